Background: an optimization exercise with open tools, aiming at small area. Do not read the settings as production practice.
RTL that was checked went through simulation tests only; none was proved equivalent to the original.
Order is by start time. A run may have started before the one above it ended, and the first run may already hold edits.
Not every run is shown, and edits may drop behaviour that the tests do not exercise.
Function not checked in runs 1, 4, 5 and 9: the RTL went through the layout flow alone.
Power and IR drop assume default switching activity.

File: flow/run.sh
#!/bin/bash
# synth_recipe.tcl (not shown) runs the flow's synth.tcl, then flattens the netlist and writes it again
# the make line also repeats each setting of config.mk as NAME=value (left out here)
make -C /OpenROAD-flow-scripts/flow DESIGN_CONFIG=/design/flow/config.mk WORK_HOME=/design/flow/orfs CLKGATE_MAP_FILE= SYNTH_SCRIPT=/design/flow/synth_recipe.tcl finish
File: flow/config.mk
export PLATFORM = sky130hd
export DESIGN_NAME = opl2
export DESIGN_NICKNAME = opl2
export VERILOG_FILES = /design/flow/design.v
export SDC_FILE = /design/flow/constraint.sdc
export NUM_CORES = 4
export LEC_CHECK = 0
export CAP_MARGIN = 20
export CORE_MARGIN = 2
export CORE_UTILIZATION = 30
export PLACE_DENSITY = 0.5
export SLEW_MARGIN = 20
File: flow/constraint.sdc
create_clock -name core_clock -period 20.8 [get_ports {clk}]
set_input_delay 4.1600 -clock core_clock [delete_from_list [all_inputs] [get_ports {clk}]]
set_output_delay 4.1600 -clock core_clock [all_outputs]
set_load 0.01 [all_outputs]
File: flow/design.v
`timescale 1ns / 1ps
module opl_edge_detector #(
  parameter EDGE_LEVEL = 1,          
  parameter CLK_DLY = 0,             
  parameter INITIAL_INPUT_LEVEL = 0
) (
  input wire rst,
  input wire clk,
  input wire clk_en,
  input wire in,
  output reg edge_detected
);
  reg in_r0;
  reg in_r1;
  always @(posedge clk)
   if (rst) begin
      in_r0 <= INITIAL_INPUT_LEVEL;
      in_r1 <= INITIAL_INPUT_LEVEL;
   end else if (!CLK_DLY)
      in_r0 <= in;
    else if (clk_en) begin
      in_r0 <= in;
      in_r1 <= in_r0;
    end
  always @ *
    if (EDGE_LEVEL)
      if (!CLK_DLY)
        edge_detected = in && !in_r0;
      else
        edge_detected = in_r0 && !in_r1;
    else
      if (!CLK_DLY)
        edge_detected = !in && in_r0;
      else
        edge_detected = !in_r0 && in_r1;
endmodule
`timescale 1ns / 1ps
module opl_exp_lut (
  input wire rst,
  input wire clk,
  input wire [7:0] in,
  output reg [9:0] out
);
  always @(posedge clk)
    if (rst)
      out <= 0;
    else case(in)
      8'h0:  out <= 0;
      8'h1:  out <= 3;
      8'h2:  out <= 6;
      8'h3:  out <= 8;
      8'h4:  out <= 11;
      8'h5:  out <= 14;
      8'h6:  out <= 17;
      8'h7:  out <= 20;
      8'h8:  out <= 22;
      8'h9:  out <= 25;
      8'ha:  out <= 28;
      8'hb:  out <= 31;
      8'hc:  out <= 34;
      8'hd:  out <= 37;
      8'he:  out <= 40;
      8'hf:  out <= 42;
      8'h10: out <= 45;
      8'h11: out <= 48;
      8'h12: out <= 51;
      8'h13: out <= 54;
      8'h14: out <= 57;
      8'h15: out <= 60;
      8'h16: out <= 63;
      8'h17: out <= 66;
      8'h18: out <= 69;
      8'h19: out <= 72;
      8'h1a: out <= 75;
      8'h1b: out <= 78;
      8'h1c: out <= 81;
      8'h1d: out <= 84;
      8'h1e: out <= 87;
      8'h1f: out <= 90;
      8'h20: out <= 93;
      8'h21: out <= 96;
      8'h22: out <= 99;
      8'h23: out <= 102;
      8'h24: out <= 105;
      8'h25: out <= 108;
      8'h26: out <= 111;
      8'h27: out <= 114;
      8'h28: out <= 117;
      8'h29: out <= 120;
      8'h2a: out <= 123;
      8'h2b: out <= 126;
      8'h2c: out <= 130;
      8'h2d: out <= 133;
      8'h2e: out <= 136;
      8'h2f: out <= 139;
      8'h30: out <= 142;
      8'h31: out <= 145;
      8'h32: out <= 148;
      8'h33: out <= 152;
      8'h34: out <= 155;
      8'h35: out <= 158;
      8'h36: out <= 161;
      8'h37: out <= 164;
      8'h38: out <= 168;
      8'h39: out <= 171;
      8'h3a: out <= 174;
      8'h3b: out <= 177;
      8'h3c: out <= 181;
      8'h3d: out <= 184;
      8'h3e: out <= 187;
      8'h3f: out <= 190;
      8'h40: out <= 194;
      8'h41: out <= 197;
      8'h42: out <= 200;
      8'h43: out <= 204;
      8'h44: out <= 207;
      8'h45: out <= 210;
      8'h46: out <= 214;
      8'h47: out <= 217;
      8'h48: out <= 220;
      8'h49: out <= 224;
      8'h4a: out <= 227;
      8'h4b: out <= 231;
      8'h4c: out <= 234;
      8'h4d: out <= 237;
      8'h4e: out <= 241;
      8'h4f: out <= 244;
      8'h50: out <= 248;
      8'h51: out <= 251;
      8'h52: out <= 255;
      8'h53: out <= 258;
      8'h54: out <= 262;
      8'h55: out <= 265;
      8'h56: out <= 268;
      8'h57: out <= 272;
      8'h58: out <= 276;
      8'h59: out <= 279;
      8'h5a: out <= 283;
      8'h5b: out <= 286;
      8'h5c: out <= 290;
      8'h5d: out <= 293;
      8'h5e: out <= 297;
      8'h5f: out <= 300;
      8'h60: out <= 304;
      8'h61: out <= 308;
      8'h62: out <= 311;
      8'h63: out <= 315;
      8'h64: out <= 318;
      8'h65: out <= 322;
      8'h66: out <= 326;
      8'h67: out <= 329;
      8'h68: out <= 333;
      8'h69: out <= 337;
      8'h6a: out <= 340;
      8'h6b: out <= 344;
      8'h6c: out <= 348;
      8'h6d: out <= 352;
      8'h6e: out <= 355;
      8'h6f: out <= 359;
      8'h70: out <= 363;
      8'h71: out <= 367;
      8'h72: out <= 370;
      8'h73: out <= 374;
      8'h74: out <= 378;
      8'h75: out <= 382;
      8'h76: out <= 385;
      8'h77: out <= 389;
      8'h78: out <= 393;
      8'h79: out <= 397;
      8'h7a: out <= 401;
      8'h7b: out <= 405;
      8'h7c: out <= 409;
      8'h7d: out <= 412;
      8'h7e: out <= 416;
      8'h7f: out <= 420;
      8'h80: out <= 424;
      8'h81: out <= 428;
      8'h82: out <= 432;
      8'h83: out <= 436;
      8'h84: out <= 440;
      8'h85: out <= 444;
      8'h86: out <= 448;
      8'h87: out <= 452;
      8'h88: out <= 456;
      8'h89: out <= 460;
      8'h8a: out <= 464;
      8'h8b: out <= 468;
      8'h8c: out <= 472;
      8'h8d: out <= 476;
      8'h8e: out <= 480;
      8'h8f: out <= 484;
      8'h90: out <= 488;
      8'h91: out <= 492;
      8'h92: out <= 496;
      8'h93: out <= 501;
      8'h94: out <= 505;
      8'h95: out <= 509;
      8'h96: out <= 513;
      8'h97: out <= 517;
      8'h98: out <= 521;
      8'h99: out <= 526;
      8'h9a: out <= 530;
      8'h9b: out <= 534;
      8'h9c: out <= 538;
      8'h9d: out <= 542;
      8'h9e: out <= 547;
      8'h9f: out <= 551;
      8'ha0: out <= 555;
      8'ha1: out <= 560;
      8'ha2: out <= 564;
      8'ha3: out <= 568;
      8'ha4: out <= 572;
      8'ha5: out <= 577;
      8'ha6: out <= 581;
      8'ha7: out <= 585;
      8'ha8: out <= 590;
      8'ha9: out <= 594;
      8'haa: out <= 599;
      8'hab: out <= 603;
      8'hac: out <= 607;
      8'had: out <= 612;
      8'hae: out <= 616;
      8'haf: out <= 621;
      8'hb0: out <= 625;
      8'hb1: out <= 630;
      8'hb2: out <= 634;
      8'hb3: out <= 639;
      8'hb4: out <= 643;
      8'hb5: out <= 648;
      8'hb6: out <= 652;
      8'hb7: out <= 657;
      8'hb8: out <= 661;
      8'hb9: out <= 666;
      8'hba: out <= 670;
      8'hbb: out <= 675;
      8'hbc: out <= 680;
      8'hbd: out <= 684;
      8'hbe: out <= 689;
      8'hbf: out <= 693;
      8'hc0: out <= 698;
      8'hc1: out <= 703;
      8'hc2: out <= 708;
      8'hc3: out <= 712;
      8'hc4: out <= 717;
      8'hc5: out <= 722;
      8'hc6: out <= 726;
      8'hc7: out <= 731;
      8'hc8: out <= 736;
      8'hc9: out <= 741;
      8'hca: out <= 745;
      8'hcb: out <= 750;
      8'hcc: out <= 755;
      8'hcd: out <= 760;
      8'hce: out <= 765;
      8'hcf: out <= 770;
      8'hd0: out <= 774;
      8'hd1: out <= 779;
      8'hd2: out <= 784;
      8'hd3: out <= 789;
      8'hd4: out <= 794;
      8'hd5: out <= 799;
      8'hd6: out <= 804;
      8'hd7: out <= 809;
      8'hd8: out <= 814;
      8'hd9: out <= 819;
      8'hda: out <= 824;
      8'hdb: out <= 829;
      8'hdc: out <= 834;
      8'hdd: out <= 839;
      8'hde: out <= 844;
      8'hdf: out <= 849;
      8'he0: out <= 854;
      8'he1: out <= 859;
      8'he2: out <= 864;
      8'he3: out <= 869;
      8'he4: out <= 874;
      8'he5: out <= 880;
      8'he6: out <= 885;
      8'he7: out <= 890;
      8'he8: out <= 895;
      8'he9: out <= 900;
      8'hea: out <= 906;
      8'heb: out <= 911;
      8'hec: out <= 916;
      8'hed: out <= 921;
      8'hee: out <= 927;
      8'hef: out <= 932;
      8'hf0: out <= 937;
      8'hf1: out <= 942;
      8'hf2: out <= 948;
      8'hf3: out <= 953;
      8'hf4: out <= 959;
      8'hf5: out <= 964;
      8'hf6: out <= 969;
      8'hf7: out <= 975;
      8'hf8: out <= 980;
      8'hf9: out <= 986;
      8'hfa: out <= 991;
      8'hfb: out <= 996;
      8'hfc: out <= 1002;
      8'hfd: out <= 1007;
      8'hfe: out <= 1013;
      8'hff: out <= 1018;
    endcase
endmodule
`timescale 1ns / 1ps
module opl_log_sine_lut (
  input wire rst,
  input wire clk,
  input wire [7:0] theta,
  output reg [11:0] out
);
  always @(posedge clk)
    if (rst)
      out <= 0;
    else case(theta)
      8'h0:  out <= 2137;
      8'h1:  out <= 1731;
      8'h2:  out <= 1543;
      8'h3:  out <= 1419;
      8'h4:  out <= 1326;
      8'h5:  out <= 1252;
      8'h6:  out <= 1190;
      8'h7:  out <= 1137;
      8'h8:  out <= 1091;
      8'h9:  out <= 1050;
      8'ha:  out <= 1013;
      8'hb:  out <= 979;
      8'hc:  out <= 949;
      8'hd:  out <= 920;
      8'he:  out <= 894;
      8'hf:  out <= 869;
      8'h10: out <= 846;
      8'h11: out <= 825;
      8'h12: out <= 804;
      8'h13: out <= 785;
      8'h14: out <= 767;
      8'h15: out <= 749;
      8'h16: out <= 732;
      8'h17: out <= 717;
      8'h18: out <= 701;
      8'h19: out <= 687;
      8'h1a: out <= 672;
      8'h1b: out <= 659;
      8'h1c: out <= 646;
      8'h1d: out <= 633;
      8'h1e: out <= 621;
      8'h1f: out <= 609;
      8'h20: out <= 598;
      8'h21: out <= 587;
      8'h22: out <= 576;
      8'h23: out <= 566;
      8'h24: out <= 556;
      8'h25: out <= 546;
      8'h26: out <= 536;
      8'h27: out <= 527;
      8'h28: out <= 518;
      8'h29: out <= 509;
      8'h2a: out <= 501;
      8'h2b: out <= 492;
      8'h2c: out <= 484;
      8'h2d: out <= 476;
      8'h2e: out <= 468;
      8'h2f: out <= 461;
      8'h30: out <= 453;
      8'h31: out <= 446;
      8'h32: out <= 439;
      8'h33: out <= 432;
      8'h34: out <= 425;
      8'h35: out <= 418;
      8'h36: out <= 411;
      8'h37: out <= 405;
      8'h38: out <= 399;
      8'h39: out <= 392;
      8'h3a: out <= 386;
      8'h3b: out <= 380;
      8'h3c: out <= 375;
      8'h3d: out <= 369;
      8'h3e: out <= 363;
      8'h3f: out <= 358;
      8'h40: out <= 352;
      8'h41: out <= 347;
      8'h42: out <= 341;
      8'h43: out <= 336;
      8'h44: out <= 331;
      8'h45: out <= 326;
      8'h46: out <= 321;
      8'h47: out <= 316;
      8'h48: out <= 311;
      8'h49: out <= 307;
      8'h4a: out <= 302;
      8'h4b: out <= 297;
      8'h4c: out <= 293;
      8'h4d: out <= 289;
      8'h4e: out <= 284;
      8'h4f: out <= 280;
      8'h50: out <= 276;
      8'h51: out <= 271;
      8'h52: out <= 267;
      8'h53: out <= 263;
      8'h54: out <= 259;
      8'h55: out <= 255;
      8'h56: out <= 251;
      8'h57: out <= 248;
      8'h58: out <= 244;
      8'h59: out <= 240;
      8'h5a: out <= 236;
      8'h5b: out <= 233;
      8'h5c: out <= 229;
      8'h5d: out <= 226;
      8'h5e: out <= 222;
      8'h5f: out <= 219;
      8'h60: out <= 215;
      8'h61: out <= 212;
      8'h62: out <= 209;
      8'h63: out <= 205;
      8'h64: out <= 202;
      8'h65: out <= 199;
      8'h66: out <= 196;
      8'h67: out <= 193;
      8'h68: out <= 190;
      8'h69: out <= 187;
      8'h6a: out <= 184;
      8'h6b: out <= 181;
      8'h6c: out <= 178;
      8'h6d: out <= 175;
      8'h6e: out <= 172;
      8'h6f: out <= 169;
      8'h70: out <= 167;
      8'h71: out <= 164;
      8'h72: out <= 161;
      8'h73: out <= 159;
      8'h74: out <= 156;
      8'h75: out <= 153;
      8'h76: out <= 151;
      8'h77: out <= 148;
      8'h78: out <= 146;
      8'h79: out <= 143;
      8'h7a: out <= 141;
      8'h7b: out <= 138;
      8'h7c: out <= 136;
      8'h7d: out <= 134;
      8'h7e: out <= 131;
      8'h7f: out <= 129;
      8'h80: out <= 127;
      8'h81: out <= 125;
      8'h82: out <= 122;
      8'h83: out <= 120;
      8'h84: out <= 118;
      8'h85: out <= 116;
      8'h86: out <= 114;
      8'h87: out <= 112;
      8'h88: out <= 110;
      8'h89: out <= 108;
      8'h8a: out <= 106;
      8'h8b: out <= 104;
      8'h8c: out <= 102;
      8'h8d: out <= 100;
      8'h8e: out <= 98;
      8'h8f: out <= 96;
      8'h90: out <= 94;
      8'h91: out <= 92;
      8'h92: out <= 91;
      8'h93: out <= 89;
      8'h94: out <= 87;
      8'h95: out <= 85;
      8'h96: out <= 83;
      8'h97: out <= 82;
      8'h98: out <= 80;
      8'h99: out <= 78;
      8'h9a: out <= 77;
      8'h9b: out <= 75;
      8'h9c: out <= 74;
      8'h9d: out <= 72;
      8'h9e: out <= 70;
      8'h9f: out <= 69;
      8'ha0: out <= 67;
      8'ha1: out <= 66;
      8'ha2: out <= 64;
      8'ha3: out <= 63;
      8'ha4: out <= 62;
      8'ha5: out <= 60;
      8'ha6: out <= 59;
      8'ha7: out <= 57;
      8'ha8: out <= 56;
      8'ha9: out <= 55;
      8'haa: out <= 53;
      8'hab: out <= 52;
      8'hac: out <= 51;
      8'had: out <= 49;
      8'hae: out <= 48;
      8'haf: out <= 47;
      8'hb0: out <= 46;
      8'hb1: out <= 45;
      8'hb2: out <= 43;
      8'hb3: out <= 42;
      8'hb4: out <= 41;
      8'hb5: out <= 40;
      8'hb6: out <= 39;
      8'hb7: out <= 38;
      8'hb8: out <= 37;
      8'hb9: out <= 36;
      8'hba: out <= 35;
      8'hbb: out <= 34;
      8'hbc: out <= 33;
      8'hbd: out <= 32;
      8'hbe: out <= 31;
      8'hbf: out <= 30;
      8'hc0: out <= 29;
      8'hc1: out <= 28;
      8'hc2: out <= 27;
      8'hc3: out <= 26;
      8'hc4: out <= 25;
      8'hc5: out <= 24;
      8'hc6: out <= 23;
      8'hc7: out <= 23;
      8'hc8: out <= 22;
      8'hc9: out <= 21;
      8'hca: out <= 20;
      8'hcb: out <= 20;
      8'hcc: out <= 19;
      8'hcd: out <= 18;
      8'hce: out <= 17;
      8'hcf: out <= 17;
      8'hd0: out <= 16;
      8'hd1: out <= 15;
      8'hd2: out <= 15;
      8'hd3: out <= 14;
      8'hd4: out <= 13;
      8'hd5: out <= 13;
      8'hd6: out <= 12;
      8'hd7: out <= 12;
      8'hd8: out <= 11;
      8'hd9: out <= 10;
      8'hda: out <= 10;
      8'hdb: out <= 9;
      8'hdc: out <= 9;
      8'hdd: out <= 8;
      8'hde: out <= 8;
      8'hdf: out <= 7;
      8'he0: out <= 7;
      8'he1: out <= 7;
      8'he2: out <= 6;
      8'he3: out <= 6;
      8'he4: out <= 5;
      8'he5: out <= 5;
      8'he6: out <= 5;
      8'he7: out <= 4;
      8'he8: out <= 4;
      8'he9: out <= 4;
      8'hea: out <= 3;
      8'heb: out <= 3;
      8'hec: out <= 3;
      8'hed: out <= 2;
      8'hee: out <= 2;
      8'hef: out <= 2;
      8'hf0: out <= 2;
      8'hf1: out <= 1;
      8'hf2: out <= 1;
      8'hf3: out <= 1;
      8'hf4: out <= 1;
      8'hf5: out <= 1;
      8'hf6: out <= 1;
      8'hf7: out <= 1;
      8'hf8: out <= 0;
      8'hf9: out <= 0;
      8'hfa: out <= 0;
      8'hfb: out <= 0;
      8'hfc: out <= 0;
      8'hfd: out <= 0;
      8'hfe: out <= 0;
      8'hff: out <= 0;
    endcase
endmodule
`timescale 1ns / 1ps
module ksl_add_rom # (
  parameter integer KSL_ADD_WIDTH = 8  
) (
  input wire rst,
  input wire clk,
  input wire [10-1:0] fnum,
  input wire [3-1:0] block,
  input wire [2-1:0] ksl,
  output reg [KSL_ADD_WIDTH-1:0] ksl_add
);
  reg [6:0] rom_out;
  wire signed [KSL_ADD_WIDTH-1:0] tmp0;
  wire signed [KSL_ADD_WIDTH-1:0] tmp1;
  wire [10-6-1:0] fnum_shifted;
  assign fnum_shifted = fnum >> 6;
  always @(posedge clk)
    if (rst)
      rom_out <= 0;
    else case (fnum_shifted)
      0:  rom_out <= 0;
      1:  rom_out <= 32;
      2:  rom_out <= 40;
      3:  rom_out <= 45;
      4:  rom_out <= 48;
      5:  rom_out <= 51;
      6:  rom_out <= 53;
      7:  rom_out <= 55;
      8:  rom_out <= 56;
      9:  rom_out <= 58;
      10: rom_out <= 59;
      11: rom_out <= 60;
      12: rom_out <= 61;
      13: rom_out <= 62;
      14: rom_out <= 63;
      15: rom_out <= 64;
    endcase
  assign tmp0 = block - 8;
  assign tmp1 = rom_out + (tmp0 << 3);
  always @(posedge clk)
    if (rst)
      ksl_add <= 0;
    else
      case (ksl)
      0: ksl_add <= 0;
      1: ksl_add <= tmp1 <= 0 ? 0 : tmp1 << 1;
      2: ksl_add <= tmp1 <= 0 ? 0 : tmp1;
      3: ksl_add <= tmp1 <= 0 ? 0 : tmp1 << 2;
      endcase
endmodule
`timescale 1ns / 1ps
module tremolo (
  input wire rst,
  input wire clk,
  input wire sample_clk_en,
  input wire [5-1:0] op_num,
  input wire dam,  
  output reg [5-1:0] am_val
);
  localparam TREMOLO_MAX_COUNT = 13*1024;
  localparam TREMOLO_INDEX_WIDTH = 14;
  reg [TREMOLO_INDEX_WIDTH-1:0] tremolo_index;
  wire [TREMOLO_INDEX_WIDTH-8-1:0] am_val_tmp0;
  wire [TREMOLO_INDEX_WIDTH-8-1:0] am_val_tmp1;
  always @(posedge clk)
    if (rst)
      tremolo_index <= 0;
    else if (sample_clk_en && op_num == 0)
      if (tremolo_index == TREMOLO_MAX_COUNT - 1)
        tremolo_index <= 0;
      else
        tremolo_index <= tremolo_index + 1;
  assign am_val_tmp0 = tremolo_index >> 8;
  assign am_val_tmp1 = (am_val_tmp0 > 26) ? (2*26 + ~am_val_tmp0) : am_val_tmp0;
  always @(posedge clk)
    if (rst)
      am_val <= 0;
    else if (dam)
      am_val <= am_val_tmp1;
    else
      am_val <= am_val_tmp1 >> 2;
endmodule
`timescale 1ns / 1ps
module vibrato (
  input wire rst,
  input wire clk,
  input wire sample_clk_en,
  input wire [10-1:0] fnum,
  input wire dvb,
  output reg [10-1:0] vib_val
);
  localparam VIBRATO_INDEX_WIDTH = 13;
  reg [VIBRATO_INDEX_WIDTH-1:0] vibrato_index;
  wire [10-1:0] delta0;
  wire [10-1:0] delta1;
  wire [10-1:0] delta2;
  always @(posedge clk)
    if (rst)
      vibrato_index <= 0;
    else if (sample_clk_en)
      vibrato_index <= vibrato_index + 1;
  assign delta0 = fnum >> 7;
  assign delta1 = ((vibrato_index >> 10) & 3) == 3 ? delta0 >> 1 : delta0;
  assign delta2 = !dvb ? delta1 >> 1 : delta1;
  always @(posedge clk)
    if (rst)
      vib_val <= 0;
    else
      vib_val <= ((vibrato_index >> 10) & 4) != 0 ? ~delta2 : delta2;
endmodule
`timescale 1ns / 1ps
module env_rate_counter (
  input wire rst,
  input wire clk,
  input wire sample_clk_en,
  input wire [5-1:0] op_num,
  input wire ksr,  
  input wire nts,  
  input wire [10-1:0] fnum,
  input wire [3-1:0] block,
  input wire [4-1:0] requested_rate,
  output wire [8-1:0] rate_counter_overflow
);
  localparam COUNTER_WIDTH = 15;
  localparam OVERFLOW_TMP_MAX_VALUE = 7<<15;
  wire [8-1:0] rate_tmp0;
  wire [8-1:0] rate_tmp1;
  wire [8-1:0] rate_tmp2;
  wire [8-1:0] effective_rate;
  wire [8-1:0] rate_value;
  wire [8-1:0] requested_rate_shifted;
  wire [1:0] rof;
  reg [COUNTER_WIDTH-1:0] counter [0:18-1];
  wire [
  (OVERFLOW_TMP_MAX_VALUE <= 2) ? 1 : (
  (OVERFLOW_TMP_MAX_VALUE <= 4) ? 2 : (
  (OVERFLOW_TMP_MAX_VALUE <= 8) ? 3 : (
  (OVERFLOW_TMP_MAX_VALUE <= 16) ? 4 : (
  (OVERFLOW_TMP_MAX_VALUE <= 32) ? 5 : (
  (OVERFLOW_TMP_MAX_VALUE <= 64) ? 6 : (
  (OVERFLOW_TMP_MAX_VALUE <= 128) ? 7 : (
  (OVERFLOW_TMP_MAX_VALUE <= 256) ? 8 : (
  (OVERFLOW_TMP_MAX_VALUE <= 512) ? 9 : (
  (OVERFLOW_TMP_MAX_VALUE <= 1024) ? 10 : (
  (OVERFLOW_TMP_MAX_VALUE <= 2048) ? 11 : (
  (OVERFLOW_TMP_MAX_VALUE <= 4196) ? 12 : (
  (OVERFLOW_TMP_MAX_VALUE <= 8192) ? 13 : (
  (OVERFLOW_TMP_MAX_VALUE <= 16384) ? 14 : (
  (OVERFLOW_TMP_MAX_VALUE <= 32768) ? 15 : (
  (OVERFLOW_TMP_MAX_VALUE <= 32768) ? 16 : (
  (OVERFLOW_TMP_MAX_VALUE <= 131072) ? 17 : (
  (OVERFLOW_TMP_MAX_VALUE <= 262144) ? 18 : (
  (OVERFLOW_TMP_MAX_VALUE <= 524288) ? 19 : (
  (OVERFLOW_TMP_MAX_VALUE <= 1048576) ? 20 : (
  (OVERFLOW_TMP_MAX_VALUE <= 2097152) ? 21 : (
  (OVERFLOW_TMP_MAX_VALUE <= 4194304) ? 22 : (
  (OVERFLOW_TMP_MAX_VALUE <= 8388608) ? 23 : (
  (OVERFLOW_TMP_MAX_VALUE <= 4194304) ? 24 : (
  (OVERFLOW_TMP_MAX_VALUE <= 16777216) ? 25 : (
  (OVERFLOW_TMP_MAX_VALUE <= 33554432) ? 26 : (
  -1))))))))))))))))))))))))))-1:0] overflow_tmp;
  reg sample_clk_en_d0;
  assign rate_tmp0 = nts ? fnum[8] : fnum[9];
  assign rate_tmp1 = rate_tmp0 | (block << 1);
  assign rate_tmp2 = ksr ? rate_tmp1 : rate_tmp1 >> 2;
  assign requested_rate_shifted = requested_rate << 2;
  assign effective_rate = (rate_tmp2 + requested_rate_shifted > 60) ?  60 : rate_tmp2 + requested_rate_shifted;
  assign rate_value = effective_rate >> 2;
  assign rof = effective_rate[1:0];
  always @(posedge clk)
    if (rst)
      sample_clk_en_d0 <= 0;
    else
      sample_clk_en_d0 <= sample_clk_en;
  genvar i;
  generate
    for (i = 0; i < 18; i = i + 1) begin: named
      always @(posedge clk)
        if (rst)
          counter[i] <= 0;
        else if (sample_clk_en_d0 && requested_rate != 0 && (op_num == i))
          counter[i] <= counter[i] + ((4 | rof) << rate_value);
    end
  endgenerate
  assign overflow_tmp = counter[op_num] + ((4 | rof) << rate_value);
  assign rate_counter_overflow = overflow_tmp >> 15;
endmodule
`timescale 1ns / 1ps
module envelope_generator #(
  parameter SILENCE = 511
)(
  input wire rst,
  input wire clk,
  input wire sample_clk_en,
  input wire [5-1:0] op_num,
  input wire [4-1:0] ar,   
  input wire [4-1:0] dr,   
  input wire [4-1:0] sl,   
  input wire [4-1:0] rr,   
  input wire [6-1:0] tl,    
  input wire ksr,                       
  input wire [2-1:0] ksl,  
  input wire egt,                       
  input wire am,                        
  input wire dam,                       
  input wire nts,                       
  input wire [10-1:0] fnum,
  input wire [3-1:0] block,
  input wire key_on_pulse,
  input wire key_off_pulse,
  output reg [9-1:0] env
);
  localparam KSL_ADD_WIDTH = 8;
  localparam PIPELINE_DELAY = 2;
  localparam [1:0]
    RELEASE  = 2'b00,
    ATTACK  = 2'b01,
    DECAY   = 2'b10,
    SUSTAIN  = 2'b11;
  reg [1:0] state [18-1:0];
  reg [1:0] next_state;
  wire [KSL_ADD_WIDTH-1:0] ksl_add;
  reg [9-1:0] env_int [0:18-1];
  wire [5-1:0] am_val;
  reg [4-1:0] requested_rate;
  wire [8-1:0] rate_counter_overflow;
  reg signed [9+1:0] env_tmp;  
  reg [PIPELINE_DELAY-1:0] sample_clk_en_delayed;
  ksl_add_rom ksl_add_rom (
    .rst(rst),
    .clk(clk),
    .fnum(fnum),
    .block(block),
    .ksl(ksl),
    .ksl_add(ksl_add)
  );
  genvar i;
  generate
    for (i = 0; i < 18; i = i + 1) begin: named
      always @(posedge clk) begin
        if (rst)
          state[i] <= RELEASE;
        else if (key_on_pulse && (op_num == i))
          state[i] <= ATTACK;
        else if (key_off_pulse && (op_num == i))
          state[i] <= RELEASE;
        else if (sample_clk_en && (op_num == i))
          state[i] <= next_state;
      end
    end
  endgenerate
  always @ *
    case (state[op_num])
    ATTACK: next_state = env_int[op_num] == 0 ? DECAY : ATTACK;
    DECAY: next_state = (env_int[op_num] >> 4) >= sl ? SUSTAIN : DECAY;
    SUSTAIN: next_state = !egt ? RELEASE : SUSTAIN;
    RELEASE: next_state = RELEASE;
    default: next_state = RELEASE;
    endcase
  always @ *
    case (state[op_num])
    ATTACK: requested_rate = ar;
    DECAY: requested_rate = dr;
    SUSTAIN: requested_rate = 0;
    RELEASE: requested_rate = rr;
    default: requested_rate = rr;
    endcase
  env_rate_counter env_rate_counter (
    .rst(rst),
    .clk(clk),
    .sample_clk_en(sample_clk_en),
    .op_num(op_num),
    .ksr(ksr),
    .nts(nts),
    .fnum(fnum),
    .block(block),
    .requested_rate(requested_rate),
    .rate_counter_overflow(rate_counter_overflow)
  );
  always @(posedge clk) begin
    if (rst)
      sample_clk_en_delayed <= 0;
    else begin
      sample_clk_en_delayed <= sample_clk_en_delayed << 1;
      sample_clk_en_delayed[0] <= sample_clk_en;
    end
  end
  generate
  for (i = 0; i < 18; i = i + 1) begin: named1
    always @(posedge clk) begin
      if (rst)
        env_int[i] <= SILENCE;
      else if (sample_clk_en_delayed[PIPELINE_DELAY-1] && (op_num == i))
        if (state[i] == ATTACK && rate_counter_overflow != 0 && env_int[i] != 0)
          env_int[i] <= env_int[i] - (((env_int[i]*rate_counter_overflow) >> 3) + 1);
        else if (state[i] == DECAY || state[i] == RELEASE)
          if (env_int[i] + rate_counter_overflow > SILENCE)
            env_int[i] <= SILENCE;
          else
            env_int[i] <= env_int[i] + rate_counter_overflow;
    end
  end
  endgenerate
  tremolo tremolo (
    .rst(rst),
    .clk(clk),
    .sample_clk_en(sample_clk_en),
    .op_num(op_num),
    .dam(dam),
    .am_val(am_val)
  );
  always @ *
    if (am)
      env_tmp = env_int[op_num] + (tl << 2) + ksl_add + am_val;
    else
      env_tmp = env_int[op_num] + (tl << 2) + ksl_add;
  always @(posedge clk)
    if (rst)
      env <= 0;
    else if (env_tmp < 0)
      env <= 0;
    else if (env_tmp > SILENCE)
      env <= SILENCE;
    else
      env <= env_tmp;
endmodule
`timescale 1ns / 1ps
module calc_rhythm_phase (
  input wire rst,
  input wire clk,
  input wire sample_clk_en,
  input wire [5-1:0] op_num,
  input wire [20-1:0] phase_acc,
  input wire [20-1:0] phase_acc_17,
  input wire [20-1:0] phase_acc_13,
  input wire [2:0] op_type,
  output reg [20-1:0] rhythm_phase
);
  localparam RAND_POLYNOMIAL = 'h800302;  
  localparam RAND_NUM_WIDTH = 24;
  reg [20-10-1:0] friend_phase;
  wire [20-10-1:0] phase_bit;
  wire [20-10-1:0] upper_current_phase;
  reg [20-10-1:0] noise_bit;
  reg [RAND_NUM_WIDTH-1:0] rand_num;
  assign upper_current_phase = phase_acc >> 10;
  always @ *
    case (op_type)
    2:   friend_phase = phase_acc_17 >> 10;
    5: friend_phase = phase_acc_13 >> 10;
    default:    friend_phase = 0;
    endcase
  assign
    phase_bit = (((upper_current_phase & 'h88) ^ ((upper_current_phase << 5) & 'h80)) |
     ((friend_phase ^ (friend_phase << 2)) & 'h20)) ? 'h02 : 'h00;
  always @ *
    case (op_type)
    2:   noise_bit = rand_num[0] << 1;
    4: noise_bit = rand_num[0] << 8;
    default:    noise_bit = 0;
    endcase
  always @ *
    case (op_type)
    0:   rhythm_phase = phase_acc;
    1: rhythm_phase = phase_acc;
    2:   rhythm_phase = ((phase_bit << 8) | ('h34 << (phase_bit ^ noise_bit))) << 10;
    3:  rhythm_phase = phase_acc;
    4: rhythm_phase = (('h100 + (upper_current_phase & 'h100)) ^ noise_bit) << 10;
    5: rhythm_phase = ((1 + phase_bit) << 8) << 10;
    default:    rhythm_phase = phase_acc;
    endcase
  always @(posedge clk)
    if (rst)
      rand_num <= 1;
    else if (sample_clk_en && op_num == 0)
      if (rand_num & 1)
        rand_num <= (rand_num ^ RAND_POLYNOMIAL) >> 1;
      else
        rand_num <= rand_num >> 1;
endmodule
`timescale 1ns / 1ps
module calc_phase_inc (
  input wire rst,
  input wire clk,
  input wire sample_clk_en,
  input wire [10-1:0] fnum,
  input wire [4-1:0] mult,
  input wire [3-1:0] block,
  input wire vib,
  input wire dvb,
  output reg signed [20-1:0] phase_inc
);
  wire signed [20-1:0] pre_mult;
  reg signed [20-1:0] post_mult;
  wire signed [10-1:0] vib_val;
  assign pre_mult = fnum << block;
  reg signed [4:0] pre_mult_adj;
  always @(*) begin
    case (mult)
    'h0: pre_mult_adj <= 1;
    'h1: pre_mult_adj <= 1;
    'h2: pre_mult_adj <= 2;
    'h3: pre_mult_adj <= 3;
    'h4: pre_mult_adj <= 4;
    'h5: pre_mult_adj <= 5;
    'h6: pre_mult_adj <= 6;
    'h7: pre_mult_adj <= 7;
    'h8: pre_mult_adj <= 8;
    'h9: pre_mult_adj <= 9;
    'hA: pre_mult_adj <= 10;
    'hB: pre_mult_adj <= 10;
    'hC: pre_mult_adj <= 12;
    'hD: pre_mult_adj <= 12;
    'hE: pre_mult_adj <= 15;
    'hF: pre_mult_adj <= 15;
    default: pre_mult_adj <= 1;
    endcase
  end
  always @(posedge clk)
    if (rst)
      post_mult <= 0;
    else
      case (mult)
      'h0: post_mult <= pre_mult >> 1;
      default: post_mult <= pre_mult * pre_mult_adj;
      endcase
  always @ *
    if (vib)
      phase_inc = post_mult + vib_val;
    else
      phase_inc = post_mult;
  vibrato vibrato (
    .clk(clk),
    .rst(rst),
    .sample_clk_en(sample_clk_en),
    .fnum(fnum),
    .dvb(dvb),
    .vib_val(vib_val)
  );
endmodule
`timescale 1ns / 1ps
module phase_generator (
  input wire rst,
  input wire clk,
  input wire sample_clk_en,
  input wire [5-1:0] op_num,
  input wire [20-1:0] phase_inc,
  input wire [2-1:0] ws,
  input wire [9-1:0] env,
  input wire key_on_pulse,
  input wire [13-1:0] modulation,
  input wire [2:0] op_type,
  output reg signed [13-1:0] out
);
  localparam LOG_SIN_OUT_WIDTH = 12;
  localparam EXP_OUT_WIDTH = 10;
  localparam LOG_SIN_PLUS_GAIN_WIDTH = 13;
  localparam PIPELINE_DELAY = 2;
  reg [PIPELINE_DELAY-1:0] sample_clk_en_delayed;
  reg [20-1:0] phase_acc [0:18-1];
  reg [20-1:0] final_phase [0:18-1];
  wire [20-1:0] rhythm_phase;
  wire [LOG_SIN_OUT_WIDTH-1:0] log_sin_out;
  wire [LOG_SIN_PLUS_GAIN_WIDTH-1:0] log_sin_plus_gain;
  wire [EXP_OUT_WIDTH-1:0] exp_out;
  wire [13-1:0] tmp_out0;
  reg signed [13-1:0] tmp_out1;
  reg signed [13-1:0] tmp_out2;
  wire signed [13-1:0] tmp_ws2;
  always @(posedge clk) begin
    if (rst)
      sample_clk_en_delayed <= 0;
    else begin
      sample_clk_en_delayed <= sample_clk_en_delayed << 1;
      sample_clk_en_delayed[0] <= sample_clk_en;
    end
  end
  calc_rhythm_phase calc_rhythm_phase (
    .rst(rst),
    .clk(clk),
    .sample_clk_en(sample_clk_en),
    .op_num(op_num),
    .phase_acc(phase_acc[op_num]),
    .phase_acc_17(phase_acc[17]),
    .phase_acc_13(phase_acc[13]),
    .op_type(op_type),
    .rhythm_phase(rhythm_phase)
  );
  integer k;
  always @(posedge clk)
    if (rst) begin
      for (k = 0; k < 18; k = k + 1) begin
        phase_acc[k] <= 0;
        final_phase[k] <= 0;
      end
    end else if (sample_clk_en_delayed[PIPELINE_DELAY-1])
      if (key_on_pulse) begin
        phase_acc[op_num] <= 0;
        final_phase[op_num] <= 0;
      end else begin
        phase_acc[op_num] <= phase_acc[op_num] + phase_inc;
        final_phase[op_num] <= rhythm_phase + phase_inc + (modulation << 10);
      end
  assign tmp_ws2 = tmp_out1 < 0 ? ~tmp_out1 : tmp_out1;
  opl_log_sine_lut log_sine_lut_inst (
    .rst(rst),
    .clk(clk),
    .theta(final_phase[op_num][18] ? ~final_phase[op_num][17:10]
     : final_phase[op_num][17:10]),
    .out(log_sin_out)
  );
  assign log_sin_plus_gain = (log_sin_out) + (env << 3);
  opl_exp_lut exp_lut_inst (
    .rst(rst),
    .clk(clk),
    .in(~log_sin_plus_gain[7:0]),
    .out(exp_out)
  );
  assign tmp_out0 = (2**10 + exp_out) << 1;
  always @ *
    if (final_phase[op_num][19])
      tmp_out1 = ~(tmp_out0 >> log_sin_plus_gain[LOG_SIN_PLUS_GAIN_WIDTH-1:8]);
    else
      tmp_out1 = tmp_out0 >> log_sin_plus_gain[LOG_SIN_PLUS_GAIN_WIDTH-1:8];
  always @ *
    case (ws)
    0: tmp_out2 = tmp_out1;
    1: tmp_out2 = tmp_out1 < 0 ? 0 : tmp_out1;
    2: tmp_out2 = tmp_ws2;
    3: tmp_out2 = final_phase[op_num][20-2] ? 0 : tmp_ws2;
    endcase
  always @(posedge clk)
    if (rst)
      out <= 0;
    else
      case (op_type)
      0:    out <= tmp_out2;
      1: out <= tmp_out2;
      default:       out <= tmp_out2 << 1;
      endcase
endmodule
`timescale 1ns / 1ps
module operator (
  input wire rst,
  input wire clk,
  input wire sample_clk_en,
  input wire [5-1:0] op_num,
  input wire [10-1:0] fnum,
  input wire [4-1:0] mult,
  input wire [3-1:0] block,
  input wire [2-1:0] ws,
  input wire vib,
  input wire dvb,
  input wire [18-1:0] kon,
  input wire [4-1:0] ar,   
  input wire [4-1:0] dr,   
  input wire [4-1:0] sl,   
  input wire [4-1:0] rr,   
  input wire [6-1:0] tl,    
  input wire ksr,                       
  input wire [2-1:0] ksl,  
  input wire egt,                       
  input wire am,                        
  input wire dam,                       
  input wire nts,                       
  input wire bd,
  input wire sd,
  input wire tom,
  input wire tc,
  input wire hh,
  input wire use_feedback,
  input wire [3-1:0] fb,
  input wire [13-1:0] modulation,
  input wire latch_feedback_pulse,
  input wire [2:0] op_type,
  output wire signed [13-1:0] out
);
  wire [18-1:0] key_on_pulse_array;
  wire [18-1:0] key_off_pulse_array;
  wire bd_on_pulse;
  wire sd_on_pulse;
  wire tom_on_pulse;
  wire tc_on_pulse;
  wire hh_on_pulse;
  wire key_on_pulse;
  wire key_off_pulse;
  wire [20-1:0] phase_inc;
  wire [9-1:0] env;
  reg signed [13-1:0] feedback1 [0:18-1];
  reg signed [13-1:0] feedback2 [0:18-1];
  wire signed [13-1:0] feedback_result;
  reg signed [13+1+2**3-1:0] feedback_result_p0;
  wire rhythm_kon_pulse;
  genvar j;
  generate
    for (j = 0; j < 18; j = j + 1) begin: detect
      opl_edge_detector #(
        .EDGE_LEVEL(1),
        .CLK_DLY(1)
      ) key_on_edge_detect (
        .clk_en(j == op_num && sample_clk_en),
        .in(kon[j]),
        .edge_detected(key_on_pulse_array[j]),
        .rst(rst),
        .clk(clk)
      );
      opl_edge_detector #(
        .EDGE_LEVEL(0),
        .CLK_DLY(1)
      ) key_off_edge_detect (
        .clk_en(j == op_num && sample_clk_en && op_type == 0),
        .in(kon[j]),
        .edge_detected(key_off_pulse_array[j]),
        .rst(rst),
        .clk(clk)
      );
    end
  endgenerate
  opl_edge_detector #(
    .EDGE_LEVEL(1),
    .CLK_DLY(1)
  ) bd_edge_detect (
    .clk_en(op_type == 1 && sample_clk_en),
    .in(bd),
    .edge_detected(bd_on_pulse),
    .rst(rst),
    .clk(clk)
  );
  opl_edge_detector #(
    .EDGE_LEVEL(1),
    .CLK_DLY(1)
  ) sd_edge_detect (
    .clk_en(op_type == 4 && sample_clk_en),
    .in(sd),
    .edge_detected(sd_on_pulse),
    .rst(rst),
    .clk(clk)
  );
  opl_edge_detector #(
    .EDGE_LEVEL(1),
    .CLK_DLY(1)
  ) tom_edge_detect (
    .clk_en(op_type == 3 && sample_clk_en),
    .in(tom),
    .edge_detected(tom_on_pulse),
    .rst(rst),
    .clk(clk)
  );
  opl_edge_detector #(
    .EDGE_LEVEL(1),
    .CLK_DLY(1)
  ) tc_edge_detect (
    .clk_en(op_type == 5 && sample_clk_en),
    .in(tc),
    .edge_detected(tc_on_pulse),
    .rst(rst),
    .clk(clk)
  );
  opl_edge_detector #(
    .EDGE_LEVEL(1),
    .CLK_DLY(1)
  ) hh_edge_detect (
    .clk_en(op_type == 2 && sample_clk_en),
    .in(hh),
    .edge_detected(hh_on_pulse),
    .rst(rst),
    .clk(clk)
  );
  assign rhythm_kon_pulse =
   (op_type == 1 && bd_on_pulse) ||
   (op_type == 4 && sd_on_pulse) ||
   (op_type == 3 && tom_on_pulse) ||
   (op_type == 5 && tc_on_pulse) ||
   (op_type == 2 && hh_on_pulse);
  assign key_on_pulse = key_on_pulse_array[op_num] || rhythm_kon_pulse;
  assign key_off_pulse = key_off_pulse_array[op_num];
  generate
    for (j = 0; j < 18; j = j + 1) begin: named
      always @(posedge clk) begin
        if (rst) begin
          feedback1[j] <= 0;
          feedback2[j] <= 0;
        end else if (latch_feedback_pulse && (op_num == j)) begin
          feedback1[j] <= out;
          feedback2[j] <= feedback1[j];
        end
      end
    end
  endgenerate
  always @ *
    if (fb == 0)
      feedback_result_p0 = 0;
    else
      feedback_result_p0 = ((feedback1[op_num] +
       feedback2[op_num]) <<< fb);
  assign feedback_result = feedback_result_p0 >>> 9;
  calc_phase_inc calc_phase_inc (
    .rst(rst),
    .clk(clk),
    .sample_clk_en(sample_clk_en),
    .fnum(fnum),
    .mult(mult),
    .block(block),
    .vib(vib),
    .dvb(dvb),
    .phase_inc(phase_inc)
  );
  envelope_generator envelope_generator (
    .rst(rst),
    .clk(clk),
    .sample_clk_en(sample_clk_en),
    .op_num(op_num),
    .ar(ar),
    .dr(dr),
    .sl(sl),
    .rr(rr),
    .tl(tl),
    .ksr(ksr),
    .ksl(ksl),
    .egt(egt),
    .am(am),
    .dam(dam),
    .nts(nts),
    .fnum(fnum),
    .block(block),
    .key_on_pulse(key_on_pulse),
    .key_off_pulse(key_off_pulse),
    .env(env)
  );
  phase_generator phase_generator (
    .rst(rst),
    .clk(clk),
    .sample_clk_en(sample_clk_en),
    .op_num(op_num),
    .phase_inc(phase_inc),
    .ws(ws),
    .env(env),
    .key_on_pulse(key_on_pulse),
    .modulation(use_feedback ? feedback_result : modulation),
    .op_type(op_type),
    .out(out)
  );
endmodule
`timescale 1ns / 1ps
module timer #(
  parameter MAX_VALUE  
) (
  input wire rst,
  input wire clk,
  input wire [8-1:0] init,
  input wire start,
  output reg overflow
);
  reg [8-1:0] counter;
  reg [
  (MAX_VALUE <= 2) ? 1 : (
  (MAX_VALUE <= 4) ? 2 : (
  (MAX_VALUE <= 8) ? 3 : (
  (MAX_VALUE <= 16) ? 4 : (
  (MAX_VALUE <= 32) ? 5 : (
  (MAX_VALUE <= 64) ? 6 : (
  (MAX_VALUE <= 128) ? 7 : (
  (MAX_VALUE <= 256) ? 8 : (
  (MAX_VALUE <= 512) ? 9 : (
  (MAX_VALUE <= 1024) ? 10 : (
  (MAX_VALUE <= 2048) ? 11 : (
  (MAX_VALUE <= 4196) ? 12 : (
  (MAX_VALUE <= 8192) ? 13 : (
  (MAX_VALUE <= 16384) ? 14 : (
  (MAX_VALUE <= 32768) ? 15 : (
  (MAX_VALUE <= 32768) ? 16 : (
  (MAX_VALUE <= 131072) ? 17 : (
  (MAX_VALUE <= 262144) ? 18 : (
  (MAX_VALUE <= 524288) ? 19 : (
  (MAX_VALUE <= 1048576) ? 20 : (
  (MAX_VALUE <= 2097152) ? 21 : (
  (MAX_VALUE <= 4194304) ? 22 : (
  (MAX_VALUE <= 8388608) ? 23 : (
  (MAX_VALUE <= 4194304) ? 24 : (
  (MAX_VALUE <= 16777216) ? 25 : (
  (MAX_VALUE <= 33554432) ? 26 : (
  -1))))))))))))))))))))))))))-1:0] sub_counter;
  wire start_pulse;
  opl_edge_detector #(
    .EDGE_LEVEL(1),
    .CLK_DLY(1)
  ) start_timer_edge_detect (
    .rst(rst),
    .clk(clk),
    .clk_en(1'b1),
    .in(start),
    .edge_detected(start_pulse)
  );
  always @(posedge clk) begin
    overflow <= 0;
    if (rst) begin
      counter <= 0;
      sub_counter <= 0;
    end else if (start_pulse) begin
      counter <= init;
      sub_counter <= MAX_VALUE - 1;
    end else if (start) begin
      sub_counter <= sub_counter - 1;
      if (!sub_counter) begin
        sub_counter <= MAX_VALUE - 1;
        counter <= counter + 1;
        if (&counter) begin
          overflow <= 1;
          counter <= init;
        end
      end
    end
  end
endmodule
`timescale 1ns / 1ps
module opl2 (
  input rst,  
  input clk,  
  input  [7:0] din,
  output [7:0] dout,
  input cs_n,
  input wr_n,
  input a0,
  output reg irq_n,
  output reg signed [15:0] sample
);
localparam integer CNTR_MAX = 873;
localparam integer TIMER1_MAX = 3456;
localparam integer TIMER2_MAX = 15360;
localparam OPERATOR_PIPELINE_DELAY = 7;
localparam NUM_OPERATOR_UPDATE_STATES = 18 + 1;
localparam IDLE = 0, CALC_OUTPUTS = 1;
reg [7:0] opl2_reg[255:0];
reg [11:0] cntr;
reg sample_clk_en;
reg nts;
reg [17:0] am;
reg [17:0] vib;
reg [17:0] egt;
reg [17:0] ksr;
reg [3:0] mult[17:0];
reg [1:0] ksl[17:0];
reg [5:0] tl[17:0];
reg [3:0] ar[17:0];
reg [3:0] dr[17:0];
reg [3:0] sl[17:0];
reg [3:0] rr[17:0];
reg [9:0] fnum[8:0];
reg [8:0] kon;
reg [2:0] block[8:0];
reg dam;
reg dvb;
reg ryt;
reg bd;
reg sd;
reg tom;
reg tc;
reg hh;
reg [8:0] chb;
reg [8:0] cha;
reg [2:0] fb[8:0];
reg [8:0] cnt;
reg [1:0] ws[17:0];
reg [9:0] fnum_tmp[17:0];
reg [2:0] block_tmp[17:0];
reg [2:0] fb_tmp[17:0];
reg [2:0] op_type_tmp[17:0];
reg [17:0] kon_tmp;
reg [17:0] use_feedback;
reg signed [12:0] modulation[17:0];
reg [
  (OPERATOR_PIPELINE_DELAY <= 2) ? 1 : (
  (OPERATOR_PIPELINE_DELAY <= 4) ? 2 : (
  (OPERATOR_PIPELINE_DELAY <= 8) ? 3 : (
  (OPERATOR_PIPELINE_DELAY <= 16) ? 4 : (
  (OPERATOR_PIPELINE_DELAY <= 32) ? 5 : (
  (OPERATOR_PIPELINE_DELAY <= 64) ? 6 : (
  (OPERATOR_PIPELINE_DELAY <= 128) ? 7 : (
  (OPERATOR_PIPELINE_DELAY <= 256) ? 8 : (
  (OPERATOR_PIPELINE_DELAY <= 512) ? 9 : (
  (OPERATOR_PIPELINE_DELAY <= 1024) ? 10 : (
  (OPERATOR_PIPELINE_DELAY <= 2048) ? 11 : (
  (OPERATOR_PIPELINE_DELAY <= 4196) ? 12 : (
  (OPERATOR_PIPELINE_DELAY <= 8192) ? 13 : (
  (OPERATOR_PIPELINE_DELAY <= 16384) ? 14 : (
  (OPERATOR_PIPELINE_DELAY <= 32768) ? 15 : (
  (OPERATOR_PIPELINE_DELAY <= 32768) ? 16 : (
  (OPERATOR_PIPELINE_DELAY <= 131072) ? 17 : (
  (OPERATOR_PIPELINE_DELAY <= 262144) ? 18 : (
  (OPERATOR_PIPELINE_DELAY <= 524288) ? 19 : (
  (OPERATOR_PIPELINE_DELAY <= 1048576) ? 20 : (
  (OPERATOR_PIPELINE_DELAY <= 2097152) ? 21 : (
  (OPERATOR_PIPELINE_DELAY <= 4194304) ? 22 : (
  (OPERATOR_PIPELINE_DELAY <= 8388608) ? 23 : (
  (OPERATOR_PIPELINE_DELAY <= 4194304) ? 24 : (
  (OPERATOR_PIPELINE_DELAY <= 16777216) ? 25 : (
  (OPERATOR_PIPELINE_DELAY <= 33554432) ? 26 : (
  -1))))))))))))))))))))))))))-1:0] delay_counter;
reg [
  (NUM_OPERATOR_UPDATE_STATES <= 2) ? 1 : (
  (NUM_OPERATOR_UPDATE_STATES <= 4) ? 2 : (
  (NUM_OPERATOR_UPDATE_STATES <= 8) ? 3 : (
  (NUM_OPERATOR_UPDATE_STATES <= 16) ? 4 : (
  (NUM_OPERATOR_UPDATE_STATES <= 32) ? 5 : (
  (NUM_OPERATOR_UPDATE_STATES <= 64) ? 6 : (
  (NUM_OPERATOR_UPDATE_STATES <= 128) ? 7 : (
  (NUM_OPERATOR_UPDATE_STATES <= 256) ? 8 : (
  (NUM_OPERATOR_UPDATE_STATES <= 512) ? 9 : (
  (NUM_OPERATOR_UPDATE_STATES <= 1024) ? 10 : (
  (NUM_OPERATOR_UPDATE_STATES <= 2048) ? 11 : (
  (NUM_OPERATOR_UPDATE_STATES <= 4196) ? 12 : (
  (NUM_OPERATOR_UPDATE_STATES <= 8192) ? 13 : (
  (NUM_OPERATOR_UPDATE_STATES <= 16384) ? 14 : (
  (NUM_OPERATOR_UPDATE_STATES <= 32768) ? 15 : (
  (NUM_OPERATOR_UPDATE_STATES <= 32768) ? 16 : (
  (NUM_OPERATOR_UPDATE_STATES <= 131072) ? 17 : (
  (NUM_OPERATOR_UPDATE_STATES <= 262144) ? 18 : (
  (NUM_OPERATOR_UPDATE_STATES <= 524288) ? 19 : (
  (NUM_OPERATOR_UPDATE_STATES <= 1048576) ? 20 : (
  (NUM_OPERATOR_UPDATE_STATES <= 2097152) ? 21 : (
  (NUM_OPERATOR_UPDATE_STATES <= 4194304) ? 22 : (
  (NUM_OPERATOR_UPDATE_STATES <= 8388608) ? 23 : (
  (NUM_OPERATOR_UPDATE_STATES <= 4194304) ? 24 : (
  (NUM_OPERATOR_UPDATE_STATES <= 16777216) ? 25 : (
  (NUM_OPERATOR_UPDATE_STATES <= 33554432) ? 26 : (
  -1))))))))))))))))))))))))))-1:0] delay_state;
reg [
  (NUM_OPERATOR_UPDATE_STATES <= 2) ? 1 : (
  (NUM_OPERATOR_UPDATE_STATES <= 4) ? 2 : (
  (NUM_OPERATOR_UPDATE_STATES <= 8) ? 3 : (
  (NUM_OPERATOR_UPDATE_STATES <= 16) ? 4 : (
  (NUM_OPERATOR_UPDATE_STATES <= 32) ? 5 : (
  (NUM_OPERATOR_UPDATE_STATES <= 64) ? 6 : (
  (NUM_OPERATOR_UPDATE_STATES <= 128) ? 7 : (
  (NUM_OPERATOR_UPDATE_STATES <= 256) ? 8 : (
  (NUM_OPERATOR_UPDATE_STATES <= 512) ? 9 : (
  (NUM_OPERATOR_UPDATE_STATES <= 1024) ? 10 : (
  (NUM_OPERATOR_UPDATE_STATES <= 2048) ? 11 : (
  (NUM_OPERATOR_UPDATE_STATES <= 4196) ? 12 : (
  (NUM_OPERATOR_UPDATE_STATES <= 8192) ? 13 : (
  (NUM_OPERATOR_UPDATE_STATES <= 16384) ? 14 : (
  (NUM_OPERATOR_UPDATE_STATES <= 32768) ? 15 : (
  (NUM_OPERATOR_UPDATE_STATES <= 32768) ? 16 : (
  (NUM_OPERATOR_UPDATE_STATES <= 131072) ? 17 : (
  (NUM_OPERATOR_UPDATE_STATES <= 262144) ? 18 : (
  (NUM_OPERATOR_UPDATE_STATES <= 524288) ? 19 : (
  (NUM_OPERATOR_UPDATE_STATES <= 1048576) ? 20 : (
  (NUM_OPERATOR_UPDATE_STATES <= 2097152) ? 21 : (
  (NUM_OPERATOR_UPDATE_STATES <= 4194304) ? 22 : (
  (NUM_OPERATOR_UPDATE_STATES <= 8388608) ? 23 : (
  (NUM_OPERATOR_UPDATE_STATES <= 4194304) ? 24 : (
  (NUM_OPERATOR_UPDATE_STATES <= 16777216) ? 25 : (
  (NUM_OPERATOR_UPDATE_STATES <= 33554432) ? 26 : (
  -1))))))))))))))))))))))))))-1:0] next_delay_state;
reg [
  (18 <= 2) ? 1 : (
  (18 <= 4) ? 2 : (
  (18 <= 8) ? 3 : (
  (18 <= 16) ? 4 : (
  (18 <= 32) ? 5 : (
  (18 <= 64) ? 6 : (
  (18 <= 128) ? 7 : (
  (18 <= 256) ? 8 : (
  (18 <= 512) ? 9 : (
  (18 <= 1024) ? 10 : (
  (18 <= 2048) ? 11 : (
  (18 <= 4196) ? 12 : (
  (18 <= 8192) ? 13 : (
  (18 <= 16384) ? 14 : (
  (18 <= 32768) ? 15 : (
  (18 <= 32768) ? 16 : (
  (18 <= 131072) ? 17 : (
  (18 <= 262144) ? 18 : (
  (18 <= 524288) ? 19 : (
  (18 <= 1048576) ? 20 : (
  (18 <= 2097152) ? 21 : (
  (18 <= 4194304) ? 22 : (
  (18 <= 8388608) ? 23 : (
  (18 <= 4194304) ? 24 : (
  (18 <= 16777216) ? 25 : (
  (18 <= 33554432) ? 26 : (
  -1))))))))))))))))))))))))))-1:0] op_num;
wire signed [12:0] operator_out_tmp;
reg signed [12:0] operator_out[17:0];
wire latch_feedback_pulse;
reg calc_state;
reg next_calc_state;
reg [3:0] channel;
reg signed [16-1:0] channel_2_op[8:0];
reg signed [19-1:0] channel_acc_pre_clamp;
reg signed [19-1:0] channel_acc_pre_clamp_p[8:0];
wire read  = !cs_n && !a0;
wire write = !cs_n && !wr_n;
wire addr_write = (!a0 && write);
wire reg_write = (a0 && write);
assign dout = read ? {timer1_overflow | timer2_overflow, timer1_overflow, timer2_overflow, 5'd0} : 8'h00;
reg [7:0] index;
always @(posedge clk, posedge rst) begin
  if (rst) index <= 0;
  else if (addr_write) index <= {din};
end
genvar i;
generate
  for (i = 0; i < 256; i = i + 1) begin: named
    always @ (posedge clk, posedge rst)
      if (rst)
        opl2_reg[i] <= 8'd0;
      else if (reg_write && index == i)
        opl2_reg[i] <= din;
  end
endgenerate
always @(posedge clk, posedge rst)
  if (rst) begin
    cntr <= 12'd0;
    sample_clk_en <= 1'b0;
  end else begin
    cntr <= cntr == CNTR_MAX-1 ? 12'd0 : cntr + 1'b1;
    sample_clk_en <= cntr == 12'd0;
  end
always @(posedge clk, posedge rst)
  if (rst) begin
    nts <= 1'b0;
    dam <= 1'b0;
    dvb <= 1'b0;
    ryt <= 1'b0;
    bd  <= 1'b0;
    sd  <= 1'b0;
    tom <= 1'b0;
    tc  <= 1'b0;
    hh  <= 1'b0;
  end else if (sample_clk_en) begin
    nts <= opl2_reg[8][6];
    dam <= opl2_reg['hBD][7];
    dvb <= opl2_reg['hBD][6];
    ryt <= opl2_reg['hBD][5];
    bd  <= opl2_reg['hBD][4];
    sd  <= opl2_reg['hBD][3];
    tom <= opl2_reg['hBD][2];
    tc  <= opl2_reg['hBD][1];
    hh  <= opl2_reg['hBD][0];
  end
generate
  for (i = 0; i < 6; i = i + 1) begin: name1
    always @(posedge clk, posedge rst) begin
      if (rst) begin
        am[i]   <= 1'b0;
        vib[i]  <= 1'b0;
        egt[i]  <= 1'b0;
        ksr[i]  <= 1'b0;
        mult[i] <= 4'd0;
        ksl[i] <= 2'd0;
        tl[i]  <= 6'd0;
        ar[i] <= 4'd0;
        dr[i] <= 4'd0;
        sl[i] <= 4'd0;
        rr[i] <= 4'd0;
        ws[i] <= 2'd0;
      end else if (sample_clk_en) begin
        am[i]   <= opl2_reg['h20+i][7];
        vib[i]  <= opl2_reg['h20+i][6];
        egt[i]  <= opl2_reg['h20+i][5];
        ksr[i]  <= opl2_reg['h20+i][4];
        mult[i] <= opl2_reg['h20+i][3:0];
        ksl[i] <= opl2_reg['h40+i][7:6];
        tl[i]  <= opl2_reg['h40+i][5:0];
        ar[i] <= opl2_reg['h60+i][7:4];
        dr[i] <= opl2_reg['h60+i][3:0];
        sl[i] <= opl2_reg['h80+i][7:4];
        rr[i] <= opl2_reg['h80+i][3:0];
        ws[i] <= opl2_reg['hE0+i][1:0];
      end
    end
  end
endgenerate
generate
  for (i = 6; i < 12; i = i + 1) begin: name2
    always @(posedge clk, posedge rst) begin
      if (rst) begin
        am[i]   <= 1'b0;
        vib[i]  <= 1'b0;
        egt[i]  <= 1'b0;
        ksr[i]  <= 1'b0;
        mult[i] <= 4'd0;
        ksl[i] <= 2'd0;
        tl[i]  <= 6'd0;
        ar[i] <= 4'd0;
        dr[i] <= 4'd0;
        sl[i] <= 4'd0;
        rr[i] <= 4'd0;
        ws[i] <= 2'd0;
      end else if (sample_clk_en) begin
        am[i]   <= opl2_reg['h22+i][7];
        vib[i]  <= opl2_reg['h22+i][6];
        egt[i]  <= opl2_reg['h22+i][5];
        ksr[i]  <= opl2_reg['h22+i][4];
        mult[i] <= opl2_reg['h22+i][3:0];
        ksl[i] <= opl2_reg['h42+i][7:6];
        tl[i]  <= opl2_reg['h42+i][5:0];
        ar[i] <= opl2_reg['h62+i][7:4];
        dr[i] <= opl2_reg['h62+i][3:0];
        sl[i] <= opl2_reg['h82+i][7:4];
        rr[i] <= opl2_reg['h82+i][3:0];
        ws[i] <= opl2_reg['hE2+i][1:0];
      end
    end
  end
endgenerate
generate
  for (i = 12; i < 18; i = i + 1) begin: name3
    always @(posedge clk, posedge rst) begin
      if (rst) begin
        am[i]   <= 1'b0;
        vib[i]  <= 1'b0;
        egt[i]  <= 1'b0;
        ksr[i]  <= 1'b0;
        mult[i] <= 4'd0;
        ksl[i] <= 2'd0;
        tl[i]  <= 6'd0;
        ar[i] <= 4'd0;
        dr[i] <= 4'd0;
        sl[i] <= 4'd0;
        rr[i] <= 4'd0;
        ws[i] <= 2'd0;
      end else if (sample_clk_en) begin
        am[i]   <= opl2_reg['h24+i][7];
        vib[i]  <= opl2_reg['h24+i][6];
        egt[i]  <= opl2_reg['h24+i][5];
        ksr[i]  <= opl2_reg['h24+i][4];
        mult[i] <= opl2_reg['h24+i][3:0];
        ksl[i] <= opl2_reg['h44+i][7:6];
        tl[i]  <= opl2_reg['h44+i][5:0];
        ar[i] <= opl2_reg['h64+i][7:4];
        dr[i] <= opl2_reg['h64+i][3:0];
        sl[i] <= opl2_reg['h84+i][7:4];
        rr[i] <= opl2_reg['h84+i][3:0];
        ws[i] <= opl2_reg['hE4+i][1:0];
      end
    end
  end
endgenerate
generate
  for (i = 0; i < 9; i = i + 1) begin: name4
    always @(posedge clk, posedge rst) begin
      if (rst) begin
        fnum[i] <= 10'd0;
        kon[i] <= 1'b0;
        block[i] <= 3'd0;
        chb[i] <= 1'b0;
        cha[i] <= 1'b0;
        fb[i]  <= 3'd0;
        cnt[i] <= 1'b0;
      end else if (sample_clk_en) begin
        fnum[i][7:0] <= opl2_reg['hA0+i];
        fnum[i][9:8] <= opl2_reg['hB0+i][1:0];
        kon[i] <= opl2_reg['hB0+i][5];
        block[i] <= opl2_reg['hB0+i][4:2];
        chb[i] <= opl2_reg['hC0+i][5];
        cha[i] <= opl2_reg['hC0+i][4];
        fb[i]  <= opl2_reg['hC0+i][3:1];
        cnt[i] <= opl2_reg['hC0+i][0];
      end
    end
  end
endgenerate
always @ (*) begin
  fnum_tmp[0] = fnum[0];
  block_tmp[0] = block[0];
  kon_tmp[0] = kon[0];
  fb_tmp[0] = fb[0];
  op_type_tmp[0] = 0;
  use_feedback[0] = 1;
  modulation[0] = 0;
  fnum_tmp[3] = fnum[0];
  block_tmp[3] = block[0];
  kon_tmp[3] = kon[0];
  fb_tmp[3] = 0;
  op_type_tmp[3] = 0;
  use_feedback[3] = 0;
  modulation[3] = cnt[0] ? 0 : operator_out[0];
  fnum_tmp[1] = fnum[1];
  block_tmp[1] = block[1];
  kon_tmp[1] = kon[1];
  fb_tmp[1] = fb[1];
  op_type_tmp[1] = 0;
  use_feedback[1] = 1;
  modulation[1] = 0;
  fnum_tmp[4] = fnum[1];
  block_tmp[4] = block[1];
  kon_tmp[4] = kon[1];
  fb_tmp[4] = 0;
  op_type_tmp[4] = 0;
  use_feedback[4] = 0;
  modulation[4] = cnt[1] ? 0 : operator_out[1];
  fnum_tmp[2] = fnum[2];
  block_tmp[2] = block[2];
  kon_tmp[2] = kon[2];
  fb_tmp[2] = fb[2];
  op_type_tmp[2] = 0;
  use_feedback[2] = 1;
  modulation[2] = 0;
  fnum_tmp[5] = fnum[2];
  block_tmp[5] = block[2];
  kon_tmp[5] = kon[2];
  fb_tmp[5] = 0;
  op_type_tmp[5] = 0;
  use_feedback[5] = 0;
  modulation[5] = cnt[2] ? 0 : operator_out[2];
  fnum_tmp[6] = fnum[3];
  block_tmp[6] = block[3];
  kon_tmp[6] = kon[3];
  fb_tmp[6] = fb[3];
  op_type_tmp[6] = 0;
  use_feedback[6] = 1;
  modulation[6] = 0;
  fnum_tmp[9] = fnum[3];
  block_tmp[9] = block[3];
  kon_tmp[9] = kon[3];
  fb_tmp[9] = 0;
  op_type_tmp[9] = 0;
  use_feedback[9] = 0;
  modulation[9] = cnt[3] ? 0 : operator_out[6];
  fnum_tmp[7] = fnum[4];
  block_tmp[7] = block[4];
  kon_tmp[7] = kon[4];
  fb_tmp[7] = fb[4];
  op_type_tmp[7] = 0;
  use_feedback[7] = 1;
  modulation[7] = 0;
  fnum_tmp[10] = fnum[4];
  block_tmp[10] = block[4];
  kon_tmp[10] = kon[4];
  fb_tmp[10] = 0;
  op_type_tmp[10] = 0;
  use_feedback[10] = 0;
  modulation[10] = cnt[4] ? 0 : operator_out[7];
  fnum_tmp[8] = fnum[5];
  block_tmp[8] = block[5];
  kon_tmp[8] = kon[5];
  fb_tmp[8] = fb[5];
  op_type_tmp[8] = 0;
  use_feedback[8] = 1;
  modulation[8] = 0;
  fnum_tmp[11] = fnum[5];
  block_tmp[11] = block[5];
  kon_tmp[11] = kon[5];
  fb_tmp[11] = 0;
  op_type_tmp[11] = 0;
  use_feedback[11] = 0;
  modulation[11] = cnt[5] ? 0 : operator_out[8];
  fnum_tmp[12] = fnum[6];
  block_tmp[12] = block[6];
  kon_tmp[12] = kon[6];
  fb_tmp[12] = fb[6];
  op_type_tmp[12] = ryt ? 1 : 0;
  use_feedback[12] = 1;
  modulation[12] = 0;
  fnum_tmp[15] = fnum[6];
  block_tmp[15] = block[6];
  kon_tmp[15] = kon[6];
  fb_tmp[15] = 0;
  op_type_tmp[15] = ryt ? 1 : 0;
  use_feedback[15] = 0;
  modulation[15] = cnt[6] ? 0 : operator_out[12];
  fnum_tmp[13] = fnum[7];
  block_tmp[13] = block[7];
  kon_tmp[13] = kon[7];
  fb_tmp[13] = ryt ? 0 : fb[7];
  op_type_tmp[13] = ryt ? 2 : 0;
  use_feedback[13] = ryt ? 0 : 1;
  modulation[13] = 0;
  fnum_tmp[16] = fnum[7];
  block_tmp[16] = block[7];
  kon_tmp[16] = kon[7];
  fb_tmp[16] = 0;
  op_type_tmp[16] = ryt ? 4 : 0;
  use_feedback[16] = 0;
  modulation[16] = cnt[7] || ryt ? 0 : operator_out[13];
  fnum_tmp[14] = fnum[8];
  block_tmp[14] = block[8];
  kon_tmp[14] = kon[8];
  fb_tmp[14] = ryt ? 0 : fb[8];
  op_type_tmp[14] = ryt ? 3 : 0;
  use_feedback[14] = ryt ? 0 : 1;
  modulation[14] = 0;
  fnum_tmp[17] = fnum[8];
  block_tmp[17] = block[8];
  kon_tmp[17] = kon[8];
  fb_tmp[17] = 0;
  op_type_tmp[17] = ryt ? 5 : 0;
  use_feedback[17] = 0;
  modulation[17] = cnt[8] || ryt ? 0 : operator_out[14];
end
always @(posedge clk, posedge rst)
  if (rst)
    delay_state <= 5'd0;
  else
    delay_state <= next_delay_state;
always @ (*)
  if (delay_state == 0)
    next_delay_state = sample_clk_en ? 1 : 0;
  else if (delay_counter == OPERATOR_PIPELINE_DELAY - 1)
    if (delay_state == NUM_OPERATOR_UPDATE_STATES - 1)
      next_delay_state = 0;
    else
      next_delay_state = delay_state + 1;
  else
    next_delay_state = delay_state;
always @(posedge clk, posedge rst)
  if (rst)
    delay_counter <= 0;
  else begin
    if (next_delay_state != delay_state)
      delay_counter <= 0;
    else if (delay_counter == OPERATOR_PIPELINE_DELAY - 1)
      delay_counter <= 0;
    else
      delay_counter <= delay_counter + 1;
  end
always @ (*)
  if (delay_state == 0)
    op_num = 0;
  else
    op_num = delay_state - 1;
operator operator_inst(
  .rst(rst),
  .clk(clk),
  .sample_clk_en(delay_state != 0 && delay_counter == 0),
  .op_num(op_num),
  .fnum(fnum_tmp[op_num]),
  .mult(mult[op_num]),
  .block(block_tmp[op_num]),
  .ws(ws[op_num]),
  .vib(vib[op_num]),
  .kon(kon_tmp),
  .ar(ar[op_num]),
  .dr(dr[op_num]),
  .sl(sl[op_num]),
  .rr(rr[op_num]),
  .tl(tl[op_num]),
  .ksr(ksr[op_num]),
  .ksl(ksl[op_num]),
  .egt(egt[op_num]),
  .am(am[op_num]),
  .dam(dam),
  .dvb(dvb),
  .nts(nts),
  .bd(bd),
  .sd(sd),
  .tom(tom),
  .tc(tc),
  .hh(hh),
  .use_feedback(use_feedback[op_num]),
  .fb(fb_tmp[op_num]),
  .modulation(modulation[op_num]),
  .op_type(op_type_tmp[op_num]),
  .latch_feedback_pulse(latch_feedback_pulse),
  .out(operator_out_tmp)
);
integer k;
always @(posedge clk, posedge rst)
  if (rst) begin
    for (k = 0; k < 18; k = k + 1)
      operator_out[k] <= 0;
  end else if (delay_state != 0 && delay_counter == OPERATOR_PIPELINE_DELAY - 1)
    operator_out[op_num] <= operator_out_tmp;
assign latch_feedback_pulse = delay_state != 0 && delay_counter == OPERATOR_PIPELINE_DELAY - 1;
always @(posedge clk, posedge rst)
  if (rst)
    calc_state <= IDLE;
  else
    calc_state <= next_calc_state;
always @ (*)
  case (calc_state)
  IDLE: next_calc_state = sample_clk_en ? CALC_OUTPUTS : IDLE;
  CALC_OUTPUTS: next_calc_state = channel == 8 ? IDLE : CALC_OUTPUTS;
  endcase
always @(posedge clk, posedge rst)
  if (rst)
    channel <= 0;
  else if (calc_state == IDLE || channel == 8)
    channel <= 0;
  else
    channel <= channel + 1;
always @ (*) begin
  channel_2_op[0] = cnt[0] ? operator_out[0] + operator_out[ 3] : operator_out[ 3];
  channel_2_op[1] = cnt[1] ? operator_out[1] + operator_out[ 4] : operator_out[ 4];
  channel_2_op[2] = cnt[2] ? operator_out[2] + operator_out[ 5] : operator_out[ 5];
  channel_2_op[3] = cnt[3] ? operator_out[6] + operator_out[ 9] : operator_out[ 9];
  channel_2_op[4] = cnt[4] ? operator_out[7] + operator_out[10] : operator_out[10];
  channel_2_op[5] = cnt[5] ? operator_out[8] + operator_out[11] : operator_out[11];
  if (ryt)
    channel_2_op[6] = cnt[6] ? operator_out[15] : operator_out[12];
  else
    channel_2_op[6] = cnt[6] ? operator_out[12] + operator_out[15] : operator_out[15];
  channel_2_op[7] = cnt[7] || (ryt) ? operator_out[13] + operator_out[16] : operator_out[16];
  channel_2_op[8] = cnt[8] || (ryt)  ? operator_out[14] + operator_out[17] : operator_out[17];
end
always @(posedge clk, posedge rst)
  if (rst) begin
    for (k = 0; k < 9; k = k + 1)
      channel_acc_pre_clamp_p[k] <= 0;
  end else begin
  channel_acc_pre_clamp_p[0] <= channel_2_op[0];
  channel_acc_pre_clamp_p[1] <= channel_2_op[1];
  channel_acc_pre_clamp_p[2] <= channel_2_op[2];
  channel_acc_pre_clamp_p[3] <= channel_2_op[3];
  channel_acc_pre_clamp_p[4] <= channel_2_op[4];
  channel_acc_pre_clamp_p[5] <= channel_2_op[5];
  channel_acc_pre_clamp_p[6] <= channel_2_op[6];
  channel_acc_pre_clamp_p[7] <= channel_2_op[7];
  channel_acc_pre_clamp_p[8] <= channel_2_op[8];
end
always @(posedge clk, posedge rst)
  if (rst)
    channel_acc_pre_clamp <= 0;
  else if (sample_clk_en)
    channel_acc_pre_clamp <= 0;
  else if (calc_state == CALC_OUTPUTS)
    channel_acc_pre_clamp <= channel_acc_pre_clamp +
     channel_acc_pre_clamp_p[channel];
always @(posedge clk, posedge rst)
  if (rst)
    sample <= 0;
  else if (sample_clk_en)
    if (channel_acc_pre_clamp > 2**15 - 1)
      sample <= 2**15 - 1;
    else if (channel_acc_pre_clamp < -2**15)
      sample <= -2**15;
    else
      sample <= channel_acc_pre_clamp;
reg [7:0] timer1_preset;
always @(posedge clk, posedge rst) begin
  if (rst)                  timer1_preset <= 0;
  else if (reg_write && index == 2) timer1_preset <= din;
end
reg timer1_mask;
reg timer1_active;
always @(posedge clk, posedge rst) begin
  if (rst) {timer1_mask, timer1_active} <= 0;
  else if (reg_write && index == 4 && ~din[7]) {timer1_mask, timer1_active} <= {din[6], din[0]};
end
wire timer1_pulse;
timer #(
  .MAX_VALUE(TIMER1_MAX)
) timer1(
  .rst(rst),
  .clk(clk),
  .init(timer1_preset),
  .start(timer1_active),
  .overflow(timer1_pulse)
);
reg timer1_overflow;
always @(posedge clk, posedge rst) begin
  if (rst) timer1_overflow <= 0;
  else begin
    if (reg_write && index == 4 && din[7]) timer1_overflow <= 0;
    if (timer1_pulse)                 		 timer1_overflow <= 1;
  end
end
reg [7:0] timer2_preset;
always @(posedge clk, posedge rst) begin
  if (rst) timer2_preset <= 0;
  else if (reg_write && index == 3) timer2_preset <= din;
end
reg timer2_mask;
reg timer2_active;
always @(posedge clk, posedge rst) begin
  if (rst) {timer2_mask, timer2_active} <= 0;
  else if (reg_write && index == 4 && ~din[7]) {timer2_mask, timer2_active} <= {din[5], din[1]};
end
wire timer2_pulse;
timer #(.MAX_VALUE(TIMER2_MAX)) timer2 (
  .rst(rst),
  .clk(clk),
  .init(timer2_preset),
  .start(timer2_active),
  .overflow(timer2_pulse)
);
reg timer2_overflow;
always @(posedge clk, posedge rst) begin
  if (rst) timer2_overflow <= 0;
  else begin
    if (reg_write && index == 4 && din[7]) timer2_overflow <= 0;
    if (timer2_pulse)                      timer2_overflow <= 1;
  end
end
always @(posedge clk, posedge rst) begin
  if (rst) irq_n <= 1;
  else begin
    if (reg_write && index == 4 && din[7]) irq_n <= 1;
    if (~timer1_mask && timer1_pulse)      irq_n <= 0;
    if (~timer2_mask && timer2_pulse)      irq_n <= 0;
  end
end
endmodule
==> impl_results.md, run 1 <==
- Outcome: finished clean
- Clk_skew: approximately 0.17 ns
- Post-DP HPWL: ~540000 um
- Site Rows: roughly 320
- Largest net degree at the start of global routing: between 150 and 200
- TNS Setup: 0 ns
- First-pass GRT wire length: between 1000000 and 1500000 um
- EDFF count, synth: 960
- Clock-pin transition on the worst setup and hold timing paths: 0.06 ns
- Clock sink count: between 4k and 5k
- Peak supply drop: 0.0000784 V
- Post-synth ARST share: between 40% and 50%
- Crit end category: flop
- Vias/cell: 5.40
- Vias in the first global route: between 150k and 200k
- Top cell type's share of synthesized area: 22.8%
- Die Span Y: 864 um
- # resized after CTS: 0
- WL final: 814000 um
- Avg Inst Size Synth: ~9.9 um2
- Final WS setup: between 3 and 4 ns
- GPL Wtd Cong: 0.878
- Mapped Cells: 22.4k
- Delay-heaviest family, CP: simple AND/OR/NAND/NOR gates
- Synth warn: 61
- Final number of hold-violating endpoints: 0
- Fin nets: 23.2k
- Initial antenna violation count: 40
- Leak pwr: approximately 100 nW
- Mapped cell area: about 220000 um2
- Multi-input logic area: 110000 um2
- Routed via count: approximately 170k
- Max reg flops: 783
- CP peak stage delay: 0.95 ns
- CP Class: flop to flop
- Area after DPL: 234000 um2
- Post-CTS Setup Bufs: 0
- Area Growth Syn to Fin: 12.6%
- Max cap viols: 0
- Post-synthesis register bit count: between 4k and 5k
- Worst hold margin: ~0.43 ns
- Fill count: 74.8k
- Pre-CTS setup slack: 3.97 ns
- CP required: 21.75 ns
- Clk buf depth: 4
- Metal-1 WL: 361000 um
- Final Cell Area: 250000 um2
- Core area: around 740000 um2
- Pwr Density: 73.1 nW/um2
- First-iteration detailed-routing DRC count: 17.2k
- Hold crit path type: flop to flop
- Cell taking the most area after synthesis: dfrtp_1
- GRT Residual Overflow: 0
- Slew @ Worst Pin: 1.30 ns
- Worst skew pair latency: 1.16 ns
- Utilization after layout: about a third
- Critical Path Source Type: flop
- Register area: ~100000 um2
- WL/cell: between 20 and 30 um
- CP max stage cell: o32ai_2
- Main flop type after synthesis: dfrtp_1
- CTS H-Tree Depth: 5
- Worst rel slew slack: 13.2%
- Horiz. Die Dim: 864 um
- Most frequent cells in the layout: 3317 x nand2_1, 2012 x dfrtp_1, 1703 x mux2_2
- Synth cell types: 110
- Crit path time final: 17.29 ns
- Period utilization: between 80% and 90%
- Cts hold-fix bufs: 0
- Top cell by count, worst path: fa_1
- Starting Density: 30.1%
- Max Clk Rate: 0.0578 GHz
- Clk Tree Root Cell: clkbuf_16
- Routed length on met3: 58300 um
- RSZ-0062 raised after global routing: false
- Share of layout cells above drive strength 1: 14.5%
- Setup Viol. Count Final: 0
- Critical Path Fanout Max: 64
- Final Max Tran Viols: 0
- Boundary Pins: 38
- PortBufs: 32
- CTS Buf Count: roughly 470
- # DRC: 0
- Most common cell after layout, fill and taps aside: nand2_1
- DRT antenna net count: 0
- Pre-Repair DR Iteration Count: 9
- Crit path buf inv count: 4
- CTS tree: built
- Largest cells by area after synthesis: dfrtp_1 23%, edfxtp_1 13%, dfxtp_1 11%
- Die Area: roughly 750000 um2
- Crit path DAT: 18.24 ns
- Highest metal used: met5
- Met2 WL post-DR: approximately 370000 um
- Seq/Total Area, Yosys: about 47%
- Aggregate global-route resource usage: 21.0%
==> worst reg2reg max path, delay by kind of cell, from the launching register on <==
kind	cells	cell delay, ns
xor+xnor	1	0.24
buf+inv	4	1.53
simple gates	18	5.79
compound gates	17	5.22
flops	1	0.94
mux	1	0.58
fa+ha+maj	7	2.85
==> layout make-up <==
class,instances,area share [%]
clock inverter,188,0.881
clock buffer,683,5.42
antenna,36,0.0361
inverter,917,1.38
timing repair buffer,520,1.70
multi-input combinational,15800,44.2
tap,9827,4.92
sequential,4184,41.4
==> worst paths after layout <==
| path | startpoint | cells after the start | endpoint | slack, ns |
|---|---|---|---|---|
| setup reg to reg | delay_state[4] | 48 | operator_inst.envelope_generator.env_int[8][8] | 3.51 |
| max in group asynchronous | rst | 7 | opl2_reg[168][1] | 12.70 |
| min in group asynchronous | rst | 2 | operator_out[8][0] | 3.44 |
| hold / removal | opl2_reg[144][1] | 1 | rr[12][1] | 0.43 |
| setup / recovery | delay_state[4] | 48 | operator_inst.envelope_generator.env_int[8][8] | 3.51 |
| hold reg to reg | opl2_reg[144][1] | 1 | rr[12][1] | 0.43 |
==> power breakdown <==
| part | internal, W | leakage [nW] | switching [W] |
|---|---|---|---|
| Clock | 0.00495 | 7.70 | 0.00365 |
| Combinational | 0.000329 | 50.4 | 0.000649 |
| Sequential | 0.00853 | 46.5 | 0.000140 |
| Total | 0.0138 | 105 | 0.00444 |
==> cells by family (layout without fill, tap and decap cells) <==
family | Yosys count | after routing | synth area share, %
multiplexers | 2091 | 2091 | 10.5
adder cells (fa/ha/maj) | 1243 | 1243 | 7.92
buffers and inverters | 2376 | 2308 | 4.10
flip-flops | 4184 | 4184 | 46.7
AO/OA/AOI/OAI | 4757 | 4757 | 14.1
XOR/XNOR | 840 | 840 | 3.33
other | 1 | 41 | 0.00169
AND/OR/NAND/NOR | 6887 | 6887 | 13.4
==> Yosys cell counts (292+ instances only) <==
library cell     n
mux2i_1        377
a21oi_1       1633
dfxtp_1       1206
nand2_1       3356
mux2_2        1703
inv_1          912
ha_1           975
o21bai_1       320
edfxtp_1       960
xor2_1         292
dfrtp_1       2017
xnor2_1        546
nand3_1        537
clkbuf_1      1170
o21ai_0        580
nor2_1        1694
a22oi_1        392
nor3_1         293
==> routing by layer <==
layer / GRT usage, % / up-vias
met1: 29.1 / 88100
met2: 33.6 / 5968
met5: 0 / -
li1: - / 78400
met3: 3.48 / 1209
met4: 6.35 / 16
==> per-stage QoR <==
stage,total power (W),std cells
after floorplan,0.00947,22400
after global placement,0.00979,31300
after detailed placement,0.00980,31300
after CTS,0.0184,32100
after global routing,0.0188,32200
final,0.0182,32200
==> run 2: changes to the inputs <==
--- a/flow/design.v
+++ b/flow/design.v
@@ -38,3 +38,2 @@
 module opl_exp_lut (
-  input wire rst,
   input wire clk,
@@ -44,5 +43,3 @@
   always @(posedge clk)
-    if (rst)
-      out <= 0;
-    else case(in)
+    case(in)
       8'h0:  out <= 0;
@@ -307,3 +304,2 @@
 module opl_log_sine_lut (
-  input wire rst,
   input wire clk,
@@ -313,5 +309,3 @@
   always @(posedge clk)
-    if (rst)
-      out <= 0;
-    else case(theta)
+    case(theta)
       8'h0:  out <= 2137;
@@ -578,3 +572,2 @@
 ) (
-  input wire rst,
   input wire clk,
@@ -591,5 +584,3 @@
   always @(posedge clk)
-    if (rst)
-      rom_out <= 0;
-    else case (fnum_shifted)
+    case (fnum_shifted)
       0:  rom_out <= 0;
@@ -614,5 +605,2 @@
   always @(posedge clk)
-    if (rst)
-      ksl_add <= 0;
-    else
       case (ksl)
@@ -649,5 +637,3 @@
   always @(posedge clk)
-    if (rst)
-      am_val <= 0;
-    else if (dam)
+    if (dam)
       am_val <= am_val_tmp1;
@@ -679,6 +665,3 @@
   always @(posedge clk)
-    if (rst)
-      vib_val <= 0;
-    else
-      vib_val <= ((vibrato_index >> 10) & 4) != 0 ? ~delta2 : delta2;
+    vib_val <= ((vibrato_index >> 10) & 4) != 0 ? ~delta2 : delta2;
 endmodule
@@ -689,3 +672,3 @@
   input wire sample_clk_en,
-  input wire [5-1:0] op_num,
+  input wire slot_end,
   input wire ksr,  
@@ -707,2 +690,3 @@
   reg [COUNTER_WIDTH-1:0] counter [0:18-1];
+  wire [COUNTER_WIDTH-1:0] counter_next;
   wire [
@@ -744,17 +728,17 @@
   always @(posedge clk)
-    if (rst)
-      sample_clk_en_d0 <= 0;
-    else
-      sample_clk_en_d0 <= sample_clk_en;
-  genvar i;
-  generate
-    for (i = 0; i < 18; i = i + 1) begin: named
-      always @(posedge clk)
-        if (rst)
-          counter[i] <= 0;
-        else if (sample_clk_en_d0 && requested_rate != 0 && (op_num == i))
-          counter[i] <= counter[i] + ((4 | rof) << rate_value);
-    end
-  endgenerate
-  assign overflow_tmp = counter[op_num] + ((4 | rof) << rate_value);
+    sample_clk_en_d0 <= sample_clk_en;
+  assign counter_next = (sample_clk_en_d0 && requested_rate != 0) ?
+   counter[0] + ((4 | rof) << rate_value) : counter[0];
+  integer k;
+  always @(posedge clk)
+    if (rst) begin
+      for (k = 0; k < 18; k = k + 1)
+        counter[k] <= 0;
+    end else if (slot_end) begin
+      for (k = 0; k < 18-1; k = k + 1)
+        counter[k] <= counter[k+1];
+      counter[18-1] <= counter_next;
+    end else
+      counter[0] <= counter_next;
+  assign overflow_tmp = counter[0] + ((4 | rof) << rate_value);
   assign rate_counter_overflow = overflow_tmp >> 15;
@@ -768,2 +752,3 @@
   input wire sample_clk_en,
+  input wire slot_end,
   input wire [5-1:0] op_num,
@@ -795,4 +780,6 @@
   reg [1:0] next_state;
+  reg [1:0] state_next;
   wire [KSL_ADD_WIDTH-1:0] ksl_add;
   reg [9-1:0] env_int [0:18-1];
+  reg [9-1:0] env_int_next;
   wire [5-1:0] am_val;
@@ -803,3 +790,2 @@
   ksl_add_rom ksl_add_rom (
-    .rst(rst),
     .clk(clk),
@@ -810,21 +796,6 @@
   );
-  genvar i;
-  generate
-    for (i = 0; i < 18; i = i + 1) begin: named
-      always @(posedge clk) begin
-        if (rst)
-          state[i] <= RELEASE;
-        else if (key_on_pulse && (op_num == i))
-          state[i] <= ATTACK;
-        else if (key_off_pulse && (op_num == i))
-          state[i] <= RELEASE;
-        else if (sample_clk_en && (op_num == i))
-          state[i] <= next_state;
-      end
-    end
-  endgenerate
   always @ *
-    case (state[op_num])
-    ATTACK: next_state = env_int[op_num] == 0 ? DECAY : ATTACK;
-    DECAY: next_state = (env_int[op_num] >> 4) >= sl ? SUSTAIN : DECAY;
+    case (state[0])
+    ATTACK: next_state = env_int[0] == 0 ? DECAY : ATTACK;
+    DECAY: next_state = (env_int[0] >> 4) >= sl ? SUSTAIN : DECAY;
     SUSTAIN: next_state = !egt ? RELEASE : SUSTAIN;
@@ -834,3 +805,12 @@
   always @ *
-    case (state[op_num])
+    if (key_on_pulse)
+      state_next = ATTACK;
+    else if (key_off_pulse)
+      state_next = RELEASE;
+    else if (sample_clk_en)
+      state_next = next_state;
+    else
+      state_next = state[0];
+  always @ *
+    case (state[0])
     ATTACK: requested_rate = ar;
@@ -845,3 +825,3 @@
     .sample_clk_en(sample_clk_en),
-    .op_num(op_num),
+    .slot_end(slot_end),
     .ksr(ksr),
@@ -854,25 +834,34 @@
   always @(posedge clk) begin
-    if (rst)
-      sample_clk_en_delayed <= 0;
-    else begin
-      sample_clk_en_delayed <= sample_clk_en_delayed << 1;
-      sample_clk_en_delayed[0] <= sample_clk_en;
-    end
+    sample_clk_en_delayed <= sample_clk_en_delayed << 1;
+    sample_clk_en_delayed[0] <= sample_clk_en;
   end
-  generate
-  for (i = 0; i < 18; i = i + 1) begin: named1
-    always @(posedge clk) begin
-      if (rst)
-        env_int[i] <= SILENCE;
-      else if (sample_clk_en_delayed[PIPELINE_DELAY-1] && (op_num == i))
-        if (state[i] == ATTACK && rate_counter_overflow != 0 && env_int[i] != 0)
-          env_int[i] <= env_int[i] - (((env_int[i]*rate_counter_overflow) >> 3) + 1);
-        else if (state[i] == DECAY || state[i] == RELEASE)
-          if (env_int[i] + rate_counter_overflow > SILENCE)
-            env_int[i] <= SILENCE;
-          else
-            env_int[i] <= env_int[i] + rate_counter_overflow;
-    end
+  always @ * begin
+    env_int_next = env_int[0];
+    if (sample_clk_en_delayed[PIPELINE_DELAY-1])
+      if (state[0] == ATTACK && rate_counter_overflow != 0 && env_int[0] != 0)
+        env_int_next = env_int[0] - (((env_int[0]*rate_counter_overflow) >> 3) + 1);
+      else if (state[0] == DECAY || state[0] == RELEASE)
+        if (env_int[0] + rate_counter_overflow > SILENCE)
+          env_int_next = SILENCE;
+        else
+          env_int_next = env_int[0] + rate_counter_overflow;
   end
-  endgenerate
+  integer k;
+  always @(posedge clk)
+    if (rst) begin
+      for (k = 0; k < 18; k = k + 1) begin
+        state[k] <= RELEASE;
+        env_int[k] <= SILENCE;
+      end
+    end else if (slot_end) begin
+      for (k = 0; k < 18-1; k = k + 1) begin
+        state[k] <= state[k+1];
+        env_int[k] <= env_int[k+1];
+      end
+      state[18-1] <= state_next;
+      env_int[18-1] <= env_int_next;
+    end else begin
+      state[0] <= state_next;
+      env_int[0] <= env_int_next;
+    end
   tremolo tremolo (
@@ -887,9 +876,7 @@
     if (am)
-      env_tmp = env_int[op_num] + (tl << 2) + ksl_add + am_val;
+      env_tmp = env_int[0] + (tl << 2) + ksl_add + am_val;
     else
-      env_tmp = env_int[op_num] + (tl << 2) + ksl_add;
+      env_tmp = env_int[0] + (tl << 2) + ksl_add;
   always @(posedge clk)
-    if (rst)
-      env <= 0;
-    else if (env_tmp < 0)
+    if (env_tmp < 0)
       env <= 0;
@@ -993,5 +980,2 @@
   always @(posedge clk)
-    if (rst)
-      post_mult <= 0;
-    else
       case (mult)
@@ -1019,2 +1003,3 @@
   input wire sample_clk_en,
+  input wire slot_end,
   input wire [5-1:0] op_num,
@@ -1034,3 +1019,4 @@
   reg [20-1:0] phase_acc [0:18-1];
-  reg [20-1:0] final_phase [0:18-1];
+  reg [20-1:0] phase_acc_next;
+  reg [20-1:0] final_phase;
   wire [20-1:0] rhythm_phase;
@@ -1044,8 +1030,4 @@
   always @(posedge clk) begin
-    if (rst)
-      sample_clk_en_delayed <= 0;
-    else begin
-      sample_clk_en_delayed <= sample_clk_en_delayed << 1;
-      sample_clk_en_delayed[0] <= sample_clk_en;
-    end
+    sample_clk_en_delayed <= sample_clk_en_delayed << 1;
+    sample_clk_en_delayed[0] <= sample_clk_en;
   end
@@ -1056,5 +1038,5 @@
     .op_num(op_num),
-    .phase_acc(phase_acc[op_num]),
-    .phase_acc_17(phase_acc[17]),
-    .phase_acc_13(phase_acc[13]),
+    .phase_acc(phase_acc[0]),
+    .phase_acc_17(phase_acc[4]),
+    .phase_acc_13(phase_acc[14]),
     .op_type(op_type),
@@ -1062,2 +1044,7 @@
   );
+  always @ *
+    if (sample_clk_en_delayed[PIPELINE_DELAY-1])
+      phase_acc_next = key_on_pulse ? 0 : phase_acc[0] + phase_inc;
+    else
+      phase_acc_next = phase_acc[0];
   integer k;
@@ -1065,20 +1052,21 @@
     if (rst) begin
-      for (k = 0; k < 18; k = k + 1) begin
+      for (k = 0; k < 18; k = k + 1)
         phase_acc[k] <= 0;
-        final_phase[k] <= 0;
-      end
-    end else if (sample_clk_en_delayed[PIPELINE_DELAY-1])
-      if (key_on_pulse) begin
-        phase_acc[op_num] <= 0;
-        final_phase[op_num] <= 0;
-      end else begin
-        phase_acc[op_num] <= phase_acc[op_num] + phase_inc;
-        final_phase[op_num] <= rhythm_phase + phase_inc + (modulation << 10);
-      end
+    end else if (slot_end) begin
+      for (k = 0; k < 18-1; k = k + 1)
+        phase_acc[k] <= phase_acc[k+1];
+      phase_acc[18-1] <= phase_acc_next;
+    end else
+      phase_acc[0] <= phase_acc_next;
+  always @(posedge clk)
+    if (sample_clk_en_delayed[PIPELINE_DELAY-1])
+      if (key_on_pulse)
+        final_phase <= 0;
+      else
+        final_phase <= rhythm_phase + phase_inc + (modulation << 10);
   assign tmp_ws2 = tmp_out1 < 0 ? ~tmp_out1 : tmp_out1;
   opl_log_sine_lut log_sine_lut_inst (
-    .rst(rst),
     .clk(clk),
-    .theta(final_phase[op_num][18] ? ~final_phase[op_num][17:10]
-     : final_phase[op_num][17:10]),
+    .theta(final_phase[18] ? ~final_phase[17:10]
+     : final_phase[17:10]),
     .out(log_sin_out)
@@ -1087,3 +1075,2 @@
   opl_exp_lut exp_lut_inst (
-    .rst(rst),
     .clk(clk),
@@ -1094,3 +1081,3 @@
   always @ *
-    if (final_phase[op_num][19])
+    if (final_phase[19])
       tmp_out1 = ~(tmp_out0 >> log_sin_plus_gain[LOG_SIN_PLUS_GAIN_WIDTH-1:8]);
@@ -1103,13 +1090,10 @@
     2: tmp_out2 = tmp_ws2;
-    3: tmp_out2 = final_phase[op_num][20-2] ? 0 : tmp_ws2;
+    3: tmp_out2 = final_phase[20-2] ? 0 : tmp_ws2;
     endcase
   always @(posedge clk)
-    if (rst)
-      out <= 0;
-    else
-      case (op_type)
-      0:    out <= tmp_out2;
-      1: out <= tmp_out2;
-      default:       out <= tmp_out2 << 1;
-      endcase
+    case (op_type)
+    0:    out <= tmp_out2;
+    1: out <= tmp_out2;
+    default:       out <= tmp_out2 << 1;
+    endcase
 endmodule
@@ -1120,2 +1104,4 @@
   input wire sample_clk_en,
+  input wire slot_end,
+  input wire fb_rot,
   input wire [5-1:0] op_num,
@@ -1127,3 +1113,3 @@
   input wire dvb,
-  input wire [18-1:0] kon,
+  input wire kon,                       
   input wire [4-1:0] ar,   
@@ -1147,3 +1133,2 @@
   input wire [13-1:0] modulation,
-  input wire latch_feedback_pulse,
   input wire [2:0] op_type,
@@ -1151,4 +1136,4 @@
 );
-  wire [18-1:0] key_on_pulse_array;
-  wire [18-1:0] key_off_pulse_array;
+  localparam N = 18;
+  localparam NFB = 9;
   wire bd_on_pulse;
@@ -1162,4 +1147,4 @@
   wire [9-1:0] env;
-  reg signed [13-1:0] feedback1 [0:18-1];
-  reg signed [13-1:0] feedback2 [0:18-1];
+  reg signed [13-1:0] feedback1 [0:NFB-1];
+  reg signed [13-1:0] feedback2 [0:NFB-1];
   wire signed [13-1:0] feedback_result;
@@ -1167,27 +1152,26 @@
   wire rhythm_kon_pulse;
-  genvar j;
-  generate
-    for (j = 0; j < 18; j = j + 1) begin: detect
-      opl_edge_detector #(
-        .EDGE_LEVEL(1),
-        .CLK_DLY(1)
-      ) key_on_edge_detect (
-        .clk_en(j == op_num && sample_clk_en),
-        .in(kon[j]),
-        .edge_detected(key_on_pulse_array[j]),
-        .rst(rst),
-        .clk(clk)
-      );
-      opl_edge_detector #(
-        .EDGE_LEVEL(0),
-        .CLK_DLY(1)
-      ) key_off_edge_detect (
-        .clk_en(j == op_num && sample_clk_en && op_type == 0),
-        .in(kon[j]),
-        .edge_detected(key_off_pulse_array[j]),
-        .rst(rst),
-        .clk(clk)
-      );
+  reg [N-1:0] kon_r0, kon_r1, koff_r0, koff_r1;
+  wire kon_clk_en = sample_clk_en;
+  wire koff_clk_en = sample_clk_en && op_type == 0;
+  wire kon_r0_next = kon_clk_en ? kon : kon_r0[0];
+  wire kon_r1_next = kon_clk_en ? kon_r0[0] : kon_r1[0];
+  wire koff_r0_next = koff_clk_en ? kon : koff_r0[0];
+  wire koff_r1_next = koff_clk_en ? koff_r0[0] : koff_r1[0];
+  always @(posedge clk)
+    if (rst) begin
+      kon_r0 <= 0;
+      kon_r1 <= 0;
+      koff_r0 <= 0;
+      koff_r1 <= 0;
+    end else if (slot_end) begin
+      kon_r0 <= {kon_r0_next, kon_r0[N-1:1]};
+      kon_r1 <= {kon_r1_next, kon_r1[N-1:1]};
+      koff_r0 <= {koff_r0_next, koff_r0[N-1:1]};
+      koff_r1 <= {koff_r1_next, koff_r1[N-1:1]};
+    end else begin
+      kon_r0[0] <= kon_r0_next;
+      kon_r1[0] <= kon_r1_next;
+      koff_r0[0] <= koff_r0_next;
+      koff_r1[0] <= koff_r1_next;
     end
-  endgenerate
   opl_edge_detector #(
@@ -1248,17 +1232,19 @@
    (op_type == 2 && hh_on_pulse);
-  assign key_on_pulse = key_on_pulse_array[op_num] || rhythm_kon_pulse;
-  assign key_off_pulse = key_off_pulse_array[op_num];
-  generate
-    for (j = 0; j < 18; j = j + 1) begin: named
-      always @(posedge clk) begin
-        if (rst) begin
-          feedback1[j] <= 0;
-          feedback2[j] <= 0;
-        end else if (latch_feedback_pulse && (op_num == j)) begin
-          feedback1[j] <= out;
-          feedback2[j] <= feedback1[j];
-        end
+  assign key_on_pulse = (kon_r0[0] && !kon_r1[0]) || rhythm_kon_pulse;
+  assign key_off_pulse = !koff_r0[0] && koff_r1[0];
+  integer k;
+  always @(posedge clk)
+    if (rst) begin
+      for (k = 0; k < NFB; k = k + 1) begin
+        feedback1[k] <= 0;
+        feedback2[k] <= 0;
       end
+    end else if (fb_rot) begin
+      for (k = 0; k < NFB-1; k = k + 1) begin
+        feedback1[k] <= feedback1[k+1];
+        feedback2[k] <= feedback2[k+1];
+      end
+      feedback1[NFB-1] <= out;
+      feedback2[NFB-1] <= feedback1[0];
     end
-  endgenerate
   always @ *
@@ -1267,4 +1253,4 @@
     else
-      feedback_result_p0 = ((feedback1[op_num] +
-       feedback2[op_num]) <<< fb);
+      feedback_result_p0 = ((feedback1[0] +
+       feedback2[0]) <<< fb);
   assign feedback_result = feedback_result_p0 >>> 9;
@@ -1285,2 +1271,3 @@
     .sample_clk_en(sample_clk_en),
+    .slot_end(slot_end),
     .op_num(op_num),
@@ -1307,2 +1294,3 @@
     .sample_clk_en(sample_clk_en),
+    .slot_end(slot_end),
     .op_num(op_num),
@@ -1406,40 +1394,12 @@
 localparam IDLE = 0, CALC_OUTPUTS = 1;
-reg [7:0] opl2_reg[255:0];
+localparam NOP = 18;
+localparam NCH = 9;
+function [7:0] op_off(input integer k);
+  op_off = (k < 6) ? k : (k < 12) ? k + 2 : k + 4;
+endfunction
+function [3:0] op_ch(input [4:0] k);
+  op_ch = (k < 3) ? k : (k < 9) ? k - 3 : (k < 15) ? k - 6 : k - 9;
+endfunction
 reg [11:0] cntr;
 reg sample_clk_en;
-reg nts;
-reg [17:0] am;
-reg [17:0] vib;
-reg [17:0] egt;
-reg [17:0] ksr;
-reg [3:0] mult[17:0];
-reg [1:0] ksl[17:0];
-reg [5:0] tl[17:0];
-reg [3:0] ar[17:0];
-reg [3:0] dr[17:0];
-reg [3:0] sl[17:0];
-reg [3:0] rr[17:0];
-reg [9:0] fnum[8:0];
-reg [8:0] kon;
-reg [2:0] block[8:0];
-reg dam;
-reg dvb;
-reg ryt;
-reg bd;
-reg sd;
-reg tom;
-reg tc;
-reg hh;
-reg [8:0] chb;
-reg [8:0] cha;
-reg [2:0] fb[8:0];
-reg [8:0] cnt;
-reg [1:0] ws[17:0];
-reg [9:0] fnum_tmp[17:0];
-reg [2:0] block_tmp[17:0];
-reg [2:0] fb_tmp[17:0];
-reg [2:0] op_type_tmp[17:0];
-reg [17:0] kon_tmp;
-reg [17:0] use_feedback;
-reg signed [12:0] modulation[17:0];
 reg [
@@ -1557,4 +1517,2 @@
 wire signed [12:0] operator_out_tmp;
-reg signed [12:0] operator_out[17:0];
-wire latch_feedback_pulse;
 reg calc_state;
@@ -1562,5 +1520,3 @@
 reg [3:0] channel;
-reg signed [16-1:0] channel_2_op[8:0];
 reg signed [19-1:0] channel_acc_pre_clamp;
-reg signed [19-1:0] channel_acc_pre_clamp_p[8:0];
 wire read  = !cs_n && !a0;
@@ -1569,2 +1525,4 @@
 wire reg_write = (a0 && write);
+reg timer1_overflow;
+reg timer2_overflow;
 assign dout = read ? {timer1_overflow | timer2_overflow, timer1_overflow, timer2_overflow, 5'd0} : 8'h00;
@@ -1575,12 +1533,35 @@
 end
+reg [7:0] r20 [0:NOP-1];
+reg [7:0] r40 [0:NOP-1];
+reg [7:0] r60 [0:NOP-1];
+reg [7:0] r80 [0:NOP-1];
+reg [1:0] rE0 [0:NOP-1];
+reg [7:0] rA0 [0:NCH-1];
+reg [5:0] rB0 [0:NCH-1];
+reg [5:0] rC0 [0:NCH-1];
+reg r08;
+reg [7:0] rBD;
 genvar i;
 generate
-  for (i = 0; i < 256; i = i + 1) begin: named
-    always @ (posedge clk, posedge rst)
-      if (rst)
-        opl2_reg[i] <= 8'd0;
-      else if (reg_write && index == i)
-        opl2_reg[i] <= din;
+  for (i = 0; i < NOP; i = i + 1) begin: op_regs
+    always @(posedge clk) begin
+      if (rst) r20[i] <= 0; else if (reg_write && index == 8'h20 + op_off(i)) r20[i] <= din;
+      if (rst) r40[i] <= 0; else if (reg_write && index == 8'h40 + op_off(i)) r40[i] <= din;
+      if (rst) r60[i] <= 0; else if (reg_write && index == 8'h60 + op_off(i)) r60[i] <= din;
+      if (rst) r80[i] <= 0; else if (reg_write && index == 8'h80 + op_off(i)) r80[i] <= din;
+      if (rst) rE0[i] <= 0; else if (reg_write && index == 8'hE0 + op_off(i)) rE0[i] <= din[1:0];
+    end
+  end
+  for (i = 0; i < NCH; i = i + 1) begin: ch_regs
+    always @(posedge clk) begin
+      if (rst) rA0[i] <= 0; else if (reg_write && index == 8'hA0 + i) rA0[i] <= din;
+      if (rst) rB0[i] <= 0; else if (reg_write && index == 8'hB0 + i) rB0[i] <= din[5:0];
+      if (rst) rC0[i] <= 0; else if (reg_write && index == 8'hC0 + i) rC0[i] <= din[5:0];
+    end
   end
 endgenerate
+always @(posedge clk) begin
+  if (rst) r08 <= 0; else if (reg_write && index == 8'h08) r08 <= din[6];
+  if (rst) rBD <= 0; else if (reg_write && index == 8'hBD) rBD <= din;
+end
 always @(posedge clk, posedge rst)
@@ -1593,275 +1574,45 @@
   end
-always @(posedge clk, posedge rst)
-  if (rst) begin
-    nts <= 1'b0;
-    dam <= 1'b0;
-    dvb <= 1'b0;
-    ryt <= 1'b0;
-    bd  <= 1'b0;
-    sd  <= 1'b0;
-    tom <= 1'b0;
-    tc  <= 1'b0;
-    hh  <= 1'b0;
-  end else if (sample_clk_en) begin
-    nts <= opl2_reg[8][6];
-    dam <= opl2_reg['hBD][7];
-    dvb <= opl2_reg['hBD][6];
-    ryt <= opl2_reg['hBD][5];
-    bd  <= opl2_reg['hBD][4];
-    sd  <= opl2_reg['hBD][3];
-    tom <= opl2_reg['hBD][2];
-    tc  <= opl2_reg['hBD][1];
-    hh  <= opl2_reg['hBD][0];
-  end
-generate
-  for (i = 0; i < 6; i = i + 1) begin: name1
-    always @(posedge clk, posedge rst) begin
-      if (rst) begin
-        am[i]   <= 1'b0;
-        vib[i]  <= 1'b0;
-        egt[i]  <= 1'b0;
-        ksr[i]  <= 1'b0;
-        mult[i] <= 4'd0;
-        ksl[i] <= 2'd0;
-        tl[i]  <= 6'd0;
-        ar[i] <= 4'd0;
-        dr[i] <= 4'd0;
-        sl[i] <= 4'd0;
-        rr[i] <= 4'd0;
-        ws[i] <= 2'd0;
-      end else if (sample_clk_en) begin
-        am[i]   <= opl2_reg['h20+i][7];
-        vib[i]  <= opl2_reg['h20+i][6];
-        egt[i]  <= opl2_reg['h20+i][5];
-        ksr[i]  <= opl2_reg['h20+i][4];
-        mult[i] <= opl2_reg['h20+i][3:0];
-        ksl[i] <= opl2_reg['h40+i][7:6];
-        tl[i]  <= opl2_reg['h40+i][5:0];
-        ar[i] <= opl2_reg['h60+i][7:4];
-        dr[i] <= opl2_reg['h60+i][3:0];
-        sl[i] <= opl2_reg['h80+i][7:4];
-        rr[i] <= opl2_reg['h80+i][3:0];
-        ws[i] <= opl2_reg['hE0+i][1:0];
-      end
-    end
-  end
-endgenerate
-generate
-  for (i = 6; i < 12; i = i + 1) begin: name2
-    always @(posedge clk, posedge rst) begin
-      if (rst) begin
-        am[i]   <= 1'b0;
-        vib[i]  <= 1'b0;
-        egt[i]  <= 1'b0;
-        ksr[i]  <= 1'b0;
-        mult[i] <= 4'd0;
-        ksl[i] <= 2'd0;
-        tl[i]  <= 6'd0;
-        ar[i] <= 4'd0;
-        dr[i] <= 4'd0;
-        sl[i] <= 4'd0;
-        rr[i] <= 4'd0;
-        ws[i] <= 2'd0;
-      end else if (sample_clk_en) begin
-        am[i]   <= opl2_reg['h22+i][7];
-        vib[i]  <= opl2_reg['h22+i][6];
-        egt[i]  <= opl2_reg['h22+i][5];
-        ksr[i]  <= opl2_reg['h22+i][4];
-        mult[i] <= opl2_reg['h22+i][3:0];
-        ksl[i] <= opl2_reg['h42+i][7:6];
-        tl[i]  <= opl2_reg['h42+i][5:0];
-        ar[i] <= opl2_reg['h62+i][7:4];
-        dr[i] <= opl2_reg['h62+i][3:0];
-        sl[i] <= opl2_reg['h82+i][7:4];
-        rr[i] <= opl2_reg['h82+i][3:0];
-        ws[i] <= opl2_reg['hE2+i][1:0];
-      end
+reg [7:0] s20 [0:NOP-1];
+reg [7:0] s40 [0:NOP-1];
+reg [7:0] s60 [0:NOP-1];
+reg [7:0] s80 [0:NOP-1];
+reg [1:0] sE0 [0:NOP-1];
+reg [7:0] sA0 [0:NCH-1];
+reg [5:0] sB0 [0:NCH-1];
+reg [5:0] sC0 [0:NCH-1];
+reg s08;
+reg [7:0] sBD;
+integer k;
+always @(posedge clk)
+  if (sample_clk_en) begin
+    for (k = 0; k < NOP; k = k + 1) begin
+      s20[k] <= r20[k];
+      s40[k] <= r40[k];
+      s60[k] <= r60[k];
+      s80[k] <= r80[k];
+      sE0[k] <= rE0[k];
     end
-  end
-endgenerate
-generate
-  for (i = 12; i < 18; i = i + 1) begin: name3
-    always @(posedge clk, posedge rst) begin
-      if (rst) begin
-        am[i]   <= 1'b0;
-        vib[i]  <= 1'b0;
-        egt[i]  <= 1'b0;
-        ksr[i]  <= 1'b0;
-        mult[i] <= 4'd0;
-        ksl[i] <= 2'd0;
-        tl[i]  <= 6'd0;
-        ar[i] <= 4'd0;
-        dr[i] <= 4'd0;
-        sl[i] <= 4'd0;
-        rr[i] <= 4'd0;
-        ws[i] <= 2'd0;
-      end else if (sample_clk_en) begin
-        am[i]   <= opl2_reg['h24+i][7];
-        vib[i]  <= opl2_reg['h24+i][6];
-        egt[i]  <= opl2_reg['h24+i][5];
-        ksr[i]  <= opl2_reg['h24+i][4];
-        mult[i] <= opl2_reg['h24+i][3:0];
-        ksl[i] <= opl2_reg['h44+i][7:6];
-        tl[i]  <= opl2_reg['h44+i][5:0];
-        ar[i] <= opl2_reg['h64+i][7:4];
-        dr[i] <= opl2_reg['h64+i][3:0];
-        sl[i] <= opl2_reg['h84+i][7:4];
-        rr[i] <= opl2_reg['h84+i][3:0];
-        ws[i] <= opl2_reg['hE4+i][1:0];
-      end
+    for (k = 0; k < NCH; k = k + 1) begin
+      sA0[k] <= rA0[k];
+      sB0[k] <= rB0[k];
+      sC0[k] <= rC0[k];
     end
+    s08 <= r08;
+    sBD <= rBD;
   end
-endgenerate
+wire nts = s08;
+wire dam = sBD[7];
+wire dvb = sBD[6];
+wire ryt = sBD[5];
+wire bd  = sBD[4];
+wire sd  = sBD[3];
+wire tom = sBD[2];
+wire tc  = sBD[1];
+wire hh  = sBD[0];
+wire [NCH-1:0] cnt;
 generate
-  for (i = 0; i < 9; i = i + 1) begin: name4
-    always @(posedge clk, posedge rst) begin
-      if (rst) begin
-        fnum[i] <= 10'd0;
-        kon[i] <= 1'b0;
-        block[i] <= 3'd0;
-        chb[i] <= 1'b0;
-        cha[i] <= 1'b0;
-        fb[i]  <= 3'd0;
-        cnt[i] <= 1'b0;
-      end else if (sample_clk_en) begin
-        fnum[i][7:0] <= opl2_reg['hA0+i];
-        fnum[i][9:8] <= opl2_reg['hB0+i][1:0];
-        kon[i] <= opl2_reg['hB0+i][5];
-        block[i] <= opl2_reg['hB0+i][4:2];
-        chb[i] <= opl2_reg['hC0+i][5];
-        cha[i] <= opl2_reg['hC0+i][4];
-        fb[i]  <= opl2_reg['hC0+i][3:1];
-        cnt[i] <= opl2_reg['hC0+i][0];
-      end
-    end
+  for (i = 0; i < NCH; i = i + 1) begin: ch_cnt
+    assign cnt[i] = sC0[i][0];
   end
 endgenerate
-always @ (*) begin
-  fnum_tmp[0] = fnum[0];
-  block_tmp[0] = block[0];
-  kon_tmp[0] = kon[0];
-  fb_tmp[0] = fb[0];
-  op_type_tmp[0] = 0;
-  use_feedback[0] = 1;
-  modulation[0] = 0;
-  fnum_tmp[3] = fnum[0];
-  block_tmp[3] = block[0];
-  kon_tmp[3] = kon[0];
-  fb_tmp[3] = 0;
-  op_type_tmp[3] = 0;
-  use_feedback[3] = 0;
-  modulation[3] = cnt[0] ? 0 : operator_out[0];
-  fnum_tmp[1] = fnum[1];
-  block_tmp[1] = block[1];
-  kon_tmp[1] = kon[1];
-  fb_tmp[1] = fb[1];
-  op_type_tmp[1] = 0;
-  use_feedback[1] = 1;
-  modulation[1] = 0;
-  fnum_tmp[4] = fnum[1];
-  block_tmp[4] = block[1];
-  kon_tmp[4] = kon[1];
-  fb_tmp[4] = 0;
-  op_type_tmp[4] = 0;
-  use_feedback[4] = 0;
-  modulation[4] = cnt[1] ? 0 : operator_out[1];
-  fnum_tmp[2] = fnum[2];
-  block_tmp[2] = block[2];
-  kon_tmp[2] = kon[2];
-  fb_tmp[2] = fb[2];
-  op_type_tmp[2] = 0;
-  use_feedback[2] = 1;
-  modulation[2] = 0;
-  fnum_tmp[5] = fnum[2];
-  block_tmp[5] = block[2];
-  kon_tmp[5] = kon[2];
-  fb_tmp[5] = 0;
-  op_type_tmp[5] = 0;
-  use_feedback[5] = 0;
-  modulation[5] = cnt[2] ? 0 : operator_out[2];
-  fnum_tmp[6] = fnum[3];
-  block_tmp[6] = block[3];
-  kon_tmp[6] = kon[3];
-  fb_tmp[6] = fb[3];
-  op_type_tmp[6] = 0;
-  use_feedback[6] = 1;
-  modulation[6] = 0;
-  fnum_tmp[9] = fnum[3];
-  block_tmp[9] = block[3];
-  kon_tmp[9] = kon[3];
-  fb_tmp[9] = 0;
-  op_type_tmp[9] = 0;
-  use_feedback[9] = 0;
-  modulation[9] = cnt[3] ? 0 : operator_out[6];
-  fnum_tmp[7] = fnum[4];
-  block_tmp[7] = block[4];
-  kon_tmp[7] = kon[4];
-  fb_tmp[7] = fb[4];
-  op_type_tmp[7] = 0;
-  use_feedback[7] = 1;
-  modulation[7] = 0;
-  fnum_tmp[10] = fnum[4];
-  block_tmp[10] = block[4];
-  kon_tmp[10] = kon[4];
-  fb_tmp[10] = 0;
-  op_type_tmp[10] = 0;
-  use_feedback[10] = 0;
-  modulation[10] = cnt[4] ? 0 : operator_out[7];
-  fnum_tmp[8] = fnum[5];
-  block_tmp[8] = block[5];
-  kon_tmp[8] = kon[5];
-  fb_tmp[8] = fb[5];
-  op_type_tmp[8] = 0;
-  use_feedback[8] = 1;
-  modulation[8] = 0;
-  fnum_tmp[11] = fnum[5];
-  block_tmp[11] = block[5];
-  kon_tmp[11] = kon[5];
-  fb_tmp[11] = 0;
-  op_type_tmp[11] = 0;
-  use_feedback[11] = 0;
-  modulation[11] = cnt[5] ? 0 : operator_out[8];
-  fnum_tmp[12] = fnum[6];
-  block_tmp[12] = block[6];
-  kon_tmp[12] = kon[6];
-  fb_tmp[12] = fb[6];
-  op_type_tmp[12] = ryt ? 1 : 0;
-  use_feedback[12] = 1;
-  modulation[12] = 0;
-  fnum_tmp[15] = fnum[6];
-  block_tmp[15] = block[6];
-  kon_tmp[15] = kon[6];
-  fb_tmp[15] = 0;
-  op_type_tmp[15] = ryt ? 1 : 0;
-  use_feedback[15] = 0;
-  modulation[15] = cnt[6] ? 0 : operator_out[12];
-  fnum_tmp[13] = fnum[7];
-  block_tmp[13] = block[7];
-  kon_tmp[13] = kon[7];
-  fb_tmp[13] = ryt ? 0 : fb[7];
-  op_type_tmp[13] = ryt ? 2 : 0;
-  use_feedback[13] = ryt ? 0 : 1;
-  modulation[13] = 0;
-  fnum_tmp[16] = fnum[7];
-  block_tmp[16] = block[7];
-  kon_tmp[16] = kon[7];
-  fb_tmp[16] = 0;
-  op_type_tmp[16] = ryt ? 4 : 0;
-  use_feedback[16] = 0;
-  modulation[16] = cnt[7] || ryt ? 0 : operator_out[13];
-  fnum_tmp[14] = fnum[8];
-  block_tmp[14] = block[8];
-  kon_tmp[14] = kon[8];
-  fb_tmp[14] = ryt ? 0 : fb[8];
-  op_type_tmp[14] = ryt ? 3 : 0;
-  use_feedback[14] = ryt ? 0 : 1;
-  modulation[14] = 0;
-  fnum_tmp[17] = fnum[8];
-  block_tmp[17] = block[8];
-  kon_tmp[17] = kon[8];
-  fb_tmp[17] = 0;
-  op_type_tmp[17] = ryt ? 5 : 0;
-  use_feedback[17] = 0;
-  modulation[17] = cnt[8] || ryt ? 0 : operator_out[14];
-end
 always @(posedge clk, posedge rst)
@@ -1897,2 +1648,43 @@
     op_num = delay_state - 1;
+wire slot_start = delay_state != 0 && delay_counter == 0;
+wire slot_end = delay_state != 0 && delay_counter == OPERATOR_PIPELINE_DELAY - 1;
+reg signed [12:0] operator_out [0:NOP-1];
+always @(posedge clk)
+  if (rst) begin
+    for (k = 0; k < NOP; k = k + 1)
+      operator_out[k] <= 0;
+  end else if (slot_end) begin
+    for (k = 0; k < NOP-1; k = k + 1)
+      operator_out[k] <= operator_out[k+1];
+    operator_out[NOP-1] <= operator_out_tmp;
+  end
+wire [3:0] ch = op_ch(op_num);
+wire is_mod = (op_num < 3) || (op_num >= 6 && op_num < 9) || (op_num >= 12 && op_num < 15);
+wire ryt_hh_tom = ryt && (op_num == 13 || op_num == 14);
+wire ryt_sd_tc = ryt && (op_num == 16 || op_num == 17);
+reg [2:0] op_type;
+always @ (*)
+  if (!ryt)
+    op_type = 0;
+  else
+    case (op_num)
+    12, 15: op_type = 1;
+    13: op_type = 2;
+    16: op_type = 4;
+    14: op_type = 3;
+    17: op_type = 5;
+    default: op_type = 0;
+    endcase
+wire [7:0] c20 = s20[op_num];
+wire [7:0] c40 = s40[op_num];
+wire [7:0] c60 = s60[op_num];
+wire [7:0] c80 = s80[op_num];
+wire [1:0] cE0 = sE0[op_num];
+wire [7:0] cA0 = sA0[ch];
+wire [5:0] cB0 = sB0[ch];
+wire [5:0] cC0 = sC0[ch];
+wire use_feedback = is_mod && !ryt_hh_tom;
+wire [2:0] fb_cur = use_feedback ? cC0[3:1] : 3'd0;
+wire [12:0] modulation = (is_mod || cC0[0] || ryt_sd_tc) ? 13'd0 : operator_out[15];
+wire fb_rot = slot_end && is_mod;
 operator operator_inst(
@@ -1900,19 +1692,21 @@
   .clk(clk),
-  .sample_clk_en(delay_state != 0 && delay_counter == 0),
+  .sample_clk_en(slot_start),
+  .slot_end(slot_end),
+  .fb_rot(fb_rot),
   .op_num(op_num),
-  .fnum(fnum_tmp[op_num]),
-  .mult(mult[op_num]),
-  .block(block_tmp[op_num]),
-  .ws(ws[op_num]),
-  .vib(vib[op_num]),
-  .kon(kon_tmp),
-  .ar(ar[op_num]),
-  .dr(dr[op_num]),
-  .sl(sl[op_num]),
-  .rr(rr[op_num]),
-  .tl(tl[op_num]),
-  .ksr(ksr[op_num]),
-  .ksl(ksl[op_num]),
-  .egt(egt[op_num]),
-  .am(am[op_num]),
+  .fnum({cB0[1:0], cA0}),
+  .mult(c20[3:0]),
+  .block(cB0[4:2]),
+  .ws(cE0),
+  .vib(c20[6]),
+  .kon(cB0[5]),
+  .ar(c60[7:4]),
+  .dr(c60[3:0]),
+  .sl(c80[7:4]),
+  .rr(c80[3:0]),
+  .tl(c40[5:0]),
+  .ksr(c20[4]),
+  .ksl(c40[7:6]),
+  .egt(c20[5]),
+  .am(c20[7]),
   .dam(dam),
@@ -1925,17 +1719,8 @@
   .hh(hh),
-  .use_feedback(use_feedback[op_num]),
-  .fb(fb_tmp[op_num]),
-  .modulation(modulation[op_num]),
-  .op_type(op_type_tmp[op_num]),
-  .latch_feedback_pulse(latch_feedback_pulse),
+  .use_feedback(use_feedback),
+  .fb(fb_cur),
+  .modulation(modulation),
+  .op_type(op_type),
   .out(operator_out_tmp)
 );
-integer k;
-always @(posedge clk, posedge rst)
-  if (rst) begin
-    for (k = 0; k < 18; k = k + 1)
-      operator_out[k] <= 0;
-  end else if (delay_state != 0 && delay_counter == OPERATOR_PIPELINE_DELAY - 1)
-    operator_out[op_num] <= operator_out_tmp;
-assign latch_feedback_pulse = delay_state != 0 && delay_counter == OPERATOR_PIPELINE_DELAY - 1;
 always @(posedge clk, posedge rst)
@@ -1957,31 +1742,27 @@
     channel <= channel + 1;
+wire [3:0] ch_next = calc_state == CALC_OUTPUTS ? channel + 1'b1 : 4'd0;
+reg signed [12:0] ch_a;
+reg signed [12:0] ch_b;
 always @ (*) begin
-  channel_2_op[0] = cnt[0] ? operator_out[0] + operator_out[ 3] : operator_out[ 3];
-  channel_2_op[1] = cnt[1] ? operator_out[1] + operator_out[ 4] : operator_out[ 4];
-  channel_2_op[2] = cnt[2] ? operator_out[2] + operator_out[ 5] : operator_out[ 5];
-  channel_2_op[3] = cnt[3] ? operator_out[6] + operator_out[ 9] : operator_out[ 9];
-  channel_2_op[4] = cnt[4] ? operator_out[7] + operator_out[10] : operator_out[10];
-  channel_2_op[5] = cnt[5] ? operator_out[8] + operator_out[11] : operator_out[11];
-  if (ryt)
-    channel_2_op[6] = cnt[6] ? operator_out[15] : operator_out[12];
-  else
-    channel_2_op[6] = cnt[6] ? operator_out[12] + operator_out[15] : operator_out[15];
-  channel_2_op[7] = cnt[7] || (ryt) ? operator_out[13] + operator_out[16] : operator_out[16];
-  channel_2_op[8] = cnt[8] || (ryt)  ? operator_out[14] + operator_out[17] : operator_out[17];
-end
-always @(posedge clk, posedge rst)
-  if (rst) begin
-    for (k = 0; k < 9; k = k + 1)
-      channel_acc_pre_clamp_p[k] <= 0;
-  end else begin
-  channel_acc_pre_clamp_p[0] <= channel_2_op[0];
-  channel_acc_pre_clamp_p[1] <= channel_2_op[1];
-  channel_acc_pre_clamp_p[2] <= channel_2_op[2];
-  channel_acc_pre_clamp_p[3] <= channel_2_op[3];
-  channel_acc_pre_clamp_p[4] <= channel_2_op[4];
-  channel_acc_pre_clamp_p[5] <= channel_2_op[5];
-  channel_acc_pre_clamp_p[6] <= channel_2_op[6];
-  channel_acc_pre_clamp_p[7] <= channel_2_op[7];
-  channel_acc_pre_clamp_p[8] <= channel_2_op[8];
+  ch_a = 0;
+  case (ch_next)
+  0: begin ch_b = operator_out[3];  if (cnt[0]) ch_a = operator_out[0]; end
+  1: begin ch_b = operator_out[4];  if (cnt[1]) ch_a = operator_out[1]; end
+  2: begin ch_b = operator_out[5];  if (cnt[2]) ch_a = operator_out[2]; end
+  3: begin ch_b = operator_out[9];  if (cnt[3]) ch_a = operator_out[6]; end
+  4: begin ch_b = operator_out[10]; if (cnt[4]) ch_a = operator_out[7]; end
+  5: begin ch_b = operator_out[11]; if (cnt[5]) ch_a = operator_out[8]; end
+  6: if (ryt)
+       ch_b = cnt[6] ? operator_out[15] : operator_out[12];
+     else begin
+       ch_b = operator_out[15];
+       if (cnt[6]) ch_a = operator_out[12];
+     end
+  7: begin ch_b = operator_out[16]; if (cnt[7] || ryt) ch_a = operator_out[13]; end
+  default: begin ch_b = operator_out[16]; if (cnt[8] || ryt) ch_a = operator_out[13]; end
+  endcase
 end
+reg signed [13:0] channel_out;
+always @(posedge clk)
+  channel_out <= ch_a + ch_b;
 always @(posedge clk, posedge rst)
@@ -1992,4 +1773,3 @@
   else if (calc_state == CALC_OUTPUTS)
-    channel_acc_pre_clamp <= channel_acc_pre_clamp +
-     channel_acc_pre_clamp_p[channel];
+    channel_acc_pre_clamp <= channel_acc_pre_clamp + channel_out;
 always @(posedge clk, posedge rst)
@@ -2025,3 +1805,2 @@
 );
-reg timer1_overflow;
 always @(posedge clk, posedge rst) begin
@@ -2052,3 +1831,2 @@
 );
-reg timer2_overflow;
 always @(posedge clk, posedge rst) begin
==> run 2 against run 1 <==
Clock power down 26%. Routed wire length down 51%. Hold slack worse by 0.060 ns. Design area down 39%. Largest cell class is now flip-flops and latches. Synthesized cell count down 32%. Non-clock buffer count down 254. Fmax up 0.39%. Power down 27%. Clock skew down 0.087 ns. Clock-buffer cell count down 181. Register-to-register slack better by 0.07 ns.
==> impl_results.md, run 2 <==
- Cts hold-fix bufs: 0
- CTS tree: built
- Final Max Tran Viols: 0
- Horiz. Die Dim: between 600 and 700 um
- Post-synthesis register bit count: 3248
- CTS H-Tree Depth: 5
- Max Clk Rate: 0.0581 GHz
- Area Growth Syn to Fin: 13.1%
- Crit. Startpoint: delay_state[0]
- Compound-Gate Fraction of Synth Area: between 15 and 20%
- Clk_skew: 0.0847 ns
- Worst rel slew slack: 17.6%
- Vias/cell: 5.06
- Crit path buf inv count: 5
- CTS Buf Count: 354
- EDFF count, synth: 793
- Post-DP HPWL: ~250000 um
- Clock share of power: 48.0%
- # resized after CTS: 0
- Switching share of power: 22.6%
- Setup Viol. Count Final: 0
- Crit path DAT: 18.03 ns
- Mux cell area share after synthesis: 2.22%
- CP peak stage delay: 0.82 ns
- Simple-Gate Fraction of Synth Area: 18.8%
- Net Switching: between 0.003 and 0.004 W
- Part of the power in registers: 48.8%
- Power share of the combinational group: between 3 and 4%
- Routed via count: 106k
- Post-synth top cells: 3880 x nand2_1, 2363 x dfxtp_1, 2290 x a21oi_1
- GRT Residual Overflow: 0
- Share of layout cells above drive strength 1: 6.95%
- # DRC: 0
- Period utilization: 82.8%
- Die Span Y: 676 um
- Worst Setup EP: operator_inst.envelope_generator.env_int[0][8]
- Critical path depth in cells: 56
- TNS Setup: 0 ns
- Largest net degree at the start of global routing: 234
- Slew @ Worst Pin: 1.24 ns
- Synth Area in XOR/XNOR: 1.50%
- Main flop type after synthesis: dfxtp_1
- Avg Inst Size Synth: around 8.9 um2
- Main combinational cell family by area after synthesis: simple AND/OR/NAND/NOR gates
- Delay-heaviest family, CP: compound AO/OA/AOI/OAI gates
- Crit end category: flop
- First-iteration detailed-routing DRC count: 9561
- Critical Path Source Type: flop
- Starting Density: 30.1%
- Clk buf depth: 4
- Die Area: 456000 um2
- Core area: 449000 um2
- Crit path time final: 17.22 ns
- R2r worst-path depth: 56
- Synth Area in Adders: 3.56%
- Leak pwr: between 50 and 60 nW
- RR Endpoint: operator_inst.envelope_generator.env_int[0][8]
- DRT antenna net count: 0
- Boundary Pins: 38
- Critical Path Fanout Max: 20
- PortBufs: 32
- Final WS setup: ~3.6 ns
- Most frequent cell after synthesis: nand2_1
- WL final: 401000 um
- First-pass GRT wire length: 610000 um
- Mapped Cells: 15.1k
- Top cell type's share of synthesized area: between 30% and 40%
- Clock-pin transition on the worst setup and hold timing paths: 0.06 ns
- Clock sink count: around 3.2k
- Most common cell after layout, fill and taps aside: nand2_1
- Pre-CTS setup slack: 3.70 ns
- Aggregate global-route resource usage: 16.9%
- Worst skew pair latency: 0.97 ns
- CP Class: flop to flop
- Cell taking the most area after synthesis: dfxtp_1
- Final number of hold-violating endpoints: 0
- Fin nets: 15.0k
- Hold crit path type: flop to flop
- Outcome: finished clean
- WL/cell: 19.2 um
- Post-CTS Setup Bufs: 0
- Post-synth ARST share: 2.83%
- Initial antenna violation count: 10
- Peak supply drop: 0.0000661 V
- CP max stage cell: or4b_1
- GPL Wtd Cong: about 0.86
- R2R Setup Slk: 3.58 ns
- CP required: 21.61 ns
- Most frequent cells in the layout: 3879 x nand2_1, 2362 x dfxtp_1, 2289 x a21oi_1
- Mapped cell area: 135000 um2
- Synth warn: 39
- Pre-Repair DR Iteration Count: 6
- Critical R2R Launch: delay_state[0]
- Largest cells by area after synthesis: dfxtp_1 35%, edfxtp_1 18%, nand2_1 11%
- Seq/Total Area, Yosys: 54.3%
- Synth cell types: 131
- Utilization after layout: between 30 and 40%
- Clk Tree Root Cell: clkbuf_16
- Max reg flops: 360
- Max cap viols: 0
- Vias in the first global route: 97.7k
- Internal: a little over 0.01 W
- Site Rows: 246
- Pwr Density: 87.2 nW/um2
- RSZ-0062 raised after global routing: false
run 2: changes by cell type after synthesis, moves of 524 or more:
cell     previous run  this run
dfrtp_1          2017        91
mux2_2           1703        67
dfxtp_1          1206      2363
nor2_1           1694       632
ha_1              975       283
a21oi_1          1633      2290
inv_1             912       267
nand2_1          3356      3880
run 2: worst min-delay path by stage:
stage               cells after the start          to  slack, ns  startpoint
detailed placement                      0  s40[15][7]       0.41  r40[15][7]
global placement                        0   sB0[3][2]       0.41   rB0[3][2]
finish                                  0  s80[17][1]       0.37  r80[17][1]
global route                            0   s60[5][3]       0.38   r60[5][3]
CTS                                     0  s80[17][1]       0.37  r80[17][1]
floorplan                               0        flop       0.35        flop
run 2: area by class of cell:
cell class / count / area (um2)
antenna: 7 / 17.5
clock buffer: 502 / 10200
clock inverter: 141 / 1610
fill: 46400 / 296000
inverter: 276 / 1050
multi-input combinational: 10500 / 57100
sequential: 3248 / 73400
tap: 5952 / 7450
timing repair buffer: 266 / 2170
run 2: cells by family (layout without fill, tap and decap cells):
family                   count (synthesis)  in the layout
adder cells (fa/ha/maj)                347            347
multiplexers                           284            284
AND/OR/NAND/NOR                       6043           6043
buffers and inverters                 1398           1185
other                                    1             12
XOR/XNOR                               225            225
flip-flops                            3248           3248
AO/OA/AOI/OAI                         3577           3577
run 2: worst reg2reg max path: cells and delay by family, from the launching register on:
kind            cells  cell delay, ns
fa+ha+maj           6            2.29
simple gates       19            4.47
compound gates     23            7.60
flops               1            0.57
buf+inv             5            1.44
xor+xnor            1            0.14
mux                 2            0.58
run 2: through the flow:
stage | total power, W | hold slack, ns | instance area [um2] | cells
2_1_floorplan | 0.00693 | 0.348 | 135000 | 15100
3_3_place_gp | 0.00708 | 0.409 | 141000 | 20200
3_5_place_dp | 0.00708 | 0.413 | 141000 | 20200
4_1_cts | 0.0135 | 0.366 | 153000 | 20900
5_1_grt | 0.0138 | 0.380 | 153000 | 20900
6_report | 0.0133 | 0.371 | 153000 | 20900
run 2: per-layer routing:
layer	global-route usage, %	vias to the layer above	share of wire, %
met5	0	-	0.0095
met4	5.06	4	3.0
met3	1.89	545	4.6
met2	27.5	2433	46
met1	23.3	51300	46
li1	-	51400	-
run 2: power by group through the flow:
stage	registers [W]	clock network [W]	logic [W]
final	0.00652	0.00640	0.000428
after CTS	0.00652	0.00657	0.000429
after global placement	0.00665	0	0.000427
after floorplan	0.00664	0	0.000290
after global routing	0.00652	0.00681	0.000466
after detailed placement	0.00665	0	0.000428
==> run 3: changes to the inputs <==
==> flow/design.v (replaced) <==
`timescale 1ns / 1ps
module opl_edge_detector #(
  parameter EDGE_LEVEL = 1,          
  parameter CLK_DLY = 0,             
  parameter INITIAL_INPUT_LEVEL = 0
) (
  input wire rst,
  input wire clk,
  input wire clk_en,
  input wire in,
  output reg edge_detected
);
  reg in_r0;
  reg in_r1;
  always @(posedge clk)
   if (rst) begin
      in_r0 <= INITIAL_INPUT_LEVEL;
      in_r1 <= INITIAL_INPUT_LEVEL;
   end else if (!CLK_DLY)
      in_r0 <= in;
    else if (clk_en) begin
      in_r0 <= in;
      in_r1 <= in_r0;
    end
  always @ *
    if (EDGE_LEVEL)
      if (!CLK_DLY)
        edge_detected = in && !in_r0;
      else
        edge_detected = in_r0 && !in_r1;
    else
      if (!CLK_DLY)
        edge_detected = !in && in_r0;
      else
        edge_detected = !in_r0 && in_r1;
endmodule
`timescale 1ns / 1ps
module opl_exp_lut (
  input wire [7:0] in,
  output reg [9:0] out
);
  always @ *
    case(in)
      8'h0:  out = 0;
      8'h1:  out = 3;
      8'h2:  out = 6;
      8'h3:  out = 8;
      8'h4:  out = 11;
      8'h5:  out = 14;
      8'h6:  out = 17;
      8'h7:  out = 20;
      8'h8:  out = 22;
      8'h9:  out = 25;
      8'ha:  out = 28;
      8'hb:  out = 31;
      8'hc:  out = 34;
      8'hd:  out = 37;
      8'he:  out = 40;
      8'hf:  out = 42;
      8'h10: out = 45;
      8'h11: out = 48;
      8'h12: out = 51;
      8'h13: out = 54;
      8'h14: out = 57;
      8'h15: out = 60;
      8'h16: out = 63;
      8'h17: out = 66;
      8'h18: out = 69;
      8'h19: out = 72;
      8'h1a: out = 75;
      8'h1b: out = 78;
      8'h1c: out = 81;
      8'h1d: out = 84;
      8'h1e: out = 87;
      8'h1f: out = 90;
      8'h20: out = 93;
      8'h21: out = 96;
      8'h22: out = 99;
      8'h23: out = 102;
      8'h24: out = 105;
      8'h25: out = 108;
      8'h26: out = 111;
      8'h27: out = 114;
      8'h28: out = 117;
      8'h29: out = 120;
      8'h2a: out = 123;
      8'h2b: out = 126;
      8'h2c: out = 130;
      8'h2d: out = 133;
      8'h2e: out = 136;
      8'h2f: out = 139;
      8'h30: out = 142;
      8'h31: out = 145;
      8'h32: out = 148;
      8'h33: out = 152;
      8'h34: out = 155;
      8'h35: out = 158;
      8'h36: out = 161;
      8'h37: out = 164;
      8'h38: out = 168;
      8'h39: out = 171;
      8'h3a: out = 174;
      8'h3b: out = 177;
      8'h3c: out = 181;
      8'h3d: out = 184;
      8'h3e: out = 187;
      8'h3f: out = 190;
      8'h40: out = 194;
      8'h41: out = 197;
      8'h42: out = 200;
      8'h43: out = 204;
      8'h44: out = 207;
      8'h45: out = 210;
      8'h46: out = 214;
      8'h47: out = 217;
      8'h48: out = 220;
      8'h49: out = 224;
      8'h4a: out = 227;
      8'h4b: out = 231;
      8'h4c: out = 234;
      8'h4d: out = 237;
      8'h4e: out = 241;
      8'h4f: out = 244;
      8'h50: out = 248;
      8'h51: out = 251;
      8'h52: out = 255;
      8'h53: out = 258;
      8'h54: out = 262;
      8'h55: out = 265;
      8'h56: out = 268;
      8'h57: out = 272;
      8'h58: out = 276;
      8'h59: out = 279;
      8'h5a: out = 283;
      8'h5b: out = 286;
      8'h5c: out = 290;
      8'h5d: out = 293;
      8'h5e: out = 297;
      8'h5f: out = 300;
      8'h60: out = 304;
      8'h61: out = 308;
      8'h62: out = 311;
      8'h63: out = 315;
      8'h64: out = 318;
      8'h65: out = 322;
      8'h66: out = 326;
      8'h67: out = 329;
      8'h68: out = 333;
      8'h69: out = 337;
      8'h6a: out = 340;
      8'h6b: out = 344;
      8'h6c: out = 348;
      8'h6d: out = 352;
      8'h6e: out = 355;
      8'h6f: out = 359;
      8'h70: out = 363;
      8'h71: out = 367;
      8'h72: out = 370;
      8'h73: out = 374;
      8'h74: out = 378;
      8'h75: out = 382;
      8'h76: out = 385;
      8'h77: out = 389;
      8'h78: out = 393;
      8'h79: out = 397;
      8'h7a: out = 401;
      8'h7b: out = 405;
      8'h7c: out = 409;
      8'h7d: out = 412;
      8'h7e: out = 416;
      8'h7f: out = 420;
      8'h80: out = 424;
      8'h81: out = 428;
      8'h82: out = 432;
      8'h83: out = 436;
      8'h84: out = 440;
      8'h85: out = 444;
      8'h86: out = 448;
      8'h87: out = 452;
      8'h88: out = 456;
      8'h89: out = 460;
      8'h8a: out = 464;
      8'h8b: out = 468;
      8'h8c: out = 472;
      8'h8d: out = 476;
      8'h8e: out = 480;
      8'h8f: out = 484;
      8'h90: out = 488;
      8'h91: out = 492;
      8'h92: out = 496;
      8'h93: out = 501;
      8'h94: out = 505;
      8'h95: out = 509;
      8'h96: out = 513;
      8'h97: out = 517;
      8'h98: out = 521;
      8'h99: out = 526;
      8'h9a: out = 530;
      8'h9b: out = 534;
      8'h9c: out = 538;
      8'h9d: out = 542;
      8'h9e: out = 547;
      8'h9f: out = 551;
      8'ha0: out = 555;
      8'ha1: out = 560;
      8'ha2: out = 564;
      8'ha3: out = 568;
      8'ha4: out = 572;
      8'ha5: out = 577;
      8'ha6: out = 581;
      8'ha7: out = 585;
      8'ha8: out = 590;
      8'ha9: out = 594;
      8'haa: out = 599;
      8'hab: out = 603;
      8'hac: out = 607;
      8'had: out = 612;
      8'hae: out = 616;
      8'haf: out = 621;
      8'hb0: out = 625;
      8'hb1: out = 630;
      8'hb2: out = 634;
      8'hb3: out = 639;
      8'hb4: out = 643;
      8'hb5: out = 648;
      8'hb6: out = 652;
      8'hb7: out = 657;
      8'hb8: out = 661;
      8'hb9: out = 666;
      8'hba: out = 670;
      8'hbb: out = 675;
      8'hbc: out = 680;
      8'hbd: out = 684;
      8'hbe: out = 689;
      8'hbf: out = 693;
      8'hc0: out = 698;
      8'hc1: out = 703;
      8'hc2: out = 708;
      8'hc3: out = 712;
      8'hc4: out = 717;
      8'hc5: out = 722;
      8'hc6: out = 726;
      8'hc7: out = 731;
      8'hc8: out = 736;
      8'hc9: out = 741;
      8'hca: out = 745;
      8'hcb: out = 750;
      8'hcc: out = 755;
      8'hcd: out = 760;
      8'hce: out = 765;
      8'hcf: out = 770;
      8'hd0: out = 774;
      8'hd1: out = 779;
      8'hd2: out = 784;
      8'hd3: out = 789;
      8'hd4: out = 794;
      8'hd5: out = 799;
      8'hd6: out = 804;
      8'hd7: out = 809;
      8'hd8: out = 814;
      8'hd9: out = 819;
      8'hda: out = 824;
      8'hdb: out = 829;
      8'hdc: out = 834;
      8'hdd: out = 839;
      8'hde: out = 844;
      8'hdf: out = 849;
      8'he0: out = 854;
      8'he1: out = 859;
      8'he2: out = 864;
      8'he3: out = 869;
      8'he4: out = 874;
      8'he5: out = 880;
      8'he6: out = 885;
      8'he7: out = 890;
      8'he8: out = 895;
      8'he9: out = 900;
      8'hea: out = 906;
      8'heb: out = 911;
      8'hec: out = 916;
      8'hed: out = 921;
      8'hee: out = 927;
      8'hef: out = 932;
      8'hf0: out = 937;
      8'hf1: out = 942;
      8'hf2: out = 948;
      8'hf3: out = 953;
      8'hf4: out = 959;
      8'hf5: out = 964;
      8'hf6: out = 969;
      8'hf7: out = 975;
      8'hf8: out = 980;
      8'hf9: out = 986;
      8'hfa: out = 991;
      8'hfb: out = 996;
      8'hfc: out = 1002;
      8'hfd: out = 1007;
      8'hfe: out = 1013;
      8'hff: out = 1018;
    endcase
endmodule
`timescale 1ns / 1ps
module opl_log_sine_lut (
  input wire [7:0] theta,
  output reg [11:0] out
);
  always @ *
    case(theta)
      8'h0:  out = 2137;
      8'h1:  out = 1731;
      8'h2:  out = 1543;
      8'h3:  out = 1419;
      8'h4:  out = 1326;
      8'h5:  out = 1252;
      8'h6:  out = 1190;
      8'h7:  out = 1137;
      8'h8:  out = 1091;
      8'h9:  out = 1050;
      8'ha:  out = 1013;
      8'hb:  out = 979;
      8'hc:  out = 949;
      8'hd:  out = 920;
      8'he:  out = 894;
      8'hf:  out = 869;
      8'h10: out = 846;
      8'h11: out = 825;
      8'h12: out = 804;
      8'h13: out = 785;
      8'h14: out = 767;
      8'h15: out = 749;
      8'h16: out = 732;
      8'h17: out = 717;
      8'h18: out = 701;
      8'h19: out = 687;
      8'h1a: out = 672;
      8'h1b: out = 659;
      8'h1c: out = 646;
      8'h1d: out = 633;
      8'h1e: out = 621;
      8'h1f: out = 609;
      8'h20: out = 598;
      8'h21: out = 587;
      8'h22: out = 576;
      8'h23: out = 566;
      8'h24: out = 556;
      8'h25: out = 546;
      8'h26: out = 536;
      8'h27: out = 527;
      8'h28: out = 518;
      8'h29: out = 509;
      8'h2a: out = 501;
      8'h2b: out = 492;
      8'h2c: out = 484;
      8'h2d: out = 476;
      8'h2e: out = 468;
      8'h2f: out = 461;
      8'h30: out = 453;
      8'h31: out = 446;
      8'h32: out = 439;
      8'h33: out = 432;
      8'h34: out = 425;
      8'h35: out = 418;
      8'h36: out = 411;
      8'h37: out = 405;
      8'h38: out = 399;
      8'h39: out = 392;
      8'h3a: out = 386;
      8'h3b: out = 380;
      8'h3c: out = 375;
      8'h3d: out = 369;
      8'h3e: out = 363;
      8'h3f: out = 358;
      8'h40: out = 352;
      8'h41: out = 347;
      8'h42: out = 341;
      8'h43: out = 336;
      8'h44: out = 331;
      8'h45: out = 326;
      8'h46: out = 321;
      8'h47: out = 316;
      8'h48: out = 311;
      8'h49: out = 307;
      8'h4a: out = 302;
      8'h4b: out = 297;
      8'h4c: out = 293;
      8'h4d: out = 289;
      8'h4e: out = 284;
      8'h4f: out = 280;
      8'h50: out = 276;
      8'h51: out = 271;
      8'h52: out = 267;
      8'h53: out = 263;
      8'h54: out = 259;
      8'h55: out = 255;
      8'h56: out = 251;
      8'h57: out = 248;
      8'h58: out = 244;
      8'h59: out = 240;
      8'h5a: out = 236;
      8'h5b: out = 233;
      8'h5c: out = 229;
      8'h5d: out = 226;
      8'h5e: out = 222;
      8'h5f: out = 219;
      8'h60: out = 215;
      8'h61: out = 212;
      8'h62: out = 209;
      8'h63: out = 205;
      8'h64: out = 202;
      8'h65: out = 199;
      8'h66: out = 196;
      8'h67: out = 193;
      8'h68: out = 190;
      8'h69: out = 187;
      8'h6a: out = 184;
      8'h6b: out = 181;
      8'h6c: out = 178;
      8'h6d: out = 175;
      8'h6e: out = 172;
      8'h6f: out = 169;
      8'h70: out = 167;
      8'h71: out = 164;
      8'h72: out = 161;
      8'h73: out = 159;
      8'h74: out = 156;
      8'h75: out = 153;
      8'h76: out = 151;
      8'h77: out = 148;
      8'h78: out = 146;
      8'h79: out = 143;
      8'h7a: out = 141;
      8'h7b: out = 138;
      8'h7c: out = 136;
      8'h7d: out = 134;
      8'h7e: out = 131;
      8'h7f: out = 129;
      8'h80: out = 127;
      8'h81: out = 125;
      8'h82: out = 122;
      8'h83: out = 120;
      8'h84: out = 118;
      8'h85: out = 116;
      8'h86: out = 114;
      8'h87: out = 112;
      8'h88: out = 110;
      8'h89: out = 108;
      8'h8a: out = 106;
      8'h8b: out = 104;
      8'h8c: out = 102;
      8'h8d: out = 100;
      8'h8e: out = 98;
      8'h8f: out = 96;
      8'h90: out = 94;
      8'h91: out = 92;
      8'h92: out = 91;
      8'h93: out = 89;
      8'h94: out = 87;
      8'h95: out = 85;
      8'h96: out = 83;
      8'h97: out = 82;
      8'h98: out = 80;
      8'h99: out = 78;
      8'h9a: out = 77;
      8'h9b: out = 75;
      8'h9c: out = 74;
      8'h9d: out = 72;
      8'h9e: out = 70;
      8'h9f: out = 69;
      8'ha0: out = 67;
      8'ha1: out = 66;
      8'ha2: out = 64;
      8'ha3: out = 63;
      8'ha4: out = 62;
      8'ha5: out = 60;
      8'ha6: out = 59;
      8'ha7: out = 57;
      8'ha8: out = 56;
      8'ha9: out = 55;
      8'haa: out = 53;
      8'hab: out = 52;
      8'hac: out = 51;
      8'had: out = 49;
      8'hae: out = 48;
      8'haf: out = 47;
      8'hb0: out = 46;
      8'hb1: out = 45;
      8'hb2: out = 43;
      8'hb3: out = 42;
      8'hb4: out = 41;
      8'hb5: out = 40;
      8'hb6: out = 39;
      8'hb7: out = 38;
      8'hb8: out = 37;
      8'hb9: out = 36;
      8'hba: out = 35;
      8'hbb: out = 34;
      8'hbc: out = 33;
      8'hbd: out = 32;
      8'hbe: out = 31;
      8'hbf: out = 30;
      8'hc0: out = 29;
      8'hc1: out = 28;
      8'hc2: out = 27;
      8'hc3: out = 26;
      8'hc4: out = 25;
      8'hc5: out = 24;
      8'hc6: out = 23;
      8'hc7: out = 23;
      8'hc8: out = 22;
      8'hc9: out = 21;
      8'hca: out = 20;
      8'hcb: out = 20;
      8'hcc: out = 19;
      8'hcd: out = 18;
      8'hce: out = 17;
      8'hcf: out = 17;
      8'hd0: out = 16;
      8'hd1: out = 15;
      8'hd2: out = 15;
      8'hd3: out = 14;
      8'hd4: out = 13;
      8'hd5: out = 13;
      8'hd6: out = 12;
      8'hd7: out = 12;
      8'hd8: out = 11;
      8'hd9: out = 10;
      8'hda: out = 10;
      8'hdb: out = 9;
      8'hdc: out = 9;
      8'hdd: out = 8;
      8'hde: out = 8;
      8'hdf: out = 7;
      8'he0: out = 7;
      8'he1: out = 7;
      8'he2: out = 6;
      8'he3: out = 6;
      8'he4: out = 5;
      8'he5: out = 5;
      8'he6: out = 5;
      8'he7: out = 4;
      8'he8: out = 4;
      8'he9: out = 4;
      8'hea: out = 3;
      8'heb: out = 3;
      8'hec: out = 3;
      8'hed: out = 2;
      8'hee: out = 2;
      8'hef: out = 2;
      8'hf0: out = 2;
      8'hf1: out = 1;
      8'hf2: out = 1;
      8'hf3: out = 1;
      8'hf4: out = 1;
      8'hf5: out = 1;
      8'hf6: out = 1;
      8'hf7: out = 1;
      8'hf8: out = 0;
      8'hf9: out = 0;
      8'hfa: out = 0;
      8'hfb: out = 0;
      8'hfc: out = 0;
      8'hfd: out = 0;
      8'hfe: out = 0;
      8'hff: out = 0;
    endcase
endmodule
`timescale 1ns / 1ps
module ksl_add_rom # (
  parameter integer KSL_ADD_WIDTH = 8  
) (
  input wire [10-1:0] fnum,
  input wire [3-1:0] block,
  input wire [2-1:0] ksl,
  output reg [KSL_ADD_WIDTH-1:0] ksl_add
);
  reg [6:0] rom_out;
  wire signed [KSL_ADD_WIDTH-1:0] tmp0;
  wire signed [KSL_ADD_WIDTH-1:0] tmp1;
  wire [10-6-1:0] fnum_shifted;
  assign fnum_shifted = fnum >> 6;
  always @ *
    case (fnum_shifted)
      0:  rom_out = 0;
      1:  rom_out = 32;
      2:  rom_out = 40;
      3:  rom_out = 45;
      4:  rom_out = 48;
      5:  rom_out = 51;
      6:  rom_out = 53;
      7:  rom_out = 55;
      8:  rom_out = 56;
      9:  rom_out = 58;
      10: rom_out = 59;
      11: rom_out = 60;
      12: rom_out = 61;
      13: rom_out = 62;
      14: rom_out = 63;
      15: rom_out = 64;
    endcase
  assign tmp0 = block - 8;
  assign tmp1 = rom_out + (tmp0 << 3);
  always @ *
    case (ksl)
    0: ksl_add = 0;
    1: ksl_add = tmp1 <= 0 ? 0 : tmp1 << 1;
    2: ksl_add = tmp1 <= 0 ? 0 : tmp1;
    3: ksl_add = tmp1 <= 0 ? 0 : tmp1 << 2;
    endcase
endmodule
`timescale 1ns / 1ps
module tremolo (
  input wire rst,
  input wire clk,
  input wire sample_clk_en,
  input wire dam,  
  output wire [5-1:0] am_val
);
  localparam TREMOLO_MAX_COUNT = 13*1024;
  localparam TREMOLO_INDEX_WIDTH = 14;
  reg [TREMOLO_INDEX_WIDTH-1:0] tremolo_index;
  wire [TREMOLO_INDEX_WIDTH-8-1:0] am_val_tmp0;
  wire [TREMOLO_INDEX_WIDTH-8-1:0] am_val_tmp1;
  always @(posedge clk)
    if (rst)
      tremolo_index <= 0;
    else if (sample_clk_en)
      if (tremolo_index == TREMOLO_MAX_COUNT - 1)
        tremolo_index <= 0;
      else
        tremolo_index <= tremolo_index + 1;
  assign am_val_tmp0 = tremolo_index >> 8;
  assign am_val_tmp1 = (am_val_tmp0 > 26) ? (2*26 + ~am_val_tmp0) : am_val_tmp0;
  assign am_val = dam ? am_val_tmp1 : am_val_tmp1 >> 2;
endmodule
`timescale 1ns / 1ps
module vibrato (
  input wire [12:0] vibrato_index,
  input wire [10-1:0] fnum,
  input wire dvb,
  output wire [10-1:0] vib_val
);
  wire [10-1:0] delta0;
  wire [10-1:0] delta1;
  wire [10-1:0] delta2;
  assign delta0 = fnum >> 7;
  assign delta1 = ((vibrato_index >> 10) & 3) == 3 ? delta0 >> 1 : delta0;
  assign delta2 = !dvb ? delta1 >> 1 : delta1;
  assign vib_val = ((vibrato_index >> 10) & 4) != 0 ? ~delta2 : delta2;
endmodule
`timescale 1ns / 1ps
module env_rate_counter (
  input wire ksr,  
  input wire nts,  
  input wire [10-1:0] fnum,
  input wire [3-1:0] block,
  input wire [4-1:0] requested_rate,
  output wire [17:0] increment
);
  wire [8-1:0] rate_tmp0;
  wire [8-1:0] rate_tmp1;
  wire [8-1:0] rate_tmp2;
  wire [8-1:0] effective_rate;
  wire [8-1:0] rate_value;
  wire [8-1:0] requested_rate_shifted;
  wire [1:0] rof;
  assign rate_tmp0 = nts ? fnum[8] : fnum[9];
  assign rate_tmp1 = rate_tmp0 | (block << 1);
  assign rate_tmp2 = ksr ? rate_tmp1 : rate_tmp1 >> 2;
  assign requested_rate_shifted = requested_rate << 2;
  assign effective_rate = (rate_tmp2 + requested_rate_shifted > 60) ?  60 : rate_tmp2 + requested_rate_shifted;
  assign rate_value = effective_rate >> 2;
  assign rof = effective_rate[1:0];
  assign increment = (4 | rof) << rate_value;
endmodule
`timescale 1ns / 1ps
module envelope_generator #(
  parameter SILENCE = 511
)(
  input wire [4-1:0] ar,   
  input wire [4-1:0] dr,   
  input wire [4-1:0] sl,   
  input wire [4-1:0] rr,   
  input wire ksr,                       
  input wire egt,                       
  input wire nts,                       
  input wire [10-1:0] fnum,
  input wire [3-1:0] block,
  input wire key_on_old,
  input wire key_off_old,
  input wire key_on_new,
  input wire key_off_new,
  input wire [1:0] state0,
  input wire [9-1:0] env_int0,
  input wire [14:0] counter0,
  output reg [1:0] state2,
  output reg [9-1:0] env_int1,
  output wire [14:0] counter1
);
  localparam [1:0]
    RELEASE  = 2'b00,
    ATTACK  = 2'b01,
    DECAY   = 2'b10,
    SUSTAIN  = 2'b11;
  reg [1:0] next_state;
  reg [1:0] state1;
  reg [4-1:0] requested_rate1;
  reg [4-1:0] requested_rate2;
  wire [17:0] increment1;
  wire [17:0] increment2;
  wire [17:0] overflow_tmp;
  wire [8-1:0] rate_counter_overflow;
  always @ *
    case (state0)
    ATTACK: next_state = env_int0 == 0 ? DECAY : ATTACK;
    DECAY: next_state = (env_int0 >> 4) >= sl ? SUSTAIN : DECAY;
    SUSTAIN: next_state = !egt ? RELEASE : SUSTAIN;
    RELEASE: next_state = RELEASE;
    default: next_state = RELEASE;
    endcase
  always @ *
    if (key_on_old)
      state1 = ATTACK;
    else if (key_off_old)
      state1 = RELEASE;
    else
      state1 = next_state;
  always @ *
    if (key_on_new)
      state2 = ATTACK;
    else if (key_off_new)
      state2 = RELEASE;
    else
      state2 = state1;
  always @ *
    case (state1)
    ATTACK: requested_rate1 = ar;
    DECAY: requested_rate1 = dr;
    SUSTAIN: requested_rate1 = 0;
    RELEASE: requested_rate1 = rr;
    default: requested_rate1 = rr;
    endcase
  always @ *
    case (state2)
    ATTACK: requested_rate2 = ar;
    DECAY: requested_rate2 = dr;
    SUSTAIN: requested_rate2 = 0;
    RELEASE: requested_rate2 = rr;
    default: requested_rate2 = rr;
    endcase
  env_rate_counter rate1 (
    .ksr(ksr),
    .nts(nts),
    .fnum(fnum),
    .block(block),
    .requested_rate(requested_rate1),
    .increment(increment1)
  );
  env_rate_counter rate2 (
    .ksr(ksr),
    .nts(nts),
    .fnum(fnum),
    .block(block),
    .requested_rate(requested_rate2),
    .increment(increment2)
  );
  assign counter1 = requested_rate1 != 0 ? counter0 + increment1 : counter0;
  assign overflow_tmp = counter1 + increment2;
  assign rate_counter_overflow = overflow_tmp >> 15;
  always @ *
    if (state2 == ATTACK && rate_counter_overflow != 0 && env_int0 != 0)
      env_int1 = env_int0 - (((env_int0*rate_counter_overflow) >> 3) + 1);
    else if (state2 == DECAY || state2 == RELEASE)
      if (env_int0 + rate_counter_overflow > SILENCE)
        env_int1 = SILENCE;
      else
        env_int1 = env_int0 + rate_counter_overflow;
    else
      env_int1 = env_int0;
endmodule
`timescale 1ns / 1ps
module calc_rhythm_phase (
  input wire rst,
  input wire clk,
  input wire sample_clk_en,
  input wire [20-1:0] phase_acc,
  input wire [20-1:0] friend_phase_acc,
  input wire [2:0] op_type,
  output reg [20-1:0] rhythm_phase
);
  localparam RAND_POLYNOMIAL = 'h800302;  
  localparam RAND_NUM_WIDTH = 24;
  reg [20-10-1:0] friend_phase;
  wire [20-10-1:0] phase_bit;
  wire [20-10-1:0] upper_current_phase;
  reg [20-10-1:0] noise_bit;
  reg [RAND_NUM_WIDTH-1:0] rand_num;
  assign upper_current_phase = phase_acc >> 10;
  always @ *
    case (op_type)
    2:   friend_phase = friend_phase_acc >> 10;
    5: friend_phase = friend_phase_acc >> 10;
    default:    friend_phase = 0;
    endcase
  assign
    phase_bit = (((upper_current_phase & 'h88) ^ ((upper_current_phase << 5) & 'h80)) |
     ((friend_phase ^ (friend_phase << 2)) & 'h20)) ? 'h02 : 'h00;
  always @ *
    case (op_type)
    2:   noise_bit = rand_num[0] << 1;
    4: noise_bit = rand_num[0] << 8;
    default:    noise_bit = 0;
    endcase
  always @ *
    case (op_type)
    0:   rhythm_phase = phase_acc;
    1: rhythm_phase = phase_acc;
    2:   rhythm_phase = ((phase_bit << 8) | ('h34 << (phase_bit ^ noise_bit))) << 10;
    3:  rhythm_phase = phase_acc;
    4: rhythm_phase = (('h100 + (upper_current_phase & 'h100)) ^ noise_bit) << 10;
    5: rhythm_phase = ((1 + phase_bit) << 8) << 10;
    default:    rhythm_phase = phase_acc;
    endcase
  always @(posedge clk)
    if (rst)
      rand_num <= 1;
    else if (sample_clk_en)
      if (rand_num & 1)
        rand_num <= (rand_num ^ RAND_POLYNOMIAL) >> 1;
      else
        rand_num <= rand_num >> 1;
endmodule
`timescale 1ns / 1ps
module calc_phase_inc (
  input wire [10-1:0] fnum,
  input wire [4-1:0] mult,
  input wire [3-1:0] block,
  input wire vib,
  input wire signed [10-1:0] vib_val,
  output reg signed [20-1:0] phase_inc
);
  wire signed [20-1:0] pre_mult;
  reg signed [20-1:0] post_mult;
  assign pre_mult = fnum << block;
  reg signed [4:0] pre_mult_adj;
  always @(*) begin
    case (mult)
    'h0: pre_mult_adj = 1;
    'h1: pre_mult_adj = 1;
    'h2: pre_mult_adj = 2;
    'h3: pre_mult_adj = 3;
    'h4: pre_mult_adj = 4;
    'h5: pre_mult_adj = 5;
    'h6: pre_mult_adj = 6;
    'h7: pre_mult_adj = 7;
    'h8: pre_mult_adj = 8;
    'h9: pre_mult_adj = 9;
    'hA: pre_mult_adj = 10;
    'hB: pre_mult_adj = 10;
    'hC: pre_mult_adj = 12;
    'hD: pre_mult_adj = 12;
    'hE: pre_mult_adj = 15;
    'hF: pre_mult_adj = 15;
    default: pre_mult_adj = 1;
    endcase
  end
  always @ *
    case (mult)
    'h0: post_mult = pre_mult >> 1;
    default: post_mult = pre_mult * pre_mult_adj;
    endcase
  always @ *
    if (vib)
      phase_inc = post_mult + vib_val;
    else
      phase_inc = post_mult;
endmodule
`timescale 1ns / 1ps
module operator (
  input wire clk,
  input wire [10-1:0] fnum,
  input wire [4-1:0] mult,
  input wire [3-1:0] block,
  input wire [2-1:0] ws,
  input wire vib,
  input wire kon,                       
  input wire [4-1:0] ar,   
  input wire [4-1:0] dr,   
  input wire [4-1:0] sl,   
  input wire [4-1:0] rr,   
  input wire [6-1:0] tl,    
  input wire ksr,                       
  input wire [2-1:0] ksl,  
  input wire egt,                       
  input wire am,                        
  input wire nts,                       
  input wire [5-1:0] am_val,
  input wire [10-1:0] vib_val,
  input wire [20-1:0] rhythm_phase_in_friend,
  input wire rhythm_on_old,             
  input wire rhythm_on_new,
  input wire use_feedback,
  input wire [3-1:0] fb,
  input wire signed [13-1:0] feedback1,
  input wire signed [13-1:0] feedback2,
  input wire [13-1:0] modulation,
  input wire [2:0] op_type,
  input wire rand_en,
  input wire rst,
  input wire [49:0] st_in,
  output wire [49:0] st_out,
  output reg signed [13-1:0] out
);
  localparam LOG_SIN_OUT_WIDTH = 12;
  localparam EXP_OUT_WIDTH = 10;
  localparam LOG_SIN_PLUS_GAIN_WIDTH = 13;
  localparam SILENCE = 511;
  wire kon_r0 = st_in[0];
  wire kon_r1 = st_in[1];
  wire koff_r0 = st_in[2];
  wire koff_r1 = st_in[3];
  wire [1:0] state0 = st_in[5:4];
  wire [9-1:0] env_int0 = st_in[14:6];
  wire [14:0] counter0 = st_in[29:15];
  wire [20-1:0] phase_acc0 = st_in[49:30];
  wire normal = op_type == 0;
  wire koff_r0_new = normal ? kon : koff_r0;
  wire koff_r1_new = normal ? koff_r0 : koff_r1;
  wire key_on_old = (kon_r0 && !kon_r1) || rhythm_on_old;
  wire key_off_old = !koff_r0 && koff_r1;
  wire key_on_new = (kon && !kon_r0) || rhythm_on_new;
  wire key_off_new = !koff_r0_new && koff_r1_new;
  wire [1:0] state2;
  wire [9-1:0] env_int1;
  wire [14:0] counter1;
  envelope_generator envelope_generator (
    .ar(ar),
    .dr(dr),
    .sl(sl),
    .rr(rr),
    .ksr(ksr),
    .egt(egt),
    .nts(nts),
    .fnum(fnum),
    .block(block),
    .key_on_old(key_on_old),
    .key_off_old(key_off_old),
    .key_on_new(key_on_new),
    .key_off_new(key_off_new),
    .state0(state0),
    .env_int0(env_int0),
    .counter0(counter0),
    .state2(state2),
    .env_int1(env_int1),
    .counter1(counter1)
  );
  wire signed [20-1:0] phase_inc;
  wire [20-1:0] rhythm_phase;
  wire signed [13-1:0] feedback_result;
  reg signed [13+1+2**3-1:0] feedback_result_p0;
  calc_phase_inc calc_phase_inc (
    .fnum(fnum),
    .mult(mult),
    .block(block),
    .vib(vib),
    .vib_val(vib_val),
    .phase_inc(phase_inc)
  );
  calc_rhythm_phase calc_rhythm_phase (
    .rst(rst),
    .clk(clk),
    .sample_clk_en(rand_en),
    .phase_acc(phase_acc0),
    .friend_phase_acc(rhythm_phase_in_friend),
    .op_type(op_type),
    .rhythm_phase(rhythm_phase)
  );
  always @ *
    if (fb == 0)
      feedback_result_p0 = 0;
    else
      feedback_result_p0 = ((feedback1 +
       feedback2) <<< fb);
  assign feedback_result = feedback_result_p0 >>> 9;
  wire [13-1:0] modulation_in = use_feedback ? feedback_result : modulation;
  wire [20-1:0] phase_acc1 = key_on_new ? 0 : phase_acc0 + phase_inc;
  wire [20-1:0] final_phase = key_on_new ? 0 :
   rhythm_phase + phase_inc + (modulation_in << 10);
  assign st_out = {phase_acc1, counter1, env_int1, state2, koff_r1_new,
   koff_r0_new, kon_r0, kon};
  wire [9+1:0] level_add;
  wire [7:0] ksl_add;
  ksl_add_rom ksl_add_rom (
    .fnum(fnum),
    .block(block),
    .ksl(ksl),
    .ksl_add(ksl_add)
  );
  assign level_add = am ? (tl << 2) + ksl_add + am_val : (tl << 2) + ksl_add;
  reg [9:0] final_phase_p;
  reg [9-1:0] env_int_p;
  reg [9+1:0] level_add_p;
  reg [2-1:0] ws_p;
  reg shift_p;
  always @(posedge clk) begin
    final_phase_p <= final_phase[19:10];
    env_int_p <= env_int1;
    level_add_p <= level_add;
    ws_p <= ws;
    shift_p <= !(op_type == 0 || op_type == 1);
  end
  reg signed [9+1:0] env_tmp;  
  reg [9-1:0] env;
  wire [LOG_SIN_OUT_WIDTH-1:0] log_sin_out;
  wire [LOG_SIN_PLUS_GAIN_WIDTH-1:0] log_sin_plus_gain;
  wire [EXP_OUT_WIDTH-1:0] exp_out;
  wire [13-1:0] tmp_out0;
  reg signed [13-1:0] tmp_out1;
  reg signed [13-1:0] tmp_out2;
  wire signed [13-1:0] tmp_ws2;
  always @ * begin
    env_tmp = env_int_p + level_add_p;
    if (env_tmp < 0)
      env = 0;
    else if (env_tmp > SILENCE)
      env = SILENCE;
    else
      env = env_tmp;
  end
  opl_log_sine_lut log_sine_lut_inst (
    .theta(final_phase_p[8] ? ~final_phase_p[7:0] : final_phase_p[7:0]),
    .out(log_sin_out)
  );
  assign log_sin_plus_gain = (log_sin_out) + (env << 3);
  opl_exp_lut exp_lut_inst (
    .in(~log_sin_plus_gain[7:0]),
    .out(exp_out)
  );
  assign tmp_out0 = (2**10 + exp_out) << 1;
  assign tmp_ws2 = tmp_out1 < 0 ? ~tmp_out1 : tmp_out1;
  always @ *
    if (final_phase_p[9])
      tmp_out1 = ~(tmp_out0 >> log_sin_plus_gain[LOG_SIN_PLUS_GAIN_WIDTH-1:8]);
    else
      tmp_out1 = tmp_out0 >> log_sin_plus_gain[LOG_SIN_PLUS_GAIN_WIDTH-1:8];
  always @ *
    case (ws_p)
    0: tmp_out2 = tmp_out1;
    1: tmp_out2 = tmp_out1 < 0 ? 0 : tmp_out1;
    2: tmp_out2 = tmp_ws2;
    3: tmp_out2 = final_phase_p[8] ? 0 : tmp_ws2;
    endcase
  always @(posedge clk)
    if (shift_p)
      out <= tmp_out2 << 1;
    else
      out <= tmp_out2;
endmodule
`timescale 1ns / 1ps
module timer #(
  parameter MAX_VALUE  
) (
  input wire rst,
  input wire clk,
  input wire [8-1:0] init,
  input wire start,
  output reg overflow
);
  reg [8-1:0] counter;
  reg [
  (MAX_VALUE <= 2) ? 1 : (
  (MAX_VALUE <= 4) ? 2 : (
  (MAX_VALUE <= 8) ? 3 : (
  (MAX_VALUE <= 16) ? 4 : (
  (MAX_VALUE <= 32) ? 5 : (
  (MAX_VALUE <= 64) ? 6 : (
  (MAX_VALUE <= 128) ? 7 : (
  (MAX_VALUE <= 256) ? 8 : (
  (MAX_VALUE <= 512) ? 9 : (
  (MAX_VALUE <= 1024) ? 10 : (
  (MAX_VALUE <= 2048) ? 11 : (
  (MAX_VALUE <= 4196) ? 12 : (
  (MAX_VALUE <= 8192) ? 13 : (
  (MAX_VALUE <= 16384) ? 14 : (
  (MAX_VALUE <= 32768) ? 15 : (
  (MAX_VALUE <= 32768) ? 16 : (
  (MAX_VALUE <= 131072) ? 17 : (
  (MAX_VALUE <= 262144) ? 18 : (
  (MAX_VALUE <= 524288) ? 19 : (
  (MAX_VALUE <= 1048576) ? 20 : (
  (MAX_VALUE <= 2097152) ? 21 : (
  (MAX_VALUE <= 4194304) ? 22 : (
  (MAX_VALUE <= 8388608) ? 23 : (
  (MAX_VALUE <= 4194304) ? 24 : (
  (MAX_VALUE <= 16777216) ? 25 : (
  (MAX_VALUE <= 33554432) ? 26 : (
  -1))))))))))))))))))))))))))-1:0] sub_counter;
  wire start_pulse;
  opl_edge_detector #(
    .EDGE_LEVEL(1),
    .CLK_DLY(1)
  ) start_timer_edge_detect (
    .rst(rst),
    .clk(clk),
    .clk_en(1'b1),
    .in(start),
    .edge_detected(start_pulse)
  );
  always @(posedge clk) begin
    overflow <= 0;
    if (rst) begin
      counter <= 0;
      sub_counter <= 0;
    end else if (start_pulse) begin
      counter <= init;
      sub_counter <= MAX_VALUE - 1;
    end else if (start) begin
      sub_counter <= sub_counter - 1;
      if (!sub_counter) begin
        sub_counter <= MAX_VALUE - 1;
        counter <= counter + 1;
        if (&counter) begin
          overflow <= 1;
          counter <= init;
        end
      end
    end
  end
endmodule
`timescale 1ns / 1ps
module opl2 (
  input rst,  
  input clk,  
  input  [7:0] din,
  output [7:0] dout,
  input cs_n,
  input wr_n,
  input a0,
  output reg irq_n,
  output reg signed [15:0] sample
);
localparam integer CNTR_MAX = 873;
localparam integer TIMER1_MAX = 3456;
localparam integer TIMER2_MAX = 15360;
localparam NOP = 18;
localparam NCH = 9;
localparam QDEPTH = 10;
localparam [49:0] STATE_RESET = 50'd511 << 6;  
function [7:0] op_off(input integer k);
  op_off = (k < 6) ? k : (k < 12) ? k + 2 : k + 4;
endfunction
wire read  = !cs_n && !a0;
wire write = !cs_n && !wr_n;
wire addr_write = (!a0 && write);
wire reg_write = (a0 && write);
reg timer1_overflow;
reg timer2_overflow;
assign dout = read ? {timer1_overflow | timer2_overflow, timer1_overflow, timer2_overflow, 5'd0} : 8'h00;
reg [7:0] index;
always @(posedge clk, posedge rst) begin
  if (rst) index <= 0;
  else if (addr_write) index <= {din};
end
reg [11:0] cntr;
reg sample_clk_en;
always @(posedge clk, posedge rst)
  if (rst) begin
    cntr <= 12'd0;
    sample_clk_en <= 1'b0;
  end else begin
    cntr <= cntr == CNTR_MAX-1 ? 12'd0 : cntr + 1'b1;
    sample_clk_en <= cntr == 12'd0;
  end
reg calc;
reg car;
reg [3:0] q;
always @(posedge clk, posedge rst)
  if (rst) begin
    calc <= 0;
    car <= 0;
    q <= 0;
  end else if (sample_clk_en) begin
    calc <= 1;
    car <= 0;
    q <= 0;
  end else if (calc) begin
    if (q == NCH - 1) begin
      q <= 0;
      car <= 1;
      if (car)
        calc <= 0;
    end else
      q <= q + 1'b1;
  end
wire calc_mod = calc && !car;
wire calc_car = calc && car;
reg [7:0] qa [0:QDEPTH-1];
reg [7:0] qd [0:QDEPTH-1];
reg [3:0] q_wp, q_rp, q_lp, q_n;
reg [7:0] q_last;
wire q_pop = !calc && q_n != 0;
wire q_use = reg_write && (sample_clk_en || calc || q_n != 0);
wire q_merge = q_use && q_n != 0 && q_last == index && !(q_pop && q_n == 1);
wire q_push = q_use && !q_merge;
function [3:0] q_inc(input [3:0] p);
  q_inc = p == QDEPTH - 1 ? 4'd0 : p + 1'b1;
endfunction
always @(posedge clk)
  if (rst) begin
    q_wp <= 0;
    q_rp <= 0;
    q_lp <= 0;
    q_n <= 0;
  end else begin
    if (q_push) begin
      q_wp <= q_inc(q_wp);
      q_lp <= q_wp;
      q_last <= index;
    end
    if (q_pop)
      q_rp <= q_inc(q_rp);
    q_n <= q_n + q_push - q_pop;
  end
genvar i;
generate
  for (i = 0; i < QDEPTH; i = i + 1) begin: queue
    always @(posedge clk) begin
      if (q_push && q_wp == i) begin
        qa[i] <= index;
        qd[i] <= din;
      end else if (q_merge && q_lp == i)
        qd[i] <= din;
    end
  end
endgenerate
wire lw = q_pop || (reg_write && !q_use);
wire [7:0] la = q_pop ? qa[q_rp] : index;
wire [7:0] ld = q_pop ? qd[q_rp] : din;
reg [7:0] r20 [0:NOP-1];
reg [7:0] r40 [0:NOP-1];
reg [7:0] r60 [0:NOP-1];
reg [7:0] r80 [0:NOP-1];
reg [1:0] rE0 [0:NOP-1];
reg [7:0] rA0 [0:NCH-1];
reg [5:0] rB0 [0:NCH-1];
reg [5:0] rC0 [0:NCH-1];
reg r08;
reg [7:0] rBD;
wire [7:0] ldr = rst ? 8'd0 : ld;
generate
  for (i = 0; i < NOP; i = i + 1) begin: op_regs
    always @(posedge clk) begin
      if (rst || (lw && la == 8'h20 + op_off(i))) r20[i] <= ldr;
      if (rst || (lw && la == 8'h40 + op_off(i))) r40[i] <= ldr;
      if (rst || (lw && la == 8'h60 + op_off(i))) r60[i] <= ldr;
      if (rst || (lw && la == 8'h80 + op_off(i))) r80[i] <= ldr;
      if (rst || (lw && la == 8'hE0 + op_off(i))) rE0[i] <= ldr[1:0];
    end
  end
  for (i = 0; i < NCH; i = i + 1) begin: ch_regs
    always @(posedge clk) begin
      if (rst || (lw && la == 8'hA0 + i)) rA0[i] <= ldr;
      if (rst || (lw && la == 8'hB0 + i)) rB0[i] <= ldr[5:0];
      if (rst || (lw && la == 8'hC0 + i)) rC0[i] <= ldr[5:0];
    end
  end
endgenerate
always @(posedge clk) begin
  if (rst || (lw && la == 8'h08)) r08 <= ldr[6];
  if (rst || (lw && la == 8'hBD)) rBD <= ldr;
end
wire nts = r08;
wire dam = rBD[7];
wire dvb = rBD[6];
wire ryt = rBD[5];
wire bd  = rBD[4];
wire sd  = rBD[3];
wire tom = rBD[2];
wire tc  = rBD[1];
wire hh  = rBD[0];
reg [49:0] mod_state [0:NCH-1];
reg [49:0] car_state [0:NCH-1];
reg signed [12:0] mod_out [0:NCH-1];
reg signed [12:0] car_out [0:NCH-1];
reg signed [12:0] feedback1 [0:NCH-1];
reg signed [12:0] feedback2 [0:NCH-1];
wire [49:0] st_out;
wire signed [12:0] op_out;
reg wb_mod_d, wb_car_d, wb_mod, wb_car;
always @(posedge clk) begin
  wb_mod_d <= calc_mod;
  wb_car_d <= calc_car;
  wb_mod <= wb_mod_d;
  wb_car <= wb_car_d;
end
reg [NCH-1:0] fresh;
always @(posedge clk)
  if (rst)
    fresh <= {NCH{1'b1}};
  else
    fresh <= {1'b0, fresh[NCH-1:1]};
wire [49:0] mod_state0 = fresh[0] ? STATE_RESET : mod_state[0];
wire [49:0] car_state0 = fresh[0] ? STATE_RESET : car_state[0];
wire signed [12:0] mod_out0 = fresh[0] ? 13'sd0 : mod_out[0];
wire signed [12:0] car_out0 = fresh[0] ? 13'sd0 : car_out[0];
wire signed [12:0] feedback10 = fresh[0] ? 13'sd0 : feedback1[0];
wire signed [12:0] feedback20 = fresh[0] ? 13'sd0 : feedback2[0];
integer k;
always @(posedge clk) begin
  for (k = 0; k < NCH - 1; k = k + 1) begin
    mod_state[k] <= mod_state[k+1];
    car_state[k] <= car_state[k+1];
    mod_out[k] <= mod_out[k+1];
    car_out[k] <= car_out[k+1];
    feedback1[k] <= feedback1[k+1];
    feedback2[k] <= feedback2[k+1];
  end
  mod_state[NCH-1] <= calc_mod ? st_out : mod_state0;
  car_state[NCH-1] <= calc_car ? st_out : car_state0;
  mod_out[NCH-1] <= mod_out0;
  car_out[NCH-1] <= car_out0;
  feedback1[NCH-1] <= feedback10;
  feedback2[NCH-1] <= feedback20;
  if (wb_mod) begin
    mod_out[6] <= op_out;
    feedback1[6] <= op_out;
    feedback2[6] <= feedback1[7];
  end
  if (wb_car)
    car_out[6] <= op_out;
end
reg [4:0] mod_op;
always @ (*)
  case (q)
  0: mod_op = 0;  1: mod_op = 1;  2: mod_op = 2;
  3: mod_op = 6;  4: mod_op = 7;  5: mod_op = 8;
  6: mod_op = 12; 7: mod_op = 13; default: mod_op = 14;
  endcase
wire [4:0] op = car ? mod_op + 5'd3 : mod_op;
wire ryt_hh_tom = ryt && (q == 7 || q == 8);
reg [2:0] op_type;
always @ (*)
  if (!ryt)
    op_type = 0;
  else
    case (q)
    6: op_type = 1;
    7: op_type = car ? 4 : 2;
    8: op_type = car ? 5 : 3;
    default: op_type = 0;
    endcase
wire [7:0] c20 = r20[op];
wire [7:0] c40 = r40[op];
wire [7:0] c60 = r60[op];
wire [7:0] c80 = r80[op];
wire [1:0] cE0 = rE0[op];
wire [7:0] cA0 = rA0[q];
wire [5:0] cB0 = rB0[q];
wire [5:0] cC0 = rC0[q];
wire [9:0] fnum = {cB0[1:0], cA0};
wire use_feedback = !car && !ryt_hh_tom;
wire [2:0] fb_cur = use_feedback ? cC0[3:1] : 3'd0;
wire [12:0] modulation = (!car || cC0[0] || ryt_hh_tom) ? 13'd0 : mod_out0;
wire [19:0] friend_phase_acc = car ? mod_state[NCH-1][49:30] : car_state[1][49:30];
reg [12:0] vibrato_base;
always @(posedge clk)
  if (rst)
    vibrato_base <= 0;
  else if (calc_car && q == NCH - 1)
    vibrato_base <= vibrato_base + NOP;
wire [12:0] vibrato_index = vibrato_base + op + 1'b1;
wire [9:0] vib_val;
vibrato vibrato (
  .vibrato_index(vibrato_index),
  .fnum(fnum),
  .dvb(dvb),
  .vib_val(vib_val)
);
wire [5-1:0] am_val;
tremolo tremolo (
  .rst(rst),
  .clk(clk),
  .sample_clk_en(sample_clk_en),
  .dam(dam),
  .am_val(am_val)
);
reg [4:0] rhy_r0, rhy_r1;
reg [4:0] rhy_sel;
always @ (*)
  case (op_type)
  1:  rhy_sel = 5'b00001;
  4: rhy_sel = 5'b00010;
  3:    rhy_sel = 5'b00100;
  5: rhy_sel = 5'b01000;
  2:     rhy_sel = 5'b10000;
  default:        rhy_sel = 5'b00000;
  endcase
wire [4:0] rhy_in = {hh, tc, tom, sd, bd};
wire rhythm_on_old = |(rhy_sel & rhy_r0 & ~rhy_r1);
wire rhythm_on_new = |(rhy_sel & rhy_in & ~rhy_r0);
always @(posedge clk)
  if (rst) begin
    rhy_r0 <= 0;
    rhy_r1 <= 0;
  end else if (calc) begin
    rhy_r0 <= (rhy_sel & rhy_in) | (~rhy_sel & rhy_r0);
    rhy_r1 <= (rhy_sel & rhy_r0) | (~rhy_sel & rhy_r1);
  end
operator operator_inst(
  .clk(clk),
  .fnum(fnum),
  .mult(c20[3:0]),
  .block(cB0[4:2]),
  .ws(cE0),
  .vib(c20[6]),
  .kon(cB0[5]),
  .ar(c60[7:4]),
  .dr(c60[3:0]),
  .sl(c80[7:4]),
  .rr(c80[3:0]),
  .tl(c40[5:0]),
  .ksr(c20[4]),
  .ksl(c40[7:6]),
  .egt(c20[5]),
  .am(c20[7]),
  .nts(nts),
  .am_val(am_val),
  .vib_val(vib_val),
  .rhythm_phase_in_friend(friend_phase_acc),
  .rhythm_on_old(rhythm_on_old),
  .rhythm_on_new(rhythm_on_new),
  .use_feedback(use_feedback),
  .fb(fb_cur),
  .feedback1(feedback10),
  .feedback2(feedback20),
  .modulation(modulation),
  .op_type(op_type),
  .rand_en(sample_clk_en),
  .rst(rst),
  .st_in(car ? car_state0 : mod_state0),
  .st_out(st_out),
  .out(op_out)
);
reg cnt0_prev;
always @(posedge clk)
  if (calc_mod && q == 0)
    cnt0_prev <= cC0[0];
wire cnt_cur = q == 0 ? cnt0_prev : cC0[0];
wire signed [12:0] m_out = mod_out0;
wire signed [12:0] c_out = car_out0;
reg signed [12:0] ch_a;
reg signed [12:0] ch_b;
always @ (*) begin
  ch_a = 0;
  ch_b = c_out;
  if (q == 6 && ryt) begin
    if (!cnt_cur) ch_b = m_out;
  end else if (cnt_cur || (ryt && q >= 7))
    ch_a = m_out;
end
wire signed [13:0] channel_out = ch_a + ch_b;
reg signed [19-1:0] channel_acc_pre_clamp;
always @(posedge clk, posedge rst)
  if (rst)
    channel_acc_pre_clamp <= 0;
  else if (sample_clk_en)
    channel_acc_pre_clamp <= 0;
  else if (calc_mod)
    channel_acc_pre_clamp <= channel_acc_pre_clamp + channel_out;
always @(posedge clk, posedge rst)
  if (rst)
    sample <= 0;
  else if (sample_clk_en)
    if (channel_acc_pre_clamp > 2**15 - 1)
      sample <= 2**15 - 1;
    else if (channel_acc_pre_clamp < -2**15)
      sample <= -2**15;
    else
      sample <= channel_acc_pre_clamp;
reg [7:0] timer1_preset;
always @(posedge clk, posedge rst) begin
  if (rst)                  timer1_preset <= 0;
  else if (reg_write && index == 2) timer1_preset <= din;
end
reg timer1_mask;
reg timer1_active;
always @(posedge clk, posedge rst) begin
  if (rst) {timer1_mask, timer1_active} <= 0;
  else if (reg_write && index == 4 && ~din[7]) {timer1_mask, timer1_active} <= {din[6], din[0]};
end
wire timer1_pulse;
timer #(
  .MAX_VALUE(TIMER1_MAX)
) timer1(
  .rst(rst),
  .clk(clk),
  .init(timer1_preset),
  .start(timer1_active),
  .overflow(timer1_pulse)
);
always @(posedge clk, posedge rst) begin
  if (rst) timer1_overflow <= 0;
  else begin
    if (reg_write && index == 4 && din[7]) timer1_overflow <= 0;
    if (timer1_pulse)                 		 timer1_overflow <= 1;
  end
end
reg [7:0] timer2_preset;
always @(posedge clk, posedge rst) begin
  if (rst) timer2_preset <= 0;
  else if (reg_write && index == 3) timer2_preset <= din;
end
reg timer2_mask;
reg timer2_active;
always @(posedge clk, posedge rst) begin
  if (rst) {timer2_mask, timer2_active} <= 0;
  else if (reg_write && index == 4 && ~din[7]) {timer2_mask, timer2_active} <= {din[5], din[1]};
end
wire timer2_pulse;
timer #(.MAX_VALUE(TIMER2_MAX)) timer2 (
  .rst(rst),
  .clk(clk),
  .init(timer2_preset),
  .start(timer2_active),
  .overflow(timer2_pulse)
);
always @(posedge clk, posedge rst) begin
  if (rst) timer2_overflow <= 0;
  else begin
    if (reg_write && index == 4 && din[7]) timer2_overflow <= 0;
    if (timer2_pulse)                      timer2_overflow <= 1;
  end
end
always @(posedge clk, posedge rst) begin
  if (rst) irq_n <= 1;
  else begin
    if (reg_write && index == 4 && din[7]) irq_n <= 1;
    if (~timer1_mask && timer1_pulse)      irq_n <= 0;
    if (~timer2_mask && timer2_pulse)      irq_n <= 0;
  end
end
endmodule
==> run 3 against run 2 <==
Sequential share of layout area grew 6.5 points. Global-route usage shrank 0.97 points. Via count shrank 39%. Sequential cell count shrank 662. Hold slack lost 0.11 ns. Final cell count shrank 38%. Utilization grew 0.61 points. Synthesized area shrank 27%. Non-clock buffer count shrank 30. Fmax shrank 10%.
==> impl_results.md, run 3 <==
- Outcome: finished clean
- Critical Path Source Type: flop
- WL/cell: about 21 um
- Area Growth Syn to Fin: 15.4%
- Crit path time final: 19.14 ns
- Crit path DAT: between 15 and 20 ns
- Boundary Pins: 38
- Top cell by count, worst path: a21oi_1
- Critical Path Fanout Max: 19
- R2R Setup Slk: 1.66 ns
- Cell taking the most area after synthesis: dfxtp_1
- CP required: 21.56 ns
- Largest net degree at the start of global routing: 90
- PortBufs: 32
- Main combinational cell family by area after synthesis: compound AO/OA/AOI/OAI gates
- Synth warn: 28
- Clk buf depth: 4
- Worst rel slew slack: just over 20%
- R2r worst-path depth: slightly below 90
- GPL Wtd Cong: 0.894
- Pre-Repair DR Iteration Count: 9
- Clk_skew: between 0.07 and 0.08 ns
- Aggregate global-route resource usage: 15.9%
- WHS Path Cells: 0
- Most frequent cells in the layout: 1546 x dfxtp_1, 952 x edfxtp_1, 615 x nand2_1
- Starting Density: 30.1%
- CP max stage cell: dfrtp_1
- EDFF count, synth: 952
- Fill count: 31.9k
- Avg Inst Size Synth: 12.0 um2
- Core area: 327000 um2
- Initial antenna violation count: 5
- Setup Viol. Count Final: 0
- Die Span Y: 576 um
- Min-delay src: car_state[3][35]
- Crit. Startpoint: q[1]
- Utilization after layout: roughly a third
- First-iteration detailed-routing DRC count: 5890
- Simple-Gate Fraction of Synth Area: 9.98%
- Final Non-Filler Cells: 12.9k
- Max cap viols: 0
- Vias/cell: ~5.0
- DRT antenna net count: 0
- CTS Buf Count: 274
- Fin nets: 8697
- Most common cell after layout, fill and taps aside: dfxtp_1
- RSZ-0062 raised after global routing: false
- Critical R2R Launch: q[1]
- Vias in the first global route: 63.2k
- RR Endpoint: operator_inst.env_int_p[8]
- Slew @ Worst Pin: between 1 and 1.5 ns
- Synth Area in XOR/XNOR: 2.30%
- Final Max Tran Viols: 0
- Synth cell types: approximately 120
- Period utilization: a little over 90%
- Placed Cells: 12.4k
- # DRC: 0
- Crit end category: flop
- Post-synth ARST share: 3.29%
- Hold crit path type: flop to flop
- Top cell type's share of synthesized area: roughly a third
- Compound-Gate Fraction of Synth Area: a little over an eighth
- TNS Setup: 0 ns
- Clock-pin transition on the worst setup and hold timing paths: 0.06 ns
- First-pass GRT wire length: 406000 um
- Largest cells by area after synthesis: dfxtp_1 32%, edfxtp_1 29%, ha_1 3.8%
- Worst skew pair latency: 0.87 ns
- CTS tree: built
- Synth Area in Adders: 5.38%
- Post-synth top cells: 1549 x dfxtp_1, 952 x edfxtp_1, 617 x nand2_1
- CP peak stage delay: 0.56 ns
- Routed via count: 64.1k
- Main flop type after synthesis: dfxtp_1
- Max Clk Rate: 0.0522 GHz
- Die Area: 332000 um2
- Mux cell area share after synthesis: roughly 3.2%
- Hold EP: car_state[2][35]
- CTS H-Tree Depth: 5
- Seq/Total Area, Yosys: 62.9%
- Share of layout cells above drive strength 1: 10.6%
- Most frequent cell after synthesis: dfxtp_1
- Clock sink count: approximately 2.6k
- Final number of hold-violating endpoints: 0
- Clk Tree Root Cell: clkbuf_16
- Mapped Cells: between 8k and 9k
- GRT Residual Overflow: 0
- Mapped cell area: 98200 um2
- CP Class: flop to flop
- WL final: 271000 um
- Post-DP HPWL: 183000 um
- Post-synthesis register bit count: 2586
- Horiz. Die Dim: ~580 um
- Site Rows: 210
-- run 3: cell types whose count changed after synthesis, moves of 220 or more --
cell      change
nand3_1     -857
nand2_1    -3263
clkbuf_1    -714
a21oi_1    -1920
o21ai_0     +220
dfxtp_1     -814
-- run 3: per-stage QoR --
stage / instance area (um2) / worst slack, ns / hold slack [ns]
after floorplan: 98200 / 4.17 / 0.310
after CTS: 113000 / 1.23 / 0.254
after global routing: 113000 / 0.0928 / 0.266
after global placement: 104000 / 1.44 / 0.310
final: 113000 / 1.66 / 0.261
after detailed placement: 104000 / 1.32 / 0.312
-- run 3: worst max-delay path by stage --
stage,depth (start not counted),slack [ns],to
after floorplan,91,4.17,operator_inst.env_int_p[8]
after global placement,86,1.44,operator_inst.env_int_p[8]
after detailed placement,86,1.32,operator_inst.env_int_p[8]
after CTS,88,1.23,operator_inst.env_int_p[8]
after global routing,87,0.09,operator_inst.env_int_p[8]
final,87,1.66,operator_inst.env_int_p[8]
-- run 3: cells by family (layout without fill, tap and decap cells) --
| family | count (synthesis) | in the layout |
|---|---|---|
| AOI/OAI and AO/OA | 1893 | 1893 |
| xor gates and xnor gates | 256 | 256 |
| adders and majority gates | 376 | 376 |
| buffers and inverters | 777 | 1077 |
| DFF | 2586 | 2586 |
| muxes | 296 | 296 |
| other | 1 | 8 |
| and+or+nand+nor | 2022 | 2022 |
-- run 3: area by class of cell --
class / count / area (um2) / share of cell area [%]
repair buffers: 236 / 1880 / 1.66
flip-flops and latches: 2586 / 61700 / 54.5
multi-input cells: 4848 / 33900 / 29.9
clock buffers: 353 / 7520 / 6.64
diodes: 3 / 7.51 / 0.00662
inverters: 364 / 1380 / 1.22
clock inverters: 124 / 1510 / 1.33
well taps: 4346 / 5440 / 4.80
-- run 3: routing by layer --
metal  track usage (%)  up-vias  wire length, um
met4              4.86        2             8120
met5                 0        -               10
met2              26.3     1975           127000
li1                  -    30000                -
met3              2.43      478            16100
met1              21.3    31700           119000
-- run 3: worst max-delay path: cells and delay by family (launching register included) --
| kind | cells | cell delay, ns |
|---|---|---|
| AO/OA/AOI/OAI | 38 | 7.87 |
| AND/OR/NAND/NOR | 25 | 4.33 |
| adder cells (fa/ha/maj) | 11 | 3.79 |
| buffers and inverters | 8 | 1.22 |
| multiplexers | 3 | 0.95 |
| flip-flops | 1 | 0.56 |
| XOR/XNOR | 2 | 0.32 |
-- run 3: what timing repair did --
item / in CTS / in global routing
resized for setup: 0 / 10
hold buffers: 0 / 0
setup endpoints to repair: 0 / 11
setup buffers: 0 / 7
Power of run 3 is not shown: the default activity estimate is doubtful for this run.
==> run 4: changes to the inputs <==
--- a/flow/design.v
+++ b/flow/design.v
@@ -840,6 +840,4 @@
 );
-  wire signed [20-1:0] pre_mult;
   reg signed [20-1:0] post_mult;
-  assign pre_mult = fnum << block;
-  reg signed [4:0] pre_mult_adj;
+  reg [3:0] pre_mult_adj;
   always @(*) begin
@@ -865,6 +863,8 @@
   end
+  wire [10+3:0] fnum_mult = fnum * pre_mult_adj;
+  wire [20-1:0] fnum_mult_shifted = fnum_mult << block;
   always @ *
     case (mult)
-    'h0: post_mult = pre_mult >> 1;
-    default: post_mult = pre_mult * pre_mult_adj;
+    'h0: post_mult = fnum_mult_shifted >> 1;
+    default: post_mult = fnum_mult_shifted;
     endcase
@@ -908,4 +908,8 @@
   input wire rst,
-  input wire [49:0] st_in,
-  output wire [49:0] st_out,
+  input wire kon_r0,
+  input wire kon_r1,
+  input wire koff_r0,
+  input wire koff_r1,
+  input wire [45:0] st_in,
+  output wire [45:0] st_out,
   output reg signed [13-1:0] out
@@ -916,10 +920,6 @@
   localparam SILENCE = 511;
-  wire kon_r0 = st_in[0];
-  wire kon_r1 = st_in[1];
-  wire koff_r0 = st_in[2];
-  wire koff_r1 = st_in[3];
-  wire [1:0] state0 = st_in[5:4];
-  wire [9-1:0] env_int0 = st_in[14:6];
-  wire [14:0] counter0 = st_in[29:15];
-  wire [20-1:0] phase_acc0 = st_in[49:30];
+  wire [1:0] state0 = st_in[1:0];
+  wire [9-1:0] env_int0 = st_in[10:2];
+  wire [14:0] counter0 = st_in[25:11];
+  wire [20-1:0] phase_acc0 = st_in[45:26];
   wire normal = op_type == 0;
@@ -984,7 +984,10 @@
   wire [13-1:0] modulation_in = use_feedback ? feedback_result : modulation;
-  wire [20-1:0] phase_acc1 = key_on_new ? 0 : phase_acc0 + phase_inc;
-  wire [20-1:0] final_phase = key_on_new ? 0 :
-   rhythm_phase + phase_inc + (modulation_in << 10);
-  assign st_out = {phase_acc1, counter1, env_int1, state2, koff_r1_new,
-   koff_r0_new, kon_r0, kon};
+  wire [20-1:0] phase_sum = phase_acc0 + phase_inc;
+  wire [20-1:0] phase_acc1 = key_on_new ? 0 : phase_sum;
+  wire rhythm_op = op_type == 2 || op_type == 4 ||
+   op_type == 5;
+  wire [9:0] phase_hi = rhythm_op ? rhythm_phase[19:10] + phase_inc[19:10] :
+   phase_sum[19:10];
+  wire [9:0] final_phase = key_on_new ? 10'd0 : phase_hi + modulation_in[9:0];
+  assign st_out = {phase_acc1, counter1, env_int1, state2};
   wire [9+1:0] level_add;
@@ -1004,3 +1007,3 @@
   always @(posedge clk) begin
-    final_phase_p <= final_phase[19:10];
+    final_phase_p <= final_phase;
     env_int_p <= env_int1;
@@ -1146,3 +1149,3 @@
 localparam QDEPTH = 10;
-localparam [49:0] STATE_RESET = 50'd511 << 6;  
+localparam [45:0] STATE_RESET = 46'd511 << 2;  
 function [7:0] op_off(input integer k);
@@ -1279,9 +1282,9 @@
 wire hh  = rBD[0];
-reg [49:0] mod_state [0:NCH-1];
-reg [49:0] car_state [0:NCH-1];
+reg [45:0] mod_state [0:NCH-1];
+reg [45:0] car_state [0:NCH-1];
+reg [5:0] key_det [0:NCH-1];
 reg signed [12:0] mod_out [0:NCH-1];
 reg signed [12:0] car_out [0:NCH-1];
-reg signed [12:0] feedback1 [0:NCH-1];
 reg signed [12:0] feedback2 [0:NCH-1];
-wire [49:0] st_out;
+wire [45:0] st_out;
 wire signed [12:0] op_out;
@@ -1300,7 +1303,7 @@
     fresh <= {1'b0, fresh[NCH-1:1]};
-wire [49:0] mod_state0 = fresh[0] ? STATE_RESET : mod_state[0];
-wire [49:0] car_state0 = fresh[0] ? STATE_RESET : car_state[0];
+wire [45:0] mod_state0 = fresh[0] ? STATE_RESET : mod_state[0];
+wire [45:0] car_state0 = fresh[0] ? STATE_RESET : car_state[0];
+wire [5:0] key_det0 = fresh[0] ? 6'd0 : key_det[0];
 wire signed [12:0] mod_out0 = fresh[0] ? 13'sd0 : mod_out[0];
 wire signed [12:0] car_out0 = fresh[0] ? 13'sd0 : car_out[0];
-wire signed [12:0] feedback10 = fresh[0] ? 13'sd0 : feedback1[0];
 wire signed [12:0] feedback20 = fresh[0] ? 13'sd0 : feedback2[0];
@@ -1313,3 +1316,3 @@
     car_out[k] <= car_out[k+1];
-    feedback1[k] <= feedback1[k+1];
+    key_det[k] <= key_det[k+1];
     feedback2[k] <= feedback2[k+1];
@@ -1320,3 +1323,3 @@
   car_out[NCH-1] <= car_out0;
-  feedback1[NCH-1] <= feedback10;
+  key_det[NCH-1] <= calc_mod ? key_det_new : key_det0;
   feedback2[NCH-1] <= feedback20;
@@ -1324,4 +1327,3 @@
     mod_out[6] <= op_out;
-    feedback1[6] <= op_out;
-    feedback2[6] <= feedback1[7];
+    feedback2[6] <= mod_out[7];
   end
@@ -1362,3 +1364,3 @@
 wire [12:0] modulation = (!car || cC0[0] || ryt_hh_tom) ? 13'd0 : mod_out0;
-wire [19:0] friend_phase_acc = car ? mod_state[NCH-1][49:30] : car_state[1][49:30];
+wire [19:0] friend_phase_acc = car ? mod_state[NCH-1][45:26] : car_state[1][45:26];
 reg [12:0] vibrato_base;
@@ -1407,2 +1409,10 @@
   end
+wire normal = op_type == 0;
+wire kx = key_det0[5], ky = key_det0[4], kz = key_det0[3];
+wire fx = key_det0[2], fy = key_det0[1], fz = key_det0[0];
+wire kon_r0 = car ? ky : kx;
+wire kon_r1 = car ? kz : ky;
+wire koff_r0 = car && normal ? fy : fx;
+wire koff_r1 = car && normal ? fz : fy;
+wire [5:0] key_det_new = {cB0[5], kx, ky, normal ? {cB0[5], fx, fy} : {fx, fy, fz}};
 operator operator_inst(
@@ -1432,3 +1442,3 @@
   .fb(fb_cur),
-  .feedback1(feedback10),
+  .feedback1(mod_out0),
   .feedback2(feedback20),
@@ -1438,2 +1448,6 @@
   .rst(rst),
+  .kon_r0(kon_r0),
+  .kon_r1(kon_r1),
+  .koff_r0(koff_r0),
+  .koff_r1(koff_r1),
   .st_in(car ? car_state0 : mod_state0),
--- a/flow/config.mk
+++ b/flow/config.mk
@@ -7,6 +7,10 @@
 export LEC_CHECK = 0
+export ABC_AREA = 1
 export CAP_MARGIN = 20
 export CORE_MARGIN = 2
-export CORE_UTILIZATION = 30
-export PLACE_DENSITY = 0.5
+export CORE_UTILIZATION = 50
+export CTS_BUF_LIST = sky130_fd_sc_hd__clkbuf_4
+export CTS_CLUSTER_SIZE = 30
+export GPL_TIMING_DRIVEN = 0
+export PLACE_DENSITY = 0.65
 export SLEW_MARGIN = 20
==> run 4 against run 3 <==
First-iteration DRC count is 14% higher. Largest cell class unchanged. Die area is 44% lower. Utilization is 22 points higher. Synthesized cell count is 4.6% higher.
==> impl_results.md, run 4 <==
- Fill count: 15.7k
- Final number of hold-violating endpoints: 0
- Post-DP HPWL: 180000 um
- Slew @ Worst Pin: 1.17 ns
- Vias/cell: between 5 and 6
- Crit path DAT: 19.73 ns
- Critical Path Fanout Max: 10
- # DRC: 0
- TNS Setup: 0 ns
- Hold crit path type: flop to flop
- RSZ-0062 raised after global routing: false
- Clock sink count: 2451
- Final Cell Area: 104000 um2
- Post-synth top cells: 1437 x nand2_1, 1414 x dfxtp_1, 952 x edfxtp_1
- Crit end category: flop
- # resized after CTS: 0
- Share of layout cells above drive strength 1: 13.1%
- Critical Path Source Type: flop
- Min-delay src: key_det[1][4]
- RR Endpoint: operator_inst.env_int_p[8]
- R2r worst-path depth: 93
- Largest cells by area after synthesis: edfxtp_1 31%, dfxtp_1 31%, nand2_1 5.9%
- Die Area: about 190000 um2
- Area Growth Syn to Fin: 13.4%
- CP max stage cell: buf_1
- Routed via count: 66.7k
- Avg Inst Size Synth: 10.7 um2
- DRT antenna net count: 0
- Pre-Repair DR Iteration Count: 8
- Post-synth ARST share: 3.47%
- R2R Setup Slk: 2.34 ns
- CTS tree: built
- First-pass GRT wire length: between 300000 and 400000 um
- PortBufs: 32
- Final Max Tran Viols: 0
- Area after DPL: 96600 um2
- Core area: 183000 um2
- Fin nets: 9642
- Aggregate global-route resource usage: 26.8%
- Die Span Y: 432 um
- Vias in the first global route: 64.9k
- CTS Buf Count: slightly above 600
- Mapped cell area: 91800 um2
- WL final: around 250000 um
- Critical R2R Launch: q[0]
- Largest net degree at the start of global routing: 45
- Worst skew pair latency: 1.41 ns
- Pre-CTS setup slack: 2.80 ns
- Most frequent cell after synthesis: nand2_1
- Clock-pin transition on the worst setup and hold timing paths: 0.07 ns
- Top cell type's share of synthesized area: 31.1%
- Main flop type after synthesis: dfxtp_1
- Max cap viols: 0
- Top cell by count, worst path: nand2_1
- Period utilization: 88.7%
- Final WS setup: 2.34 ns
- Synth Area in Adders: about 4.8%
- Max Clk Rate: around 0.054 GHz
- Most common cell after layout, fill and taps aside: nand2_1
- Crit path time final: 18.46 ns
- CP peak stage delay: 0.75 ns
- Initial antenna violation count: 13
- Site Rows: 157
- Starting Density: approximately half
- Clk_skew: 0.149 ns
- Main combinational cell family by area after synthesis: simple AND/OR/NAND/NOR gates
- Hold EP: key_det[0][4]
- Worst rel slew slack: 20.9%
- Compound-Gate Fraction of Synth Area: 11.2%
- Mapped Cells: 8582
- Clk buf depth: 4
- Clk Tree Root Cell: clkbuf_4
- GPL Wtd Cong: 0.930
- Met1 GRT Util: 37.8%
- Mux cell area share after synthesis: 0.312%
- Grt met2 use: 40.8%
- Post-CTS Setup Bufs: 0
- Setup Viol. Count Final: 0
- CTS H-Tree Depth: 6
- Most frequent cells in the layout: 1437 x nand2_1, 1414 x dfxtp_1, 952 x edfxtp_1
- GRT Residual Overflow: 0
- GR peak layer: met2
- Simple-Gate Fraction of Synth Area: 13.0%
- WHS Path Cells: 0
- EDFF count, synth: 952
- Synth cell types: ~80
- Synth warn: 28
- CP Class: flop to flop
- Worst hold margin: between 0.2 and 0.25 ns
- Cell taking the most area after synthesis: edfxtp_1
- Boundary Pins: 38
- M3 GR Usage: under 10%
- CP required: 22.08 ns
- Synth Area in XOR/XNOR: about 1.6%
- WL/cell: 20.9 um
- First-iteration detailed-routing DRC count: about 6.7k
- Seq/Total Area, Yosys: 64.3%
- Cts hold-fix bufs: 0
- Horiz. Die Dim: between 400 and 500 um
- Post-synthesis register bit count: 2451
- Outcome: finished clean
run 4: changes by cell type after synthesis, sizes merged, moves of 82 or more:
| cell | delta |
|---|---|
| nand2 | +849 |
| o21ai | +284 |
| nor2 | +182 |
| nand3b | -82 |
| nor2b | -139 |
| dfxtp | -135 |
| mux2i | -160 |
| xnor2 | -93 |
| nand3 | +209 |
| inv | +457 |
| mux2 | -104 |
run 4: stage by stage:
stage               std cells  utilization [%]
floorplan                8586                -
global placement        11000             52.1
detailed placement      11100             52.9
CTS                     12100             57.0
global route            12100             57.0
finish                  12100             57.0
run 4: how the worst max path moves through the flow:
stage | cells past startpoint | slack [ns] | start | end
4_1_cts | 95 | 2.79 | q[0] | operator_inst.env_int_p[8]
2_1_floorplan | 95 | 6.83 | q[0] | operator_inst.env_int_p[8]
5_1_grt | 95 | 1.13 | q[0] | car_state[8][10]
3_5_place_dp | 96 | 2.80 | q[0] | car_state[8][10]
3_3_place_gp | 93 | 2.30 | q[0] | car_state[8][10]
6_report | 93 | 2.34 | q[0] | operator_inst.env_int_p[8]
run 4: kinds of logic (layout without fill, tap and decap cells):
logic type,count (synthesis),after routing
compound gates,1680,1680
xor+xnor,164,164
fa+ha+maj,319,319
buf+inv,1139,2285
flops,2451,2451
mux,27,27
other cells,1,13
simple gates,2801,2801
run 4: per-layer routing:
| metal | up-vias | routed length, um |
|---|---|---|
| met3 | 484 | 21300 |
| met4 | 0 | 8140 |
| met1 | 32000 | 112000 |
| li1 | 31300 | - |
| met2 | 2980 | 112000 |
| met5 | - | 0 |
run 4: worst max-delay path: cells and delay by family, from the launching register on:
kind	cells	cell delay [ns]
flip-flops	1	0.46
adder cells (fa/ha/maj)	10	3.45
XOR/XNOR	3	0.52
buffers and inverters	16	3.47
AO/OA/AOI/OAI	27	5.34
AND/OR/NAND/NOR	37	5.17
run 4: cell type report:
class / instances / area, um2 / share of cell area, %
Inverter: 833 / 3130 / 3.01
Clock inverter: 143 / 754 / 0.725
Multi-Input combinational cell: 4996 / 28700 / 27.6
Timing Repair Buffer: 107 / 1520 / 1.46
Buffer: 306 / 1240 / 1.19
Clock buffer: 896 / 6730 / 6.46
Antenna cell: 8 / 20.0 / 0.0192
Tap cell: 2385 / 2980 / 2.87
Sequential cell: 2451 / 59000 / 56.7
Power of run 4 is not shown: the default activity estimate is doubtful for this run.
==> run 5: changes to the inputs <==
--- a/flow/design.v
+++ b/flow/design.v
@@ -992,3 +992,3 @@
   assign st_out = {phase_acc1, counter1, env_int1, state2};
-  wire [9+1:0] level_add;
+  wire [9-1:0] level_add;  
   wire [7:0] ksl_add;
@@ -1003,3 +1003,3 @@
   reg [9-1:0] env_int_p;
-  reg [9+1:0] level_add_p;
+  reg [9-1:0] level_add_p;
   reg [2-1:0] ws_p;
@@ -1054,7 +1054,7 @@
     endcase
-  always @(posedge clk)
+  always @ *
     if (shift_p)
-      out <= tmp_out2 << 1;
+      out = tmp_out2 << 1;
     else
-      out <= tmp_out2;
+      out = tmp_out2;
 endmodule
@@ -1290,8 +1290,6 @@
 wire signed [12:0] op_out;
-reg wb_mod_d, wb_car_d, wb_mod, wb_car;
+reg wb_mod, wb_car;
 always @(posedge clk) begin
-  wb_mod_d <= calc_mod;
-  wb_car_d <= calc_car;
-  wb_mod <= wb_mod_d;
-  wb_car <= wb_car_d;
+  wb_mod <= calc_mod;
+  wb_car <= calc_car;
 end
@@ -1326,7 +1324,7 @@
   if (wb_mod) begin
-    mod_out[6] <= op_out;
-    feedback2[6] <= mod_out[7];
+    mod_out[7] <= op_out;
+    feedback2[7] <= mod_out[8];
   end
   if (wb_car)
-    car_out[6] <= op_out;
+    car_out[7] <= op_out;
 end
==> flow/flow/run.sh (new file) <==
#!/bin/bash
# The standard layout (standard.sh), with clock tree synthesis using
# clkbuf_4 buffers and no dummy loads. The make output goes to
# standard_flow.log; each ORFS step keeps its own log under orfs/logs/.
set -euo pipefail
export CTS_ARGS="-sink_clustering_enable -repair_clock_nets -dont_use_dummy_load -buf_list sky130_fd_sc_hd__clkbuf_4"
bash standard.sh > standard_flow.log 2>&1
==> flow/standard.sh (new file) <==
#!/bin/bash
# synth_recipe.tcl (not shown) runs the flow's synth.tcl, then flattens the netlist and writes it again
# the make line also repeats each setting of config.mk as NAME=value (left out here)
make -C /OpenROAD-flow-scripts/flow DESIGN_CONFIG=/design/flow/config.mk WORK_HOME=/design/flow/orfs CLKGATE_MAP_FILE= SYNTH_SCRIPT=/design/flow/synth_recipe.tcl "${@:-finish}"
--- a/flow/config.mk
+++ b/flow/config.mk
@@ -10,7 +10,5 @@
 export CORE_MARGIN = 2
-export CORE_UTILIZATION = 50
-export CTS_BUF_LIST = sky130_fd_sc_hd__clkbuf_4
-export CTS_CLUSTER_SIZE = 30
+export CORE_UTILIZATION = 55
 export GPL_TIMING_DRIVEN = 0
-export PLACE_DENSITY = 0.65
+export PLACE_DENSITY = 0.7
 export SLEW_MARGIN = 20
removed: flow/run.sh
==> run 5 against run 4 <==
Design area down 4.0%. Clock skew down 0.014 ns. Routed wire length down 2.8%. Highest routed layer is now met5. Global-route usage up 1.9 points. Still clean on timing, DRC and antenna. Largest cell class unchanged. Critical endpoint is now car_state[8][10]. Register-to-register slack worse by 0.14 ns.
==> impl_results.md, run 5 <==
- Outcome: finished clean
- Top cell type's share of synthesized area: 31.4%
- Seq/Total Area, Yosys: between 60 and 70%
- Final Non-Filler Cells: 11.5k
- Clock sink count: 2435
- Area Growth Syn to Fin: 9.90%
- Avg Inst Size Synth: about 11 um2
- Starting Density: 55.2%
- Initial antenna violation count: 14
- Clock-pin transition on the worst setup and hold timing paths: 0.07 ns
- WL/cell: 21.5 um
- Placed Cells: 10.9k
- Mapped cell area: 90900 um2
- Vias/cell: 5.73
- Mapped Cells: between 8k and 9k
- Final number of hold-violating endpoints: 0
- CP required: 22.00 ns
- Post-synth ARST share: 3.49%
- Min-delay src: key_det[2][1]
- Share of layout cells above drive strength 1: a little under a tenth
- RR Endpoint: car_state[8][10]
- # resized after CTS: 0
- Cts hold-fix bufs: 0
- Largest cells by area after synthesis: edfxtp_1 31%, dfxtp_1 31%, nand2_1 6.5%
- Vias in the first global route: 63.2k
- Cell taking the most area after synthesis: edfxtp_1
- Crit path time final: approximately 19 ns
- Most frequent cells in the layout: 1563 x nand2_1, 1398 x dfxtp_1, 952 x edfxtp_1
- Period utilization: 89.4%
- Worst rel slew slack: 20.6%
- DRT antenna net count: 0
- # DRC: 0
- Critical R2R Launch: q[0]
- Most common cell after layout, fill and taps aside: nand2_1
- Pre-Repair DR Iteration Count: 9
- R2r worst-path depth: 91
- Max cap viols: 0
- EDFF count, synth: 952
- Synth cell types: 75
- Top cell by count, worst path: nand2_1
- Routed via count: 65.7k
- Site Rows: around 150
- Hold EP: key_det[1][1]
- CTS Buf Count: 601
- Synth warn: 28
- PortBufs: 32
- Critical Path Fanout Max: 10
- Setup Viol. Count Final: 0
- TNS Setup: 0 ns
- Post-CTS Setup Bufs: 0
- Hold crit path type: flop to flop
- Crit end category: flop
- CP peak stage delay: between 0.9 and 1 ns
- Most frequent cell after synthesis: nand2_1
- CTS tree: built
- Main flop type after synthesis: dfxtp_1
- GPL Wtd Cong: approximately 0.95
- Slew @ Worst Pin: 1.19 ns
- Largest net degree at the start of global routing: between 40 and 50
- Crit path DAT: roughly 20 ns
- Boundary Pins: 38
- Post-DP HPWL: between 150000 and 200000 um
- Worst skew pair latency: 1.44 ns
- Core area: between 150000 and 200000 um2
- R2R Setup Slk: 2.21 ns
- Fill count: ~13k
- WHS Path Cells: 0
- CP Class: flop to flop
- Die Area: 169000 um2
- Post-synthesis register bit count: 2435
- Die Span Y: 411 um
- Horiz. Die Dim: 411 um
- First-iteration detailed-routing DRC count: 7379
- First-pass GRT wire length: 369000 um
- Clk_skew: between 0.1 and 0.15 ns
- CP max stage cell: clkbuf_1
- Clk buf depth: 4
- Post-synth top cells: 1563 x nand2_1, 1398 x dfxtp_1, 952 x edfxtp_1
- CTS H-Tree Depth: 6
- Final Max Tran Viols: 0
- Aggregate global-route resource usage: 28.8%
- RSZ-0062 raised after global routing: false
- GRT Residual Overflow: 0
- Clk Tree Root Cell: clkbuf_4
- Max Clk Rate: 0.0538 GHz
- Fin nets: between 9k and 10k
- WL final: 246000 um
- Critical Path Source Type: flop
==> run 5: changes by cell type after synthesis, sizes merged, moves of 11 or more <==
cell / delta
a21oi: -14
nand3: -24
a221oi: -17
mux2: -11
nand2: +116
xnor2: -11
nor2: -19
a22oi: -11
dfxtp: -16
inv: -20
==> run 5: stage by stage <==
stage	setup slack [ns]	hold slack, ns	utilization [%]	instance area [um2]
after floorplan	7.17	0.310	-	91000
after global placement	2.59	0.310	57.1	94000
after detailed placement	2.81	0.312	58.0	95400
after CTS	2.71	0.237	60.7	99900
after global routing	1.06	0.258	60.7	99900
final	2.21	0.257	60.7	100000
==> run 5: layout make-up <==
cell class	instances	area (um2)	share of cell area [%]
Multi-Input combinational cell	5024	28300	28.3
Timing Repair Buffer	107	1470	1.47
Tap cell	2189	2740	2.74
Antenna cell	9	22.5	0.0225
Clock buffer	601	4510	4.51
Inverter	803	3020	3.02
Sequential cell	2435	58700	58.7
Buffer	295	1180	1.18
==> run 5: worst max path at each step <==
stage               from                    endpoint
floorplan           q[0]  operator_inst.env_int_p[8]
global placement    q[0]  operator_inst.env_int_p[8]
detailed placement  q[0]  operator_inst.env_int_p[8]
CTS                 q[0]            car_state[8][10]
global route        q[0]            car_state[8][10]
finish              q[0]            car_state[8][10]
==> run 5: kinds of logic (layout without fill, tap and decap cells) <==
logic type | Yosys count | in the layout | synth area share, %
other | 1 | 14 | 0.00412
adder cells (fa/ha/maj) | 320 | 320 | 4.88
buffers and inverters | 1098 | 1806 | 4.61
AO/OA/AOI/OAI | 1647 | 1647 | 11.1
multiplexers | 7 | 7 | 0.0798
XOR/XNOR | 160 | 160 | 1.54
AND/OR/NAND/NOR | 2885 | 2885 | 13.3
flip-flops | 2435 | 2435 | 64.5
==> run 5: worst max-delay path: cells and delay by family (launching register included) <==
family                   cells  cell delay [ns]
adder cells (fa/ha/maj)     12             4.27
AO/OA/AOI/OAI               23             4.50
buffers and inverters       15             3.56
XOR/XNOR                     4             1.00
AND/OR/NAND/NOR             37             4.62
flip-flops                   1             0.41
==> run 5: routing by layer <==
| layer | up-vias | global-route usage, % | part of all wire, % |
|---|---|---|---|
| li1 | 30700 | - | - |
| met1 | 31400 | 41.2 | 44 |
| met2 | 3067 | 42.5 | 43 |
| met3 | 531 | 6.59 | 9.4 |
| met4 | 6 | 11.4 | 3.4 |
| met5 | - | 0 | 0.016 |
Power of run 5 is not shown: the default activity estimate is doubtful for this run.
==> run 6: changes to the inputs <==
--- a/flow/design.v
+++ b/flow/design.v
@@ -1202,4 +1202,5 @@
 reg [7:0] q_last;
-wire q_pop = !calc && q_n != 0;
-wire q_use = reg_write && (sample_clk_en || calc || q_n != 0);
+wire any_fresh;
+wire q_pop = !calc && !any_fresh && q_n != 0;
+wire q_use = reg_write && (sample_clk_en || calc || any_fresh || q_n != 0);
 wire q_merge = q_use && q_n != 0 && q_last == index && !(q_pop && q_n == 1);
@@ -1240,10 +1241,5 @@
 wire [7:0] ld = q_pop ? qd[q_rp] : din;
-reg [7:0] r20 [0:NOP-1];
-reg [7:0] r40 [0:NOP-1];
-reg [7:0] r60 [0:NOP-1];
-reg [7:0] r80 [0:NOP-1];
-reg [1:0] rE0 [0:NOP-1];
-reg [7:0] rA0 [0:NCH-1];
-reg [5:0] rB0 [0:NCH-1];
-reg [5:0] rC0 [0:NCH-1];
+reg [33:0] reg_mod [0:NCH-1];
+reg [33:0] reg_car [0:NCH-1];
+reg [19:0] reg_ch [0:NCH-1];
 reg r08;
@@ -1251,20 +1247,2 @@
 wire [7:0] ldr = rst ? 8'd0 : ld;
-generate
-  for (i = 0; i < NOP; i = i + 1) begin: op_regs
-    always @(posedge clk) begin
-      if (rst || (lw && la == 8'h20 + op_off(i))) r20[i] <= ldr;
-      if (rst || (lw && la == 8'h40 + op_off(i))) r40[i] <= ldr;
-      if (rst || (lw && la == 8'h60 + op_off(i))) r60[i] <= ldr;
-      if (rst || (lw && la == 8'h80 + op_off(i))) r80[i] <= ldr;
-      if (rst || (lw && la == 8'hE0 + op_off(i))) rE0[i] <= ldr[1:0];
-    end
-  end
-  for (i = 0; i < NCH; i = i + 1) begin: ch_regs
-    always @(posedge clk) begin
-      if (rst || (lw && la == 8'hA0 + i)) rA0[i] <= ldr;
-      if (rst || (lw && la == 8'hB0 + i)) rB0[i] <= ldr[5:0];
-      if (rst || (lw && la == 8'hC0 + i)) rC0[i] <= ldr[5:0];
-    end
-  end
-endgenerate
 always @(posedge clk) begin
@@ -1273,2 +1251,31 @@
 end
+reg [3:0] head_ch;
+always @(posedge clk, posedge rst)
+  if (rst)
+    head_ch <= NCH - 2;
+  else
+    head_ch <= head_ch == NCH - 1 ? 4'd0 : head_ch + 1'b1;
+wire [3:0] head_ch_next = head_ch == NCH - 1 ? 4'd0 : head_ch + 1'b1;
+wire [4:0] la_off = la[4:0];
+wire la_op_grp = la[7:5] == 3'd1 || la[7:5] == 3'd2 || la[7:5] == 3'd3 ||
+ la[7:5] == 3'd4 || la[7:5] == 3'd7;
+wire la_op = la_op_grp && la_off[4:3] != 2'd3 && la_off[2:1] != 2'd3;
+wire la_op_car = la_off[2:0] >= 3'd3;
+wire la_ch = (la[7:4] == 4'hA || la[7:4] == 4'hB || la[7:4] == 4'hC) && la[3:0] < NCH;
+wire [3:0] la_q = la_op ? la_off[4:3] * 3 + (la_off[2:0] >= 3'd3 ? la_off[2:0] - 3'd3 : la_off[2:0]) : la[3:0];
+wire [3:0] la_pos = la_q >= head_ch_next ? la_q - head_ch_next : la_q + NCH - head_ch_next;
+wire [4:0] wr_op_byte = {la[7:5] == 3'd1, la[7:5] == 3'd2, la[7:5] == 3'd3,
+ la[7:5] == 3'd4, la[7:5] == 3'd7};
+wire [2:0] wr_ch_byte = {la[7:4] == 4'hA, la[7:4] == 4'hB, la[7:4] == 4'hC};
+wire wr_mod = lw && la_op && !la_op_car;
+wire wr_car = lw && la_op && la_op_car;
+wire wr_ch = lw && la_ch;
+function [33:0] put_op(input [33:0] old, input [4:0] sel, input [7:0] d);
+  put_op = {sel[4] ? d : old[33:26], sel[3] ? d : old[25:18],
+   sel[2] ? d : old[17:10], sel[1] ? d : old[9:2], sel[0] ? d[1:0] : old[1:0]};
+endfunction
+function [19:0] put_ch(input [19:0] old, input [2:0] sel, input [7:0] d);
+  put_ch = {sel[2] ? d : old[19:12], sel[1] ? d[5:0] : old[11:6],
+   sel[0] ? d[5:0] : old[5:0]};
+endfunction
 wire nts = r08;
@@ -1296,2 +1303,3 @@
 reg [NCH-1:0] fresh;
+assign any_fresh = |fresh;
 always @(posedge clk)
@@ -1307,2 +1315,19 @@
 wire signed [12:0] feedback20 = fresh[0] ? 13'sd0 : feedback2[0];
+wire [33:0] reg_mod0 = fresh[0] ? 34'd0 : reg_mod[0];
+wire [33:0] reg_car0 = fresh[0] ? 34'd0 : reg_car[0];
+wire [19:0] reg_ch0 = fresh[0] ? 20'd0 : reg_ch[0];
+genvar p;
+generate
+  for (p = 0; p < NCH; p = p + 1) begin: reg_ring
+    wire [33:0] mod_in = p == NCH - 1 ? reg_mod0 : reg_mod[(p + 1) % NCH];
+    wire [33:0] car_in = p == NCH - 1 ? reg_car0 : reg_car[(p + 1) % NCH];
+    wire [19:0] ch_in = p == NCH - 1 ? reg_ch0 : reg_ch[(p + 1) % NCH];
+    wire here = la_pos == p;
+    always @(posedge clk) begin
+      reg_mod[p] <= put_op(mod_in, {5{wr_mod && here}} & wr_op_byte, ld);
+      reg_car[p] <= put_op(car_in, {5{wr_car && here}} & wr_op_byte, ld);
+      reg_ch[p] <= put_ch(ch_in, {3{wr_ch && here}} & wr_ch_byte, ld);
+    end
+  end
+endgenerate
 integer k;
@@ -1350,10 +1375,11 @@
     endcase
-wire [7:0] c20 = r20[op];
-wire [7:0] c40 = r40[op];
-wire [7:0] c60 = r60[op];
-wire [7:0] c80 = r80[op];
-wire [1:0] cE0 = rE0[op];
-wire [7:0] cA0 = rA0[q];
-wire [5:0] cB0 = rB0[q];
-wire [5:0] cC0 = rC0[q];
+wire [33:0] c_op = car ? reg_car0 : reg_mod0;
+wire [7:0] c20 = c_op[33:26];
+wire [7:0] c40 = c_op[25:18];
+wire [7:0] c60 = c_op[17:10];
+wire [7:0] c80 = c_op[9:2];
+wire [1:0] cE0 = c_op[1:0];
+wire [7:0] cA0 = reg_ch0[19:12];
+wire [5:0] cB0 = reg_ch0[11:6];
+wire [5:0] cC0 = reg_ch0[5:0];
 wire [9:0] fnum = {cB0[1:0], cA0};
==> flow/flow/run.sh (replaced) <==
#!/bin/bash
# The standard layout (standard.sh), with clock tree synthesis using
# clkbuf_8 buffers, large sink clusters and no dummy loads. The make output
# goes to standard_flow.log; each ORFS step keeps its own log under orfs/logs/.
set -euo pipefail
export CTS_ARGS="-sink_clustering_enable -repair_clock_nets -dont_use_dummy_load -buf_list sky130_fd_sc_hd__clkbuf_8 -sink_clustering_size 20 -sink_clustering_max_diameter 40"
bash standard.sh > standard_flow.log 2>&1
--- a/flow/config.mk
+++ b/flow/config.mk
@@ -8,7 +8,7 @@
 export ABC_AREA = 1
-export CAP_MARGIN = 20
+export CAP_MARGIN = 10
 export CORE_MARGIN = 2
-export CORE_UTILIZATION = 55
+export CORE_UTILIZATION = 60
 export GPL_TIMING_DRIVEN = 0
-export PLACE_DENSITY = 0.7
-export SLEW_MARGIN = 20
+export PLACE_DENSITY = 0.72
+export SLEW_MARGIN = 10
==> run 6 against run 5 <==
Still clean. Utilization rose by 3.8 points. Synthesized area down 3.8%. Worst setup slack gained 1.3 ns. Non-clock buffer count is 40 higher. Sequential cell count is 4 higher. Routed wire length up 8.3%. First-iteration DRC count shrank 6.3%. Final cell count increased by 4.3%. Hold slack lost 0.036 ns.
==> impl_results.md, run 6 <==
- Top cell type's share of synthesized area: 49.7%
- PortBufs: 32
- Hold crit path type: flop to flop
- Top cell by count, worst path: nand2_1
- Boundary Pins: 38
- WHS Path Cells: 0
- Hold EP: car_state[7][11]
- Utilization after layout: 64.5%
- EDFF count, synth: ~180
- CP required: 21.64 ns
- Avg Inst Size Synth: 8.98 um2
- Mapped Cells: about 9.7k
- DRT antenna net count: 0
- RR Endpoint: car_state[8][10]
- Net Switching: about 0.0017 W
- Final Non-Filler Cells: between 10k and 15k
- Horiz. Die Dim: 386 um
- Seq/Total Area, Yosys: 58.4%
- Post-DP HPWL: between 200000 and 250000 um
- Post-synth top cells: 2203 x nand2_1, 2172 x dfxtp_1, 1354 x o21ai_0
- Critical Path Source Type: flop
- Routed via count: 68.2k
- Power share of the combinational group: 4.6%
- Die Area: ~150000 um2
- Post-synth ARST share: 3.65%
- GRT Residual Overflow: 0
- GPL Wtd Cong: 1.03
- Slew @ Worst Pin: 1.35 ns
- Outcome: finished clean
- WL/cell: between 20 and 25 um
- Pre-Repair DR Iteration Count: 6
- Most common cell after layout, fill and taps aside: nand2_1
- Post-CTS Setup Bufs: 0
- Most frequent cell after synthesis: nand2_1
- Most frequent cells in the layout: 2203 x nand2_1, 2172 x dfxtp_1, 1353 x o21ai_0
- Critical R2R Launch: fresh[0]
- Clk buf depth: 3
- Share of layout cells above drive strength 1: 4.23%
- Core area: 145000 um2
- CP Class: flop to flop
- Clock sink count: between 2k and 2.5k
- Fin nets: 10.4k
- Vias/cell: about 5.7
- Worst skew pair latency: between 1 and 1.5 ns
- RSZ-0062 raised after global routing: false
- Final number of hold-violating endpoints: 0
- Pre-CTS setup slack: 3.74 ns
- CTS Buf Count: 234
- Part of the power in registers: between 60% and 70%
- Synth warn: 23
- Clk_skew: 0.179 ns
- Peak supply drop: roughly 0.000073 V
- WL final: approximately 270000 um
- Largest net degree at the start of global routing: 50
- Final Max Tran Viols: 0
- Main flop type after synthesis: dfxtp_1
- Worst rel slew slack: between 9 and 10%
- Site Rows: 140
- CP peak stage delay: between 1 and 1.5 ns
- Area Growth Syn to Fin: 7.15%
- Cell taking the most area after synthesis: dfxtp_1
- Max cap viols: 0
- Crit path time final: between 15 and 20 ns
- Aggregate global-route resource usage: 35.1%
- CP max stage cell: clkbuf_1
- Crit path DAT: 18.14 ns
- Largest cells by area after synthesis: dfxtp_1 50%, nand2_1 9.5%, o21ai_0 7.7%
- Period utilization: between 80% and 90%
- Fill count: between 10k and 15k
- CTS H-Tree Depth: 4
- Leak pwr: ~38 nW
- CTS tree: built
- # resized after CTS: 0
- Initial antenna violation count: 22
- Starting Density: around three fifths
- Die Span Y: 386 um
- Vias in the first global route: 62.7k
- Final WS setup: 3.51 ns
- R2R Setup Slk: about 3.5 ns
- R2r worst-path depth: slightly below 90
- Synth cell types: between 70 and 80
- Clk Tree Root Cell: clkbuf_8
- Critical Path Fanout Max: 10
- Mapped cell area: a little under 90000 um2
- TNS Setup: 0 ns
- Post-synthesis register bit count: roughly 2.4k
- Internal: 0.00583 W
- Clock-pin transition on the worst setup and hold timing paths: 0.09 ns
- Switching share of power: 22.6%
- Clock share of power: 31.8%
- Pwr Density: 80.4 nW/um2
- # DRC: 0
- Max Clk Rate: 0.0578 GHz
- First-iteration detailed-routing DRC count: a little under 7k
- Setup Viol. Count Final: 0
- Cts hold-fix bufs: 0
- Min-delay src: car_state[8][11]
- Crit end category: flop
- Placed Cells: 11.7k
- First-pass GRT wire length: 388000 um
==> run 6: cell count changes in the layout (fill, tap and decap cells not counted), sizes merged, moves of 58 or more <==
cell	delta
a221oi	-91
a22oi	-79
clkbuf	-269
a22o	-73
buf	-58
dfxtp	+774
o21ai	+678
nand3	+101
edfxtp	-774
nand2	+643
nand4	-80
==> run 6: cell families after synthesis <==
kind of cell	Yosys count	share of synthesized area, %
and+or+nand+nor	3518	16.3
DFF	2439	58.4
AOI/OAI and AO/OA	2047	12.7
buffers and inverters	1224	5.38
adders and majority gates	342	5.43
xor gates and xnor gates	158	1.59
muxes	13	0.149
other	1	0.00429
==> run 6: area by class of cell <==
cell class                 instances  area [um2]  area share (%)
multi-input combinational       6083       31800            33.9
inverter                         827        3110            3.32
clock buffer                     234        3220            3.44
timing repair buffer              45         518           0.553
antenna                           12        30.0          0.0320
sequential                      2439       51100            54.5
buffer                           397        1600            1.71
tap                             1917        2400            2.56
==> run 6: worst max-delay path, delay by kind of cell, from the launching register on <==
kind | cells | cell delay [ns]
AO/OA/AOI/OAI | 13 | 2.58
adder cells (fa/ha/maj) | 10 | 3.61
flip-flops | 1 | 0.56
XOR/XNOR | 3 | 0.70
buffers and inverters | 17 | 5.60
AND/OR/NAND/NOR | 46 | 4.14
==> run 6: per-stage QoR <==
step	instance area, um2	power, W	hold WS (ns)
floorplan	87500	0.00509	0.310
global placement	90200	0.00522	0.310
detailed placement	90500	0.00524	0.312
CTS	93700	0.00756	0.212
global route	93700	0.00778	0.190
finish	93700	0.00754	0.221
==> run 6: worst max path at each step <==
stage | start | endpoint | slack [ns] | depth (start not counted)
3_3_place_gp | fresh[0] | mod_state[8][10] | 3.86 | 89
3_5_place_dp | fresh[0] | mod_state[8][10] | 3.74 | 89
5_1_grt | fresh[0] | car_state[8][10] | 2.49 | 89
4_1_cts | fresh[0] | mod_state[8][10] | 3.82 | 89
6_report | fresh[0] | car_state[8][10] | 3.51 | 89
2_1_floorplan | car | mod_state[8][10] | 8.78 | 87
==> run 6: layer usage <==
layer | vias up | GRT usage, % | wire [um]
met1 | 31800 | 47.1 | 111000
met2 | 3316 | 53.8 | 116000
met5 | - | 0 | 109
met3 | 786 | 7.22 | 24200
met4 | 18 | 18.3 | 15700
li1 | 32300 | - | -
==> run 6: power by group through the flow <==
stage | combinational [W] | clock (W) | sequential (W)
after detailed placement | 0.000338 | 0 | 0.00490
after CTS | 0.000339 | 0.00243 | 0.00479
final | 0.000346 | 0.00240 | 0.00479
after global placement | 0.000324 | 0 | 0.00490
after floorplan | 0.000206 | 0 | 0.00488
after global routing | 0.000380 | 0.00260 | 0.00480
==> run 7: changes to the inputs <==
==> flow/flow/run.sh (replaced) <==
#!/bin/bash
# The standard layout (standard.sh), with clock tree synthesis using
# clkbuf_4 buffers and no dummy loads. The make output goes to
# standard_flow.log; each ORFS step keeps its own log under orfs/logs/.
set -euo pipefail
export CTS_ARGS="-sink_clustering_enable -repair_clock_nets -dont_use_dummy_load -buf_list sky130_fd_sc_hd__clkbuf_4"
bash standard.sh > standard_flow.log 2>&1
--- a/flow/config.mk
+++ b/flow/config.mk
@@ -8,7 +8,7 @@
 export ABC_AREA = 1
-export CAP_MARGIN = 10
+export CAP_MARGIN = 20
 export CORE_MARGIN = 2
-export CORE_UTILIZATION = 60
+export CORE_UTILIZATION = 55
 export GPL_TIMING_DRIVEN = 0
-export PLACE_DENSITY = 0.72
-export SLEW_MARGIN = 10
+export PLACE_DENSITY = 0.7
+export SLEW_MARGIN = 20
==> run 7 against run 6 <==
Final cell count grew 4.4%. Power rose by 6.8%. Routed wire length about the same. Sequential cell count did not move. First-iteration DRC count shrank 3.9%. Sequential share of layout area fell by 0.88 points. Combinational power down 5%. Global-route usage is 2.8 points lower. Die area up 9.0%. Register-to-register slack better by 0.28 ns. Still clean. Worst setup slack improved by 0.28 ns.
==> impl_results.md, run 7 <==
- Outcome: finished clean
- Most common cell after layout, fill and taps aside: nand2_1
- Compound-Gate Fraction of Synth Area: 12.7%
- Post-synth ARST share: 3.65%
- Routed via count: approximately 70k
- Period utilization: 81.8%
- EDFF count, synth: ~180
- Crit path DAT: 18.26 ns
- Peak supply drop: 0.0000654 V
- Hold crit path type: flop to flop
- Site Rows: 146
- Initial antenna violation count: 18
- Vias/cell: 5.55
- Final Max Tran Viols: 0
- Die Area: 162000 um2
- Synth cell types: 76
- Most frequent cell after synthesis: nand2_1
- Clock sink count: about 2.4k
- Cell taking the most area after synthesis: dfxtp_1
- Starting Density: 55.3%
- Critical Path Fanout Max: 10
- Worst rel slew slack: 22.1%
- Leak pwr: roughly 39 nW
- Synth Area in Adders: 5.43%
- Share of layout cells above drive strength 1: 7.70%
- Final WS setup: approximately 3.8 ns
- GRT Residual Overflow: 0
- TNS Setup: 0 ns
- Simple-Gate Fraction of Synth Area: 16.3%
- CTS Buf Count: about 600
- CP required: 22.04 ns
- First-iteration detailed-routing DRC count: 6649
- Clock-pin transition on the worst setup and hold timing paths: 0.06 ns
- Top cell by count, worst path: nand2_1
- Fin nets: 10.8k
- GPL Wtd Cong: between 1 and 1.5
- Clk buf depth: 4
- Pwr Density: 84.5 nW/um2
- CP peak stage delay: ~0.9 ns
- Synth Area in XOR/XNOR: 1.59%
- Crit path time final: 17.01 ns
- Final number of hold-violating endpoints: 0
- CTS tree: built
- # DRC: 0
- Avg Inst Size Synth: 8.98 um2
- Fill count: 14.1k
- WL final: approximately 270000 um
- First-pass GRT wire length: 397000 um
- Mapped Cells: 9742
- Critical R2R Launch: fresh[0]
- Pre-Repair DR Iteration Count: 8
- Setup Viol. Count Final: 0
- Largest net degree at the start of global routing: 48
- WL/cell: around 21 um
- CP max stage cell: buf_1
- Clk_skew: 0.152 ns
- Synth warn: 23
- Most frequent cells in the layout: 2203 x nand2_1, 2172 x dfxtp_1, 1352 x o21ai_0
- DRT antenna net count: 0
- Horiz. Die Dim: 403 um
- Worst skew pair latency: ~1.4 ns
- Mux cell area share after synthesis: less than 1%
- Post-CTS Setup Bufs: 0
- Crit. Startpoint: fresh[0]
- Post-synthesis register bit count: between 2k and 2.5k
- Aggregate global-route resource usage: about a third
- PortBufs: 32
- Seq/Total Area, Yosys: 58.4%
- Max cap viols: 0
- Mapped cell area: 87500 um2
- Critical Path Source Type: flop
- Largest cells by area after synthesis: dfxtp_1 50%, nand2_1 9.5%, o21ai_0 7.7%
- Cts hold-fix bufs: 0
- RSZ-0062 raised after global routing: false
- Top cell type's share of synthesized area: around half
- Worst hold margin: 0.223 ns
- Core area: 158000 um2
- Post-synth top cells: 2203 x nand2_1, 2172 x dfxtp_1, 1354 x o21ai_0
- Utilization after layout: 60.2%
- Clk Tree Root Cell: clkbuf_4
- Crit end category: flop
- Pre-CTS setup slack: around 3.5 ns
- Main flop type after synthesis: dfxtp_1
- Vias in the first global route: roughly 67k
- R2R Setup Slk: 3.79 ns
- Die Span Y: 403 um
- # resized after CTS: 0
- Max Clk Rate: 0.0588 GHz
- Min-delay src: mod_out[3][2]
- Main combinational cell family by area after synthesis: simple AND/OR/NAND/NOR gates
- Boundary Pins: 38
- Slew @ Worst Pin: approximately 1.2 ns
- CP Class: flop to flop
- Post-DP HPWL: 198000 um
- Area Growth Syn to Fin: 8.90%
- CTS H-Tree Depth: 6
run 7: worst paths after layout:
kind / endpoint / cells after the start
worst max-delay path: mod_state[8][10] / 83
worst min-delay path: mod_out[2][2] / 0
worst max register to register: mod_state[8][10] / 83
worst min register to register: mod_out[2][2] / 0
max in group asynchronous: channel_acc_pre_clamp[0] / 5
min in group asynchronous: timer2_overflow / 4
run 7: per-layer routing:
layer,global-route usage [%],up-vias,part of all wire (%)
met3,6.67,719,8.3
met2,50.0,3103,44
li1,-,33200,-
met5,0,-,0.0034
met1,42.8,32300,42
met4,17.4,2,5.4
run 7: critical path: cells and delay by family, from the launching register on:
kind	cells	cell delay, ns
buf+inv	15	5.28
xor+xnor	3	0.69
compound gates	15	2.77
simple gates	41	4.20
fa+ha+maj	9	3.46
flops	1	0.55
run 7: layout make-up:
cell class	instances	area, um2	share of cell area [%]
multi-input cells	6083	31800	33.4
plain buffers	397	1600	1.68
clock buffers	604	4530	4.76
flip-flops and latches	2439	51100	53.6
repair buffers	46	505	0.531
inverters	827	3110	3.27
well taps	2072	2590	2.72
diodes	15	37.5	0.0394
run 7: kinds of logic (layout without fill, tap and decap cells):
logic type	count (synthesis)	in the layout
AO/OA/AOI/OAI	2047	2047
XOR/XNOR	158	158
adder cells (fa/ha/maj)	342	342
buffers and inverters	1224	1874
flip-flops	2439	2439
multiplexers	13	13
other	1	20
AND/OR/NAND/NOR	3518	3518
run 7: power breakdown:
| group | internal (W) | switching [W] | total (W) |
|---|---|---|---|
| sequential | 0.00476 | 0.0000336 | 0.00480 |
| combinational | 0.0000879 | 0.000241 | 0.000329 |
| clock | 0.00132 | 0.00160 | 0.00292 |
run 7: through the flow:
stage / cells / total power, W / area, um2
finish: 12500 / 0.00805 / 95300
global placement: 11900 / 0.00521 / 90400
floorplan: 9746 / 0.00509 / 87500
CTS: 12500 / 0.00812 / 95200
detailed placement: 11900 / 0.00522 / 90700
global route: 12500 / 0.00838 / 95200
==> run 8: changes to the inputs <==
--- a/flow/design.v
+++ b/flow/design.v
@@ -1149,3 +1149,3 @@
 localparam QDEPTH = 10;
-localparam [45:0] STATE_RESET = 46'd511 << 2;  
+localparam [44:0] STATE_RESET = 45'd511 << 2;  
 function [7:0] op_off(input integer k);
@@ -1177,3 +1177,3 @@
 reg car;
-reg [3:0] q;
+wire [3:0] q;
 always @(posedge clk, posedge rst)
@@ -1182,3 +1182,2 @@
     car <= 0;
-    q <= 0;
   end else if (sample_clk_en) begin
@@ -1186,11 +1185,6 @@
     car <= 0;
-    q <= 0;
-  end else if (calc) begin
-    if (q == NCH - 1) begin
-      q <= 0;
-      car <= 1;
-      if (car)
-        calc <= 0;
-    end else
-      q <= q + 1'b1;
+  end else if (calc && q == NCH - 1) begin
+    car <= 1;
+    if (car)
+      calc <= 0;
   end
@@ -1258,2 +1252,3 @@
 wire [3:0] head_ch_next = head_ch == NCH - 1 ? 4'd0 : head_ch + 1'b1;
+assign q = head_ch;
 wire [4:0] la_off = la[4:0];
@@ -1289,4 +1284,4 @@
 wire hh  = rBD[0];
-reg [45:0] mod_state [0:NCH-1];
-reg [45:0] car_state [0:NCH-1];
+reg [44:0] mod_state [0:NCH-1];
+reg [44:0] car_state [0:NCH-1];
 reg [5:0] key_det [0:NCH-1];
@@ -1309,4 +1304,5 @@
     fresh <= {1'b0, fresh[NCH-1:1]};
-wire [45:0] mod_state0 = fresh[0] ? STATE_RESET : mod_state[0];
-wire [45:0] car_state0 = fresh[0] ? STATE_RESET : car_state[0];
+wire [44:0] mod_state0 = fresh[0] ? STATE_RESET : mod_state[0];
+wire [44:0] car_state0 = fresh[0] ? STATE_RESET : car_state[0];
+wire [44:0] st_out_kept = {st_out[45:12], st_out[10:0]};
 wire [5:0] key_det0 = fresh[0] ? 6'd0 : key_det[0];
@@ -1342,4 +1338,4 @@
   end
-  mod_state[NCH-1] <= calc_mod ? st_out : mod_state0;
-  car_state[NCH-1] <= calc_car ? st_out : car_state0;
+  mod_state[NCH-1] <= calc_mod ? st_out_kept : mod_state0;
+  car_state[NCH-1] <= calc_car ? st_out_kept : car_state0;
   mod_out[NCH-1] <= mod_out0;
@@ -1388,3 +1384,3 @@
 wire [12:0] modulation = (!car || cC0[0] || ryt_hh_tom) ? 13'd0 : mod_out0;
-wire [19:0] friend_phase_acc = car ? mod_state[NCH-1][45:26] : car_state[1][45:26];
+wire [19:0] friend_phase_acc = car ? mod_state[NCH-1][44:25] : car_state[1][44:25];
 reg [12:0] vibrato_base;
@@ -1476,3 +1472,3 @@
   .koff_r1(koff_r1),
-  .st_in(car ? car_state0 : mod_state0),
+  .st_in(car ? {car_state0[44:11], 1'b0, car_state0[10:0]} : {mod_state0[44:11], 1'b0, mod_state0[10:0]}),
   .st_out(st_out),
==> flow/flow/run.sh (replaced) <==
#!/bin/bash
# The standard layout (standard.sh), with clock tree synthesis using
# clkbuf_8 buffers, large sink clusters and no dummy loads. The make output
# goes to standard_flow.log; each ORFS step keeps its own log under orfs/logs/.
set -euo pipefail
export CTS_ARGS="-sink_clustering_enable -repair_clock_nets -dont_use_dummy_load -buf_list sky130_fd_sc_hd__clkbuf_8 -sink_clustering_size 20 -sink_clustering_max_diameter 40"
bash standard.sh > standard_flow.log 2>&1
--- a/flow/config.mk
+++ b/flow/config.mk
@@ -8,7 +8,7 @@
 export ABC_AREA = 1
-export CAP_MARGIN = 20
+export CAP_MARGIN = 10
 export CORE_MARGIN = 2
-export CORE_UTILIZATION = 55
+export CORE_UTILIZATION = 60
 export GPL_TIMING_DRIVEN = 0
-export PLACE_DENSITY = 0.7
-export SLEW_MARGIN = 20
+export PLACE_DENSITY = 0.72
+export SLEW_MARGIN = 10
==> run 8 against run 7 <==
Clock power decreased by about 20%. Synthesized cell count decreased by 0.85%. Global-route usage increased by 1.5 points. Combinational power increased by 4%. Utilization increased by 4.4 points. Sequential cell count decreased by 22. Routed wire length decreased by 4.3%. Sequential power decreased by 1%. Worst setup slack got worse by 1.2 ns. Still clean. Sequential share of layout area increased by 0.90 points. Clock skew increased by 0.033 ns.
==> impl_results.md, run 8 <==
- Crit path DAT: roughly 19 ns
- Post-DP HPWL: 192000 um
- Crit path time final: 18.26 ns
- Utilization after layout: between 60% and 70%
- Pre-Repair DR Iteration Count: 19
- Most frequent cell after synthesis: nand2_1
- Met2 WL post-DR: 111000 um
- TNS Setup: 0 ns
- First-pass GRT wire length: 376000 um
- Die Span Y: ~380 um
- Share of layout cells above drive strength 1: between 4 and 5%
- Largest net degree at the start of global routing: 51
- Cts hold-fix bufs: 0
- Post-synth ARST share: 3.52%
- Slew @ Worst Pin: 1.28 ns
- Synth cell types: between 70 and 80
- CP Class: flop to flop
- WL/cell: between 20 and 25 um
- Main flop type after synthesis: dfxtp_1
- Most common cell after layout, fill and taps aside: nand2_1
- Mapped cell area: slightly below 90000 um2
- Metal-1 WL: about 110000 um
- Final number of hold-violating endpoints: 0
- Boundary Pins: 38
- Vias/cell: 5.67
- Largest cells by area after synthesis: dfxtp_1 50%, nand2_1 9.5%, o21ai_0 7.4%
- Worst hold margin: 0.252 ns
- Avg Inst Size Synth: 8.99 um2
- First-iteration detailed-routing DRC count: 7327
- Max Clk Rate: 0.0548 GHz
- Aggregate global-route resource usage: 33.9%
- Area Growth Syn to Fin: 6.92%
- Most frequent cells in the layout: 2208 x nand2_1, 2154 x dfxtp_1, 1285 x o21ai_0
- Mapped Cells: approximately 9.7k
- RSZ-0062 raised after global routing: false
- Fin nets: 10.3k
- Final Non-Filler Cells: 11.8k
- Clock-pin transition on the worst setup and hold timing paths: 0.11 ns
- CP required: 21.62 ns
- Initial antenna violation count: 15
- Top cell by count, worst path: nand2_1
- Worst skew pair latency: 1.01 ns
- Routed via count: 67.2k
- Outcome: finished clean
- Setup Viol. Count Final: 0
- Die Area: 148000 um2
- CP peak stage delay: between 0.9 and 1 ns
- Starting Density: slightly above 60%
- Top cell type's share of synthesized area: 49.7%
- Highest metal used: met5
- Peak supply drop: 0.0000842 V
- CTS Buf Count: 224
- CP max stage cell: clkbuf_1
- Period utilization: 87.8%
- # resized after CTS: 0
- Routed length on met3: 23300 um
- Placed Cells: 11.6k
- Vias in the first global route: ~62k
- Post-synthesis register bit count: 2417
- Post-synth top cells: 2208 x nand2_1, 2154 x dfxtp_1, 1288 x o21ai_0
- Clock sink count: 2417
- Horiz. Die Dim: 384 um
- GRT Residual Overflow: 0
- Clk buf depth: 3
- Pwr Density: 80.2 nW/um2
- Critical Path Source Type: flop
- PnR Total Power: 0.00744 W
- Core area: about 140000 um2
- Fill count: 12.1k
- Hold crit path type: flop to flop
- Final Max Tran Viols: 0
- Worst rel slew slack: 12.4%
- DRT antenna net count: 0
- Crit end category: flop
- Seq/Total Area, Yosys: approximately 58%
- # DRC: 0
- Leak pwr: about 38 nW
- Clk Tree Root Cell: clkbuf_8
- EDFF count, synth: between 150 and 200
- Max cap viols: 0
- Clk_skew: 0.185 ns
- PortBufs: 32
- GPL Wtd Cong: 1.02
- Critical Path Fanout Max: 10
- Site Rows: between 100 and 150
- WL final: 256000 um
- CTS tree: built
- Cell taking the most area after synthesis: dfxtp_1
- CTS H-Tree Depth: 4
- Synth warn: 23
- Post-CTS Setup Bufs: 0
[run 8: cell count changes in the layout (fill, tap and decap cells not counted), moves of 28 or more]
cell      before   now
o21ai_0     1352  1285
a21oi_1      297   269
o21ai_1       69    98
clkbuf_8       0   224
nor2_1       685   650
clkbuf_4     605     1
[run 8: path summary, 6_finish.rpt]
| kind | start | to | slack [ns] | cells after the start |
|---|---|---|---|---|
| min in group asynchronous | rst | head_ch[3] | 5.51 | 5 |
| max in group asynchronous | rst | irq_n | 14.57 | 6 |
| worst max-delay path | fresh[0] | mod_state[8][10] | 2.54 | 87 |
| worst max register to register | fresh[0] | mod_state[8][10] | 2.54 | 87 |
| worst min register to register | mod_state[6][28] | mod_state[5][28] | 0.25 | 0 |
| worst min-delay path | mod_state[6][28] | mod_state[5][28] | 0.25 | 0 |
[run 8: logic make-up (layout without fill, tap and decap cells)]
group | after synthesis | count (layout) | share of synthesized area [%]
AO/OA/AOI/OAI | 1994 | 1994 | 12.6
XOR/XNOR | 150 | 150 | 1.52
adder cells (fa/ha/maj) | 339 | 339 | 5.43
buffers and inverters | 1240 | 1505 | 5.46
flip-flops | 2417 | 2417 | 58.3
multiplexers | 16 | 16 | 0.184
other | 1 | 14 | 0.00432
AND/OR/NAND/NOR | 3502 | 3502 | 16.6
[run 8: critical path, delay by kind of cell (launching register included)]
kind	cells	cell delay, ns
buf+inv	19	6.41
fa+ha+maj	8	3.01
simple gates	42	4.54
flops	1	0.39
xor+xnor	3	0.54
compound gates	15	3.26
[run 8: metal layers]
layer / up-vias / track usage (%)
met2: 3212 / 52.2
met1: 31400 / 46.9
met3: 631 / 6.01
met4: 2 / 14.7
li1: 32000 / -
met5: - / 0
[run 8: final cells by class]
| cell class | count | area, um2 | share of cell area [%] |
|---|---|---|---|
| sequential | 2417 | 50600 | 54.5 |
| multi-input combinational | 6006 | 31600 | 34.0 |
| inverter | 846 | 3180 | 3.42 |
| clock buffer | 224 | 3080 | 3.32 |
| tap | 1903 | 2380 | 2.56 |
| buffer | 394 | 1570 | 1.69 |
| timing repair buffer | 41 | 423 | 0.456 |
| antenna | 9 | 22.5 | 0.0243 |
[run 8: per-stage QoR]
step / worst slack, ns / cell area (um2)
finish: 2.54 / 92800
global route: 1.60 / 92800
CTS: 2.86 / 92800
detailed placement: 2.92 / 89700
global placement: 3.31 / 89500
floorplan: 8.65 / 86800
[run 8: power by group]
group | total [W] | switching (W) | internal, W
Combinational | 0.000341 | 0.000249 | 0.0000912
Clock | 0.00235 | 0.00140 | 0.000949
Sequential | 0.00475 | 0.0000336 | 0.00472
==> run 9: changes to the inputs <==
--- a/flow/design.v
+++ b/flow/design.v
@@ -1148,3 +1148,3 @@
 localparam NCH = 9;
-localparam QDEPTH = 10;
+localparam QDEPTH = 9;
 localparam [44:0] STATE_RESET = 45'd511 << 2;  
@@ -1197,4 +1197,5 @@
 wire any_fresh;
-wire q_pop = !calc && !any_fresh && q_n != 0;
-wire q_use = reg_write && (sample_clk_en || calc || any_fresh || q_n != 0);
+wire hold = calc && !(car && q == NCH - 1);
+wire q_pop = !hold && !any_fresh && q_n != 0;
+wire q_use = reg_write && (sample_clk_en || hold || any_fresh || q_n != 0);
 wire q_merge = q_use && q_n != 0 && q_last == index && !(q_pop && q_n == 1);
--- a/flow/config.mk
+++ b/flow/config.mk
@@ -10,5 +10,5 @@
 export CORE_MARGIN = 2
-export CORE_UTILIZATION = 60
+export CORE_UTILIZATION = 68
 export GPL_TIMING_DRIVEN = 0
-export PLACE_DENSITY = 0.72
+export PLACE_DENSITY = 0.78
 export SLEW_MARGIN = 10
==> run 9 against run 8 <==
Still clean. Clock-buffer cell count is 15 lower. Register-to-register slack lost 0.04 ns. Clock power is 3% lower. Sequential share of layout area shrank 0.26 points. Routed wire length fell by 1.8%.
==> impl_results.md, run 9 <==
- Internal: between 0.005 and 0.006 W
- Avg Inst Size Synth: 8.99 um2
- CTS tree: built
- Setup Viol. Count Final: 0
- Most frequent cell after synthesis: dfxtp_1
- Most frequent cells in the layout: 2154 x dfxtp_1, 2130 x nand2_1, 1035 x o21ai_0
- Die Area: around 130000 um2
- Period utilization: 88.0%
- PnR Total Power: 0.00735 W
- Critical Path Source Type: flop
- Die Span Y: 361 um
- CP max stage cell: clkbuf_1
- Fin nets: 10.3k
- CP Class: flop to flop
- Cts hold-fix bufs: 0
- Boundary Pins: 38
- Synth warn: 23
- Switching share of power: a little under a quarter
- Pre-Repair DR Iteration Count: 9
- Post-synthesis register bit count: 2401
- Aggregate global-route resource usage: a little under two fifths
- WL final: 251000 um
- Site Rows: 131
- Core area: 127000 um2
- GPL Wtd Cong: 1.04
- Crit end category: flop
- Post-synth ARST share: 3.54%
- CTS Buf Count: 209
- Cell taking the most area after synthesis: dfxtp_1
- Vias/cell: 5.88
- Slew @ Worst Pin: ~1.4 ns
- # DRC: 0
- Final Max Tran Viols: 0
- Critical Path Fanout Max: 10
- Post-CTS Setup Bufs: 0
- Final number of hold-violating endpoints: 0
- GRT Residual Overflow: 0
- Critical R2R Launch: fresh[0]
- Starting Density: between 60% and 70%
- WL/cell: 21.6 um
- Crit path time final: ~18 ns
- First-pass GRT wire length: 376000 um
- Horiz. Die Dim: 361 um
- # resized after CTS: 0
- Initial antenna violation count: 15
- Worst Setup EP: mod_state[8][10]
- RR Endpoint: mod_state[8][10]
- Largest cells by area after synthesis: dfxtp_1 50%, nand2_1 9.2%, o21ai_0 6.0%
- Multi-input logic area: between 30000 and 40000 um2
- Peak supply drop: ~0.000075 V
- Clock-pin transition on the worst setup and hold timing paths: 0.11 ns
- Placed Cells: ~11k
- DRT antenna net count: 0
- PortBufs: 32
- Clk buf depth: 3
- Largest net degree at the start of global routing: 53
- Crit. Startpoint: fresh[0]
- Worst rel slew slack: 8.97%
- Worst hold margin: 0.233 ns
- Final Non-Filler Cells: approximately 12k
- Crit path DAT: 19.17 ns
- Clock sink count: between 2k and 2.5k
- Worst skew pair latency: 0.97 ns
- Hold crit path type: flop to flop
- R2r worst-path depth: between 80 and 90
- Post-DP HPWL: 186000 um
- CP peak stage delay: 1.00 ns
- CP required: 21.67 ns
- Share of layout cells above drive strength 1: 5.17%
- Register area: 50100 um2
- Utilization after layout: about 73%
- First-iteration detailed-routing DRC count: 8523
- RSZ-0062 raised after global routing: false
- Most common cell after layout, fill and taps aside: dfxtp_1
- Power share of the combinational group: 4.9%
- Top cell by count, worst path: nand2_1
- Clk Tree Root Cell: clkbuf_8
- Pwr Density: between 70 and 80 nW/um2
- Routed via count: roughly 70k
- Clk_skew: 0.120 ns
- Outcome: finished clean
- Synth cell types: 80
- TNS Setup: 0 ns
- Main flop type after synthesis: dfxtp_1
- Mapped Cells: 9670
- Mapped cell area: 86900 um2
- CTS H-Tree Depth: 4
- Max Clk Rate: 0.0546 GHz
- R2R Setup Slk: 2.50 ns
- Vias in the first global route: 64.4k
- Clock share of power: 31.0%
- Area Growth Syn to Fin: 6.31%
- Part of the power in registers: 64.1%
- Fill count: 9363
- EDFF count, synth: 162
- Net Switching: 0.00168 W
- Leak pwr: 38.3 nW
- Seq/Total Area, Yosys: between 50% and 60%
- Max cap viols: 0
- Top cell type's share of synthesized area: between 40% and 50%
- Post-synth top cells: 2154 x dfxtp_1, 2130 x nand2_1, 1039 x o21ai_0
-- run 9: layer usage --
layer  wire length, um  global-route usage, %  part of all wire [%]  up-vias
met5                75                      0                 0.030        -
met4             13700                   18.7                   5.5       10
met3             24500                   7.37                   9.8      780
met1            102000                   50.7                    41    31700
met2            111000                   58.6                    44     3674
li1                  -                      -                     -    31900
-- run 9: how the worst min path moves through the flow --
stage,slack [ns],cells past startpoint,end,from
after floorplan,0.31,0,car_out[0][0],car_out[1][0]
after global placement,0.31,0,car_state[5][18],car_state[6][18]
after detailed placement,0.31,0,car_out[0][4],car_out[1][4]
after CTS,0.22,0,mod_state[0][2],mod_state[1][2]
after global routing,0.22,0,mod_state[0][2],mod_state[1][2]
final,0.23,0,mod_state[0][2],mod_state[1][2]
-- run 9: metrics by stage --
step | worst slack, ns | instance area (um2)
finish | 2.50 | 92400
floorplan | 8.37 | 86900
CTS | 2.94 | 92400
global placement | 3.56 | 89300
global route | 1.48 | 92400
detailed placement | 3.00 | 89500
-- run 9: kinds of logic (layout without fill, tap and decap cells) --
logic type / Yosys count / after routing / synth area share (%)
AO/OA/AOI/OAI: 2033 / 2033 / 12.8
XOR/XNOR: 151 / 151 / 1.53
adder cells (fa/ha/maj): 347 / 347 / 5.54
buffers and inverters: 1242 / 1492 / 5.57
flip-flops: 2401 / 2401 / 57.7
multiplexers: 8 / 8 / 0.0921
other: 1 / 11 / 0.00431
AND/OR/NAND/NOR: 3487 / 3487 / 16.8
-- run 9: power groups by stage --
stage	Clock (W)	Combinational [W]	Sequential, W
6_report	0.00228	0.000359	0.00471
4_1_cts	0.00229	0.000351	0.00471
5_1_grt	0.00245	0.000391	0.00472
3_5_place_dp	0	0.000349	0.00482
2_1_floorplan	0	0.000239	0.00481
3_3_place_gp	0	0.000333	0.00481
-- run 9: critical path, delay by kind of cell (launching register included) --
family / cells / cell delay (ns)
buffers and inverters: 15 / 5.90
AOI/OAI and AO/OA: 16 / 3.21
DFF: 1 / 0.38
and+or+nand+nor: 40 / 4.97
adders and majority gates: 9 / 3.16
xor gates and xnor gates: 3 / 0.60
-- run 9: area by class of cell --
cell class	count	area share (%)
buffer	389	1.77
antenna	6	0.0163
timing repair buffer	41	0.474
inverter	853	3.47
multi-input combinational	6031	34.7
tap	1662	2.25
clock buffer	209	3.11
sequential	2401	54.2
==> run 10: changes to the inputs <==
--- a/flow/design.v
+++ b/flow/design.v
@@ -1150,5 +1150,2 @@
 localparam [44:0] STATE_RESET = 45'd511 << 2;  
-function [7:0] op_off(input integer k);
-  op_off = (k < 6) ? k : (k < 12) ? k + 2 : k + 4;
-endfunction
 wire read  = !cs_n && !a0;
@@ -1165,11 +1162,13 @@
 end
-reg [11:0] cntr;
+reg [6:0] tick_cnt;
 reg sample_clk_en;
+reg [3:0] head_ch;
 always @(posedge clk, posedge rst)
   if (rst) begin
-    cntr <= 12'd0;
+    tick_cnt <= 7'd0;
     sample_clk_en <= 1'b0;
   end else begin
-    cntr <= cntr == CNTR_MAX-1 ? 12'd0 : cntr + 1'b1;
-    sample_clk_en <= cntr == 12'd0;
+    if (head_ch == NCH - 3)
+      tick_cnt <= tick_cnt == CNTR_MAX / NCH - 1 ? 7'd0 : tick_cnt + 1'b1;
+    sample_clk_en <= tick_cnt == 7'd0 && head_ch == NCH - 2;
   end
@@ -1246,3 +1245,2 @@
 end
-reg [3:0] head_ch;
 always @(posedge clk, posedge rst)
--- a/flow/config.mk
+++ b/flow/config.mk
@@ -11,3 +11,3 @@
 export CORE_UTILIZATION = 68
-export GPL_TIMING_DRIVEN = 0
+export GPL_TIMING_DRIVEN = 1
 export PLACE_DENSITY = 0.78
==> run 10 against run 9 <==
Sequential share of layout area is 0.99 points higher. Worst setup slack improved by 5.5 ns. Combinational power fell by 18%. Global-route usage fell by 6.7 points. Fmax grew 43%. Non-clock buffer count fell by 325. Critical endpoint unchanged. Hold slack got worse by 0.016 ns. Critical path depth down 14. Final cell count down 3.2%. Still clean on timing, DRC and antenna. Design area down 2.0%. Utilization down 0.64 points. First-iteration DRC count fell by 27%.
==> impl_results.md, run 10 <==
- CP Class: flop to flop
- Critical R2R Launch: fresh[0]
- Most common cell after layout, fill and taps aside: nand2_1
- Peak supply drop: about 0.000089 V
- Multi-input logic area: between 30000 and 40000 um2
- Clock-pin transition on the worst setup and hold timing paths: 0.09 ns
- CP required: 21.53 ns
- Outcome: finished clean
- TNS Setup: 0 ns
- # DRC: 0
- Pre-Repair DR Iteration Count: 8
- Hold crit path type: flop to flop
- Starting Density: between 60 and 70%
- Worst rel slew slack: 15.9%
- Max cap viols: 0
- Die Span Y: 360 um
- Largest net degree at the start of global routing: 93
- Slew @ Worst Pin: 1.23 ns
- Final number of hold-violating endpoints: 0
- Clock sink count: 2396
- Crit. Startpoint: fresh[0]
- WL/cell: 18.2 um
- Period utilization: 61.4%
- Final Cell Area: 90500 um2
- Crit path buf inv count: 5
- Avg Inst Size Synth: between 8 and 9 um2
- Core area: 126000 um2
- Top cell type's share of synthesized area: 50.1%
- Crit end category: flop
- WL final: 204000 um
- DRT antenna net count: 0
- Post-DP HPWL: 141000 um
- Worst skew pair latency: 0.97 ns
- Aggregate global-route resource usage: 31.1%
- GRT Residual Overflow: 0
- Main flop type after synthesis: dfxtp_1
- Vias/cell: ~5.6
- EDFF count, synth: 162
- Critical Path Source Type: flop
- # resized after CTS: 0
- Routed via count: 63.4k
- PortBufs: 32
- Register area: ~50000 um2
- Final Max Tran Viols: 0
- GPL Wtd Cong: 0.944
- Max Clk Rate: ~0.078 GHz
- Post-synthesis register bit count: 2396
- First-iteration detailed-routing DRC count: 6244
- Largest cells by area after synthesis: dfxtp_1 50%, nand2_1 9.5%, o21ai_0 5.7%
- Top cell by count, worst path: nand2_1
- Final WS setup: 8.03 ns
- CTS Buf Count: between 200 and 250
- First-pass GRT wire length: roughly 320000 um
- CP max stage cell: dfxtp_4
- Clk Tree Root Cell: clkbuf_8
- Seq/Total Area, Yosys: 58.0%
- Vias in the first global route: between 60k and 70k
- Horiz. Die Dim: roughly 360 um
- Crit path time final: 12.77 ns
- Area after DPL: 87600 um2
- Crit path DAT: between 10 and 15 ns
- Initial antenna violation count: 3
- Die Area: 130000 um2
- Mapped Cells: 9641
- Critical Path Fanout Max: 56
- Most frequent cell after synthesis: nand2_1
- Share of layout cells above drive strength 1: under 10%
- CP peak stage delay: 0.75 ns
- Worst hold margin: 0.217 ns
- Delay-heaviest family, CP: compound AO/OA/AOI/OAI gates
- Min-delay src: car_state[5][0]
- Mapped cell area: around 86000 um2
- Pwr Density: 80.0 nW/um2
- Cell taking the most area after synthesis: dfxtp_1
- Post-synth ARST share: 3.34%
- RSZ-0062 raised after global routing: false
- Post-synth top cells: 2187 x nand2_1, 2154 x dfxtp_1, 978 x o21ai_0
- Fin nets: slightly below 10k
- Clk_skew: 0.162 ns
- Fill count: 9470
- Synth warn: 23
- Pre-CTS setup slack: 8.27 ns
- Site Rows: 130
- Setup Viol. Count Final: 0
- Post-CTS Setup Bufs: 0
- Boundary Pins: 38
- CTS tree: built
- Final Non-Filler Cells: roughly 11k
- Leak pwr: 37.2 nW
- Cts hold-fix bufs: 0
- Clk buf depth: 3
- Area Growth Syn to Fin: 5.11%
- Synth cell types: 76
- Placed Cells: 11.0k
- Most frequent cells in the layout: 2185 x nand2_1, 2153 x dfxtp_1, 976 x o21ai_0
- CTS H-Tree Depth: 4
## run 10: changes by cell type after synthesis, moves of 16 or more
cell / previous run / this run
nand3_1: 389 / 373
nand4_1: 26 / 48
clkbuf_1: 294 / 329
buf_2: 46 / 16
o21ai_1: 360 / 404
nor2_1: 675 / 697
nand2_2: 50 / 18
nand2_1: 2130 / 2187
o21ai_0: 1039 / 978
a21oi_1: 288 / 317
inv_1: 810 / 787
## run 10: final cells by class
type                    instances  share of cell area [%]
diodes                          3                 0.00829
clock buffers                 211                    3.21
inverters                     827                    3.45
multi-input cells            6027                    34.9
flip-flops and latches       2396                    55.2
well taps                    1650                    2.28
repair buffers                105                   0.954
## run 10: path summary, 6_finish.rpt
kind | endpoint | slack, ns | cells past startpoint
setup / recovery | mod_state[8][10] | 8.03 | 69
hold / removal | car_state[4][0] | 0.22 | 0
setup reg to reg | mod_state[8][10] | 8.03 | 69
hold reg to reg | car_state[4][0] | 0.22 | 0
max in group asynchronous | sample[5] | 15.39 | 5
min in group asynchronous | timer2_preset[5] | 3.64 | 3
## run 10: cell families after synthesis
group / share of synthesized area, %
AND/OR/NAND/NOR: 16.6
buffers and inverters: 5.47
multiplexers: 0.0814
XOR/XNOR: 1.67
AO/OA/AOI/OAI: 12.6
other: 0.00435
adder cells (fa/ha/maj): 5.59
flip-flops: 58.0
## run 10: per-layer routing
metal	part of all wire (%)	wire length [um]	track usage, %
met1	45	92300	43.9
met2	45	91000	49.1
met3	6.9	14200	4.68
met4	3.2	6620	10.7
met5	0	0	0
## run 10: per-stage QoR
stage          util (%)  total power [W]
2_1_floorplan         -          0.00499
3_3_place_gp       69.7          0.00507
3_5_place_dp       69.7          0.00508
4_1_cts            72.0          0.00727
5_1_grt            72.0          0.00749
6_report           72.0          0.00724
## run 10: power breakdown
part | total, W | leakage (nW) | switching, W | internal (W)
Sequential | 0.00469 | 19.9 | 0.0000224 | 0.00467
Combinational | 0.000293 | 15.8 | 0.000212 | 0.0000813
Clock | 0.00226 | 1.52 | 0.00136 | 0.000897
==> run 11: changes to the inputs <==
==> flow/flow/run.sh (replaced) <==
#!/bin/bash
# The standard layout (standard.sh), with clock tree synthesis using
# clkbuf_8 buffers, large sink clusters and no dummy loads. The make output
# goes to standard_flow.log; each ORFS step keeps its own log under orfs/logs/.
set -euo pipefail
export CTS_ARGS="-sink_clustering_enable -repair_clock_nets -dont_use_dummy_load -buf_list sky130_fd_sc_hd__clkbuf_8 -sink_clustering_size 16 -sink_clustering_max_diameter 35"
bash standard.sh > standard_flow.log 2>&1
--- a/flow/config.mk
+++ b/flow/config.mk
@@ -10,5 +10,5 @@
 export CORE_MARGIN = 2
-export CORE_UTILIZATION = 68
+export CORE_UTILIZATION = 60
 export GPL_TIMING_DRIVEN = 1
-export PLACE_DENSITY = 0.78
+export PLACE_DENSITY = 0.72
 export SLEW_MARGIN = 10
==> run 11 against run 10 <==
Routed wire length shrank 0.29%. Worst setup slack lost 0.28 ns. Fmax shrank 2.1%. Critical path type unchanged. Critical endpoint is now car_state[8][10].
==> impl_results.md, run 11 <==
- Outcome: finished clean
- RR Endpoint: car_state[8][10]
- Clock sink count: around 2.4k
- Share of layout cells above drive strength 1: 5.63%
- Most frequent cells in the layout: 2185 x nand2_1, 2153 x dfxtp_1, 978 x o21ai_0
- Slew @ Worst Pin: between 1 and 1.5 ns
- Peak supply drop: 0.0000825 V
- Max cap viols: 0
- TNS Setup: 0 ns
- R2r worst-path depth: 72
- WHS Path Cells: 0
- Worst skew pair latency: slightly below 1 ns
- Fill count: 12.0k
- Register area: 50000 um2
- Synth cell types: 76
- Pwr Density: 84.6 nW/um2
- Critical Path Fanout Max: 66
- Site Rows: 139
- Post-synth ARST share: 3.34%
- Routed via count: 63.2k
- Boundary Pins: 38
- Avg Inst Size Synth: 8.93 um2
- Most frequent cell after synthesis: nand2_1
- Final Max Tran Viols: 0
- Critical Path Source Type: flop
- Largest net degree at the start of global routing: 89
- Post-DP HPWL: 140000 um
- Multi-input logic area: 31600 um2
- Leak pwr: 38.0 nW
- Fin nets: 10.0k
- Largest cells by area after synthesis: dfxtp_1 50%, nand2_1 9.5%, o21ai_0 5.7%
- Cell taking the most area after synthesis: dfxtp_1
- Initial antenna violation count: 7
- CP required: 21.59 ns
- RSZ-0062 raised after global routing: false
- Crit path DAT: 13.84 ns
- Mapped cell area: roughly 86000 um2
- Seq/Total Area, Yosys: about 58%
- Die Area: 147000 um2
- Horiz. Die Dim: 383 um
- WL final: just over 200000 um
- Utilization after layout: 64.6%
- WL/cell: 17.6 um
- Pre-Repair DR Iteration Count: 8
- # DRC: 0
- CTS H-Tree Depth: 5
- Clk Tree Root Cell: clkbuf_8
- CTS tree: built
- CP peak stage delay: 0.66 ns
- R2R Setup Slk: between 7 and 8 ns
- Min-delay src: mod_state[8][31]
- GPL Wtd Cong: between 0.9 and 1
- Worst rel slew slack: a little over a fifth
- CP max stage cell: fa_1
- CP Class: flop to flop
- CTS Buf Count: 318
- EDFF count, synth: 162
- Hold crit path type: flop to flop
- Die Span Y: 383 um
- Main flop type after synthesis: dfxtp_1
- Post-synthesis register bit count: 2396
- Placed Cells: 11.3k
- Post-CTS Setup Bufs: 0
- Final Non-Filler Cells: 11.6k
- Critical R2R Launch: car
- Hold EP: mod_state[7][31]
- Vias in the first global route: 59.9k
- First-pass GRT wire length: 322000 um
- Clk_skew: 0.122 ns
- Period utilization: 62.7%
- Vias/cell: 5.46
- Worst hold margin: 0.258 ns
- Top cell type's share of synthesized area: 50.1%
- DRT antenna net count: 0
- Top cell by count, worst path: nand2_1
- Crit end category: flop
- PortBufs: 32
- GRT Residual Overflow: 0
- Setup Viol. Count Final: 0
- Crit path time final: 13.04 ns
- Most common cell after layout, fill and taps aside: nand2_1
- Aggregate global-route resource usage: 27.5%
- Clk buf depth: 4
- First-iteration detailed-routing DRC count: approximately 5.3k
- Post-synth top cells: 2187 x nand2_1, 2154 x dfxtp_1, 978 x o21ai_0
- Synth warn: 23
- Max Clk Rate: 0.0767 GHz
- Cts hold-fix bufs: 0
- Clock-pin transition on the worst setup and hold timing paths: approximately 0.060 ns
- Mapped Cells: approximately 9.6k
- Core area: 143000 um2
- # resized after CTS: 0
- Final number of hold-violating endpoints: 0
- Starting Density: 60.2%
- Area Growth Syn to Fin: 7.20%
==> run 11: cell counts after synthesis <==
Identical to the previous run, type by type.
==> run 11: through the flow <==
stage	setup WS (ns)	instance area (um2)	power (W)
final	7.76	92300	0.00781
after floorplan	8.78	86100	0.00499
after detailed placement	7.86	87900	0.00509
after global routing	6.53	92300	0.00811
after CTS	7.82	92300	0.00788
after global placement	8.11	87900	0.00508
==> run 11: critical path, delay by kind of cell (launching register included) <==
family	cells	cell delay, ns
and+or+nand+nor	36	3.55
adders and majority gates	10	3.43
AOI/OAI and AO/OA	15	2.92
buffers and inverters	7	1.59
DFF	1	0.65
xor gates and xnor gates	4	0.65
==> run 11: how the worst max path moves through the flow <==
stage,from,end,cells after the start
after CTS,car,car_state[8][10],74
after detailed placement,car,car_state[8][10],74
after floorplan,car,mod_state[8][10],79
after global routing,car,mod_state[8][10],74
after global placement,car,car_state[8][10],74
final,car,car_state[8][10],72
==> run 11: cell families after synthesis <==
family                     count (synthesis)  synth area share, %
AOI/OAI and AO/OA                       2002                 12.6
xor gates and xnor gates                 163                 1.67
adders and majority gates                347                 5.59
buffers and inverters                   1222                 5.47
DFF                                     2396                 58.0
muxes                                      7               0.0814
other                                      1              0.00435
and+or+nand+nor                         3503                 16.6
==> run 11: report_power, final <==
part           internal (W)  switching, W  total [W]  leakage [nW]
clock               0.00135       0.00148    0.00283          2.29
combinational     0.0000820      0.000217   0.000299          15.8
sequential          0.00467     0.0000187    0.00469          19.9
==> run 11: layout make-up <==
type	count	share of cell area, %
clock buffer	318	4.74
tap	1903	2.58
sequential	2396	54.2
antenna	4	0.0108
timing repair buffer	104	0.927
inverter	827	3.38
multi-input combinational	6027	34.2
==> run 11: per-layer routing <==
layer | wire, um | global-route usage [%] | share of wire (%) | up-vias
met4 | 5840 | 9.14 | 2.9 | 2
met2 | 90100 | 43.0 | 44 | 1869
met5 | 9 | 0 | 0.0044 | -
met1 | 95300 | 39.0 | 47 | 29600
met3 | 12200 | 4.22 | 6.0 | 425
li1 | - | - | - | 31300

-- static timing again, ports no longer ideal --
Ports are ideal in the flow. The routed layouts listed here were re-timed in OpenROAD.
Step 1, drivers: a clkbuf_16 drives clk and a buf_2 each remaining input, both assumed.
Step 2 times the ports against the registers' clock, not the clock port: input delays grow and output delays shrink by t, the midpoint of the rising clock arrivals with the driver on.
Slacks: no drivers / after step 1 / after step 2; pairs: no drivers / after step 1.
run | shift t [ns] | setup WS [ns] | worst setup path at the end | clock arrival spread, ns | pins driven straight from the clock port
run 1 | 1.202 | 3.513 / 3.513 / 3.513 | register to register | 0.173 / 0.172 | 1
run 2 | 1.026 | 3.579 / 3.579 / 3.579 | register to register | 0.086 / 0.086 | 1
run 3 | 0.918 | 1.659 / 1.659 / 1.659 | register to register | 0.082 / 0.081 | 1
run 4 | 1.418 | 2.344 / 2.344 / 2.344 | register to register | 0.152 / 0.152 | 1
run 5 | 1.444 | 2.208 / 2.208 / 2.208 | register to register | 0.150 / 0.150 | 1
run 6 | 0.996 | 3.507 / 3.507 / 3.507 | register to register | 0.235 / 0.236 | 1
run 7 | 1.390 | 3.786 / 3.786 / 3.786 | register to register | 0.174 / 0.174 | 1
run 8 | 0.996 | 2.542 / 2.542 / 2.542 | register to register | 0.198 / 0.197 | 1
run 9 | 1.001 | 2.502 / 2.502 / 2.502 | register to register | 0.131 / 0.131 | 1
run 10 | 0.964 | 8.034 / 8.034 / 8.034 | register to register | 0.164 / 0.164 | 1
run 11 | 1.012 | 7.756 / 7.756 / 7.756 | register to register | 0.137 / 0.137 | 1
After both steps every run listed still meets setup and hold.
